This design comes from an exercise in tuning for small area on the open sky130 flow, not from production work.
Only simulation tests tie the RTL to the original design; equivalence was not proved.
The runs stand in the order in which they began. Some may have run side by side, so a run need not build on the results above it, and the first need not be the original design.
Not every run is shown, and edits may drop behaviour that the tests do not exercise.
No activity file was given, so power comes from the tool's default toggle rates.

[flow/design.v]
`timescale 1ns / 1ps
module morze2 (input clock,
input reset, input [10:0] data,  output reg buzz);
reg [24:0] clk; 
reg[3:0] clk_div1;
reg flag;
reg [4:0] clk_div2;
reg[9:0] cnt;
reg[3:0] state; 
reg res;
parameter   duo=14,    
		    lai=12;
always@(posedge clock or negedge reset)
begin
	if(!reset) begin
		clk_div1<=0;
	 end
	else begin
		if(clk_div1!=11)
			clk_div1<=clk_div1+1;
		else
			clk_div1<=0;
	 end
end
always@ (posedge clock or negedge reset)
begin
	if (!reset) begin
		clk_div2<=0;
		state<=0;
		cnt<=0;
		buzz<=1;
	 end
	else if(clk_div1==11) 
	begin
	case (data)
	11'b10000111000: begin  
			case(state)
			3'b000: begin                
				cnt<=cnt+1;
				if(cnt==10'h03f) 
					state<=3'b001;
				if(clk_div2!=14)   
					clk_div2<=clk_div2+1;
				else begin
					clk_div2<=0;
					buzz<=~buzz;
				end
			 end
			3'b001: begin				 
				cnt<=cnt+1;
				if(cnt==10'h3ff) 
					state<=3'b010;
				if(clk_div2!=lai)
					clk_div2<=clk_div2+1;  
				else begin
					clk_div2<=0;
					buzz<=1;
				end
				end
			3'b010: begin                
				cnt<=cnt+1;
				if(cnt==10'h3ff) 
					state<=3'b011;
				if(clk_div2!=14)   
					clk_div2<=clk_div2+1;
				else begin
					clk_div2<=0;
					buzz<=~buzz;
				end
				end
				3'b011: begin                
					buzz<=1;
					cnt<=0;
					clk_div2<=0;
					end
					endcase
		end
  11'b10001100100:begin  
		case(state)
			3'b000: begin                
				cnt<=cnt+1;
				if(cnt==10'h3ff) 
					state<=3'b001;
				if(clk_div2!=14)   
					clk_div2<=clk_div2+1;
				else begin
					clk_div2<=0;
					buzz<=~buzz;
				end
				end
				3'b001: begin                
				cnt<=cnt+1;
				if(cnt==10'h3ff) 
					state<=3'b010;
				if(clk_div2!=12)   
					clk_div2<=clk_div2+1;
				else begin
					clk_div2<=0;
					buzz<=1;
				end
				end
			3'b010: begin                
				cnt<=cnt+1;
				if(cnt==10'h03f) 
					state<=3'b011;
				if(clk_div2!=14)   
					clk_div2<=clk_div2+1;
				else begin
					clk_div2<=0;
					buzz<=~buzz;
				end
			 end
			3'b011: begin				 
				cnt<=cnt+1;
				if(cnt==10'h3ff) 
					state<=3'b100;
				if(clk_div2!=12)
					clk_div2<=clk_div2+1;  
				else begin
					clk_div2<=0;
					buzz<=1;
				end
				end
			3'b100: begin                
				cnt<=cnt+1;
				if(cnt==10'h03f) 
					state<=3'b101;
				if(clk_div2!=14)   
					clk_div2<=clk_div2+1;
				else begin
					clk_div2<=0;
					buzz<=~buzz;
				end
			   end
			3'b101: begin				 
				cnt<=cnt+1;
				if(cnt==10'h3ff) 
					state<=3'b110;
				if(clk_div2!=12)
					clk_div2<=clk_div2+1;  
				else begin
					clk_div2<=0;
					buzz<=1;
				end
				end
			3'b110:begin                
				cnt<=cnt+1;
				if(cnt==10'h03f) 
					state<=3'b111;
				if(clk_div2!=14)   
					clk_div2<=clk_div2+1;
				else begin
					clk_div2<=0;
					buzz<=~buzz;
				end
			   end	
			3'b111:begin
				buzz<=1;
				cnt<=0;
				clk_div2<=0;
				end
				endcase
			   end
  11'b11001000010: begin 
  case(state)
			   3'b000: begin                
				cnt<=cnt+1;
				if(cnt==10'h3ff) 
					state<=3'b001;
				if(clk_div2!=14)   
					clk_div2<=clk_div2+1;
				else begin
					clk_div2<=0;
					buzz<=~buzz;
				end
				end
				3'b001: begin                
				cnt<=cnt+1;
				if(cnt==10'h3ff) 
					state<=3'b010;
				if(clk_div2!=12)   
					clk_div2<=clk_div2+1;
				else begin
					clk_div2<=0;
					buzz<=1;
				end
				end
			  3'b010: begin                
				cnt<=cnt+1;
				if(cnt==10'h03f) 
					state<=3'b011;
				if(clk_div2!=14)   
					clk_div2<=clk_div2+1;
				else begin
					clk_div2<=0;
					buzz<=~buzz;
				end
			  end
			  3'b011: begin				 
				cnt<=cnt+1;
				if(cnt==10'h3ff) 
					state<=3'b100;
				if(clk_div2!=12)
					clk_div2<=clk_div2+1;  
				else begin
					clk_div2<=0;
					buzz<=1;
				end
				end
				 3'b100: begin                
				cnt<=cnt+1;
				if(cnt==10'h3ff) 
					state<=3'b101;
				if(clk_div2!=14)   
					clk_div2<=clk_div2+1;
				else begin
					clk_div2<=0;
					buzz<=~buzz;
				end
				end
				3'b101: begin                
				cnt<=cnt+1;
				if(cnt==10'h3ff) 
					state<=3'b110;
				if(clk_div2!=12)   
					clk_div2<=clk_div2+1;
				else begin
					clk_div2<=0;
					buzz<=1;
				end
				end
			   3'b110: begin                
				cnt<=cnt+1;
				if(cnt==10'h03f) 
					state<=3'b111;
				if(clk_div2!=14)   
					clk_div2<=clk_div2+1;
				else begin
					clk_div2<=0;
					buzz<=~buzz;
				end
			  end
			  3'b111: begin				 
				cnt<=cnt+1;
				if(cnt==10'h3ff) 
				if(clk_div2!=12)
					clk_div2<=clk_div2+1;  
				else begin
					clk_div2<=0;
					buzz<=1;
				end
				end
				endcase
				end
  11'b10001000110:begin  
	case(state)
			3'b000: begin                
				cnt<=cnt+1;
				if(cnt==10'h3ff) 
					state<=3'b001;
				if(clk_div2!=14)   
					clk_div2<=clk_div2+1;
				else begin
					clk_div2<=0;
					buzz<=~buzz;
				end
				end
				3'b001: begin                
				cnt<=cnt+1;
				if(cnt==10'h3ff) 
					state<=3'b010;
				if(clk_div2!=12)   
					clk_div2<=clk_div2+1;
				else begin
					clk_div2<=0;
					buzz<=1;
				end
				end
			3'b010: begin                
				cnt<=cnt+1;
				if(cnt==10'h03f)       
            	state<=3'b011;
				if(clk_div2!=14)   
					clk_div2<=clk_div2+1;
				else begin
					clk_div2<=0;
					buzz<=~buzz;
				end
			  end
			  3'b011: begin				 
				cnt<=cnt+1;
				if(cnt==10'h3ff) 
					state<=3'b100;
				if(clk_div2!=12)
					clk_div2<=clk_div2+1;  
				else begin
					clk_div2<=0;
					buzz<=1;
						end 
						end
				3'b100: begin                
				cnt<=cnt+1;
				if(cnt==10'h03f)       
            	state<=3'b101;
				if(clk_div2!=14)   
					clk_div2<=clk_div2+1;
				else begin
					clk_div2<=0;
					buzz<=~buzz;
				end
			  end
			  3'b101: begin				 
					clk_div2<=0;
					buzz<=1;
						end
				endcase
				end
  11'b11001001000: begin  
    case (state)
				3'b000: begin                
				cnt<=cnt+1;
				if(cnt==10'h03f)       
            	state<=3'b001;
				if(clk_div2!=14)   
					clk_div2<=clk_div2+1;
				else begin
					clk_div2<=0;
					buzz<=~buzz;
				end
			  end
			  3'b101: begin				 
					clk_div2<=0;
					buzz<=1;
						end
						endcase
						end
  11'b11001010110: begin   
		case (state)
				4'b0000: begin                
				cnt<=cnt+1;
				if(cnt==10'h03f)       
            	state<=3'b001;
				if(clk_div2!=14)   
					clk_div2<=clk_div2+1;
				else begin
					clk_div2<=0;
					buzz<=~buzz;
				end
			  end	
				4'b0001: begin				 
				cnt<=cnt+1;
				if(cnt==10'h3ff) 
					state<=3'b010;
				if(clk_div2!=12)
					clk_div2<=clk_div2+1;  
				else begin
					clk_div2<=0;
					buzz<=1;
						end 
						end	
				4'b0010: begin                
				cnt<=cnt+1;
				if(cnt==10'h03f)       
            	state<=3'b011;
				if(clk_div2!=14)   
					clk_div2<=clk_div2+1;
				else begin
					clk_div2<=0;
					buzz<=~buzz;
				end
			  end	
				4'b0011: begin				 
				cnt<=cnt+1;
				if(cnt==10'h3ff) 
					state<=3'b100;
				if(clk_div2!=12)
					clk_div2<=clk_div2+1;  
				else begin
					clk_div2<=0;
					buzz<=1;
						end 
						end
				4'b0100: begin                
				cnt<=cnt+1;
				if(cnt==10'h3ff) 
					state<=3'b101;
				if(clk_div2!=14)   
					clk_div2<=clk_div2+1;
				else begin
					clk_div2<=0;
					buzz<=~buzz;
				end
				end
				4'b0101: begin                
				cnt<=cnt+1;
				if(cnt==10'h3ff) 
					state<=3'b111;
				if(clk_div2!=12)   
					clk_div2<=clk_div2+1;
				else begin
					clk_div2<=0;
					buzz<=1;
				end
				end
				4'b0111: begin                
				cnt<=cnt+1;
				if(cnt==10'h03f)
				 state<=4'b1000;
				if(clk_div2!=14)   
					clk_div2<=clk_div2+1;
				else begin
					clk_div2<=0;
					buzz<=~buzz;
				end
				end
				4'b1000:begin	
					clk_div2<=0;
					buzz<=1;
					end
				endcase
						end
  11'b10001101000: begin  
       case (state)
				4'b0000: begin                
				cnt<=cnt+1;
				if(cnt==10'h3ff) 
					state<=4'b0001;
				if(clk_div2!=14)   
					clk_div2<=clk_div2+1;
				else begin
					clk_div2<=0;
					buzz<=~buzz;
				end
				end
				4'b0001: begin                
				cnt<=cnt+1;
				if(cnt==10'h3ff) 
					state<=4'b0010;
				if(clk_div2!=12)   
					clk_div2<=clk_div2+1;
				else begin
					clk_div2<=0;
					buzz<=1;
				end
				end
				4'b0010: begin                
				cnt<=cnt+1;
				if(cnt==10'h3ff) 
					state<=4'b0011;
				if(clk_div2!=14)   
					clk_div2<=clk_div2+1;
				else begin
					clk_div2<=0;
					buzz<=~buzz;
				end
				end
				4'b0011: begin                
				cnt<=cnt+1;
				if(cnt==10'h3ff) 
					state<=4'b0100;
				if(clk_div2!=12)   
					clk_div2<=clk_div2+1;
				else begin
					clk_div2<=0;
					buzz<=1;
				end
				end
				4'b0100: begin                
				cnt<=cnt+1;
				if(cnt==10'h03f)
				 state<=4'b0101;
				if(clk_div2!=14)   
					clk_div2<=clk_div2+1;
				else begin
					clk_div2<=0;
					buzz<=~buzz;
				end
				end
				4'b0101:begin	
					clk_div2<=0;
					buzz<=1;
					end
				endcase
						end
	11'b11001100110: begin  
	     case (state)
				4'b0000: begin                
				cnt<=cnt+1;
				if(cnt==10'h03f)       
            	state<=4'b0001;
				if(clk_div2!=14)   
					clk_div2<=clk_div2+1;
				else begin
					clk_div2<=0;
					buzz<=~buzz;
				end
			  end	
				4'b0001: begin				 
				cnt<=cnt+1;
				if(cnt==10'h3ff) 
					state<=4'b0010;
				if(clk_div2!=12)
					clk_div2<=clk_div2+1;  
				else begin
					clk_div2<=0;
					buzz<=1;
						end 
						end
				4'b0010: begin                
				cnt<=cnt+1;
				if(cnt==10'h03f)       
            	state<=4'b0011;
				if(clk_div2!=14)   
					clk_div2<=clk_div2+1;
				else begin
					clk_div2<=0;
					buzz<=~buzz;
				end
			  end	
				4'b0011: begin				 
				cnt<=cnt+1;
				if(cnt==10'h3ff) 
					state<=4'b0100;
				if(clk_div2!=12)
					clk_div2<=clk_div2+1;  
				else begin
					clk_div2<=0;
					buzz<=1;
						end 
						end
				4'b0100: begin                
				cnt<=cnt+1;
				if(cnt==10'h03f)       
            	state<=4'b0101;
				if(clk_div2!=14)   
					clk_div2<=clk_div2+1;
				else begin
					clk_div2<=0;
					buzz<=~buzz;
				end
			  end	
				4'b0101: begin				 
				cnt<=cnt+1;
				if(cnt==10'h3ff) 
					state<=4'b0110;
				if(clk_div2!=12)
					clk_div2<=clk_div2+1;  
				else begin
					clk_div2<=0;
					buzz<=1;
						end 		
						end
				4'b0110: begin                
				cnt<=cnt+1;
				if(cnt==10'h03f)       
            	state<=4'b0111;
				if(clk_div2!=14)   
					clk_div2<=clk_div2+1;
				else begin
					clk_div2<=0;
					buzz<=~buzz;
				end
			  end	
				4'b0111: begin				 
					clk_div2<=0;
					buzz<=1;
						end 		
				endcase
				end
	11'b10010000110: begin  
      case (state)
				3'b000: begin                
				cnt<=cnt+1;
				if(cnt==10'h03f)       
            	state<=3'b001;
				if(clk_div2!=14)   
					clk_div2<=clk_div2+1;
				else begin
					clk_div2<=0;
					buzz<=~buzz;
				end
			  end
			  3'b001: begin				 
				cnt<=cnt+1;
				if(cnt==10'h3ff) 
					state<=3'b010;
				if(clk_div2!=12)
					clk_div2<=clk_div2+1;  
				else begin
					clk_div2<=0;
					buzz<=1;
						end 
						end
				3'b010: begin                
				cnt<=cnt+1;
				if(cnt==10'h03f)       
            	state<=3'b011;
				if(clk_div2!=14)   
					clk_div2<=clk_div2+1;
				else begin
					clk_div2<=0;
					buzz<=~buzz;
				end
			  end
			  3'b011: begin				 
					clk_div2<=0;
					buzz<=1;
						end 
				endcase
				end
	11'b10001110110: begin	 
			case (state)
				4'b000: begin                
				cnt<=cnt+1;
				if(cnt==10'h03f)       
            	state<=4'b0001;
				if(clk_div2!=14)   
					clk_div2<=clk_div2+1;
				else begin
					clk_div2<=0;
					buzz<=~buzz;
				end
			  end
			  4'b001: begin				 
				cnt<=cnt+1;
				if(cnt==10'h3ff) 
					state<=4'b0010;
				if(clk_div2!=12)
					clk_div2<=clk_div2+1;  
				else begin
					clk_div2<=0;
					buzz<=1;
						end 
						end
				4'b0010: begin                
				cnt<=cnt+1;
				if(cnt==10'h3ff) 
					state<=4'b0011;
				if(clk_div2!=14)   
					clk_div2<=clk_div2+1;
				else begin
					clk_div2<=0;
					buzz<=~buzz;
				end
				end
				4'b0011: begin                
				cnt<=cnt+1;
				if(cnt==10'h3ff) 
					state<=4'b0100;
				if(clk_div2!=12)   
					clk_div2<=clk_div2+1;
				else begin
					clk_div2<=0;
					buzz<=1;
				end
				end
				4'b0100: begin                
				cnt<=cnt+1;
				if(cnt==10'h3ff) 
					state<=4'b0101;
				if(clk_div2!=14)   
					clk_div2<=clk_div2+1;
				else begin
					clk_div2<=0;
					buzz<=~buzz;
				end
				end
				4'b0101: begin                
				cnt<=cnt+1;
				if(cnt==10'h3ff) 
					state<=4'b0110;
				if(clk_div2!=12)   
					clk_div2<=clk_div2+1;
				else begin
					clk_div2<=0;
					buzz<=1;
				end
				end
				4'b0110: begin                
				cnt<=cnt+1;
				if(cnt==10'h3ff) 
					state<=4'b0111;
				if(clk_div2!=14)   
					clk_div2<=clk_div2+1;
				else begin
					clk_div2<=0;
					buzz<=~buzz;
				end
				end
				4'b0111: begin                
				cnt<=cnt+1;
				if(cnt==10'h3ff) 
					state<=4'b1000;
				if(clk_div2!=12)   
					clk_div2<=clk_div2+1;
				else begin
					clk_div2<=0;
					buzz<=1;
				end
				end
				4'b1000: buzz<=1;
				endcase
				end
	11'b11010000100: begin  
			case (state)
				4'b0000: begin                
				cnt<=cnt+1;
				if(cnt==10'h3ff) 
					state<=4'b0001;
				if(clk_div2!=14)   
					clk_div2<=clk_div2+1;
				else begin
					clk_div2<=0;
					buzz<=~buzz;
				end
				end
				4'b0001: begin                
				cnt<=cnt+1;
				if(cnt==10'h3ff) 
					state<=4'b0010;
				if(clk_div2!=12)   
					clk_div2<=clk_div2+1;
				else begin
					clk_div2<=0;
					buzz<=1;
				end
				end
				4'b0010: begin                
				cnt<=cnt+1;
				if(cnt==10'h03f)       
            	state<=4'b0011;
				if(clk_div2!=14)   
					clk_div2<=clk_div2+1;
				else begin
					clk_div2<=0;
					buzz<=~buzz;
				end
			  end
			  4'b0011: begin				 
				cnt<=cnt+1;
				if(cnt==10'h3ff) 
					state<=4'b0100;
				if(clk_div2!=12)
					clk_div2<=clk_div2+1;  
				else begin
					clk_div2<=0;
					buzz<=1;
						end 
						end
				4'b0100: begin               
				cnt<=cnt+1;
				if(cnt==10'h3ff)       
            	state<=4'b0101;
				if(clk_div2!=14)   
					clk_div2<=clk_div2+1;
				else begin
					clk_div2<=0;
					buzz<=~buzz;
				end
			  end
			  4'b0101: begin				 
					clk_div2<=0;
					buzz<=1;
						end 
						endcase
				end
	11'b11010010110: begin	 
			case(state)
				4'b0000: begin                
				cnt<=cnt+1;
				if(cnt==10'h03f)       
            	state<=4'b0001;
				if(clk_div2!=14)   
					clk_div2<=clk_div2+1;
				else begin
					clk_div2<=0;
					buzz<=~buzz;
				end
			  end
			  4'b0001: begin				 
				cnt<=cnt+1;
				if(cnt==10'h3ff) 
					state<=4'b0010;
				if(clk_div2!=12)
					clk_div2<=clk_div2+1;  
				else begin
					clk_div2<=0;
					buzz<=1;
						end 
						end
				4'b0010: begin                
				cnt<=cnt+1;
				if(cnt==10'h3ff) 
					state<=4'b0011;
				if(clk_div2!=14)   
					clk_div2<=clk_div2+1;
				else begin
					clk_div2<=0;
					buzz<=~buzz;
				end
				end
				4'b0011: begin                
				cnt<=cnt+1;
				if(cnt==10'h3ff) 
					state<=4'b0100;
				if(clk_div2!=12)   
					clk_div2<=clk_div2+1;
				else begin
					clk_div2<=0;
					buzz<=1;
				end
				end
				4'b0100: begin                
				cnt<=cnt+1;
				if(cnt==10'h03f)       
            	state<=4'b0101;
				if(clk_div2!=14)   
					clk_div2<=clk_div2+1;
				else begin
					clk_div2<=0;
					buzz<=~buzz;
				end
			  end
			  4'b0101: begin				 
				cnt<=cnt+1;
				if(cnt==10'h3ff) 
					state<=4'b0110;
				if(clk_div2!=12)
					clk_div2<=clk_div2+1;  
				else begin
					clk_div2<=0;
					buzz<=1;
						end
						end
				4'b0110: begin                
				cnt<=cnt+1;
				if(cnt==10'h03f)       
            	state<=4'b0111;
				if(clk_div2!=14)   
					clk_div2<=clk_div2+1;
				else begin
					clk_div2<=0;
					buzz<=~buzz;
				end
			  end
			  4'b0111: begin				 
					clk_div2<=0;
					buzz<=1;
						end 		
				endcase
				end
	11'b11001110100: begin  
			case (state)
				4'b0000: begin                
				cnt<=cnt+1;
				if(cnt==10'h3ff) 
					state<=4'b0001;
				if(clk_div2!=14)   
					clk_div2<=clk_div2+1;
				else begin
					clk_div2<=0;
					buzz<=~buzz;
				end
				end
				4'b0001: begin                
				cnt<=cnt+1;
				if(cnt==10'h3ff) 
					state<=4'b0010;
				if(clk_div2!=12)   
					clk_div2<=clk_div2+1;
				else begin
					clk_div2<=0;
					buzz<=1;
				end
				end
				4'b0010: begin                
				cnt<=cnt+1;
				if(cnt==10'h3ff) 
					state<=4'b0011;
				if(clk_div2!=14)   
					clk_div2<=clk_div2+1;
				else begin
					clk_div2<=0;
					buzz<=~buzz;
				end
				end
				4'b0011: begin                
					clk_div2<=0;
					buzz<=1;
					end
					endcase
					end
	11'b10001100010: begin
			case (state)	
				3'b000: begin                
				cnt<=cnt+1;
				if(cnt==10'h3ff) 
					state<=3'b001;
				if(clk_div2!=14)   
					clk_div2<=clk_div2+1;
				else begin
					clk_div2<=0;
					buzz<=~buzz;
				end
				end
				3'b001: begin                
				cnt<=cnt+1;
				if(cnt==10'h3ff) 
					state<=3'b010;
				if(clk_div2!=12)   
					clk_div2<=clk_div2+1;
				else begin
					clk_div2<=0;
					buzz<=1;
				end
				end
			  3'b010: begin                
				cnt<=cnt+1;
				if(cnt==10'h03f) 
					state<=3'b011;
				if(clk_div2!=14)   
					clk_div2<=clk_div2+1;
				else begin
					clk_div2<=0;
					buzz<=~buzz;
				end
			  end
			  3'b011: begin				 
					clk_div2<=0;
					buzz<=1;
	              end
				endcase
				end
	11'b11010001000: begin  
			case (state)
				4'b0000: begin                
				cnt<=cnt+1;
				if(cnt==10'h3ff) 
					state<=4'b0001;
				if(clk_div2!=14)   
					clk_div2<=clk_div2+1;
				else begin
					clk_div2<=0;
					buzz<=~buzz;
				end
				end
				4'b0001: begin                
				cnt<=cnt+1;
				if(cnt==10'h3ff) 
					state<=4'b0010;
				if(clk_div2!=12)   
					clk_div2<=clk_div2+1;
				else begin
					clk_div2<=0;
					buzz<=1;
				end
				end
				4'b0010: begin                
				cnt<=cnt+1;
				if(cnt==10'h3ff) 
					state<=4'b0011;
				if(clk_div2!=14)   
					clk_div2<=clk_div2+1;
				else begin
					clk_div2<=0;
					buzz<=~buzz;
				end
				end
				4'b0011: begin                
				cnt<=cnt+1;
				if(cnt==10'h3ff) 
					state<=4'b0100;
				if(clk_div2!=12)   
					clk_div2<=clk_div2+1;
				else begin
					clk_div2<=0;
					buzz<=1;
				end
				end
				4'b0100: begin                
				cnt<=cnt+1;
				if(cnt==10'h3ff) 
					state<=4'b0101;
				if(clk_div2!=14)   
					clk_div2<=clk_div2+1;
				else begin
					clk_div2<=0;
					buzz<=~buzz;
				end
				end
				4'b0101: begin                
					clk_div2<=0;
					buzz<=1;
					end
					endcase
				end
	11'b11010011010: begin  
			case(state)
				4'b0000: begin                
				cnt<=cnt+1;
				if(cnt==10'h03f)       
            	state<=4'b0001;
				if(clk_div2!=14)   
					clk_div2<=clk_div2+1;
				else begin
					clk_div2<=0;
					buzz<=~buzz;
				end
			  end
			  4'b0001: begin				 
				cnt<=cnt+1;
				if(cnt==10'h3ff) 
					state<=4'b0010;
				if(clk_div2!=12)
					clk_div2<=clk_div2+1;  
				else begin
					clk_div2<=0;
					buzz<=1;
						end 
						end
				4'b0010: begin                
				cnt<=cnt+1;
				if(cnt==10'h3ff) 
					state<=4'b0011;
				if(clk_div2!=14)   
					clk_div2<=clk_div2+1;
				else begin
					clk_div2<=0;
					buzz<=~buzz;
				end
				end
				4'b0011: begin                
				cnt<=cnt+1;
				if(cnt==10'h3ff) 
					state<=4'b0100;
				if(clk_div2!=12)   
					clk_div2<=clk_div2+1;
				else begin
					clk_div2<=0;
					buzz<=1;
				end
				end
				4'b0100: begin                
				cnt<=cnt+1;
				if(cnt==10'h3ff) 
					state<=4'b0101;
				if(clk_div2!=14)   
					clk_div2<=clk_div2+1;
				else begin
					clk_div2<=0;
					buzz<=~buzz;
				end
				end
				4'b0101: begin                
				cnt<=cnt+1;
				if(cnt==10'h3ff) 
					state<=4'b0110;
				if(clk_div2!=12)   
					clk_div2<=clk_div2+1;
				else begin
					clk_div2<=0;
					buzz<=1;
				end
				end
				4'b0110: begin                
				cnt<=cnt+1;
				if(cnt==10'h03f)       
            	state<=4'b0111;
				if(clk_div2!=14)   
					clk_div2<=clk_div2+1;
				else begin
					clk_div2<=0;
					buzz<=~buzz;
				end
			  end
			  4'b0111: begin				 
					clk_div2<=0;
					buzz<=1;
						end 
				endcase
					end
	11'b10000101010: begin  
			case (state)
				4'b0000: begin                
				cnt<=cnt+1;
				if(cnt==10'h3ff) 
					state<=4'b0001;
				if(clk_div2!=14)   
					clk_div2<=clk_div2+1;
				else begin
					clk_div2<=0;
					buzz<=~buzz;
				end
				end
				4'b0001: begin                
				cnt<=cnt+1;
				if(cnt==10'h3ff) 
					state<=4'b0010;
				if(clk_div2!=12)   
					clk_div2<=clk_div2+1;
				else begin
					clk_div2<=0;
					buzz<=1;
				end
				end
				4'b0010: begin                
				cnt<=cnt+1;
				if(cnt==10'h3ff) 
					state<=4'b0011;
				if(clk_div2!=14)   
					clk_div2<=clk_div2+1;
				else begin
					clk_div2<=0;
					buzz<=~buzz;
				end
				end
				4'b0011: begin                
				cnt<=cnt+1;
				if(cnt==10'h3ff) 
					state<=4'b0100;
				if(clk_div2!=12)   
					clk_div2<=clk_div2+1;
				else begin
					clk_div2<=0;
					buzz<=1;
				end
				end
				4'b0100: begin                
				cnt<=cnt+1;
				if(cnt==10'h03f)       
            	state<=4'b0101;
				if(clk_div2!=14)   
					clk_div2<=clk_div2+1;
				else begin
					clk_div2<=0;
					buzz<=~buzz;
				end
			  end
			  4'b0101: begin				 
				cnt<=cnt+1;
				if(cnt==10'h3ff) 
					state<=4'b0110;
				if(clk_div2!=12)
					clk_div2<=clk_div2+1;  
				else begin
					clk_div2<=0;
					buzz<=1;
						end 
						end
				4'b0110: begin                
				cnt<=cnt+1;
				if(cnt==10'h3ff) 
					state<=4'b0111;
				if(clk_div2!=14)   
					clk_div2<=clk_div2+1;
				else begin
					clk_div2<=0;
					buzz<=~buzz;
				end
				end
				4'b0111: begin                
					clk_div2<=0;
					buzz<=1;
				end
			endcase
				end
	11'b11001011010: begin  
			case(state)
				4'b0000: begin                
				cnt<=cnt+1;
				if(cnt==10'h03f)       
            	state<=4'b0001;
				if(clk_div2!=14)   
					clk_div2<=clk_div2+1;
				else begin
					clk_div2<=0;
					buzz<=~buzz;
				end
			  end
			  4'b0001: begin				 
				cnt<=cnt+1;
				if(cnt==10'h3ff) 
					state<=4'b0010;
				if(clk_div2!=12)
					clk_div2<=clk_div2+1;  
				else begin
					clk_div2<=0;
					buzz<=1;
						end 
						end
				4'b0010: begin                
				cnt<=cnt+1;
				if(cnt==10'h3ff) 
					state<=4'b0011;
				if(clk_div2!=14)   
					clk_div2<=clk_div2+1;
				else begin
					clk_div2<=0;
					buzz<=~buzz;
				end
				end
				4'b0011: begin                
				cnt<=cnt+1;
				if(cnt==10'h3ff) 
					state<=4'b0100;
				if(clk_div2!=12)   
					clk_div2<=clk_div2+1;
				else begin
					clk_div2<=0;
					buzz<=1;
				end
				end
				4'b0100: begin                
				cnt<=cnt+1;
				if(cnt==10'h03f)       
            	state<=4'b0101;
				if(clk_div2!=14)   
					clk_div2<=clk_div2+1;
				else begin
					clk_div2<=0;
					buzz<=~buzz;
				end
			  end
			  4'b0101: begin				 
					clk_div2<=0;
					buzz<=1;
						end 
				endcase
				end
	11'b11000110110: begin  
			case (state)
				4'b0000: begin                
				cnt<=cnt+1;
				if(cnt==10'h03f)       
            	state<=4'b0001;
				if(clk_div2!=14)   
					clk_div2<=clk_div2+1;
				else begin
					clk_div2<=0;
					buzz<=~buzz;
				end
			  end
			  4'b0001: begin				 
				cnt<=cnt+1;
				if(cnt==10'h3ff) 
					state<=4'b0010;
				if(clk_div2!=12)
					clk_div2<=clk_div2+1;  
				else begin
					clk_div2<=0;
					buzz<=1;
						end
						end
				4'b0010: begin                
				cnt<=cnt+1;
				if(cnt==10'h03f)       
            	state<=4'b0011;
				if(clk_div2!=14)   
					clk_div2<=clk_div2+1;
				else begin
					clk_div2<=0;
					buzz<=~buzz;
				end
			  end
			  4'b0011: begin				 
				cnt<=cnt+1;
				if(cnt==10'h3ff) 
					state<=4'b0100;
				if(clk_div2!=12)
					clk_div2<=clk_div2+1;  
				else begin
					clk_div2<=0;
					buzz<=1;
						end
						end
				4'b0100: begin                
				cnt<=cnt+1;
				if(cnt==10'h03f)       
            	state<=4'b0101;
				if(clk_div2!=14)   
					clk_div2<=clk_div2+1;
				else begin
					clk_div2<=0;
					buzz<=~buzz;
				end
			  end
			  4'b0101: begin				 
					clk_div2<=0;
					buzz<=1;
						end 		
				endcase
				end
	11'b10001011000:begin  
			case(state)
			   3'b000: begin                
				cnt<=cnt+1;
				if(cnt==10'h3ff) 
					state<=3'b001;
				if(clk_div2!=14)   
					clk_div2<=clk_div2+1;
				else begin
					clk_div2<=0;
					buzz<=~buzz;
				end
				end
				3'b001: begin                
					clk_div2<=0;
					buzz<=1;
					end
				endcase	
					end
	11'b11001111000: begin  
				case (state)
				4'b0000: begin                
				cnt<=cnt+1;
				if(cnt==10'h03f)       
            	state<=4'b0001;
				if(clk_div2!=14)   
					clk_div2<=clk_div2+1;
				else begin
					clk_div2<=0;
					buzz<=~buzz;
				end
			  end
			  4'b0001: begin				 
				cnt<=cnt+1;
				if(cnt==10'h3ff) 
					state<=4'b0010;
				if(clk_div2!=12)
					clk_div2<=clk_div2+1;  
				else begin
					clk_div2<=0;
					buzz<=1;
						end
						end
				4'b0010: begin                
				cnt<=cnt+1;
				if(cnt==10'h03f)       
            	state<=4'b0011;
				if(clk_div2!=14)   
					clk_div2<=clk_div2+1;
				else begin
					clk_div2<=0;
					buzz<=~buzz;
				end
			  end
			  4'b0011: begin				 
				cnt<=cnt+1;
				if(cnt==10'h3ff) 
					state<=4'b0100;
				if(clk_div2!=12)
					clk_div2<=clk_div2+1;  
				else begin
					clk_div2<=0;
					buzz<=1;
					end
					end
			 4'b0100: begin                
				cnt<=cnt+1;
				if(cnt==10'h3ff) 
					state<=4'b0101;
				if(clk_div2!=14)   
					clk_div2<=clk_div2+1;
				else begin
					clk_div2<=0;
					buzz<=~buzz;
				end
				end
				4'b0101: begin                
					clk_div2<=0;
					buzz<=1;
					end
				endcase	
					end	
	11'b10001010100:begin  
			case (state)
				4'b0000: begin                
				cnt<=cnt+1;
				if(cnt==10'h03f)       
            	state<=4'b0001;
				if(clk_div2!=14)   
					clk_div2<=clk_div2+1;
				else begin
					clk_div2<=0;
					buzz<=~buzz;
				end
			   end
			   4'b0001: begin				 
				cnt<=cnt+1;
				if(cnt==10'h3ff) 
					state<=4'b0010;
				if(clk_div2!=12)
					clk_div2<=clk_div2+1;  
				else begin
					clk_div2<=0;
					buzz<=1;
						end
						end
				4'b0010: begin                
				cnt<=cnt+1;
				if(cnt==10'h03f)       
            	state<=4'b0011;
				if(clk_div2!=14)   
					clk_div2<=clk_div2+1;
				else begin
					clk_div2<=0;
					buzz<=~buzz;
				end
			  end
			   4'b0011: begin				 
				cnt<=cnt+1;
				if(cnt==10'h3ff) 
					state<=4'b0100;
				if(clk_div2!=12)
					clk_div2<=clk_div2+1;  
				else begin
					clk_div2<=0;
					buzz<=1;
					end
					end
			   4'b0100: begin                
				cnt<=cnt+1;
				if(cnt==10'h03f)       
            	state<=4'b0101;
				if(clk_div2!=14)   
					clk_div2<=clk_div2+1;
				else begin
					clk_div2<=0;
					buzz<=~buzz;
				end
			  end
			   4'b0101: begin				 
				cnt<=cnt+1;
				if(cnt==10'h3ff) 
					state<=4'b0110;
				if(clk_div2!=12)
					clk_div2<=clk_div2+1;  
				else begin
					clk_div2<=0;
					buzz<=1;
					end
					end
			   4'b0110: begin                
				cnt<=cnt+1;
				if(cnt==10'h3ff) 
					state<=4'b0111;
				if(clk_div2!=14)   
					clk_div2<=clk_div2+1;
				else begin
					clk_div2<=0;
					buzz<=~buzz;
				end
				end
				4'b0111: begin                
					clk_div2<=0;
					buzz<=1;
					end
				endcase	
					end
	11'b11000111010: begin  
			case(state)
				4'b0000: begin                
				cnt<=cnt+1;
				if(cnt==10'h03f)       
            	state<=4'b0001;
				if(clk_div2!=14)   
					clk_div2<=clk_div2+1;
				else begin
					clk_div2<=0;
					buzz<=~buzz;
				end
			  end
			  4'b0001: begin				 
				cnt<=cnt+1;
				if(cnt==10'h3ff) 
					state<=4'b0010;
				if(clk_div2!=12)
					clk_div2<=clk_div2+1;  
				else begin
					clk_div2<=0;
					buzz<=1;
						end 
						end
				4'b0010: begin                
				cnt<=cnt+1;
				if(cnt==10'h3ff) 
					state<=4'b0011;
				if(clk_div2!=14)   
					clk_div2<=clk_div2+1;
				else begin
					clk_div2<=0;
					buzz<=~buzz;
				end
				end
				4'b0011: begin                
				cnt<=cnt+1;
				if(cnt==10'h3ff) 
					state<=4'b0100;
				if(clk_div2!=12)   
					clk_div2<=clk_div2+1;
				else begin
					clk_div2<=0;
					buzz<=1;
				end
				end
				4'b0100: begin                
				cnt<=cnt+1;
				if(cnt==10'h3ff) 
					state<=4'b0101;
				if(clk_div2!=14)   
					clk_div2<=clk_div2+1;
				else begin
					clk_div2<=0;
					buzz<=~buzz;
				end
				end
				4'b0101: begin                
					clk_div2<=0;
					buzz<=1;
				end
				endcase
				end
	11'b11001000100: begin  
			case (state)
				4'b0000: begin                
				cnt<=cnt+1;
				if(cnt==10'h3ff) 
					state<=4'b0001;
				if(clk_div2!=14)   
					clk_div2<=clk_div2+1;
				else begin
					clk_div2<=0;
					buzz<=~buzz;
				end
				end
				4'b0001: begin                
				cnt<=cnt+1;
				if(cnt==10'h3ff) 
					state<=4'b0010;
				if(clk_div2!=12)   
					clk_div2<=clk_div2+1;
				else begin
					clk_div2<=0;
					buzz<=1;
				end
				end
				4'b0010: begin                
				cnt<=cnt+1;
				if(cnt==10'h03f)       
            	state<=4'b0011;
				if(clk_div2!=14)   
					clk_div2<=clk_div2+1;
				else begin
					clk_div2<=0;
					buzz<=~buzz;
				end
			  end
			  4'b0011: begin				 
				cnt<=cnt+1;
				if(cnt==10'h3ff) 
					state<=4'b0100;
				if(clk_div2!=12)
					clk_div2<=clk_div2+1;  
				else begin
					clk_div2<=0;
					buzz<=1;
						end
					end
				4'b0100: begin                
				cnt<=cnt+1;
				if(cnt==10'h03f)       
            	state<=4'b0101;
				if(clk_div2!=14)   
					clk_div2<=clk_div2+1;
				else begin
					clk_div2<=0;
					buzz<=~buzz;
				end
			  end
			  4'b0101: begin				 
				cnt<=cnt+1;
				if(cnt==10'h3ff) 
					state<=4'b0110;
				if(clk_div2!=12)
					clk_div2<=clk_div2+1;  
				else begin
					clk_div2<=0;
					buzz<=1;
						end
					end
				4'b0110: begin                
				cnt<=cnt+1;
				if(cnt==10'h3ff) 
					state<=4'b0111;
				if(clk_div2!=14)   
					clk_div2<=clk_div2+1;
				else begin
					clk_div2<=0;
					buzz<=~buzz;
				end
				end
				4'b0111: begin                
					clk_div2<=0;
					buzz<=1;	
					end
					endcase
					end
	11'b11001101010: begin  
	      case (state)
				4'b0000: begin                
				cnt<=cnt+1;
				if(cnt==10'h3ff) 
					state<=4'b0001;
				if(clk_div2!=14)   
					clk_div2<=clk_div2+1;
				else begin
					clk_div2<=0;
					buzz<=~buzz;
				end
				end
				4'b0001: begin                
				cnt<=cnt+1;
				if(cnt==10'h3ff) 
					state<=4'b0010;
				if(clk_div2!=12)   
					clk_div2<=clk_div2+1;
				else begin
					clk_div2<=0;
					buzz<=1;
				end
				end
				4'b0010: begin                
				cnt<=cnt+1;
				if(cnt==10'h03f)       
            	state<=4'b0011;
				if(clk_div2!=14)   
					clk_div2<=clk_div2+1;
				else begin
					clk_div2<=0;
					buzz<=~buzz;
				end
			   end
			   4'b0011: begin				 
				cnt<=cnt+1;
				if(cnt==10'h3ff) 
					state<=4'b0100;
				if(clk_div2!=12)
					clk_div2<=clk_div2+1;  
				else begin
					clk_div2<=0;
					buzz<=1;
						end
					end
				4'b0100: begin                
				cnt<=cnt+1;
				if(cnt==10'h3ff) 
					state<=4'b0101;
				if(clk_div2!=14)   
					clk_div2<=clk_div2+1;
				else begin
					clk_div2<=0;
					buzz<=~buzz;
				end
				end
				4'b0101: begin                
				cnt<=cnt+1;
				if(cnt==10'h3ff) 
					state<=4'b0110;
				if(clk_div2!=12)   
					clk_div2<=clk_div2+1;
				else begin
					clk_div2<=0;
					buzz<=1;
				end
				end
				4'b0110: begin                
				cnt<=cnt+1;
				if(cnt==10'h3ff) 
					state<=4'b0111;
				if(clk_div2!=14)   
					clk_div2<=clk_div2+1;
				else begin
					clk_div2<=0;
					buzz<=~buzz;
				end
				end
				4'b0111: begin                
					clk_div2<=0;
					buzz<=1;
				end
				endcase
				end
	11'b10000110100: begin  
			case (state)
				4'b0000: begin                
				cnt<=cnt+1;
				if(cnt==10'h3ff) 
					state<=4'b0001;
				if(clk_div2!=14)   
					clk_div2<=clk_div2+1;
				else begin
					clk_div2<=0;
					buzz<=~buzz;
				end
				end
				4'b0001: begin                
				cnt<=cnt+1;
				if(cnt==10'h3ff) 
					state<=4'b0010;
				if(clk_div2!=12)   
					clk_div2<=clk_div2+1;
				else begin
					clk_div2<=0;
					buzz<=1;
				end
				end
				4'b0010: begin                
				cnt<=cnt+1;
				if(cnt==10'h3ff) 
					state<=4'b0011;
				if(clk_div2!=14)   
					clk_div2<=clk_div2+1;
				else begin
					clk_div2<=0;
					buzz<=~buzz;
				end
				end
				4'b0011: begin                
				cnt<=cnt+1;
				if(cnt==10'h3ff) 
					state<=4'b0100;
				if(clk_div2!=12)   
					clk_div2<=clk_div2+1;
				else begin
					clk_div2<=0;
					buzz<=1;
				end
				end
				4'b0100: begin                
				cnt<=cnt+1;
				if(cnt==10'h03f)       
            	state<=4'b0101;
				if(clk_div2!=14)   
					clk_div2<=clk_div2+1;
				else begin
					clk_div2<=0;
					buzz<=~buzz;
					end
			   end
			   4'b0101: begin				 
				cnt<=cnt+1;
				if(cnt==10'h3ff) 
					state<=4'b0110;
				if(clk_div2!=12)
					clk_div2<=clk_div2+1;  
				else begin
					clk_div2<=0;
					buzz<=1;
						end
					end
				4'b0110: begin                
				cnt<=cnt+1;
				if(cnt==10'h03f)       
            	state<=4'b0111;
				if(clk_div2!=14)   
					clk_div2<=clk_div2+1;
				else begin
					clk_div2<=0;
					buzz<=~buzz;
					end
			   end
			   4'b0111: begin				 
					clk_div2<=0;
					buzz<=1;
						end
				endcase
					end
   11'b11111100000: begin  
				clk_div2<=0;
				state<=0;
				cnt<=0;
				buzz<=1;
				end
default: buzz<=1; 
endcase
end
end
 endmodule
[flow/run.sh]
#!/bin/bash
# synth_recipe.tcl (not shown) runs the flow's synth.tcl, then flattens the netlist and writes it again
# the make line also repeats each setting of config.mk as NAME=value (left out here)
make -C /OpenROAD-flow-scripts/flow DESIGN_CONFIG=/design/flow/config.mk WORK_HOME=/design/flow/orfs CLKGATE_MAP_FILE= SYNTH_SCRIPT=/design/flow/synth_recipe.tcl finish
[flow/config.mk]
export PLATFORM = sky130hd
export DESIGN_NAME = morze2
export DESIGN_NICKNAME = morze2
export VERILOG_FILES = /design/flow/design.v
export SDC_FILE = /design/flow/constraint.sdc
export NUM_CORES = 4
export LEC_CHECK = 0
export CAP_MARGIN = 20
export CORE_MARGIN = 2
export CORE_UTILIZATION = 40
export SLEW_MARGIN = 20
[flow/constraint.sdc]
create_clock -name core_clock -period 6.0 [get_ports {clock}]
set_input_delay 1.2000 -clock core_clock [delete_from_list [all_inputs] [get_ports {clock}]]
set_output_delay 1.2000 -clock core_clock [all_outputs]
set_load 0.01 [all_outputs]
==> flow_metrics.py, run 1 <==
metrics = {
    "synth": {
        "netlist_area_sq_mm": 0.00398,
        "synth-main-ff-cell": "dfrtp_1",
        "yosys_warnings": 1,
        "synth.distinct_cells": 86,
        "synth_seq_cells": 24,
        "syn-num-nets": 590,
        "synth_edf_count": 0,
        "synthCells": 572,
        "synthArstFlopShare": 1.00,
        "syn_area_per_cell_sq_um": 6.96,
        "yosysSeqAreaShare": 0.151,
    },
    "global_routing": {
        "grt_overflow_total": 0,
        "gr-usage-all-layers": 0.279,
        "grt_pass1_wl_microns": 24600,
        "grt_pass1_vias": 4548,
        "grt_max_degree": 39,
        "antenna_found_initial": 0,
    },
    "placed_design": {
        "globalplace.congestion": 0.996,
        "dpl_worst_slack_ns": 1.15,
        "dp_hpwl_microns": 11300,
        "io_buffers": 13,
    },
    "critical_path": {
        "crit_path_max_fanout": 13,
        "r2r_cells": 9,
        "crit_path_end_kind": "flip-flop",
        "r2r_setup_slack_ns": 2.68,
        "critPathLaunchType": "input port",
        "r2r-end": "state[2]",
        "critical_path_class": "in2reg",
        "cp.arrival_ns": 4.84,
        "cp.required_ns": 6.18,
        "reg2reg_from": "cnt[0]",
    },
    "sta": {
        "slew_headroom": 0.373,
        "slew_violations": 0,
        "fin_crit_ns": 4.66,
        "setup_slack_ns": 1.34,
        "finalSetupViolCount": 0,
        "hold_viol_final": 0,
        "rsz0062_at_grt": "false",
        "clock.fmax_mhz": 215,
        "fin_worst_skew_ns": 0.00396,
        "worst_slew_pin_slew_ns": 0.938,
        "period_share": 0.776,
        "fin_setup_tns_ns": 0,
    },
    "clock_tree": {
        "cts_tree": "yes",
        "clk_latency_ns": 0.27,
        "cts_made_buffers": 3,
        "cts_resized": 0,
        "clock-root-buffer": "clkbuf_8",
        "holdBufCountCts": 0,
        "cts_max_level": 1,
        "numClockSinks": 24,
        "cts_setup_buffers": 0,
        "clk_pin_slew_ns": 0.09,
        "cts_buffer_depth": 2,
    },
    "drt": {
        "avgRoutedWirePerCell_microns": 22.4,
        "ant_nets": 0,
        "vias": 4893,
        "drc": 0,
        "wirelength_microns": 15500,
        "firstDrtPassIters": 5,
        "drt_iter0_drc": 764,
        "viasPerCell": 7.09,
    },
    "floorplanning": {
        "die-width_microns": 104,
        "core_area_sq_mm": 0.00973,
        "die_h_microns": 104,
        "initial_core_util": 0.409,
        "rows": 36,
        "io_pins": 14,
        "die-area_sq_mm": 0.0108,
    },
    "layout": {
        "fillerInstances": 1058,
        "n_antenna_cell": 0,
        "drive_gt1_frac": 0.0844,
        "nNetsFinal": 576,
        "area_delta_synth_final_pct": 6.72,
    },
    "power": {
        "p_leak_nw": 1.50,
        "total_power_mw": 0.409,
        "power.density_mw_per_mm2": 96.3,
        "vdd_drop_max_v": 0.0000865,
    },
    "min_path": {
        "hold_path_startpoint": "clk_div1[0]",
        "hold_depth": 1,
        "hold_path_end": "clk_div1[0]",
        "hold_path.class": "reg2reg",
    },
    "run_status": {
        "status": "complete, no violations",
    },
    "flow_run": {
        "cap_violations": 0,
    },
}
layer usage:
layer | vias up | wire [microns] | share of wire | GRT usage
met3 | 52 | 1600 | 0.10 | 0.0516
met4 | 0 | 388 | 0.025 | 0.0714
met2 | 315 | 6920 | 0.45 | 0.438
met1 | 2307 | 6580 | 0.42 | 0.395
met5 | - | 0 | 0 | 0
li1 | 2219 | - | - | -
metrics by stage:
stage	hold slack (ns)	cell area (sq um)	instances	utilization
3_3_place_gp	0.444	4190	686	0.430
3_5_place_dp	0.455	4190	686	0.430
2_1_floorplan	0.432	3980	572	-
5_1_grt	0.513	4250	690	0.437
4_1_cts	0.467	4260	690	0.438
6_report	0.461	4250	690	0.437
state kept, by name, indices dropped and copies added, names as in the netlist:
signal,cells
cnt,10
clk_div2,5
clk_div1,4
state,4
buzz,1
placed cells by master, fill, tap and decap left out, types with 7 or more instances in the layout:
| cell type | count |
|---|---|
| nand2_1 | 56 |
| a21oi_1 | 39 |
| o31ai_1 | 11 |
| nor2_1 | 48 |
| a221oi_1 | 8 |
| clkdlybuf4s50_1 | 12 |
| o21ai_0 | 43 |
| nand3_1 | 42 |
| buf_4 | 13 |
| nand4b_1 | 8 |
| inv_1 | 8 |
| and3_1 | 12 |
| nor3_1 | 22 |
| o2111ai_1 | 7 |
| nand4_1 | 9 |
| a211oi_1 | 8 |
| o22ai_1 | 13 |
| a31oi_1 | 14 |
| dfrtp_1 | 23 |
| a22oi_1 | 8 |
worst max-delay path, stage by stage:
cell and delay [ns]:
clkdlybuf4s50_1 0.65, nor4b_2 0.75, nand3_1 0.40, nand4_2 0.33
nor3_1 0.10, nand4b_1 0.19, nand3_1 0.45, or2_1 0.49
o31ai_1 0.26
Yosys cell counts, types with 5 or more instances:
master | n | area share
nand2_1 | 56 | 0.053
nor2_1 | 48 | 0.045
o21ai_0 | 43 | 0.054
nand3_1 | 42 | 0.053
a21oi_1 | 39 | 0.049
dfrtp_1 | 23 | 0.14
clkbuf_1 | 22 | 0.021
nor3_1 | 22 | 0.028
buf_2 | 18 | 0.023
a31oi_1 | 14 | 0.022
o22ai_1 | 13 | 0.020
and3_1 | 12 | 0.019
o31ai_1 | 11 | 0.021
nand4_1 | 9 | 0.014
a211oi_1 | 8 | 0.015
a221oi_1 | 8 | 0.018
a22oi_1 | 8 | 0.015
inv_1 | 8 | 0.0075
nand4b_1 | 8 | 0.018
o2111ai_1 | 7 | 0.015
a32oi_1 | 6 | 0.013
nand2b_1 | 6 | 0.0094
and2_1 | 5 | 0.0079
and4b_1 | 5 | 0.013
ha_1 | 5 | 0.016
nor4bb_1 | 5 | 0.013
or3_1 | 5 | 0.0079
xnor2_1 | 5 | 0.011
cells by family after synthesis:
group,Yosys count,synth area share
adder cells (fa/ha/maj),7,0.0207
multiplexers,7,0.0188
XOR/XNOR,7,0.0154
AND/OR/NAND/NOR,266,0.383
AO/OA/AOI/OAI,206,0.353
buffers and inverters,55,0.0578
flip-flops,24,0.151
worst max-delay path by stage:
stage	endpoint	cells after the start	from	slack (ns)
global placement	cnt[4]	9	data[2]	1.20
floorplan	cnt[3]	11	data[3]	2.66
global route	cnt[6]	9	data[7]	1.07
detailed placement	cnt[6]	9	data[2]	1.15
CTS	cnt[6]	9	data[2]	1.49
finish	cnt[6]	9	data[2]	1.34
power by group:
part | total, mW | internal (mW) | switching [mW]
Clock | 0.145 | 0.0892 | 0.0555
Sequential | 0.167 | 0.164 | 0.00256
Combinational | 0.0980 | 0.0336 | 0.0644
Total | 0.409 | 0.287 | 0.122
cell type report:
| class | count | area, sq um | area share |
|---|---|---|---|
| repair buffers | 26 | 223 | 0.0524 |
| multi-input cells | 493 | 3150 | 0.741 |
| flip-flops and latches | 24 | 602 | 0.142 |
| inverters | 10 | 37.5 | 0.00883 |
| clock inverters | 1 | 30.0 | 0.00706 |
| well taps | 133 | 166 | 0.0391 |
| clock buffers | 3 | 41.3 | 0.00971 |
==> inputs of run 2 (changes only) <==
==> flow/design.v (replaced) <==
module morze2 (input clock, input reset, input [10:0] data, output reg buzz);
reg pendn;
reg [1:0] pa;    
reg [1:0] pb;    
reg [4:0] div;
reg [9:0] cnt;
reg [3:0] state;
wire pend = ~pendn;
wire tick = pa[1] & pa[0] & pb[0];
reg valid;
always @* begin
  case (data)
  11'b10000111000,
  11'b10001100100,
  11'b11001000010,
  11'b10001000110,
  11'b11001001000,
  11'b11001010110,
  11'b10001101000,
  11'b11001100110,
  11'b10010000110,
  11'b10001110110,
  11'b11010000100,
  11'b11010010110,
  11'b11001110100,
  11'b10001100010,
  11'b11010001000,
  11'b11010011010,
  11'b10000101010,
  11'b11001011010,
  11'b11000110110,
  11'b10001011000,
  11'b11001111000,
  11'b10001010100,
  11'b11000111010,
  11'b11001000100,
  11'b11001101010,
  11'b10000110100: valid = 1'b1;
  default: valid = 1'b0;
  endcase
end
wire brk = data == 11'b11111100000;
wire advS, advL, Q, T, clrD, clrC, bset, n0, n1, n2, n3;
ctl u_ctl(.d1(data[1]), .d2(data[2]), .d3(data[3]), .d4(data[4]), .d5(data[5]), .d6(data[6]), .s(state),
  .advS(advS), .advL(advL), .Q(Q), .T(T), .clrD(clrD), .clrC(clrC), .bset(bset), .n0(n0), .n1(n1), .n2(n2), .n3(n3));
wire c3f = cnt == 10'h03f;
wire c3ff = &cnt;
wire lv = tick & valid;
wire inc = lv & (advS | advL | Q);
wire run = lv & (advS | advL | (Q & c3ff));
wire adv = lv & ((advS & c3f) | (advL & c3ff));
wire wrap = T ? (div == 5'd14) : (div == 5'd12);
wire cclr = pend | (tick & brk) | (lv & clrC);
wire dclr = pend | (tick & brk) | (lv & clrD) | (run & wrap);
wire sclr = pend | (tick & brk);
wire bone = pend | (tick & ~valid) | (lv & bset) | (run & wrap & ~T);
wire btog = run & wrap & T;
always @(posedge clock or negedge reset)
  if (!reset) pendn <= 1'b0;
  else pendn <= 1'b1;
always @(posedge clock or negedge reset)
  if (!reset) buzz <= 1'b1;
  else if (bone) buzz <= 1'b1;
  else if (btog) buzz <= ~buzz;
always @(posedge clock) begin
  pa <= pend ? 2'b00 : {pa[0], ~pa[1]};
  pb <= pend ? 2'b00 : {pb[0], ~pb[0] & ~pb[1]};
  cnt <= cclr ? 10'd0 : (inc ? cnt + 10'd1 : cnt);
  div <= dclr ? 5'd0 : (run ? div + 5'd1 : div);
  state <= sclr ? 4'd0 : (adv ? {n3, n2, n1, n0} : state);
end
endmodule
module ctl(input d1,d2,d3,d4,d5,d6, input [3:0] s, output advS,advL,Q,T,clrD,clrC,bset,n0,n1,n2,n3);
assign advS = (d2&~d4&d6&~s[0]&~s[1]&s[2]) | (~d1&~d4&d5&~s[0]&~s[1]&s[2]) | (~d3&~d4&~s[0]&s[1]&~s[2]) | (d1&d4&~s[0]&~s[1]&~s[2]&~s[3]) | (~d3&d4&~d6&~s[0]&~s[1]&s[2]) | (d2&d4&~d5&d6&~s[0]&~s[2]&~s[3]) | (d2&~d4&d5&~s[0]&s[1]) | (d4&~d5&~d6&~s[0]&s[1]&s[2]) | (d3&d4&d5&d6&~s[0]&~s[2]&~s[3]) | (~d2&~d3&~d5&~s[0]&s[1]) | (~d1&~d3&d5&~d6&~s[0]&s[2]) | (d1&d2&~d4&d5&~s[0]&~s[3]) | (~d4&d5&~d6&~s[0]&~s[1]&s[2]) | (d1&~d4&d6&~s[0]&s[1]&~s[2]) | (d1&~d2&d4&d6&~s[0]&~s[1]&s[2]) | (~d1&d2&d4&~d5&~s[0]&~s[1]&~s[3]) | (d3&d4&~d6&~s[0]&~s[1]&~s[2]&~s[3]) | (d1&d2&d5&~d6&~s[0]&s[1]&~s[2]) | (d1&~d3&~d4&~d6&~s[0]&~s[2]&~s[3]) | (d1&~d3&d4&~d5&d6&s[0]&s[1]&s[2]) | (d3&~d4&~d5&d6&~s[0]&~s[1]&~s[2]&~s[3]);
assign advL = (d4&~d5&~d6&s[1]&~s[2]) | (~d3&s[0]&~s[1]&~s[2]) | (d1&d3&s[0]&~s[2]) | (d3&~d4&~d6&~s[2]&~s[3]) | (~d3&~d5&d6&s[0]&~s[2]) | (d3&d5&d6&s[0]&~s[2]) | (~d1&~d3&d4&d5&~s[0]&~s[2]&~s[3]) | (~d3&d4&~d5&s[0]&~s[1]) | (d1&d2&d5&s[0]&~s[2]) | (~d2&~d3&~d5&~s[1]&~s[3]) | (d1&d3&~d4&d6&~s[1]&~s[3]) | (~d1&~d4&~d6&~s[0]&~s[1]&~s[3]) | (d1&d3&d4&s[1]&~s[2]) | (~d1&d2&~d6&s[0]&~s[2]) | (d2&~d4&d5&s[0]&~s[1]) | (~d1&~d4&d5&~s[1]&~s[2]&~s[3]) | (~d2&d4&~d5&~d6&~s[1]&s[2]) | (d1&d3&~d4&~s[0]&s[1]&s[2]) | (~d3&~d4&~d5&d6&~s[1]&~s[2]&~s[3]) | (~d1&d2&~d5&d6&~s[0]&s[1]&s[2]) | (d5&s[0]&~s[1]&~s[2]) | (d3&~d6&~s[0]&s[1]&~s[2]) | (~d1&~d4&d5&s[0]&~s[2]) | (~d2&~d3&~s[1]&~s[2]&~s[3]) | (d1&d3&~d4&s[0]&~s[1]) | (d1&d4&d5&d6&s[1]) | (~d1&~d3&d4&~d6&s[0]&~s[1]) | (~d1&d3&~d4&d5&~s[2]&~s[3]) | (~d1&d2&~d5&d6&s[0]&~s[1]) | (d1&~d3&d4&d6&~s[1]&s[2]) | (~d2&d4&d5&d6&~s[0]&~s[1]&s[2]) | (d1&d3&d4&~d6&~s[0]&~s[1]&s[2]) | (~d1&~d2&d4&~d5&~s[0]&~s[1]&~s[2]&~s[3]);
assign Q = (~d2&~d3&~d5&s[0]&s[1]&s[2]);
assign T = (~s[0]) | (d2&~d5&s[1]&s[2]);
assign clrD = (d4&~d5&~d6&s[0]&s[1]&s[2]) | (d1&d2&~d4&~d5&d6&s[0]&~s[1]&s[2]) | (~d2&~d3&d5&s[0]&s[1]&~s[2]) | (d2&~d4&d5&s[0]&s[1]&s[2]) | (~d1&d3&~d4&s[0]&~s[1]&s[2]) | (d1&d3&~d4&s[0]&s[1]&s[2]) | (~d1&d2&~d5&d6&s[0]&s[1]&s[2]) | (d1&d4&d5&~d6&s[0]&~s[1]&s[2]) | (~d1&~d5&~d6&s[0]&~s[1]&s[2]) | (d1&~d3&d4&~d5&d6&s[3]) | (d1&~d4&~d5&~d6&s[0]&s[1]&~s[2]) | (~d1&~d2&d4&~d6&s[0]&s[1]&~s[2]) | (d1&d3&~d5&d6&s[0]&~s[1]&s[2]) | (~d1&d3&d5&d6&s[0]&~s[1]&s[2]) | (~d1&d2&d5&~d6&s[0]&s[1]&s[2]) | (~d1&~d2&d4&~d5&s[0]&~s[1]&~s[2]) | (~d1&~d3&d4&d5&d6&s[0]&s[1]&~s[2]);
assign clrC = (~d1&~d2&d4&~d6&s[0]&s[1]&~s[2]) | (~d1&d2&~d4&d5&s[0]&s[1]&s[2]);
assign bset = (d4&~d5&~d6&s[0]&s[1]&s[2]) | (d1&d2&~d4&~d5&d6&s[0]&~s[1]&s[2]) | (~d2&~d3&d5&s[0]&s[1]&~s[2]) | (d2&~d4&d5&s[0]&s[1]&s[2]) | (~d1&d3&~d4&s[0]&~s[1]&s[2]) | (d1&~d3&d4&d6&s[3]) | (d1&d3&~d4&s[0]&s[1]&s[2]) | (~d1&d2&~d5&d6&s[0]&s[1]&s[2]) | (d1&d4&d5&~d6&s[0]&~s[1]&s[2]) | (~d1&~d5&~d6&s[0]&~s[1]&s[2]) | (d1&~d4&~d5&~d6&s[0]&s[1]&~s[2]) | (~d1&~d2&d4&~d6&s[0]&s[1]&~s[2]) | (d1&d3&~d5&d6&s[0]&~s[1]&s[2]) | (~d1&d3&d5&d6&s[0]&~s[1]&s[2]) | (~d1&d2&d5&~d6&s[0]&s[1]&s[2]) | (~d1&~d2&d4&~d5&s[0]&~s[1]&~s[2]) | (~d1&~d3&d4&d5&d6&s[0]&s[1]&~s[2]);
assign n0 = (~s[0]) | (d1&d4&~d5&d6&~s[1]&s[2]);
assign n1 = (s[0]&~s[1]) | (~s[0]&s[1]);
assign n2 = (~s[0]&s[2]) | (s[0]&s[1]&~s[2]) | (~s[1]&s[2]);
assign n3 = (s[0]&s[1]&s[2]);
endmodule
==> run 2 against run 1 <==
  * Combinational power fell by about 10%
  * Register-to-register slack got worse by 0.02 ns
  * Synthesized cell count fell by 41%
  * Clock skew rose by 0.0064 ns
  * Total power fell by 12%
  * Final cell count fell by 41%
  * Setup slack improved by 0.20 ns
  * Final area fell by 36%
  * Clock-buffer cell count did not move
  * Via count fell by 48%
  * Flip-flop and latch count rose by 1
  * Sequential share of layout area rose by 4.8 points
==> flow_metrics.py, run 2 <==
metrics = {
    "drt": {
        "met1_length_microns": 3190,
        "viasPerCell": 6.27,
        "wirelength_microns": 6610,
        "drc": 0,
        "ant_nets": 0,
        "vias": 2553,
        "wl_met3_microns": 292,
        "drt_iter0_drc": 219,
        "wl_met2_microns": 3060,
        "firstDrtPassIters": 5,
        "top_layer_used": "met4",
        "avgRoutedWirePerCell_microns": 16.2,
    },
    "synth": {
        "synth-main-ff-cell": "dfxtp_1",
        "synth_compound_area_frac": 0.293,
        "synth_edf_count": 0,
        "yosys.area_share.simple": 0.360,
        "synth_common_cells": "nand2_1 (26), dfxtp_1 (23), nor2_1 (21)",
        "syn-num-nets": 352,
        "synth_seq_cells": 25,
        "synth_top_area_frac": 0.180,
        "netlist_area_sq_mm": 0.00255,
        "yosys_warnings": 1,
        "synth_adder_area_share": 0.0147,
        "syn_area_per_cell_sq_um": 7.60,
        "synth.distinct_cells": 84,
        "yosysMostFrequentCell": "nand2_1",
        "yosysSeqAreaShare": 0.200,
        "synth-xor-area-share": 0.0309,
        "ys_top_cells_by_area": "dfxtp_1 (18%), nand2_1 (3.8%), nand3_1 (3.3%), o21ai_0 (3.3%), nor2_1 (3.1%)",
        "synth_top_family_by_area": "simple AND/OR/NAND/NOR gates",
        "synth_mux_area_frac": 0.0157,
        "synth_top_cell_by_area": "dfxtp_1",
        "synthCells": 336,
        "synthArstFlopShare": 0.0800,
    },
    "flow_run": {
        "cap_violations": 0,
    },
    "floorplanning": {
        "initial_core_util": 0.407,
        "die-width_microns": 83.9,
        "io_pins": 14,
        "rows": 29,
        "core_area_sq_mm": 0.00628,
        "die-area_sq_mm": 0.00704,
        "die_h_microns": 83.9,
    },
    "power": {
        "power.density_mw_per_mm2": 133,
        "power.share.switching": 0.307,
        "p_seq_frac": 0.472,
        "pwr-share-clk": 0.284,
        "p_leak_nw": 0.923,
        "comb_power_share": 0.244,
        "total_power_mw": 0.360,
        "intPower_mw": 0.250,
        "power.switching_mw": 0.111,
        "vdd_drop_max_v": 0.000116,
    },
    "sta": {
        "hold_viol_final": 0,
        "rsz0062_at_grt": "false",
        "worst_slew_pin_slew_ns": 0.989,
        "slew_violations": 0,
        "fin_setup_tns_ns": 0,
        "clock.fmax_mhz": 224,
        "period_share": 0.743,
        "fin_worst_skew_ns": 0.0104,
        "finalSetupViolCount": 0,
        "fin_crit_ns": 4.46,
        "slew_headroom": 0.339,
    },
    "layout": {
        "top_register": "cnt",
        "nNetsFinal": 347,
        "drive_gt1_frac": 0.0758,
        "layout_common_cells": "nand2_1 (26), dfxtp_1 (23), nor2_1 (21)",
        "largest_reg_flops": 10,
        "area_delta_synth_final_pct": 5.78,
        "final_common_cell": "nand2_1",
        "reg_top3": "cnt (10), div (5), state (4)",
        "n_antenna_cell": 0,
    },
    "clock_tree": {
        "cts_tree": "yes",
        "numClockSinks": 25,
        "cts_resized": 0,
        "holdBufCountCts": 0,
        "cts_max_level": 1,
        "clock-root-buffer": "clkbuf_8",
        "clk_pin_slew_ns": 0.10,
        "clk_latency_ns": 0.27,
        "cts_setup_buffers": 0,
        "cts_made_buffers": 3,
        "cts_buffer_depth": 2,
    },
    "placed_design": {
        "dp_hpwl_microns": 4640,
        "io_buffers": 13,
        "globalplace.congestion": 0.903,
    },
    "critical_path": {
        "crit_path_end_kind": "flip-flop",
        "cp.required_ns": 6.14,
        "cp.arrival_ns": 4.60,
        "critPathLaunchType": "input port",
        "critical_path_class": "in2reg",
        "crit_path_max_fanout": 20,
    },
    "min_path": {
        "hold_path.class": "reg2reg",
    },
    "global_routing": {
        "antenna_found_initial": 0,
        "grt_overflow_total": 0,
        "gr-usage-all-layers": 0.188,
        "grt_pass1_vias": 2286,
        "grt_pass1_wl_microns": 11300,
        "grt_max_degree": 31,
    },
    "run_status": {
        "status": "complete, no violations",
    },
}
-- run 2: final timing paths --
check | from | endpoint | slack, ns | cells past startpoint
min in group asynchronous | reset | pendn | 1.10 | 1
min | pb[1] | pb[0] | 0.40 | 1
max in group asynchronous | reset | buzz | 4.68 | 1
max reg2reg | state[2] | cnt[1] | 2.66 | 8
min reg2reg | pb[1] | pb[0] | 0.40 | 1
max | data[6] | cnt[1] | 1.54 | 9
-- run 2: power groups by stage --
stage	Clock (mW)	Sequential, mW	Combinational, mW
finish	0.102	0.170	0.0880
global route	0.113	0.170	0.0963
CTS	0.104	0.170	0.0871
detailed placement	0	0.174	0.0868
global placement	0	0.174	0.0865
floorplan	0	0.173	0.0655
-- run 2: per-layer routing --
layer | up-vias | GRT usage
li1 | 1263 | -
met1 | 1205 | 0.271
met2 | 79 | 0.311
met3 | 6 | 0.0208
met4 | 0 | 0.0264
met5 | - | 0
-- run 2: cell type report --
| cell class | instances | area [sq um] |
|---|---|---|
| clock buffer | 3 | 41.3 |
| clock inverter | 1 | 7.51 |
| fill | 667 | 3570 |
| inverter | 11 | 41.3 |
| multi-input combinational | 271 | 1830 |
| sequential | 25 | 512 |
| tap | 77 | 96.3 |
| timing repair buffer | 19 | 175 |
-- run 2: stage by stage --
step	util	hold slack [ns]	instance area, sq um	worst slack, ns	std cells
after floorplan	-	0.372	2550	2.59	336
after global routing	0.431	0.415	2700	1.32	407
after detailed placement	0.423	0.392	2650	1.27	403
after CTS	0.431	0.405	2700	1.56	407
final	0.431	0.405	2700	1.54	407
after global placement	0.423	0.379	2650	1.38	403
-- run 2: worst max-delay path, stage by stage --
cell and delay [ns]:
clkdlybuf4s50_1 0.82, and2_1 0.39, o2111a_1 0.26, or4_4 0.50, a2111oi_4 0.39, o311ai_4 0.24
o21ai_2 0.50, mux2i_1 0.24, nor2_1 0.05
-- run 2: logic make-up (layout without fill, tap and decap cells) --
group	count (synthesis)	count (layout)
multiplexers	4	4
buffers and inverters	40	34
adder cells (fa/ha/maj)	3	3
flip-flops	25	25
other	1	1
XOR/XNOR	9	9
AO/OA/AOI/OAI	97	97
AND/OR/NAND/NOR	157	157
==> inputs of run 3 (changes only) <==
==> flow/design.v (replaced) <==
module morze2 (input clock, input reset, input [10:0] data, output reg buzz);
reg pendn;
reg [1:0] pa;    
reg [1:0] pb;    
reg [4:0] div;   
reg [9:0] cnt;   
reg [3:0] state;
wire [1:0] pa_d, pb_d;
wire [4:0] div_d;
wire [9:0] cnt_d;
wire [3:0] state_d;
wire buzz_d;
nxt u_nxt(.data(data), .pendn(pendn), .pa(pa), .pb(pb), .div(div), .cnt(cnt), .state(state), .buzz(buzz),
  .pa_d(pa_d), .pb_d(pb_d), .div_d(div_d), .cnt_d(cnt_d), .state_d(state_d), .buzz_d(buzz_d));
always @(posedge clock or negedge reset)
  if (!reset) pendn <= 1'b0;
  else pendn <= 1'b1;
always @(posedge clock or negedge reset)
  if (!reset) buzz <= 1'b1;
  else buzz <= buzz_d;
always @(posedge clock) begin
  pa <= pa_d;
  pb <= pb_d;
  div <= div_d;
  cnt <= cnt_d;
  state <= state_d;
end
endmodule
module nxt(input [10:0] data, input pendn, input [1:0] pa, input [1:0] pb, input [4:0] div, input [9:0] cnt,
  input [3:0] state, input buzz, output [1:0] pa_d, output [1:0] pb_d, output [4:0] div_d, output [9:0] cnt_d,
  output [3:0] state_d, output buzz_d);
  wire new_n61, new_n64, new_n65, new_n68, new_n69, new_n70, new_n71,
    new_n72, new_n73, new_n74, new_n75, new_n76, new_n77, new_n78, new_n79,
    new_n80, new_n81, new_n82, new_n83, new_n84, new_n85, new_n86, new_n87,
    new_n88, new_n89, new_n90, new_n91, new_n92, new_n93, new_n94, new_n95,
    new_n96, new_n97, new_n98, new_n99, new_n100, new_n101, new_n102,
    new_n103, new_n104, new_n105, new_n106, new_n107, new_n108, new_n109,
    new_n110, new_n111, new_n112, new_n113, new_n114, new_n115, new_n116,
    new_n117, new_n118, new_n119, new_n120, new_n121, new_n122, new_n123,
    new_n124, new_n125, new_n126, new_n127, new_n128, new_n129, new_n130,
    new_n131, new_n132, new_n133, new_n134, new_n135, new_n136, new_n137,
    new_n138, new_n139, new_n140, new_n141, new_n142, new_n143, new_n144,
    new_n145, new_n146, new_n147, new_n148, new_n149, new_n150, new_n151,
    new_n152, new_n153, new_n154, new_n155, new_n156, new_n157, new_n158,
    new_n159, new_n160, new_n161, new_n162, new_n163, new_n164, new_n165,
    new_n166, new_n167, new_n168, new_n169, new_n170, new_n171, new_n172,
    new_n173, new_n174, new_n175, new_n176, new_n177, new_n178, new_n179,
    new_n180, new_n181, new_n182, new_n183, new_n184, new_n185, new_n186,
    new_n187, new_n188, new_n189, new_n190, new_n191, new_n192, new_n193,
    new_n194, new_n195, new_n196, new_n197, new_n198, new_n199, new_n200,
    new_n201, new_n202, new_n203, new_n204, new_n205, new_n206, new_n207,
    new_n208, new_n209, new_n210, new_n211, new_n212, new_n213, new_n214,
    new_n215, new_n216, new_n217, new_n218, new_n219, new_n220, new_n221,
    new_n222, new_n223, new_n224, new_n225, new_n226, new_n227, new_n228,
    new_n229, new_n230, new_n231, new_n232, new_n233, new_n235, new_n236,
    new_n237, new_n238, new_n239, new_n241, new_n242, new_n243, new_n244,
    new_n246, new_n247, new_n249, new_n251, new_n252, new_n253, new_n254,
    new_n255, new_n257, new_n259, new_n260, new_n262, new_n264, new_n265,
    new_n267, new_n268, new_n270, new_n272, new_n274, new_n276, new_n277,
    new_n279, new_n280, new_n281, new_n282, new_n283, new_n284, new_n285,
    new_n286, new_n287, new_n290, new_n291, new_n293, new_n294, new_n296,
    new_n297, new_n298, new_n299;
  g_clkinv_1 g000(.A(pendn), .Y(new_n61));
  g_nor2_1 g001(.A(pa[1]), .B(new_n61), .Y(pa_d[0]));
  g_and2_1 g002(.A(pendn), .B(pa[0]), .X(pa_d[1]));
  g_clkinv_1 g003(.A(pb[0]), .Y(new_n64));
  g_nand2_1 g004(.A(new_n64), .B(pendn), .Y(new_n65));
  g_nor2_1 g005(.A(pb[1]), .B(new_n65), .Y(pb_d[0]));
  g_nor2_1 g006(.A(new_n61), .B(new_n64), .Y(pb_d[1]));
  g_clkinv_1 g007(.A(div[1]), .Y(new_n68));
  g_nand3_1 g008(.A(pa[0]), .B(pa[1]), .C(pb[0]), .Y(new_n69));
  g_clkinv_1 g009(.A(new_n69), .Y(new_n70));
  g_nor2_1 g010(.A(data[4]), .B(data[6]), .Y(new_n71));
  g_o22ai_1 g011(.A1(data[5]), .A2(data[6]), .B1(data[7]), .B2(new_n71), .Y(new_n72));
  g_clkinv_1 g012(.A(data[3]), .Y(new_n73));
  g_nand2_1 g013(.A(new_n73), .B(data[2]), .Y(new_n74));
  g_clkinv_1 g014(.A(data[2]), .Y(new_n75));
  g_nand2_1 g015(.A(new_n75), .B(data[3]), .Y(new_n76));
  g_nand2_1 g016(.A(new_n74), .B(new_n76), .Y(new_n77));
  g_clkinv_1 g017(.A(data[7]), .Y(new_n78));
  g_clkinv_1 g018(.A(data[9]), .Y(new_n79));
  g_clkinv_1 g019(.A(data[1]), .Y(new_n80));
  g_o22ai_1 g020(.A1(data[5]), .A2(data[6]), .B1(data[9]), .B2(new_n80), .Y(new_n81));
  g_o21ai_0 g021(.A1(new_n78), .A2(new_n79), .B1(new_n81), .Y(new_n82));
  g_nor2_1 g022(.A(data[1]), .B(new_n79), .Y(new_n83));
  g_clkinv_1 g023(.A(data[4]), .Y(new_n84));
  g_clkinv_1 g024(.A(data[5]), .Y(new_n85));
  g_nand2_1 g025(.A(new_n84), .B(new_n85), .Y(new_n86));
  g_nand2_1 g026(.A(data[4]), .B(data[6]), .Y(new_n87));
  g_nand2_1 g027(.A(new_n86), .B(new_n87), .Y(new_n88));
  g_o21ai_0 g028(.A1(new_n84), .A2(data[5]), .B1(new_n88), .Y(new_n89));
  g_xor2_1 g029(.A(new_n83), .B(new_n89), .X(new_n90));
  g_nand4_1 g030(.A(new_n90), .B(new_n72), .C(new_n77), .D(new_n82), .Y(new_n91));
  g_clkinv_1 g031(.A(data[6]), .Y(new_n92));
  g_nor2_1 g032(.A(data[3]), .B(new_n92), .Y(new_n93));
  g_nand2_1 g033(.A(new_n75), .B(data[4]), .Y(new_n94));
  g_o21ai_0 g034(.A1(data[7]), .A2(new_n93), .B1(new_n94), .Y(new_n95));
  g_o21ai_0 g035(.A1(data[7]), .A2(new_n95), .B1(data[6]), .Y(new_n96));
  g_nor2_1 g036(.A(data[4]), .B(new_n75), .Y(new_n97));
  g_o21ai_0 g037(.A1(data[5]), .A2(data[9]), .B1(new_n78), .Y(new_n98));
  g_o22ai_1 g038(.A1(new_n74), .A2(new_n86), .B1(new_n97), .B2(new_n98), .Y(new_n99));
  g_o21ai_0 g039(.A1(new_n73), .A2(data[4]), .B1(new_n95), .Y(new_n100));
  g_nand3_1 g040(.A(new_n75), .B(new_n73), .C(new_n85), .Y(new_n101));
  g_a21oi_1 g041(.A1(new_n101), .A2(data[9]), .B1(new_n80), .Y(new_n102));
  g_nand4_1 g042(.A(new_n96), .B(new_n102), .C(new_n99), .D(new_n100), .Y(new_n103));
  g_clkinv_1 g043(.A(data[0]), .Y(new_n104));
  g_nand2_1 g044(.A(new_n104), .B(data[10]), .Y(new_n105));
  g_a211oi_1 g045(.A1(new_n91), .A2(new_n103), .B1(data[8]), .C1(new_n105), .Y(new_n106));
  g_and2_1 g046(.A(new_n106), .B(new_n70), .X(new_n107));
  g_clkinv_1 g047(.A(state[0]), .Y(new_n108));
  g_o21ai_0 g048(.A1(state[2]), .A2(new_n94), .B1(data[6]), .Y(new_n109));
  g_nor2_1 g049(.A(data[1]), .B(data[5]), .Y(new_n110));
  g_nor2_1 g050(.A(new_n85), .B(new_n92), .Y(new_n111));
  g_nand3_1 g051(.A(new_n111), .B(data[1]), .C(data[3]), .Y(new_n112));
  g_nand2_1 g052(.A(new_n112), .B(new_n101), .Y(new_n113));
  g_a31oi_1 g053(.A1(new_n109), .A2(new_n108), .A3(new_n110), .B1(new_n113), .Y(new_n114));
  g_nand3_1 g054(.A(new_n73), .B(new_n84), .C(state[1]), .Y(new_n115));
  g_nor2_1 g055(.A(data[1]), .B(new_n85), .Y(new_n116));
  g_clkinv_1 g056(.A(new_n116), .Y(new_n117));
  g_nor2_1 g057(.A(state[0]), .B(new_n117), .Y(new_n118));
  g_nor2_1 g058(.A(data[4]), .B(new_n73), .Y(new_n119));
  g_nor2_1 g059(.A(new_n80), .B(new_n84), .Y(new_n120));
  g_a31oi_1 g060(.A1(new_n119), .A2(new_n85), .A3(data[6]), .B1(new_n120), .Y(new_n121));
  g_clkinv_1 g061(.A(new_n93), .Y(new_n122));
  g_nor2_1 g062(.A(data[5]), .B(new_n122), .Y(new_n123));
  g_clkinv_1 g063(.A(new_n123), .Y(new_n124));
  g_o22a_1 g064(.A1(state[1]), .A2(new_n121), .B1(new_n84), .B2(new_n124), .X(new_n125));
  g_o21ai_0 g065(.A1(data[5]), .A2(new_n92), .B1(data[2]), .Y(new_n126));
  g_nand2_1 g066(.A(data[6]), .B(state[1]), .Y(new_n127));
  g_a32oi_1 g067(.A1(new_n125), .A2(new_n126), .A3(new_n127), .B1(new_n115), .B2(new_n118), .Y(new_n128));
  g_nor2_1 g068(.A(new_n73), .B(new_n84), .Y(new_n129));
  g_o32a_1 g069(.A1(state[2]), .A2(new_n129), .A3(new_n128), .B1(state[1]), .B2(new_n114), .X(new_n130));
  g_clkinv_1 g070(.A(state[1]), .Y(new_n131));
  g_nand2_1 g071(.A(new_n120), .B(state[2]), .Y(new_n132));
  g_nand2_1 g072(.A(new_n132), .B(new_n131), .Y(new_n133));
  g_a32oi_1 g073(.A1(new_n111), .A2(data[4]), .A3(state[2]), .B1(new_n133), .B2(new_n92), .Y(new_n134));
  g_clkinv_1 g074(.A(state[2]), .Y(new_n135));
  g_nor2_1 g075(.A(new_n131), .B(new_n135), .Y(new_n136));
  g_nor2_1 g076(.A(state[0]), .B(new_n136), .Y(new_n137));
  g_o21ai_0 g077(.A1(new_n73), .A2(new_n134), .B1(new_n137), .Y(new_n138));
  g_nor2_1 g078(.A(new_n80), .B(new_n119), .Y(new_n139));
  g_nor2_1 g079(.A(data[1]), .B(new_n123), .Y(new_n140));
  g_nor2_1 g080(.A(new_n139), .B(new_n140), .Y(new_n141));
  g_nand2_1 g081(.A(new_n141), .B(new_n108), .Y(new_n142));
  g_nand2_1 g082(.A(new_n142), .B(new_n136), .Y(new_n143));
  g_nor2_1 g083(.A(data[3]), .B(new_n85), .Y(new_n144));
  g_nor2_1 g084(.A(new_n92), .B(new_n144), .Y(new_n145));
  g_o22ai_1 g085(.A1(new_n73), .A2(data[5]), .B1(new_n131), .B2(new_n145), .Y(new_n146));
  g_nand2_1 g086(.A(new_n97), .B(new_n80), .Y(new_n147));
  g_nand3b_1 g087(.A_N(new_n120), .B(new_n146), .C(new_n147), .Y(new_n148));
  g_nand2_1 g088(.A(new_n148), .B(new_n135), .Y(new_n149));
  g_nor2_1 g089(.A(new_n75), .B(new_n120), .Y(new_n150));
  g_nor2_1 g090(.A(new_n85), .B(new_n150), .Y(new_n151));
  g_nor2_1 g091(.A(new_n88), .B(new_n151), .Y(new_n152));
  g_nor2_1 g092(.A(new_n152), .B(new_n141), .Y(new_n153));
  g_nand3_1 g093(.A(new_n153), .B(state[0]), .C(new_n149), .Y(new_n154));
  g_nor2_1 g094(.A(state[1]), .B(new_n135), .Y(new_n155));
  g_nor2_1 g095(.A(new_n131), .B(new_n123), .Y(new_n156));
  g_nor2_1 g096(.A(data[5]), .B(state[2]), .Y(new_n157));
  g_o221a_1 g097(.A1(new_n93), .A2(new_n157), .B1(new_n155), .B2(new_n156), .C1(new_n120), .X(new_n158));
  g_a31oi_1 g098(.A1(new_n154), .A2(new_n138), .A3(new_n143), .B1(new_n158), .Y(new_n159));
  g_o21ai_0 g099(.A1(state[3]), .A2(new_n130), .B1(new_n159), .Y(new_n160));
  g_o21ai_0 g100(.A1(new_n132), .A2(new_n124), .B1(state[0]), .Y(new_n161));
  g_or2b_1 g101(.A(new_n146), .B_N(new_n129), .X(new_n162));
  g_a31oi_1 g102(.A1(new_n110), .A2(data[4]), .A3(new_n131), .B1(new_n135), .Y(new_n163));
  g_a211oi_1 g103(.A1(new_n125), .A2(new_n162), .B1(state[3]), .C1(new_n163), .Y(new_n164));
  g_o21ai_0 g104(.A1(state[3]), .A2(new_n126), .B1(new_n131), .Y(new_n165));
  g_o21ai_0 g105(.A1(data[2]), .A2(data[6]), .B1(new_n135), .Y(new_n166));
  g_o21ai_0 g106(.A1(data[2]), .A2(data[5]), .B1(new_n166), .Y(new_n167));
  g_nand2_1 g107(.A(new_n115), .B(new_n80), .Y(new_n168));
  g_o21ai_0 g108(.A1(data[6]), .A2(new_n85), .B1(data[4]), .Y(new_n169));
  g_nand4_1 g109(.A(new_n165), .B(new_n167), .C(new_n168), .D(new_n169), .Y(new_n170));
  g_o21ai_0 g110(.A1(state[0]), .A2(new_n152), .B1(new_n136), .Y(new_n171));
  g_or2b_1 g111(.A(new_n71), .B_N(new_n87), .X(new_n172));
  g_nor2_1 g112(.A(data[4]), .B(new_n117), .Y(new_n173));
  g_a211o_1 g113(.A1(data[1]), .A2(new_n172), .B1(data[2]), .C1(new_n173), .X(new_n174));
  g_nand2_1 g114(.A(new_n172), .B(data[2]), .Y(new_n175));
  g_nand3_1 g115(.A(new_n174), .B(new_n155), .C(new_n175), .Y(new_n176));
  g_nand3_1 g116(.A(new_n176), .B(new_n171), .C(new_n170), .Y(new_n177));
  g_o21ai_0 g117(.A1(new_n177), .A2(new_n164), .B1(new_n161), .Y(new_n178));
  g_or2b_1 g118(.A(new_n160), .B_N(new_n178), .X(new_n179));
  g_and2_1 g119(.A(new_n179), .B(new_n107), .X(new_n180));
  g_clkinv_1 g120(.A(cnt[9]), .Y(new_n181));
  g_clkinv_1 g121(.A(cnt[8]), .Y(new_n182));
  g_clkinv_1 g122(.A(cnt[7]), .Y(new_n183));
  g_clkinv_1 g123(.A(cnt[6]), .Y(new_n184));
  g_clkinv_1 g124(.A(cnt[4]), .Y(new_n185));
  g_clkinv_1 g125(.A(cnt[3]), .Y(new_n186));
  g_clkinv_1 g126(.A(cnt[1]), .Y(new_n187));
  g_nand2_1 g127(.A(new_n107), .B(state[1]), .Y(new_n188));
  g_o21bai_1 g128(.A1(new_n101), .A2(new_n188), .B1_N(new_n180), .Y(new_n189));
  g_nand2_1 g129(.A(new_n189), .B(cnt[0]), .Y(new_n190));
  g_nor2_1 g130(.A(new_n187), .B(new_n190), .Y(new_n191));
  g_nand2_1 g131(.A(new_n191), .B(cnt[2]), .Y(new_n192));
  g_nor2_1 g132(.A(new_n186), .B(new_n192), .Y(new_n193));
  g_clkinv_1 g133(.A(new_n193), .Y(new_n194));
  g_nor2_1 g134(.A(new_n185), .B(new_n194), .Y(new_n195));
  g_nand2_1 g135(.A(new_n195), .B(cnt[5]), .Y(new_n196));
  g_nor2_1 g136(.A(new_n184), .B(new_n196), .Y(new_n197));
  g_clkinv_1 g137(.A(new_n197), .Y(new_n198));
  g_nor2_1 g138(.A(new_n183), .B(new_n198), .Y(new_n199));
  g_clkinv_1 g139(.A(new_n199), .Y(new_n200));
  g_nor2_1 g140(.A(new_n182), .B(new_n200), .Y(new_n201));
  g_clkinv_1 g141(.A(new_n201), .Y(new_n202));
  g_nor2_1 g142(.A(new_n181), .B(new_n202), .Y(new_n203));
  g_or2_1 g143(.A(new_n180), .B(new_n203), .X(new_n204));
  g_a31oi_1 g144(.A1(new_n136), .A2(data[2]), .A3(new_n85), .B1(new_n108), .Y(new_n205));
  g_nand2_1 g145(.A(new_n205), .B(div[1]), .Y(new_n206));
  g_clkinv_1 g146(.A(div[2]), .Y(new_n207));
  g_nor2_1 g147(.A(div[0]), .B(new_n207), .Y(new_n208));
  g_clkinv_1 g148(.A(div[3]), .Y(new_n209));
  g_nor2_1 g149(.A(div[4]), .B(new_n209), .Y(new_n210));
  g_nand4_1 g150(.A(new_n204), .B(new_n206), .C(new_n208), .D(new_n210), .Y(new_n211));
  g_nor2_1 g151(.A(new_n68), .B(new_n211), .Y(new_n212));
  g_clkinv_1 g152(.A(new_n212), .Y(new_n213));
  g_or2b_1 g153(.A(new_n211), .B_N(new_n205), .X(new_n214));
  g_nand4_1 g154(.A(new_n104), .B(new_n75), .C(data[8]), .D(data[10]), .Y(new_n215));
  g_nand3_1 g155(.A(new_n93), .B(data[7]), .C(data[9]), .Y(new_n216));
  g_nor2_1 g156(.A(new_n215), .B(new_n216), .Y(new_n217));
  g_a31oi_1 g157(.A1(new_n217), .A2(new_n70), .A3(new_n173), .B1(new_n61), .Y(new_n218));
  g_nand2_1 g158(.A(new_n131), .B(data[4]), .Y(new_n219));
  g_a311o_1 g159(.A1(data[3]), .A2(new_n85), .A3(new_n219), .B1(state[2]), .C1(new_n148), .X(new_n220));
  g_nand2_1 g160(.A(new_n220), .B(new_n176), .Y(new_n221));
  g_nand2_1 g161(.A(new_n153), .B(state[1]), .Y(new_n222));
  g_nand2_1 g162(.A(data[2]), .B(data[6]), .Y(new_n223));
  g_o21ai_0 g163(.A1(new_n84), .A2(new_n85), .B1(data[1]), .Y(new_n224));
  g_o311ai_0 g164(.A1(data[1]), .A2(new_n84), .A3(new_n111), .B1(new_n223), .C1(new_n224), .Y(new_n225));
  g_nand2_1 g165(.A(new_n225), .B(new_n131), .Y(new_n226));
  g_a32o_1 g166(.A1(state[2]), .A2(new_n222), .A3(new_n226), .B1(new_n221), .B2(new_n153), .X(new_n227));
  g_nand2_1 g167(.A(new_n227), .B(state[0]), .Y(new_n228));
  g_nand3_1 g168(.A(new_n120), .B(new_n93), .C(state[3]), .Y(new_n229));
  g_o21ai_0 g169(.A1(data[5]), .A2(new_n229), .B1(new_n228), .Y(new_n230));
  g_nand2_1 g170(.A(new_n230), .B(new_n107), .Y(new_n231));
  g_nand4_1 g171(.A(new_n213), .B(new_n214), .C(new_n218), .D(new_n231), .Y(new_n232));
  g_xnor2_1 g172(.A(div[0]), .B(new_n204), .Y(new_n233));
  g_nor2_1 g173(.A(new_n233), .B(new_n232), .Y(div_d[0]));
  g_nand2_1 g174(.A(new_n204), .B(div[0]), .Y(new_n235));
  g_nor2_1 g175(.A(new_n68), .B(new_n235), .Y(new_n236));
  g_clkinv_1 g176(.A(new_n236), .Y(new_n237));
  g_nand2_1 g177(.A(new_n235), .B(new_n68), .Y(new_n238));
  g_nand2_1 g178(.A(new_n237), .B(new_n238), .Y(new_n239));
  g_nor2_1 g179(.A(new_n239), .B(new_n232), .Y(div_d[1]));
  g_nor2_1 g180(.A(new_n207), .B(new_n237), .Y(new_n241));
  g_clkinv_1 g181(.A(new_n241), .Y(new_n242));
  g_nand2_1 g182(.A(new_n237), .B(new_n207), .Y(new_n243));
  g_nand2_1 g183(.A(new_n242), .B(new_n243), .Y(new_n244));
  g_nor2_1 g184(.A(new_n232), .B(new_n244), .Y(div_d[2]));
  g_nor2_1 g185(.A(new_n209), .B(new_n242), .Y(new_n246));
  g_nor2_1 g186(.A(div[3]), .B(new_n241), .Y(new_n247));
  g_nor3_1 g187(.A(new_n232), .B(new_n247), .C(new_n246), .Y(div_d[3]));
  g_o21bai_1 g188(.A1(div[4]), .A2(new_n246), .B1_N(new_n232), .Y(new_n249));
  g_a31oi_1 g189(.A1(div[3]), .A2(div[4]), .A3(new_n241), .B1(new_n249), .Y(div_d[4]));
  g_nor2_1 g190(.A(cnt[0]), .B(new_n189), .Y(new_n251));
  g_nor2_1 g191(.A(new_n135), .B(new_n97), .Y(new_n252));
  g_nand3_1 g192(.A(new_n116), .B(new_n166), .C(state[0]), .Y(new_n253));
  g_o31a_1 g193(.A1(new_n252), .A2(new_n253), .A3(new_n188), .B1(new_n218), .X(new_n254));
  g_nand2_1 g194(.A(new_n190), .B(new_n254), .Y(new_n255));
  g_nor2_1 g195(.A(new_n251), .B(new_n255), .Y(cnt_d[0]));
  g_nand2_1 g196(.A(new_n190), .B(new_n187), .Y(new_n257));
  g_and3b_1 g197(.A_N(new_n191), .B(new_n254), .C(new_n257), .X(cnt_d[1]));
  g_nor2_1 g198(.A(cnt[2]), .B(new_n191), .Y(new_n259));
  g_nand2_1 g199(.A(new_n192), .B(new_n254), .Y(new_n260));
  g_nor2_1 g200(.A(new_n259), .B(new_n260), .Y(cnt_d[2]));
  g_nand2_1 g201(.A(new_n192), .B(new_n186), .Y(new_n262));
  g_and3_1 g202(.A(new_n194), .B(new_n254), .C(new_n262), .X(cnt_d[3]));
  g_nor2_1 g203(.A(cnt[4]), .B(new_n193), .Y(new_n264));
  g_o21ai_0 g204(.A1(new_n185), .A2(new_n194), .B1(new_n254), .Y(new_n265));
  g_nor2_1 g205(.A(new_n264), .B(new_n265), .Y(cnt_d[4]));
  g_nor2_1 g206(.A(cnt[5]), .B(new_n195), .Y(new_n267));
  g_nand2_1 g207(.A(new_n196), .B(new_n254), .Y(new_n268));
  g_nor2_1 g208(.A(new_n267), .B(new_n268), .Y(cnt_d[5]));
  g_nand2_1 g209(.A(new_n196), .B(new_n184), .Y(new_n270));
  g_and3_1 g210(.A(new_n198), .B(new_n254), .C(new_n270), .X(cnt_d[6]));
  g_nand2_1 g211(.A(new_n198), .B(new_n183), .Y(new_n272));
  g_and3_1 g212(.A(new_n200), .B(new_n254), .C(new_n272), .X(cnt_d[7]));
  g_nand2_1 g213(.A(new_n200), .B(new_n182), .Y(new_n274));
  g_and3_1 g214(.A(new_n202), .B(new_n254), .C(new_n274), .X(cnt_d[8]));
  g_nor2_1 g215(.A(cnt[9]), .B(new_n201), .Y(new_n276));
  g_o21ai_0 g216(.A1(new_n181), .A2(new_n202), .B1(new_n254), .Y(new_n277));
  g_nor2_1 g217(.A(new_n276), .B(new_n277), .Y(cnt_d[9]));
  g_nand2_1 g218(.A(new_n203), .B(new_n160), .Y(new_n279));
  g_nand4_1 g219(.A(new_n184), .B(new_n183), .C(new_n182), .D(new_n181), .Y(new_n280));
  g_or3_1 g220(.A(new_n178), .B(new_n280), .C(new_n196), .X(new_n281));
  g_nand2_1 g221(.A(new_n279), .B(new_n281), .Y(new_n282));
  g_nand2_1 g222(.A(new_n282), .B(state[0]), .Y(new_n283));
  g_nor2_1 g223(.A(new_n131), .B(new_n283), .Y(new_n284));
  g_clkinv_1 g224(.A(new_n284), .Y(new_n285));
  g_nand2_1 g225(.A(new_n285), .B(new_n218), .Y(new_n286));
  g_mux2i_1 g226(.A0(state[0]), .A1(new_n161), .S(new_n282), .Y(new_n287));
  g_nor2_1 g227(.A(new_n287), .B(new_n286), .Y(state_d[0]));
  g_a21oi_1 g228(.A1(new_n131), .A2(new_n283), .B1(new_n286), .Y(state_d[1]));
  g_nor2_1 g229(.A(new_n135), .B(new_n285), .Y(new_n290));
  g_o21ai_0 g230(.A1(state[2]), .A2(new_n284), .B1(new_n218), .Y(new_n291));
  g_nor2_1 g231(.A(new_n291), .B(new_n290), .Y(state_d[2]));
  g_clkinv_1 g232(.A(new_n218), .Y(new_n293));
  g_a31oi_1 g233(.A1(state[3]), .A2(new_n279), .A3(new_n281), .B1(new_n290), .Y(new_n294));
  g_nor2_1 g234(.A(new_n293), .B(new_n294), .Y(state_d[3]));
  g_nand2_1 g235(.A(new_n213), .B(buzz), .Y(new_n296));
  g_or3_1 g236(.A(new_n68), .B(buzz), .C(new_n211), .X(new_n297));
  g_a31oi_1 g237(.A1(new_n228), .A2(new_n106), .A3(new_n229), .B1(new_n69), .Y(new_n298));
  g_nor2_1 g238(.A(new_n61), .B(new_n298), .Y(new_n299));
  g_nand4_1 g239(.A(new_n296), .B(new_n214), .C(new_n297), .D(new_n299), .Y(buzz_d));
endmodule
module g_a211o_1(input A1, A2, B1, C1, output X);
  assign X = (A1&A2) | (B1) | (C1);
endmodule
module g_a211oi_1(input A1, A2, B1, C1, output Y);
  assign Y = (~A1&~B1&~C1) | (~A2&~B1&~C1);
endmodule
module g_a21oi_1(input A1, A2, B1, output Y);
  assign Y = (~A1&~B1) | (~A2&~B1);
endmodule
module g_a311o_1(input A1, A2, A3, B1, C1, output X);
  assign X = (A1&A2&A3) | (B1) | (C1);
endmodule
module g_a31oi_1(input A1, A2, A3, B1, output Y);
  assign Y = (~A1&~B1) | (~A2&~B1) | (~A3&~B1);
endmodule
module g_a32o_1(input A1, A2, A3, B1, B2, output X);
  assign X = (A1&A2&A3) | (B1&B2);
endmodule
module g_a32oi_1(input A1, A2, A3, B1, B2, output Y);
  assign Y = (~A1&~B1) | (~A1&~B2) | (~A2&~B1) | (~A3&~B1) | (~A2&~B2) | (~A3&~B2);
endmodule
module g_and2_1(input A, B, output X);
  assign X = (A&B);
endmodule
module g_and3_1(input A, B, C, output X);
  assign X = (A&B&C);
endmodule
module g_and3b_1(input A_N, B, C, output X);
  assign X = (~A_N&B&C);
endmodule
module g_clkinv_1(input A, output Y);
  assign Y = (~A);
endmodule
module g_mux2i_1(input A0, A1, S, output Y);
  assign Y = (~A0&~S) | (~A1&S);
endmodule
module g_nand2_1(input A, B, output Y);
  assign Y = (~A) | (~B);
endmodule
module g_nand3_1(input A, B, C, output Y);
  assign Y = (~A) | (~B) | (~C);
endmodule
module g_nand3b_1(input A_N, B, C, output Y);
  assign Y = (A_N) | (~B) | (~C);
endmodule
module g_nand4_1(input A, B, C, D, output Y);
  assign Y = (~A) | (~B) | (~C) | (~D);
endmodule
module g_nor2_1(input A, B, output Y);
  assign Y = (~A&~B);
endmodule
module g_nor3_1(input A, B, C, output Y);
  assign Y = (~A&~B&~C);
endmodule
module g_o21ai_0(input A1, A2, B1, output Y);
  assign Y = (~A1&~A2) | (~B1);
endmodule
module g_o21bai_1(input A1, A2, B1_N, output Y);
  assign Y = (~A1&~A2) | (B1_N);
endmodule
module g_o221a_1(input A1, A2, B1, B2, C1, output X);
  assign X = (A1&B1&C1) | (A2&B1&C1) | (A1&B2&C1) | (A2&B2&C1);
endmodule
module g_o22a_1(input A1, A2, B1, B2, output X);
  assign X = (A1&B1) | (A2&B1) | (A1&B2) | (A2&B2);
endmodule
module g_o22ai_1(input A1, A2, B1, B2, output Y);
  assign Y = (~B1&~B2) | (~A1&~A2);
endmodule
module g_o311ai_0(input A1, A2, A3, B1, C1, output Y);
  assign Y = (~A1&~A2&~A3) | (~B1) | (~C1);
endmodule
module g_o31a_1(input A1, A2, A3, B1, output X);
  assign X = (A1&B1) | (A2&B1) | (A3&B1);
endmodule
module g_o32a_1(input A1, A2, A3, B1, B2, output X);
  assign X = (A1&B1) | (A1&B2) | (A2&B1) | (A3&B1) | (A2&B2) | (A3&B2);
endmodule
module g_or2_1(input A, B, output X);
  assign X = (A) | (B);
endmodule
module g_or2b_1(input A, B_N, output X);
  assign X = (A) | (~B_N);
endmodule
module g_or3_1(input A, B, C, output X);
  assign X = (A) | (B) | (C);
endmodule
module g_xnor2_1(input A, B, output Y);
  assign Y = (~A&~B) | (A&B);
endmodule
module g_xor2_1(input A, B, output X);
  assign X = (A&~B) | (~A&B);
endmodule
--- a/flow/config.mk
+++ b/flow/config.mk
@@ -9,3 +9,5 @@
 export CORE_MARGIN = 2
 export CORE_UTILIZATION = 40
 export SLEW_MARGIN = 20
+export SYNTH_HIERARCHICAL = 1
+export SYNTH_MINIMUM_KEEP_SIZE = 0
==> run 3 against run 2 <==
  * Still clean
  * Final cell count fell by 15%
  * Total power fell by 9.2%
  * Global-route usage rose by 0.36 points
  * Clock skew fell by 0.0088 ns
  * Fmax fell by 18%
  * First-iteration DRC count fell by 1.8%
  * Critical path type unchanged
==> flow_metrics.py, run 3 <==
metrics = {
    "drt": {
        "ant_nets": 0,
        "drc": 0,
        "wirelength_microns": 4130,
        "firstDrtPassIters": 4,
        "avgRoutedWirePerCell_microns": 11.9,
        "viasPerCell": 5.19,
        "drt_iter0_drc": 215,
        "vias": 1802,
    },
    "global_routing": {
        "grt_overflow_total": 0,
        "grt_max_degree": 14,
        "gr-usage-all-layers": 0.192,
        "grt_pass1_vias": 1619,
        "antenna_found_initial": 0,
        "grt_pass1_wl_microns": 6960,
    },
    "critical_path": {
        "worstSetupEndpoint": "div[4]",
        "crit_path_end_kind": "flip-flop",
        "r2r-end": "div[4]",
        "critical_path_class": "in2reg",
        "cp_slowest_cell": "clkdlybuf4s50_1",
        "crit_path_max_fanout": 11,
        "cp.required_ns": 6.20,
        "r2r_cells": 32,
        "reg2reg_from": "state[2]",
        "r2r_setup_slack_ns": 1.65,
        "cp.arrival_ns": 5.66,
        "cp_common_cell": "nor2_1",
        "startpoint": "data[6]",
        "critPathLaunchType": "input port",
        "max_stage_delay_ns": 0.51,
    },
    "flow_run": {
        "cap_violations": 0,
    },
    "clock_tree": {
        "holdBufCountCts": 0,
        "cts_made_buffers": 3,
        "clk_latency_ns": 0.26,
        "cts_max_level": 1,
        "numClockSinks": 25,
        "cts_buffer_depth": 2,
        "clock-root-buffer": "clkbuf_8",
        "cts_tree": "yes",
        "clk_pin_slew_ns": 0.08,
    },
    "layout": {
        "fillerInstances": 413,
        "drive_gt1_frac": 0.108,
        "stdcell_count": 347,
        "final_common_cell": "nor2_1",
        "stdcell_area_sq_mm": 0.00203,
        "nNetsFinal": 311,
        "largest_reg_flops": 10,
        "top_register": "cnt",
        "n_antenna_cell": 0,
        "layout_common_cells": "nor2_1 (61), nand2_1 (49), inv_1 (33)",
        "reg_top3": "cnt (10), div (5), state (4)",
        "area_delta_synth_final_pct": 21.8,
    },
    "synth": {
        "yosysMostFrequentCell": "nor2_1",
        "netlist_area_sq_mm": 0.00167,
        "yosysSeqAreaShare": 0.307,
        "synthArstFlopShare": 0.0800,
        "syn_area_per_cell_sq_um": 6.27,
        "synth_top_cell_by_area": "dfxtp_1",
        "synth_compound_area_frac": 0.206,
        "synthCells": 266,
        "synth_seq_cells": 25,
        "synth_top_area_frac": 0.276,
        "yosys.area_share.simple": 0.385,
        "ys_top_cells_by_area": "dfxtp_1 (28%), nor2_1 (15%), nand2_1 (11%), inv_1 (8.3%), o21ai_1 (6.6%)",
        "yosys_warnings": 7,
        "synth.distinct_cells": 35,
        "synth_mux_area_frac": 0.00601,
        "syn-num-nets": 279,
        "synth_common_cells": "nor2_1 (65), nand2_1 (49), inv_1 (37)",
        "synth-main-ff-cell": "dfxtp_1",
        "synth_top_family_by_area": "simple AND/OR/NAND/NOR gates",
        "synth_edf_count": 0,
        "synth_adder_area_share": 0,
        "synth-xor-area-share": 0.0105,
    },
    "sta": {
        "fin_crit_ns": 5.46,
        "slew_violations": 0,
        "fin_worst_skew_ns": 0.00161,
        "finalSetupViolCount": 0,
        "hold_viol_final": 0,
        "period_share": 0.910,
        "holdWs_ns": 0.377,
        "fin_setup_tns_ns": 0,
        "rsz0062_at_grt": "false",
        "worst_slew_pin_slew_ns": 0.500,
        "clock.fmax_mhz": 183,
        "slew_headroom": 0.665,
    },
    "power": {
        "total_power_mw": 0.327,
        "p_seq_frac": 0.518,
        "vdd_drop_max_v": 0.000111,
        "power.switching_mw": 0.0843,
        "power.share.switching": 0.258,
        "intPower_mw": 0.243,
        "comb_power_share": 0.189,
        "p_leak_nw": 0.888,
        "pwr-share-clk": 0.294,
        "power.density_mw_per_mm2": 161,
    },
    "floorplanning": {
        "die-area_sq_mm": 0.00470,
        "die_h_microns": 68.6,
        "core_area_sq_mm": 0.00400,
        "die-width_microns": 68.6,
        "io_pins": 14,
        "rows": 23,
        "initial_core_util": 0.417,
    },
    "run_status": {
        "status": "complete, no violations",
    },
    "placed_design": {
        "place_area_sq_mm": 0.00196,
        "globalplace.congestion": 0.907,
        "io_buffers": 13,
        "dp_hpwl_microns": 3160,
        "place_inst": 343,
    },
    "min_path": {
        "hold_path.class": "reg2reg",
    },
}
run 3: cell types whose count changed after synthesis, sizes merged, moves of 6 or more:
cell	change
a21oi	-13
clkbuf	-6
buf	-23
nor2	+43
inv	+26
nand2	+23
nor3b	-9
nand3	-7
o211ai	-6
nor3	-9
o31ai	-7
nor2b	-8
run 3: power by group through the flow:
stage               combinational (mW)  sequential (mW)  clock [mW]
global route                    0.0683            0.170       0.106
global placement                0.0606            0.173           0
detailed placement              0.0598            0.173           0
CTS                             0.0603            0.169       0.101
finish                          0.0617            0.169      0.0960
floorplan                       0.0320            0.173           0
run 3: cell families after synthesis:
logic type / count (synthesis)
simple gates: 149
compound gates: 51
buf+inv: 37
flops: 25
xor+xnor: 2
mux: 1
other cells: 1
run 3: how the worst min path moves through the flow:
stage / from / to / slack (ns) / cells past startpoint
floorplan: pb[1] / pb[0] / 0.36 / 1
global placement: pb[1] / pb[0] / 0.37 / 1
detailed placement: pb[1] / pb[0] / 0.37 / 1
CTS: pb[1] / pb[0] / 0.38 / 1
global route: pb[1] / pb[0] / 0.40 / 1
finish: pb[1] / pb[0] / 0.38 / 1
run 3: layout make-up:
type,instances,area [sq um],share of cell area
tap,50,62.6,0.0308
multi-input combinational,204,1030,0.506
timing repair buffer,27,244,0.120
clock buffer,4,45.0,0.0222
inverter,37,139,0.0684
sequential,25,512,0.252
run 3: timing repair:
action,4_1_cts,5_1_grt
endpoints found under the setup margin,0,3
resized for setup,0,12
setup buffers,0,0
run 3: metrics by stage:
stage                util  worst slack, ns
CTS                 0.502            0.392
floorplan               -             1.02
finish              0.508            0.540
global placement    0.491            0.125
detailed placement  0.491            0.143
global route        0.508          0.00220
run 3: per-module statistics from Yosys (local to each module, per instance), excerpt:
module,cells inside,flops+latches
g_o311ai_0,1,0
g_o22a_1,1,0
g_and2_1,1,0
g_a32o_1,1,0
g_xnor2_1,1,0
g_a32oi_1,1,0
g_nand4_1,1,0
g_o21bai_1,1,0
g_or3_1,1,0
g_or2_1,1,0
g_a21oi_1,1,0
g_nor2_1,1,0
morze2,26,25
g_nand3b_1,1,0
g_clkinv_1,1,0
g_a31oi_1,1,0
run 3: metal layers:
metal	vias up	track usage	wire length [microns]	part of all wire
met4	0	0.0725	51	0.012
met1	782	0.257	1950	0.47
met3	6	0.0179	271	0.066
met5	-	0	0	0
li1	948	-	-	-
met2	66	0.319	1860	0.45
run 3: worst max-delay path: cells and delay by family:
family	cells	cell delay, ns
and+or+nand+nor	20	2.40
buffers and inverters	8	1.09
AOI/OAI and AO/OA	5	0.79
xor gates and xnor gates	1	0.15
==> inputs of run 4 (changes only) <==
==> flow/design.v (replaced) <==
module morze2 (input clock, input reset, input [10:0] data, output reg buzz);
reg pendn;
reg [1:0] pa;    
reg [1:0] pb;    
reg [4:0] div;   
reg [9:0] cnt;   
reg [3:0] state;
wire [1:0] pa_d, pb_d;
wire [4:0] div_d;
wire [9:0] cnt_d;
wire [3:0] state_d;
wire buzz_d;
nxt u_nxt(.data(data), .pendn(pendn), .pa(pa), .pb(pb), .div(div), .cnt(cnt), .state(state), .buzz(buzz),
  .pa_d(pa_d), .pb_d(pb_d), .div_d(div_d), .cnt_d(cnt_d), .state_d(state_d), .buzz_d(buzz_d));
always @(posedge clock or negedge reset)
  if (!reset) pendn <= 1'b0;
  else pendn <= 1'b1;
always @(posedge clock or negedge reset)
  if (!reset) buzz <= 1'b1;
  else buzz <= buzz_d;
always @(posedge clock) begin
  pa <= pa_d;
  pb <= pb_d;
  div <= div_d;
  cnt <= cnt_d;
  state <= state_d;
end
endmodule
module nxt(input [10:0] data, input pendn, input [1:0] pa, input [1:0] pb, input [4:0] div, input [9:0] cnt,
  input [3:0] state, input buzz, output [1:0] pa_d, output [1:0] pb_d, output [4:0] div_d, output [9:0] cnt_d,
  output [3:0] state_d, output buzz_d);
  wire new_n61, new_n64, new_n65, new_n68, new_n69, new_n70, new_n71,
    new_n72, new_n73, new_n74, new_n75, new_n76, new_n77, new_n78, new_n79,
    new_n80, new_n81, new_n82, new_n83, new_n84, new_n85, new_n86, new_n87,
    new_n88, new_n89, new_n90, new_n91, new_n92, new_n93, new_n94, new_n95,
    new_n96, new_n97, new_n98, new_n99, new_n100, new_n101, new_n102,
    new_n103, new_n104, new_n105, new_n106, new_n107, new_n108, new_n109,
    new_n110, new_n111, new_n112, new_n113, new_n114, new_n115, new_n116,
    new_n117, new_n118, new_n119, new_n120, new_n121, new_n122, new_n123,
    new_n124, new_n125, new_n126, new_n127, new_n128, new_n129, new_n130,
    new_n131, new_n132, new_n133, new_n134, new_n135, new_n136, new_n137,
    new_n138, new_n139, new_n140, new_n141, new_n142, new_n143, new_n144,
    new_n145, new_n146, new_n147, new_n148, new_n149, new_n150, new_n151,
    new_n152, new_n153, new_n154, new_n155, new_n156, new_n157, new_n158,
    new_n159, new_n160, new_n161, new_n162, new_n163, new_n164, new_n165,
    new_n166, new_n167, new_n168, new_n169, new_n170, new_n171, new_n172,
    new_n173, new_n174, new_n175, new_n176, new_n177, new_n178, new_n179,
    new_n180, new_n181, new_n182, new_n183, new_n184, new_n185, new_n186,
    new_n187, new_n188, new_n189, new_n190, new_n191, new_n192, new_n193,
    new_n194, new_n195, new_n196, new_n197, new_n198, new_n199, new_n200,
    new_n201, new_n202, new_n203, new_n204, new_n205, new_n206, new_n207,
    new_n208, new_n209, new_n211, new_n212, new_n213, new_n215, new_n216,
    new_n217, new_n219, new_n220, new_n222, new_n224, new_n225, new_n226,
    new_n227, new_n229, new_n230, new_n232, new_n233, new_n235, new_n236,
    new_n238, new_n239, new_n241, new_n242, new_n244, new_n245, new_n247,
    new_n248, new_n249, new_n251, new_n253, new_n254, new_n256, new_n257,
    new_n258, new_n259, new_n260, new_n261, new_n263, new_n264, new_n266,
    new_n267, new_n269, new_n270, new_n272, new_n273, new_n274, new_n275;
  g_clkinv_1 g000(.A(pendn), .Y(new_n61));
  g_nor2_1 g001(.A(pa[1]), .B(new_n61), .Y(pa_d[0]));
  g_and2_1 g002(.A(pendn), .B(pa[0]), .X(pa_d[1]));
  g_clkinv_1 g003(.A(pb[0]), .Y(new_n64));
  g_nand2_1 g004(.A(new_n64), .B(pendn), .Y(new_n65));
  g_nor2_1 g005(.A(pb[1]), .B(new_n65), .Y(pb_d[0]));
  g_nor2_1 g006(.A(new_n61), .B(new_n64), .Y(pb_d[1]));
  g_clkinv_1 g007(.A(data[3]), .Y(new_n68));
  g_xnor2_1 g008(.A(data[3]), .B(data[6]), .Y(new_n69));
  g_clkinv_1 g009(.A(data[6]), .Y(new_n70));
  g_o21ai_0 g010(.A1(data[5]), .A2(new_n70), .B1(data[4]), .Y(new_n71));
  g_a32o_1 g011(.A1(new_n69), .A2(data[5]), .A3(data[9]), .B1(new_n68), .B2(new_n71), .X(new_n72));
  g_nand3_1 g012(.A(new_n72), .B(data[1]), .C(data[4]), .Y(new_n73));
  g_clkinv_1 g013(.A(state[1]), .Y(new_n74));
  g_clkinv_1 g014(.A(state[2]), .Y(new_n75));
  g_nor2_1 g015(.A(new_n74), .B(new_n75), .Y(new_n76));
  g_clkinv_1 g016(.A(new_n76), .Y(new_n77));
  g_o21ai_0 g017(.A1(new_n77), .A2(new_n73), .B1(state[0]), .Y(new_n78));
  g_and2_1 g018(.A(new_n78), .B(div[1]), .X(new_n79));
  g_nor2_1 g019(.A(div[1]), .B(new_n78), .Y(new_n80));
  g_clkinv_1 g020(.A(div[0]), .Y(new_n81));
  g_nand3_1 g021(.A(pa[0]), .B(pa[1]), .C(pb[0]), .Y(new_n82));
  g_clkinv_1 g022(.A(new_n82), .Y(new_n83));
  g_o21ai_0 g023(.A1(data[1]), .A2(data[7]), .B1(new_n68), .Y(new_n84));
  g_clkinv_1 g024(.A(data[5]), .Y(new_n85));
  g_o21ai_0 g025(.A1(data[4]), .A2(new_n85), .B1(data[3]), .Y(new_n86));
  g_nand3_1 g026(.A(new_n86), .B(data[9]), .C(new_n84), .Y(new_n87));
  g_clkinv_1 g027(.A(data[1]), .Y(new_n88));
  g_nor2_1 g028(.A(data[5]), .B(data[7]), .Y(new_n89));
  g_nand2_1 g029(.A(new_n89), .B(new_n88), .Y(new_n90));
  g_clkinv_1 g030(.A(data[9]), .Y(new_n91));
  g_nor2_1 g031(.A(new_n88), .B(new_n89), .Y(new_n92));
  g_clkinv_1 g032(.A(new_n92), .Y(new_n93));
  g_nand2_1 g033(.A(new_n93), .B(new_n86), .Y(new_n94));
  g_nand2_1 g034(.A(new_n94), .B(new_n91), .Y(new_n95));
  g_nand3_1 g035(.A(new_n95), .B(new_n87), .C(new_n90), .Y(new_n96));
  g_nor2_1 g036(.A(new_n72), .B(new_n96), .Y(new_n97));
  g_clkinv_1 g037(.A(data[4]), .Y(new_n98));
  g_nand2_1 g038(.A(new_n88), .B(new_n70), .Y(new_n99));
  g_o21ai_0 g039(.A1(data[2]), .A2(new_n91), .B1(new_n99), .Y(new_n100));
  g_nand2_1 g040(.A(new_n100), .B(new_n98), .Y(new_n101));
  g_clkinv_1 g041(.A(data[2]), .Y(new_n102));
  g_nand3_1 g042(.A(new_n102), .B(data[1]), .C(data[6]), .Y(new_n103));
  g_o21ai_0 g043(.A1(new_n88), .A2(new_n70), .B1(data[2]), .Y(new_n104));
  g_nand4_1 g044(.A(new_n104), .B(data[4]), .C(new_n99), .D(new_n103), .Y(new_n105));
  g_nand2_1 g045(.A(new_n105), .B(new_n101), .Y(new_n106));
  g_nand2_1 g046(.A(new_n96), .B(new_n72), .Y(new_n107));
  g_nand3b_1 g047(.A_N(new_n97), .B(new_n106), .C(new_n107), .Y(new_n108));
  g_nand2_1 g048(.A(data[5]), .B(data[6]), .Y(new_n109));
  g_mux2i_1 g049(.A0(data[5]), .A1(new_n109), .S(data[4]), .Y(new_n110));
  g_or2b_1 g050(.A(new_n110), .B_N(new_n108), .X(new_n111));
  g_or3_1 g051(.A(data[5]), .B(new_n70), .C(new_n108), .X(new_n112));
  g_nor2_1 g052(.A(data[1]), .B(new_n91), .Y(new_n113));
  g_nand2_1 g053(.A(new_n91), .B(data[1]), .Y(new_n114));
  g_nor2_1 g054(.A(data[3]), .B(new_n114), .Y(new_n115));
  g_xor2_1 g055(.A(data[2]), .B(data[3]), .X(new_n116));
  g_o21ai_0 g056(.A1(new_n113), .A2(new_n115), .B1(new_n116), .Y(new_n117));
  g_clkinv_1 g057(.A(new_n113), .Y(new_n118));
  g_a31oi_1 g058(.A1(new_n116), .A2(new_n114), .A3(new_n118), .B1(new_n110), .Y(new_n119));
  g_nor2_1 g059(.A(data[6]), .B(data[7]), .Y(new_n120));
  g_o21a_1 g060(.A1(new_n98), .A2(new_n85), .B1(new_n120), .X(new_n121));
  g_nand2_1 g061(.A(new_n102), .B(data[1]), .Y(new_n122));
  g_o32a_1 g062(.A1(new_n85), .A2(new_n69), .A3(new_n122), .B1(new_n121), .B2(new_n119), .X(new_n123));
  g_o21ai_0 g063(.A1(data[5]), .A2(data[6]), .B1(data[7]), .Y(new_n124));
  g_clkinv_1 g064(.A(data[0]), .Y(new_n125));
  g_nand2_1 g065(.A(new_n125), .B(data[10]), .Y(new_n126));
  g_nor2_1 g066(.A(data[8]), .B(new_n126), .Y(new_n127));
  g_o311ai_0 g067(.A1(new_n98), .A2(data[5]), .A3(new_n99), .B1(new_n124), .C1(new_n127), .Y(new_n128));
  g_a311oi_1 g068(.A1(new_n112), .A2(new_n111), .A3(new_n117), .B1(new_n123), .C1(new_n128), .Y(new_n129));
  g_and2_1 g069(.A(new_n129), .B(new_n83), .X(new_n130));
  g_nand2_1 g070(.A(data[1]), .B(data[4]), .Y(new_n131));
  g_o21ai_0 g071(.A1(new_n98), .A2(data[5]), .B1(new_n93), .Y(new_n132));
  g_a21oi_1 g072(.A1(new_n90), .A2(new_n98), .B1(data[2]), .Y(new_n133));
  g_nand2_1 g073(.A(new_n132), .B(new_n102), .Y(new_n134));
  g_o21ai_0 g074(.A1(new_n132), .A2(new_n133), .B1(new_n134), .Y(new_n135));
  g_a21o_1 g075(.A1(new_n135), .A2(new_n131), .B1(state[3]), .X(new_n136));
  g_nand2_1 g076(.A(new_n136), .B(new_n74), .Y(new_n137));
  g_o21ai_0 g077(.A1(new_n74), .A2(new_n72), .B1(new_n137), .Y(new_n138));
  g_clkinv_1 g078(.A(new_n96), .Y(new_n139));
  g_nor2_1 g079(.A(new_n85), .B(new_n91), .Y(new_n140));
  g_nor2_1 g080(.A(data[1]), .B(data[4]), .Y(new_n141));
  g_nor2_1 g081(.A(data[7]), .B(new_n98), .Y(new_n142));
  g_o22ai_1 g082(.A1(new_n141), .A2(new_n142), .B1(data[3]), .B2(new_n140), .Y(new_n143));
  g_nor2_1 g083(.A(data[7]), .B(new_n115), .Y(new_n144));
  g_o21a_1 g084(.A1(data[4]), .A2(new_n144), .B1(new_n143), .X(new_n145));
  g_nand2_1 g085(.A(new_n139), .B(new_n145), .Y(new_n146));
  g_o21ai_0 g086(.A1(new_n74), .A2(new_n146), .B1(state[2]), .Y(new_n147));
  g_clkinv_1 g087(.A(state[0]), .Y(new_n148));
  g_nor2_1 g088(.A(new_n75), .B(new_n73), .Y(new_n149));
  g_nand2_1 g089(.A(new_n149), .B(new_n148), .Y(new_n150));
  g_o21ai_0 g090(.A1(new_n75), .A2(new_n73), .B1(state[0]), .Y(new_n151));
  g_nand3_1 g091(.A(new_n147), .B(new_n150), .C(new_n151), .Y(new_n152));
  g_clkinv_1 g092(.A(new_n106), .Y(new_n153));
  g_o21ai_0 g093(.A1(new_n75), .A2(new_n145), .B1(new_n108), .Y(new_n154));
  g_o21ai_0 g094(.A1(new_n141), .A2(new_n139), .B1(new_n75), .Y(new_n155));
  g_o31a_1 g095(.A1(new_n75), .A2(new_n141), .A3(new_n139), .B1(new_n74), .X(new_n156));
  g_nand2_1 g096(.A(new_n156), .B(new_n155), .Y(new_n157));
  g_nand2_1 g097(.A(new_n157), .B(new_n154), .Y(new_n158));
  g_nand4_1 g098(.A(new_n158), .B(new_n148), .C(new_n74), .D(new_n153), .Y(new_n159));
  g_a22o_1 g099(.A1(new_n75), .A2(new_n138), .B1(new_n159), .B2(new_n152), .X(new_n160));
  g_o21ai_0 g100(.A1(data[3]), .A2(new_n153), .B1(state[0]), .Y(new_n161));
  g_nand2_1 g101(.A(new_n161), .B(new_n96), .Y(new_n162));
  g_nand3_1 g102(.A(new_n159), .B(new_n145), .C(new_n152), .Y(new_n163));
  g_nor2_1 g103(.A(new_n74), .B(new_n72), .Y(new_n164));
  g_nor2_1 g104(.A(state[0]), .B(new_n85), .Y(new_n165));
  g_nor2_1 g105(.A(new_n74), .B(new_n165), .Y(new_n166));
  g_o21ai_0 g106(.A1(new_n89), .A2(new_n166), .B1(new_n96), .Y(new_n167));
  g_o21ai_0 g107(.A1(state[0]), .A2(new_n153), .B1(state[2]), .Y(new_n168));
  g_o311ai_0 g108(.A1(state[0]), .A2(state[2]), .A3(new_n164), .B1(new_n167), .C1(new_n168), .Y(new_n169));
  g_a22o_1 g109(.A1(new_n76), .A2(new_n162), .B1(new_n163), .B2(new_n169), .X(new_n170));
  g_o41a_1 g110(.A1(state[0]), .A2(state[2]), .A3(state[3]), .A4(new_n137), .B1(new_n170), .X(new_n171));
  g_nand2_1 g111(.A(new_n171), .B(new_n160), .Y(new_n172));
  g_nand2_1 g112(.A(new_n172), .B(new_n130), .Y(new_n173));
  g_clkinv_1 g113(.A(cnt[6]), .Y(new_n174));
  g_nand3_1 g114(.A(new_n135), .B(data[6]), .C(state[2]), .Y(new_n175));
  g_o22ai_1 g115(.A1(new_n99), .A2(new_n135), .B1(new_n175), .B2(new_n146), .Y(new_n176));
  g_nand2_1 g116(.A(new_n130), .B(new_n176), .Y(new_n177));
  g_o21ai_0 g117(.A1(new_n96), .A2(new_n177), .B1(new_n173), .Y(new_n178));
  g_nand2_1 g118(.A(new_n178), .B(cnt[0]), .Y(new_n179));
  g_clkinv_1 g119(.A(new_n179), .Y(new_n180));
  g_nand2_1 g120(.A(new_n180), .B(cnt[1]), .Y(new_n181));
  g_clkinv_1 g121(.A(new_n181), .Y(new_n182));
  g_nand2_1 g122(.A(new_n182), .B(cnt[2]), .Y(new_n183));
  g_clkinv_1 g123(.A(new_n183), .Y(new_n184));
  g_nand2_1 g124(.A(new_n184), .B(cnt[3]), .Y(new_n185));
  g_clkinv_1 g125(.A(new_n185), .Y(new_n186));
  g_nand2_1 g126(.A(new_n186), .B(cnt[4]), .Y(new_n187));
  g_clkinv_1 g127(.A(new_n187), .Y(new_n188));
  g_nand2_1 g128(.A(new_n188), .B(cnt[5]), .Y(new_n189));
  g_nor2_1 g129(.A(new_n174), .B(new_n189), .Y(new_n190));
  g_and3_1 g130(.A(new_n190), .B(cnt[7]), .C(cnt[8]), .X(new_n191));
  g_nand2_1 g131(.A(new_n191), .B(cnt[9]), .Y(new_n192));
  g_nand2_1 g132(.A(new_n192), .B(new_n173), .Y(new_n193));
  g_clkinv_1 g133(.A(div[3]), .Y(new_n194));
  g_nor2_1 g134(.A(div[4]), .B(new_n194), .Y(new_n195));
  g_nand4_1 g135(.A(new_n193), .B(new_n81), .C(div[2]), .D(new_n195), .Y(new_n196));
  g_o21bai_1 g136(.A1(new_n79), .A2(new_n80), .B1_N(new_n196), .Y(new_n197));
  g_nand3_1 g137(.A(data[5]), .B(data[6]), .C(data[8]), .Y(new_n198));
  g_nand3_1 g138(.A(new_n141), .B(new_n125), .C(data[10]), .Y(new_n199));
  g_or4_1 g139(.A(new_n82), .B(new_n198), .C(new_n199), .D(new_n108), .X(new_n200));
  g_and2_1 g140(.A(new_n200), .B(pendn), .X(new_n201));
  g_nand3_1 g141(.A(new_n170), .B(state[0]), .C(new_n158), .Y(new_n202));
  g_nand3b_1 g142(.A_N(new_n73), .B(state[3]), .C(new_n145), .Y(new_n203));
  g_nand2_1 g143(.A(new_n202), .B(new_n203), .Y(new_n204));
  g_nand2_1 g144(.A(new_n204), .B(new_n130), .Y(new_n205));
  g_nand3_1 g145(.A(new_n197), .B(new_n201), .C(new_n205), .Y(new_n206));
  g_clkinv_1 g146(.A(new_n206), .Y(new_n207));
  g_nand2_1 g147(.A(new_n193), .B(div[0]), .Y(new_n208));
  g_nand3_1 g148(.A(new_n192), .B(new_n81), .C(new_n173), .Y(new_n209));
  g_and3_1 g149(.A(new_n207), .B(new_n208), .C(new_n209), .X(div_d[0]));
  g_clkinv_1 g150(.A(div[1]), .Y(new_n211));
  g_nand2_1 g151(.A(new_n208), .B(new_n211), .Y(new_n212));
  g_nor2_1 g152(.A(new_n211), .B(new_n208), .Y(new_n213));
  g_and3b_1 g153(.A_N(new_n213), .B(new_n207), .C(new_n212), .X(div_d[1]));
  g_nor2_1 g154(.A(div[2]), .B(new_n213), .Y(new_n215));
  g_nand2_1 g155(.A(new_n213), .B(div[2]), .Y(new_n216));
  g_nand2_1 g156(.A(new_n207), .B(new_n216), .Y(new_n217));
  g_nor2_1 g157(.A(new_n215), .B(new_n217), .Y(div_d[2]));
  g_nand2_1 g158(.A(new_n216), .B(new_n194), .Y(new_n219));
  g_nor2_1 g159(.A(new_n194), .B(new_n216), .Y(new_n220));
  g_and3b_1 g160(.A_N(new_n220), .B(new_n207), .C(new_n219), .X(div_d[3]));
  g_o21ai_0 g161(.A1(div[4]), .A2(new_n220), .B1(new_n207), .Y(new_n222));
  g_a21oi_1 g162(.A1(div[4]), .A2(new_n220), .B1(new_n222), .Y(div_d[4]));
  g_nor2_1 g163(.A(cnt[0]), .B(new_n178), .Y(new_n224));
  g_o21ai_0 g164(.A1(new_n177), .A2(new_n202), .B1(new_n201), .Y(new_n225));
  g_clkinv_1 g165(.A(new_n225), .Y(new_n226));
  g_nand2_1 g166(.A(new_n179), .B(new_n226), .Y(new_n227));
  g_nor2_1 g167(.A(new_n224), .B(new_n227), .Y(cnt_d[0]));
  g_nor2_1 g168(.A(cnt[1]), .B(new_n180), .Y(new_n229));
  g_nand2_1 g169(.A(new_n181), .B(new_n226), .Y(new_n230));
  g_nor2_1 g170(.A(new_n229), .B(new_n230), .Y(cnt_d[1]));
  g_nor2_1 g171(.A(cnt[2]), .B(new_n182), .Y(new_n232));
  g_nand2_1 g172(.A(new_n183), .B(new_n226), .Y(new_n233));
  g_nor2_1 g173(.A(new_n232), .B(new_n233), .Y(cnt_d[2]));
  g_nor2_1 g174(.A(cnt[3]), .B(new_n184), .Y(new_n235));
  g_nand2_1 g175(.A(new_n185), .B(new_n226), .Y(new_n236));
  g_nor2_1 g176(.A(new_n235), .B(new_n236), .Y(cnt_d[3]));
  g_nor2_1 g177(.A(cnt[4]), .B(new_n186), .Y(new_n238));
  g_nand2_1 g178(.A(new_n187), .B(new_n226), .Y(new_n239));
  g_nor2_1 g179(.A(new_n238), .B(new_n239), .Y(cnt_d[4]));
  g_nor2_1 g180(.A(cnt[5]), .B(new_n188), .Y(new_n241));
  g_nand2_1 g181(.A(new_n189), .B(new_n226), .Y(new_n242));
  g_nor2_1 g182(.A(new_n241), .B(new_n242), .Y(cnt_d[5]));
  g_clkinv_1 g183(.A(new_n190), .Y(new_n244));
  g_nand2_1 g184(.A(new_n189), .B(new_n174), .Y(new_n245));
  g_and3_1 g185(.A(new_n244), .B(new_n226), .C(new_n245), .X(cnt_d[6]));
  g_clkinv_1 g186(.A(cnt[7]), .Y(new_n247));
  g_nor2_1 g187(.A(new_n247), .B(new_n244), .Y(new_n248));
  g_nor2_1 g188(.A(new_n225), .B(new_n248), .Y(new_n249));
  g_o21a_1 g189(.A1(cnt[7]), .A2(new_n190), .B1(new_n249), .X(cnt_d[7]));
  g_nor2_1 g190(.A(new_n225), .B(new_n191), .Y(new_n251));
  g_o21a_1 g191(.A1(cnt[8]), .A2(new_n248), .B1(new_n251), .X(cnt_d[8]));
  g_nor2_1 g192(.A(cnt[9]), .B(new_n191), .Y(new_n253));
  g_nand2_1 g193(.A(new_n192), .B(new_n226), .Y(new_n254));
  g_nor2_1 g194(.A(new_n253), .B(new_n254), .Y(cnt_d[9]));
  g_or4_1 g195(.A(cnt[6]), .B(cnt[7]), .C(cnt[8]), .D(cnt[9]), .X(new_n256));
  g_or3_1 g196(.A(new_n160), .B(new_n256), .C(new_n189), .X(new_n257));
  g_o21ai_0 g197(.A1(new_n171), .A2(new_n192), .B1(new_n257), .Y(new_n258));
  g_nand2_1 g198(.A(new_n258), .B(state[0]), .Y(new_n259));
  g_o21ai_0 g199(.A1(new_n74), .A2(new_n259), .B1(new_n201), .Y(new_n260));
  g_mux2i_1 g200(.A0(state[0]), .A1(new_n151), .S(new_n258), .Y(new_n261));
  g_nor2_1 g201(.A(new_n260), .B(new_n261), .Y(state_d[0]));
  g_clkinv_1 g202(.A(new_n259), .Y(new_n263));
  g_nor2_1 g203(.A(state[1]), .B(new_n263), .Y(new_n264));
  g_nor2_1 g204(.A(new_n260), .B(new_n264), .Y(state_d[1]));
  g_o21ai_0 g205(.A1(new_n74), .A2(new_n259), .B1(new_n75), .Y(new_n266));
  g_nand2_1 g206(.A(new_n263), .B(new_n76), .Y(new_n267));
  g_and3_1 g207(.A(new_n267), .B(new_n266), .C(new_n201), .X(state_d[2]));
  g_or2b_1 g208(.A(new_n258), .B_N(state[3]), .X(new_n269));
  g_nand2_1 g209(.A(new_n267), .B(new_n269), .Y(new_n270));
  g_and2_1 g210(.A(new_n270), .B(new_n201), .X(state_d[3]));
  g_or2b_1 g211(.A(buzz), .B_N(new_n197), .X(new_n272));
  g_nand3b_1 g212(.A_N(new_n196), .B(buzz), .C(new_n79), .Y(new_n273));
  g_nand4_1 g213(.A(new_n91), .B(data[1]), .C(data[4]), .D(state[3]), .Y(new_n274));
  g_nand4_1 g214(.A(new_n202), .B(new_n129), .C(new_n203), .D(new_n274), .Y(new_n275));
  g_a221o_1 g215(.A1(new_n83), .A2(new_n275), .B1(new_n272), .B2(new_n273), .C1(new_n61), .X(buzz_d));
endmodule
module g_a21o_1(input A1, A2, B1, output X);
  assign X = (A1&A2) | (B1);
endmodule
module g_a21oi_1(input A1, A2, B1, output Y);
  assign Y = (~A1&~B1) | (~A2&~B1);
endmodule
module g_a221o_1(input A1, A2, B1, B2, C1, output X);
  assign X = (B1&B2) | (A1&A2) | (C1);
endmodule
module g_a22o_1(input A1, A2, B1, B2, output X);
  assign X = (B1&B2) | (A1&A2);
endmodule
module g_a311oi_1(input A1, A2, A3, B1, C1, output Y);
  assign Y = (~A1&~B1&~C1) | (~A2&~B1&~C1) | (~A3&~B1&~C1);
endmodule
module g_a31oi_1(input A1, A2, A3, B1, output Y);
  assign Y = (~A1&~B1) | (~A2&~B1) | (~A3&~B1);
endmodule
module g_a32o_1(input A1, A2, A3, B1, B2, output X);
  assign X = (A1&A2&A3) | (B1&B2);
endmodule
module g_and2_1(input A, B, output X);
  assign X = (A&B);
endmodule
module g_and3_1(input A, B, C, output X);
  assign X = (A&B&C);
endmodule
module g_and3b_1(input A_N, B, C, output X);
  assign X = (~A_N&B&C);
endmodule
module g_clkinv_1(input A, output Y);
  assign Y = (~A);
endmodule
module g_mux2i_1(input A0, A1, S, output Y);
  assign Y = (~A0&~S) | (~A1&S);
endmodule
module g_nand2_1(input A, B, output Y);
  assign Y = (~A) | (~B);
endmodule
module g_nand3_1(input A, B, C, output Y);
  assign Y = (~A) | (~B) | (~C);
endmodule
module g_nand3b_1(input A_N, B, C, output Y);
  assign Y = (A_N) | (~B) | (~C);
endmodule
module g_nand4_1(input A, B, C, D, output Y);
  assign Y = (~A) | (~B) | (~C) | (~D);
endmodule
module g_nor2_1(input A, B, output Y);
  assign Y = (~A&~B);
endmodule
module g_o21a_1(input A1, A2, B1, output X);
  assign X = (A1&B1) | (A2&B1);
endmodule
module g_o21ai_0(input A1, A2, B1, output Y);
  assign Y = (~A1&~A2) | (~B1);
endmodule
module g_o21bai_1(input A1, A2, B1_N, output Y);
  assign Y = (~A1&~A2) | (B1_N);
endmodule
module g_o22ai_1(input A1, A2, B1, B2, output Y);
  assign Y = (~B1&~B2) | (~A1&~A2);
endmodule
module g_o311ai_0(input A1, A2, A3, B1, C1, output Y);
  assign Y = (~A1&~A2&~A3) | (~B1) | (~C1);
endmodule
module g_o31a_1(input A1, A2, A3, B1, output X);
  assign X = (A1&B1) | (A2&B1) | (A3&B1);
endmodule
module g_o32a_1(input A1, A2, A3, B1, B2, output X);
  assign X = (A1&B1) | (A1&B2) | (A2&B1) | (A3&B1) | (A2&B2) | (A3&B2);
endmodule
module g_o41a_1(input A1, A2, A3, A4, B1, output X);
  assign X = (A1&B1) | (A2&B1) | (A3&B1) | (A4&B1);
endmodule
module g_or2b_1(input A, B_N, output X);
  assign X = (A) | (~B_N);
endmodule
module g_or3_1(input A, B, C, output X);
  assign X = (A) | (B) | (C);
endmodule
module g_or4_1(input A, B, C, D, output X);
  assign X = (A) | (B) | (C) | (D);
endmodule
module g_xnor2_1(input A, B, output Y);
  assign Y = (~A&~B) | (A&B);
endmodule
module g_xor2_1(input A, B, output X);
  assign X = (A&~B) | (~A&B);
endmodule
--- a/flow/config.mk
+++ b/flow/config.mk
@@ -8,6 +8,7 @@
 export CAP_MARGIN = 20
 export CORE_MARGIN = 2
 export CORE_UTILIZATION = 40
+export GPL_TIMING_DRIVEN = 0
 export SLEW_MARGIN = 20
 export SYNTH_HIERARCHICAL = 1
 export SYNTH_MINIMUM_KEEP_SIZE = 0
==> run 4 against run 3 <==
  * Still clean
  * Combinational power shrank 12%
  * Area after synthesis shrank 5.9%
  * Die area shrank 5.6%
  * Wire length shrank 20%
  * Flip-flop and latch count is the same
==> flow_metrics.py, run 4 <==
metrics = {
    "layout": {
        "area_delta_synth_final_pct": 16.8,
        "fillerInstances": 383,
        "reg_top3": "cnt (10), div (5), state (4)",
        "regArea_sq_um": 512,
        "final_common_cell": "nand2_1",
        "stdcell_count": 307,
        "multiInputGateArea_sq_um": 957,
        "layout_common_cells": "nand2_1 (49), nor2_1 (44), inv_1 (32)",
        "largest_reg_flops": 10,
        "n_antenna_cell": 0,
        "top_register": "cnt",
        "nNetsFinal": 273,
        "drive_gt1_frac": 0.0618,
    },
    "drt": {
        "drc": 0,
        "firstDrtPassIters": 4,
        "ant_nets": 0,
        "viasPerCell": 5.00,
        "wirelength_microns": 3310,
        "vias": 1535,
        "avgRoutedWirePerCell_microns": 10.8,
        "drt_iter0_drc": 80,
    },
    "synth": {
        "synth-main-ff-cell": "dfxtp_1",
        "synth_top_cell_by_area": "dfxtp_1",
        "syn-num-nets": 255,
        "synth_mux_area_frac": 0.0128,
        "syn_area_per_cell_sq_um": 6.48,
        "ys_top_cells_by_area": "dfxtp_1 (29%), nand2_1 (12%), nor2_1 (11%), inv_1 (7.9%), o21ai_1 (7.7%)",
        "synth_top_family_by_area": "simple AND/OR/NAND/NOR gates",
        "synth_top_area_frac": 0.294,
        "yosys_warnings": 7,
        "yosysMostFrequentCell": "nand2_1",
        "yosys.area_share.simple": 0.380,
        "yosysSeqAreaShare": 0.326,
        "synth_compound_area_frac": 0.188,
        "synth_edf_count": 0,
        "synth.distinct_cells": 34,
        "synthCells": 242,
        "synthArstFlopShare": 0.0800,
        "synth_common_cells": "nand2_1 (49), nor2_1 (46), inv_1 (33)",
        "synth_adder_area_share": 0,
        "netlist_area_sq_mm": 0.00157,
        "synth_seq_cells": 25,
        "synth-xor-area-share": 0.0112,
    },
    "sta": {
        "setup_slack_ns": 0.550,
        "clock.fmax_mhz": 183,
        "fin_crit_ns": 5.45,
        "rsz0062_at_grt": "false",
        "holdWs_ns": 0.385,
        "fin_setup_tns_ns": 0,
        "finalSetupViolCount": 0,
        "hold_viol_final": 0,
        "period_share": 0.908,
        "slew_violations": 0,
        "fin_worst_skew_ns": 0.00806,
    },
    "critical_path": {
        "cp_slowest_cell": "clkdlybuf4s50_1",
        "max_stage_delay_ns": 0.45,
        "cp_common_cell": "nand2_1",
        "critical_path_class": "in2reg",
        "cp.depth": 31,
        "reg2reg_from": "state[2]",
        "cp.required_ns": 6.16,
        "path_buf_inv": 7,
        "crit_path_end_kind": "flip-flop",
        "startpoint": "data[9]",
        "r2r-end": "div[3]",
        "cpLargestDelayFamily": "simple AND/OR/NAND/NOR gates",
        "r2r_cells": 31,
        "worstSetupEndpoint": "div[3]",
        "crit_path_max_fanout": 6,
        "r2r_setup_slack_ns": 1.85,
        "critPathLaunchType": "input port",
        "cp.arrival_ns": 5.61,
    },
    "floorplanning": {
        "rows": 22,
        "initial_core_util": 0.422,
        "die-area_sq_mm": 0.00444,
        "core_area_sq_mm": 0.00372,
        "io_pins": 14,
        "die_h_microns": 66.6,
        "die-width_microns": 66.6,
    },
    "clock_tree": {
        "holdBufCountCts": 0,
        "cts_max_level": 1,
        "cts_setup_buffers": 0,
        "cts_made_buffers": 3,
        "cts_buffer_depth": 2,
        "clk_pin_slew_ns": 0.08,
        "clk_latency_ns": 0.27,
        "cts_tree": "yes",
        "numClockSinks": 25,
        "clock-root-buffer": "clkbuf_8",
    },
    "placed_design": {
        "place_inst": 303,
        "globalplace.congestion": 0.812,
        "io_buffers": 13,
        "dp_hpwl_microns": 2540,
        "dpl_worst_slack_ns": -0.331,
    },
    "power": {
        "comb_power_share": 0.170,
        "power.share.switching": 0.264,
        "power.switching_mw": 0.0849,
        "pwr-share-clk": 0.303,
        "intPower_mw": 0.236,
        "p_leak_nw": 0.900,
        "total_power_mw": 0.321,
        "p_seq_frac": 0.527,
        "vdd_drop_max_v": 0.0000964,
        "power.density_mw_per_mm2": 175,
    },
    "flow_run": {
        "cap_violations": 0,
    },
    "run_status": {
        "status": "complete, no violations",
    },
    "global_routing": {
        "grt_max_degree": 15,
        "grt_pass1_vias": 1396,
        "gr-usage-all-layers": 0.166,
        "grt_pass1_wl_microns": 5910,
        "antenna_found_initial": 0,
        "grt_overflow_total": 0,
    },
    "min_path": {
        "hold_path.class": "reg2reg",
    },
}
==> run 4: changes by cell type after synthesis, sizes merged, moves of 3 or more <==
cell   before  now
o21a        0    4
a31oi       9    1
inv        37   33
nand3      10   13
nor2       65   46
nand4       8    5
==> run 4: cells by family after synthesis <==
family	count (synthesis)
buffers and inverters	33
XOR/XNOR	2
other	1
multiplexers	2
flip-flops	25
AND/OR/NAND/NOR	134
AO/OA/AOI/OAI	45
==> run 4: per-module statistics from Yosys (local to each module, per instance), excerpt <==
module      cells inside  times used
g_a311oi_1             1           1
morze2                26           1
g_nand2_1              1          49
g_o22ai_1              1           2
g_nand4_1              1           5
g_or3_1                1           2
g_xor2_1               1           1
g_xnor2_1              1           1
g_or2b_1               1           3
g_a21oi_1              1           2
g_nand3b_1             1           3
g_o21ai_0              1          24
g_clkinv_1             1          33
g_o21bai_1             1           1
==> run 4: routing by layer <==
| layer | part of all wire | vias up | routed length (microns) | GRT usage |
|---|---|---|---|---|
| li1 | - | 844 | - | - |
| met1 | 0.54 | 667 | 1800 | 0.224 |
| met2 | 0.41 | 22 | 1370 | 0.270 |
| met3 | 0.040 | 2 | 134 | 0.0389 |
| met4 | 0.0033 | 0 | 11 | 0.0332 |
| met5 | 0 | - | 0 | 0 |
==> run 4: power by group through the flow <==
stage               clock, mW  sequential [mW]  combinational [mW]
global placement            0            0.173              0.0534
finish                 0.0972            0.169              0.0546
detailed placement          0            0.173              0.0531
global route            0.111            0.170              0.0622
CTS                     0.102            0.169              0.0529
floorplan                   0            0.173              0.0327
==> run 4: final cells by class <==
| type | instances | area share |
|---|---|---|
| clock buffer | 3 | 0.0225 |
| clock inverter | 1 | 0.00273 |
| inverter | 33 | 0.0676 |
| multi-input combinational | 184 | 0.523 |
| sequential | 25 | 0.279 |
| tap | 48 | 0.0328 |
| timing repair buffer | 13 | 0.0724 |
==> run 4: worst min-delay path by stage <==
stage                     startpoint     to  cells past startpoint
after floorplan                pb[1]  pb[0]                      1
after global placement         pb[1]  pb[0]                      1
after detailed placement       pb[1]  pb[0]                      1
after CTS                      pb[1]  pb[0]                      1
after global routing           pb[1]  pb[0]                      1
final                          pb[1]  pb[0]                      1
==> run 4: per-stage QoR <==
stage,utilization,instance area (sq um)
floorplan,-,1570
global placement,0.473,1760
finish,0.493,1830
detailed placement,0.473,1760
global route,0.493,1830
CTS,0.485,1800
==> run 4: what timing repair did <==
action,CTS,global route
endpoints found under the setup margin,2,10
gates resized for setup,2,16
pin swaps,0,0
==> run 4: worst reg2reg max path, delay by kind of cell (launching register included) <==
family / cells / cell delay (ns)
AND/OR/NAND/NOR: 21 / 2.31
buffers and inverters: 6 / 0.51
flip-flops: 1 / 0.42
AO/OA/AOI/OAI: 4 / 0.80
==> inputs of run 5 (changes only) <==
==> flow/flow/run.sh (new file) <==
#!/bin/bash
# The standard layout, except that the port buffers are the smallest buffer (buf_1)
# instead of the resizer's default choice. Full make output goes to standard.log;
# ORFS keeps each step's own log under orfs/logs/.
set -euo pipefail
bash standard.sh BUFFER_PORTS_ARGS="-buffer_cell sky130_fd_sc_hd__buf_1" finish > standard.log 2>&1
==> flow/standard.sh (new file) <==
#!/bin/bash
# synth_recipe.tcl (not shown) runs the flow's synth.tcl, then flattens the netlist and writes it again
# the make line also repeats each setting of config.mk as NAME=value (left out here)
make -C /OpenROAD-flow-scripts/flow DESIGN_CONFIG=/design/flow/config.mk WORK_HOME=/design/flow/orfs CLKGATE_MAP_FILE= SYNTH_SCRIPT=/design/flow/synth_recipe.tcl "${@:-finish}"
removed: flow/run.sh
==> run 5 against run 4 <==
  * First-iteration DRC count grew 16%
  * Wire length up 3.0%
  * Worst hold slack got worse by 0.0053 ns
  * Critical path type unchanged
  * Final area shrank 4.4%
  * Non-clock buffer count did not move
  * Combinational power decreased by 7.3%
  * Clock-buffer cell count up 1
  * Critical path depth unchanged
  * Still clean on timing, DRC and antenna
  * Highest routed layer unchanged
==> flow_metrics.py, run 5 <==
metrics = {
    "clock_tree": {
        "numClockSinks": 25,
        "clk_latency_ns": 0.26,
        "clk_pin_slew_ns": 0.08,
        "holdBufCountCts": 0,
        "cts_made_buffers": 3,
        "cts_max_level": 1,
        "cts_setup_buffers": 0,
        "cts_tree": "yes",
        "clock-root-buffer": "clkbuf_8",
        "cts_buffer_depth": 2,
    },
    "synth": {
        "yosysSeqAreaShare": 0.326,
        "synth.distinct_cells": 34,
        "yosysMostFrequentCell": "nand2_1",
        "synth-main-ff-cell": "dfxtp_1",
        "synth_top_cell_by_area": "dfxtp_1",
        "synth_common_cells": "nand2_1 (49), nor2_1 (46), inv_1 (33)",
        "synthArstFlopShare": 0.0800,
        "netlist_area_sq_mm": 0.00157,
        "synth_edf_count": 0,
        "ys_top_cells_by_area": "dfxtp_1 (29%), nand2_1 (12%), nor2_1 (11%), inv_1 (7.9%), o21ai_1 (7.7%)",
        "yosys_warnings": 7,
        "synth_seq_cells": 25,
        "synthCells": 242,
        "syn_area_per_cell_sq_um": 6.48,
        "syn-num-nets": 255,
        "synth_top_area_frac": 0.294,
    },
    "sta": {
        "clock.fmax_mhz": 182,
        "fin_crit_ns": 5.50,
        "holdWs_ns": 0.380,
        "slew_violations": 0,
        "period_share": 0.917,
        "hold_viol_final": 0,
        "fin_worst_skew_ns": 0.00466,
        "finalSetupViolCount": 0,
    },
    "global_routing": {
        "grt_pass1_vias": 1382,
        "grt_overflow_total": 0,
        "grt_pass1_wl_microns": 5920,
        "grt_max_degree": 14,
        "gr-usage-all-layers": 0.169,
        "antenna_found_initial": 0,
    },
    "layout": {
        "top_register": "cnt",
        "reg_top3": "cnt (10), div (5), state (4)",
        "stdcell_count": 307,
        "drive_gt1_frac": 0.0656,
        "fin_util": 0.471,
        "n_antenna_cell": 0,
        "layout_common_cells": "nand2_1 (49), nor2_1 (42), inv_1 (32)",
        "area_delta_synth_final_pct": 11.7,
        "largest_reg_flops": 10,
        "final_common_cell": "nand2_1",
        "nNetsFinal": 273,
    },
    "critical_path": {
        "critPathLaunchType": "input port",
        "cpLargestDelayFamily": "simple AND/OR/NAND/NOR gates",
        "r2r-end": "div[3]",
        "cp.depth": 31,
        "cp.required_ns": 6.16,
        "critical_path_class": "in2reg",
        "cp.arrival_ns": 5.66,
        "r2r_cells": 31,
        "max_stage_delay_ns": 0.37,
        "worstSetupEndpoint": "div[3]",
        "path_buf_inv": 7,
        "crit_path_end_kind": "flip-flop",
        "r2r_setup_slack_ns": 1.87,
        "cp_common_cell": "nand2_1",
        "crit_path_max_fanout": 8,
        "reg2reg_from": "state[2]",
        "startpoint": "data[6]",
        "cp_slowest_cell": "or3_1",
    },
    "placed_design": {
        "place_inst": 303,
        "io_buffers": 13,
        "globalplace.congestion": 0.829,
        "dp_hpwl_microns": 2580,
    },
    "power": {
        "power.density_mw_per_mm2": 181,
        "p_leak_nw": 0.815,
        "vdd_drop_max_v": 0.000134,
    },
    "floorplanning": {
        "die-width_microns": 66.6,
        "rows": 22,
        "io_pins": 14,
        "initial_core_util": 0.422,
        "core_area_sq_mm": 0.00372,
        "die-area_sq_mm": 0.00444,
        "die_h_microns": 66.6,
    },
    "flow_run": {
        "cap_violations": 0,
    },
    "drt": {
        "firstDrtPassIters": 4,
        "drc": 0,
        "vias": 1554,
        "drt_iter0_drc": 93,
        "avgRoutedWirePerCell_microns": 11.1,
        "viasPerCell": 5.06,
        "wirelength_microns": 3410,
        "ant_nets": 0,
    },
    "run_status": {
        "status": "complete, no violations",
    },
    "min_path": {
        "hold_path.class": "reg2reg",
    },
}
-- run 5: how the worst min path moves through the flow --
| stage | from | endpoint | slack [ns] | cells after the start |
|---|---|---|---|---|
| floorplan | pb[1] | pb[0] | 0.36 | 1 |
| global placement | pb[1] | pb[0] | 0.37 | 1 |
| detailed placement | pb[1] | pb[0] | 0.37 | 1 |
| CTS | pb[1] | pb[0] | 0.38 | 1 |
| global route | pb[1] | pb[0] | 0.41 | 1 |
| finish | pb[1] | pb[0] | 0.38 | 1 |
-- run 5: cell type report --
class | instances | area [sq um]
timing repair buffer | 13 | 52.6
sequential | 25 | 512
clock buffer | 4 | 45.0
fill | 393 | 1970
tap | 48 | 60.1
multi-input combinational | 184 | 957
inverter | 33 | 124
-- run 5: metrics by stage --
stage,instance area [sq um],power (mW),setup TNS (ns),setup WS (ns)
after floorplan,1570,0.206,0,1.06
after CTS,1720,0.322,0,0.165
after global placement,1680,0.221,-0.110,-0.0728
final,1750,0.317,0,0.500
after global routing,1750,0.336,-0.0190,-0.0190
after detailed placement,1680,0.221,-0.174,-0.103
-- run 5: what timing repair did --
item,in CTS,in global routing
setup endpoints to repair,0,10
gates resized for setup,0,11
endpoints found under the hold margin,0,0
-- run 5: cells by family after synthesis --
logic type             count (synthesis)  synth area share
AND/OR/NAND/NOR                      134             0.380
buffers and inverters                 33            0.0790
flip-flops                            25             0.326
XOR/XNOR                               2            0.0112
AO/OA/AOI/OAI                         45             0.188
multiplexers                           2            0.0128
other                                  1           0.00239
-- run 5: routing by layer --
metal | up-vias | routed length [microns] | GRT usage
met4 | 0 | 17 | 0.0383
met5 | - | 0 | 0
met3 | 2 | 100 | 0.0355
met1 | 699 | 1850 | 0.234
li1 | 835 | - | -
met2 | 18 | 1450 | 0.269
-- run 5: Yosys stat by module, one instance, submodules excluded, excerpt --
| module | flops+latches | times used |
|---|---|---|
| g_a21o_1 | 0 | 1 |
| g_a22o_1 | 0 | 2 |
| g_nand3_1 | 0 | 13 |
| g_o21ai_0 | 0 | 24 |
| g_xnor2_1 | 0 | 1 |
| g_xor2_1 | 0 | 1 |
| morze2 | 25 | 1 |
-- run 5: worst reg2reg max path: cells and delay by family (launching register included) --
kind,cells,cell delay (ns)
compound gates,4,0.84
buf+inv,6,0.51
flops,1,0.42
simple gates,21,2.29
-- run 5: power by group --
| group | internal [mW] | leakage (nW) | switching [mW] |
|---|---|---|---|
| Clock | 0.0474 | 0.0228 | 0.0497 |
| Sequential | 0.168 | 0.208 | 0.00118 |
| Combinational | 0.0174 | 0.584 | 0.0332 |
==> inputs of run 6 (changes only) <==
==> flow/design.v (replaced) <==
module morze2 (input clock, input reset, input [10:0] data, output reg buzz);
reg pendn;
reg [1:0] pa;    
reg [1:0] pb;    
reg [4:0] div;   
reg [9:0] cnt;   
reg [3:0] state;
wire [1:0] pa_d, pb_d;
wire [4:0] div_d;
wire [9:0] cnt_d;
wire [3:0] state_d;
wire buzz_d;
nxt u_nxt(.data(data), .pendn(pendn), .pa(pa), .pb(pb), .div(div), .cnt(cnt), .state(state), .buzz(buzz),
  .pa_d(pa_d), .pb_d(pb_d), .div_d(div_d), .cnt_d(cnt_d), .state_d(state_d), .buzz_d(buzz_d));
always @(posedge clock or negedge reset)
  if (!reset) pendn <= 1'b0;
  else pendn <= 1'b1;
always @(posedge clock or negedge reset)
  if (!reset) buzz <= 1'b1;
  else buzz <= buzz_d;
always @(posedge clock) begin
  pa <= pa_d;
  pb <= pb_d;
  div <= div_d;
  cnt <= cnt_d;
  state <= state_d;
end
endmodule
module nxt(input [10:0] data, input pendn, input [1:0] pa, input [1:0] pb, input [4:0] div, input [9:0] cnt,
  input [3:0] state, input buzz, output [1:0] pa_d, output [1:0] pb_d, output [4:0] div_d, output [9:0] cnt_d,
  output [3:0] state_d, output buzz_d);
  wire new_n61, new_n64, new_n65, new_n68, new_n69, new_n70, new_n71,
    new_n72, new_n73, new_n74, new_n75, new_n76, new_n77, new_n78, new_n79,
    new_n80, new_n81, new_n82, new_n83, new_n84, new_n85, new_n86, new_n87,
    new_n88, new_n89, new_n90, new_n91, new_n92, new_n93, new_n94, new_n95,
    new_n96, new_n97, new_n98, new_n99, new_n100, new_n101, new_n102,
    new_n103, new_n104, new_n105, new_n106, new_n107, new_n108, new_n109,
    new_n110, new_n111, new_n112, new_n113, new_n114, new_n115, new_n116,
    new_n117, new_n118, new_n119, new_n120, new_n121, new_n122, new_n123,
    new_n124, new_n125, new_n126, new_n127, new_n128, new_n129, new_n130,
    new_n131, new_n132, new_n133, new_n134, new_n135, new_n136, new_n137,
    new_n138, new_n139, new_n140, new_n141, new_n142, new_n143, new_n144,
    new_n145, new_n146, new_n147, new_n148, new_n149, new_n150, new_n151,
    new_n152, new_n153, new_n154, new_n155, new_n156, new_n157, new_n158,
    new_n159, new_n160, new_n161, new_n162, new_n163, new_n164, new_n165,
    new_n166, new_n167, new_n168, new_n169, new_n170, new_n171, new_n172,
    new_n173, new_n174, new_n175, new_n176, new_n177, new_n178, new_n179,
    new_n180, new_n181, new_n182, new_n183, new_n184, new_n185, new_n186,
    new_n187, new_n188, new_n189, new_n190, new_n191, new_n192, new_n193,
    new_n194, new_n195, new_n196, new_n197, new_n198, new_n199, new_n200,
    new_n202, new_n203, new_n204, new_n205, new_n206, new_n208, new_n209,
    new_n210, new_n212, new_n213, new_n214, new_n215, new_n217, new_n218,
    new_n220, new_n221, new_n222, new_n223, new_n224, new_n225, new_n227,
    new_n228, new_n230, new_n232, new_n233, new_n235, new_n236, new_n238,
    new_n239, new_n241, new_n242, new_n244, new_n245, new_n247, new_n248,
    new_n250, new_n251, new_n253, new_n254, new_n255, new_n256, new_n257,
    new_n258, new_n259, new_n260, new_n261, new_n262, new_n263, new_n265,
    new_n267, new_n268, new_n270, new_n272, new_n273, new_n274;
  g_clkinv_1 g000(.A(pendn), .Y(new_n61));
  g_nor2_1 g001(.A(pa[1]), .B(new_n61), .Y(pa_d[0]));
  g_and2_1 g002(.A(pendn), .B(pa[0]), .X(pa_d[1]));
  g_clkinv_1 g003(.A(pb[0]), .Y(new_n64));
  g_nand2_1 g004(.A(new_n64), .B(pendn), .Y(new_n65));
  g_nor2_1 g005(.A(pb[1]), .B(new_n65), .Y(pb_d[0]));
  g_nor2_1 g006(.A(new_n61), .B(new_n64), .Y(pb_d[1]));
  g_clkinv_1 g007(.A(state[0]), .Y(new_n68));
  g_clkinv_1 g008(.A(state[2]), .Y(new_n69));
  g_nor2_1 g009(.A(state[0]), .B(state[1]), .Y(new_n70));
  g_nor2_1 g010(.A(data[3]), .B(data[9]), .Y(new_n71));
  g_clkinv_1 g011(.A(data[4]), .Y(new_n72));
  g_o21ai_0 g012(.A1(data[7]), .A2(new_n72), .B1(data[1]), .Y(new_n73));
  g_clkinv_1 g013(.A(data[9]), .Y(new_n74));
  g_nor2_1 g014(.A(data[5]), .B(data[7]), .Y(new_n75));
  g_nor2_1 g015(.A(new_n74), .B(new_n75), .Y(new_n76));
  g_clkinv_1 g016(.A(data[3]), .Y(new_n77));
  g_nand2_1 g017(.A(new_n73), .B(new_n77), .Y(new_n78));
  g_o22ai_1 g018(.A1(new_n71), .A2(new_n73), .B1(new_n76), .B2(new_n78), .Y(new_n79));
  g_nor2_1 g019(.A(new_n70), .B(new_n79), .Y(new_n80));
  g_clkinv_1 g020(.A(new_n80), .Y(new_n81));
  g_clkinv_1 g021(.A(data[1]), .Y(new_n82));
  g_clkinv_1 g022(.A(new_n75), .Y(new_n83));
  g_nand2_1 g023(.A(new_n74), .B(data[1]), .Y(new_n84));
  g_nand2_1 g024(.A(new_n83), .B(new_n84), .Y(new_n85));
  g_o21ai_0 g025(.A1(new_n82), .A2(new_n83), .B1(new_n85), .Y(new_n86));
  g_nor2_1 g026(.A(new_n72), .B(new_n74), .Y(new_n87));
  g_nor2_1 g027(.A(data[1]), .B(data[4]), .Y(new_n88));
  g_clkinv_1 g028(.A(new_n88), .Y(new_n89));
  g_nand2_1 g029(.A(new_n89), .B(data[3]), .Y(new_n90));
  g_nand2_1 g030(.A(new_n82), .B(data[9]), .Y(new_n91));
  g_o221a_1 g031(.A1(data[3]), .A2(new_n91), .B1(new_n87), .B2(new_n90), .C1(new_n86), .X(new_n92));
  g_o21ai_0 g032(.A1(new_n92), .A2(new_n81), .B1(new_n69), .Y(new_n93));
  g_nand2_1 g033(.A(new_n83), .B(new_n69), .Y(new_n94));
  g_o21ai_0 g034(.A1(data[2]), .A2(new_n74), .B1(new_n70), .Y(new_n95));
  g_nand3_1 g035(.A(data[1]), .B(data[4]), .C(data[6]), .Y(new_n96));
  g_clkinv_1 g036(.A(state[1]), .Y(new_n97));
  g_nor2_1 g037(.A(new_n68), .B(new_n97), .Y(new_n98));
  g_clkinv_1 g038(.A(new_n98), .Y(new_n99));
  g_clkinv_1 g039(.A(data[2]), .Y(new_n100));
  g_o22ai_1 g040(.A1(new_n100), .A2(new_n96), .B1(data[6]), .B2(new_n89), .Y(new_n101));
  g_a31oi_1 g041(.A1(new_n95), .A2(new_n96), .A3(new_n99), .B1(new_n101), .Y(new_n102));
  g_a221o_1 g042(.A1(new_n80), .A2(new_n94), .B1(new_n92), .B2(state[1]), .C1(new_n102), .X(new_n103));
  g_nand2_1 g043(.A(new_n103), .B(new_n93), .Y(new_n104));
  g_a31oi_1 g044(.A1(new_n82), .A2(new_n72), .A3(state[2]), .B1(new_n92), .Y(new_n105));
  g_o21bai_1 g045(.A1(state[1]), .A2(new_n105), .B1_N(new_n79), .Y(new_n106));
  g_nor2_1 g046(.A(data[3]), .B(new_n96), .Y(new_n107));
  g_xor2_1 g047(.A(new_n68), .B(new_n107), .X(new_n108));
  g_nand2_1 g048(.A(new_n106), .B(new_n108), .Y(new_n109));
  g_nor2_1 g049(.A(new_n100), .B(new_n75), .Y(new_n110));
  g_nor2_1 g050(.A(data[2]), .B(new_n83), .Y(new_n111));
  g_nor2_1 g051(.A(new_n110), .B(new_n111), .Y(new_n112));
  g_o22ai_1 g052(.A1(data[4]), .A2(new_n110), .B1(data[1]), .B2(new_n112), .Y(new_n113));
  g_nand2_1 g053(.A(new_n111), .B(new_n88), .Y(new_n114));
  g_nor2_1 g054(.A(state[1]), .B(state[3]), .Y(new_n115));
  g_nand3_1 g055(.A(new_n113), .B(new_n114), .C(new_n115), .Y(new_n116));
  g_clkinv_1 g056(.A(data[6]), .Y(new_n117));
  g_nand2_1 g057(.A(new_n117), .B(data[3]), .Y(new_n118));
  g_nand2_1 g058(.A(new_n77), .B(data[6]), .Y(new_n119));
  g_and4_1 g059(.A(new_n118), .B(new_n119), .C(data[5]), .D(data[9]), .X(new_n120));
  g_nor2_1 g060(.A(data[5]), .B(new_n119), .Y(new_n121));
  g_o21ai_0 g061(.A1(data[3]), .A2(data[4]), .B1(state[1]), .Y(new_n122));
  g_nor2_1 g062(.A(state[0]), .B(state[2]), .Y(new_n123));
  g_o311ai_0 g063(.A1(new_n120), .A2(new_n121), .A3(new_n122), .B1(new_n123), .C1(new_n116), .Y(new_n124));
  g_and2_1 g064(.A(new_n97), .B(state[3]), .X(new_n125));
  g_o22ai_1 g065(.A1(new_n124), .A2(new_n125), .B1(new_n104), .B2(new_n109), .Y(new_n126));
  g_nor2_1 g066(.A(new_n68), .B(new_n126), .Y(new_n127));
  g_nand2_1 g067(.A(new_n107), .B(state[3]), .Y(new_n128));
  g_nor2_1 g068(.A(new_n74), .B(new_n128), .Y(new_n129));
  g_nor2_1 g069(.A(new_n129), .B(new_n127), .Y(new_n130));
  g_a31oi_1 g070(.A1(new_n104), .A2(new_n114), .A3(new_n124), .B1(new_n126), .Y(new_n131));
  g_nand2_1 g071(.A(new_n84), .B(new_n91), .Y(new_n132));
  g_nor2_1 g072(.A(data[2]), .B(data[3]), .Y(new_n133));
  g_nor2_1 g073(.A(data[4]), .B(new_n133), .Y(new_n134));
  g_xnor2_1 g074(.A(new_n134), .B(new_n132), .Y(new_n135));
  g_clkinv_1 g075(.A(data[5]), .Y(new_n136));
  g_nor2_1 g076(.A(new_n136), .B(new_n117), .Y(new_n137));
  g_clkinv_1 g077(.A(new_n137), .Y(new_n138));
  g_clkinv_1 g078(.A(data[7]), .Y(new_n139));
  g_nand2_1 g079(.A(new_n87), .B(new_n136), .Y(new_n140));
  g_a31oi_1 g080(.A1(new_n140), .A2(new_n84), .A3(new_n89), .B1(new_n139), .Y(new_n141));
  g_a31oi_1 g081(.A1(new_n90), .A2(new_n72), .A3(data[5]), .B1(new_n137), .Y(new_n142));
  g_o311ai_0 g082(.A1(data[5]), .A2(data[6]), .A3(new_n141), .B1(new_n135), .C1(new_n142), .Y(new_n143));
  g_o21ai_0 g083(.A1(new_n135), .A2(new_n138), .B1(new_n143), .Y(new_n144));
  g_nand2_1 g084(.A(new_n72), .B(data[5]), .Y(new_n145));
  g_a31oi_1 g085(.A1(new_n145), .A2(data[1]), .A3(new_n74), .B1(data[2]), .Y(new_n146));
  g_o21ai_0 g086(.A1(data[4]), .A2(new_n82), .B1(new_n133), .Y(new_n147));
  g_o21ai_0 g087(.A1(data[5]), .A2(data[6]), .B1(data[7]), .Y(new_n148));
  g_clkinv_1 g088(.A(data[10]), .Y(new_n149));
  g_nor2_1 g089(.A(data[0]), .B(new_n149), .Y(new_n150));
  g_and3b_1 g090(.A_N(data[8]), .B(new_n150), .C(new_n148), .X(new_n151));
  g_o2111a_1 g091(.A1(new_n77), .A2(new_n146), .B1(new_n147), .C1(new_n151), .D1(new_n144), .X(new_n152));
  g_nand3_1 g092(.A(pa[0]), .B(pa[1]), .C(pb[0]), .Y(new_n153));
  g_clkinv_1 g093(.A(new_n153), .Y(new_n154));
  g_nand2_1 g094(.A(new_n152), .B(new_n154), .Y(new_n155));
  g_clkinv_1 g095(.A(cnt[2]), .Y(new_n156));
  g_clkinv_1 g096(.A(cnt[0]), .Y(new_n157));
  g_nand2_1 g097(.A(new_n133), .B(data[9]), .Y(new_n158));
  g_o21ai_0 g098(.A1(new_n69), .A2(new_n158), .B1(new_n131), .Y(new_n159));
  g_clkinv_1 g099(.A(new_n155), .Y(new_n160));
  g_nand2_1 g100(.A(new_n159), .B(new_n160), .Y(new_n161));
  g_nor2_1 g101(.A(new_n157), .B(new_n161), .Y(new_n162));
  g_nand2_1 g102(.A(new_n162), .B(cnt[1]), .Y(new_n163));
  g_nor2_1 g103(.A(new_n156), .B(new_n163), .Y(new_n164));
  g_nand2_1 g104(.A(new_n164), .B(cnt[3]), .Y(new_n165));
  g_clkinv_1 g105(.A(new_n165), .Y(new_n166));
  g_nand2_1 g106(.A(new_n166), .B(cnt[4]), .Y(new_n167));
  g_clkinv_1 g107(.A(new_n167), .Y(new_n168));
  g_nand2_1 g108(.A(new_n168), .B(cnt[5]), .Y(new_n169));
  g_clkinv_1 g109(.A(new_n169), .Y(new_n170));
  g_nand2_1 g110(.A(new_n170), .B(cnt[6]), .Y(new_n171));
  g_clkinv_1 g111(.A(new_n171), .Y(new_n172));
  g_nand2_1 g112(.A(new_n172), .B(cnt[7]), .Y(new_n173));
  g_clkinv_1 g113(.A(new_n173), .Y(new_n174));
  g_nand2_1 g114(.A(new_n174), .B(cnt[8]), .Y(new_n175));
  g_clkinv_1 g115(.A(new_n175), .Y(new_n176));
  g_nand2_1 g116(.A(new_n176), .B(cnt[9]), .Y(new_n177));
  g_o21ai_0 g117(.A1(new_n131), .A2(new_n155), .B1(new_n177), .Y(new_n178));
  g_clkinv_1 g118(.A(div[4]), .Y(new_n179));
  g_nand2_1 g119(.A(new_n127), .B(div[1]), .Y(new_n180));
  g_clkinv_1 g120(.A(div[2]), .Y(new_n181));
  g_nor2_1 g121(.A(div[0]), .B(new_n181), .Y(new_n182));
  g_and4_1 g122(.A(new_n180), .B(div[3]), .C(new_n179), .D(new_n182), .X(new_n183));
  g_nand2_1 g123(.A(new_n178), .B(new_n183), .Y(new_n184));
  g_clkinv_1 g124(.A(new_n129), .Y(new_n185));
  g_a31oi_1 g125(.A1(data[4]), .A2(data[6]), .A3(state[1]), .B1(data[9]), .Y(new_n186));
  g_nor2_1 g126(.A(new_n186), .B(new_n87), .Y(new_n187));
  g_nor2_1 g127(.A(state[2]), .B(new_n187), .Y(new_n188));
  g_o21ai_0 g128(.A1(new_n106), .A2(new_n188), .B1(new_n160), .Y(new_n189));
  g_a21o_1 g129(.A1(new_n159), .A2(new_n185), .B1(new_n189), .X(new_n190));
  g_a21o_1 g130(.A1(new_n184), .A2(new_n190), .B1(new_n130), .X(new_n191));
  g_and3_1 g131(.A(new_n137), .B(new_n150), .C(data[8]), .X(new_n192));
  g_nor2_1 g132(.A(new_n153), .B(new_n158), .Y(new_n193));
  g_a31oi_1 g133(.A1(new_n141), .A2(new_n192), .A3(new_n193), .B1(new_n61), .Y(new_n194));
  g_clkinv_1 g134(.A(new_n194), .Y(new_n195));
  g_clkinv_1 g135(.A(div[1]), .Y(new_n196));
  g_nor2_1 g136(.A(new_n196), .B(new_n184), .Y(new_n197));
  g_nor2_1 g137(.A(new_n195), .B(new_n197), .Y(new_n198));
  g_nand2_1 g138(.A(new_n198), .B(new_n191), .Y(new_n199));
  g_xnor2_1 g139(.A(div[0]), .B(new_n178), .Y(new_n200));
  g_nor2_1 g140(.A(new_n200), .B(new_n199), .Y(div_d[0]));
  g_clkinv_1 g141(.A(new_n199), .Y(new_n202));
  g_nand2_1 g142(.A(new_n178), .B(div[0]), .Y(new_n203));
  g_nand2_1 g143(.A(new_n203), .B(new_n196), .Y(new_n204));
  g_nor2_1 g144(.A(new_n196), .B(new_n203), .Y(new_n205));
  g_clkinv_1 g145(.A(new_n205), .Y(new_n206));
  g_and3_1 g146(.A(new_n202), .B(new_n204), .C(new_n206), .X(div_d[1]));
  g_nand2_1 g147(.A(new_n206), .B(new_n181), .Y(new_n208));
  g_nor2_1 g148(.A(new_n181), .B(new_n206), .Y(new_n209));
  g_clkinv_1 g149(.A(new_n209), .Y(new_n210));
  g_and3_1 g150(.A(new_n202), .B(new_n210), .C(new_n208), .X(div_d[2]));
  g_clkinv_1 g151(.A(div[3]), .Y(new_n212));
  g_nand2_1 g152(.A(new_n210), .B(new_n212), .Y(new_n213));
  g_nor2_1 g153(.A(new_n212), .B(new_n210), .Y(new_n214));
  g_clkinv_1 g154(.A(new_n214), .Y(new_n215));
  g_and3_1 g155(.A(new_n215), .B(new_n202), .C(new_n213), .X(div_d[3]));
  g_nand2_1 g156(.A(new_n215), .B(new_n179), .Y(new_n217));
  g_nand2_1 g157(.A(new_n214), .B(div[4]), .Y(new_n218));
  g_and3_1 g158(.A(new_n217), .B(new_n202), .C(new_n218), .X(div_d[4]));
  g_nand2_1 g159(.A(new_n161), .B(new_n157), .Y(new_n220));
  g_nand2_1 g160(.A(data[6]), .B(state[2]), .Y(new_n221));
  g_nand2_1 g161(.A(new_n118), .B(new_n221), .Y(new_n222));
  g_nand4_1 g162(.A(new_n222), .B(new_n82), .C(data[5]), .D(new_n98), .Y(new_n223));
  g_nor2_1 g163(.A(new_n223), .B(new_n189), .Y(new_n224));
  g_nor2_1 g164(.A(new_n195), .B(new_n224), .Y(new_n225));
  g_and3b_1 g165(.A_N(new_n162), .B(new_n220), .C(new_n225), .X(cnt_d[0]));
  g_nor2_1 g166(.A(cnt[1]), .B(new_n162), .Y(new_n227));
  g_nand2_1 g167(.A(new_n163), .B(new_n225), .Y(new_n228));
  g_nor2_1 g168(.A(new_n227), .B(new_n228), .Y(cnt_d[1]));
  g_nand2_1 g169(.A(new_n163), .B(new_n156), .Y(new_n230));
  g_and3b_1 g170(.A_N(new_n164), .B(new_n225), .C(new_n230), .X(cnt_d[2]));
  g_nor2_1 g171(.A(cnt[3]), .B(new_n164), .Y(new_n232));
  g_nand2_1 g172(.A(new_n165), .B(new_n225), .Y(new_n233));
  g_nor2_1 g173(.A(new_n232), .B(new_n233), .Y(cnt_d[3]));
  g_nor2_1 g174(.A(cnt[4]), .B(new_n166), .Y(new_n235));
  g_nand2_1 g175(.A(new_n167), .B(new_n225), .Y(new_n236));
  g_nor2_1 g176(.A(new_n235), .B(new_n236), .Y(cnt_d[4]));
  g_nor2_1 g177(.A(cnt[5]), .B(new_n168), .Y(new_n238));
  g_nand2_1 g178(.A(new_n169), .B(new_n225), .Y(new_n239));
  g_nor2_1 g179(.A(new_n238), .B(new_n239), .Y(cnt_d[5]));
  g_nor2_1 g180(.A(cnt[6]), .B(new_n170), .Y(new_n241));
  g_nand2_1 g181(.A(new_n171), .B(new_n225), .Y(new_n242));
  g_nor2_1 g182(.A(new_n241), .B(new_n242), .Y(cnt_d[6]));
  g_nor2_1 g183(.A(cnt[7]), .B(new_n172), .Y(new_n244));
  g_nand2_1 g184(.A(new_n173), .B(new_n225), .Y(new_n245));
  g_nor2_1 g185(.A(new_n244), .B(new_n245), .Y(cnt_d[7]));
  g_nor2_1 g186(.A(cnt[8]), .B(new_n174), .Y(new_n247));
  g_nand2_1 g187(.A(new_n175), .B(new_n225), .Y(new_n248));
  g_nor2_1 g188(.A(new_n247), .B(new_n248), .Y(cnt_d[8]));
  g_nor2_1 g189(.A(cnt[9]), .B(new_n176), .Y(new_n250));
  g_nand2_1 g190(.A(new_n177), .B(new_n225), .Y(new_n251));
  g_nor2_1 g191(.A(new_n250), .B(new_n251), .Y(cnt_d[9]));
  g_nand3_1 g192(.A(new_n104), .B(new_n114), .C(new_n124), .Y(new_n253));
  g_nor2_1 g193(.A(cnt[6]), .B(cnt[7]), .Y(new_n254));
  g_nor2_1 g194(.A(cnt[8]), .B(cnt[9]), .Y(new_n255));
  g_nand3_1 g195(.A(new_n126), .B(new_n254), .C(new_n255), .Y(new_n256));
  g_o22ai_1 g196(.A1(new_n169), .A2(new_n256), .B1(new_n253), .B2(new_n177), .Y(new_n257));
  g_nand2_1 g197(.A(new_n257), .B(state[0]), .Y(new_n258));
  g_a31oi_1 g198(.A1(new_n139), .A2(state[2]), .A3(new_n87), .B1(new_n258), .Y(new_n259));
  g_nand2_1 g199(.A(new_n257), .B(new_n98), .Y(new_n260));
  g_clkinv_1 g200(.A(new_n260), .Y(new_n261));
  g_nor2_1 g201(.A(new_n195), .B(new_n261), .Y(new_n262));
  g_o21ai_0 g202(.A1(state[0]), .A2(new_n257), .B1(new_n262), .Y(new_n263));
  g_nor2_1 g203(.A(new_n259), .B(new_n263), .Y(state_d[0]));
  g_nand2_1 g204(.A(new_n258), .B(new_n97), .Y(new_n265));
  g_and3_1 g205(.A(new_n265), .B(new_n194), .C(new_n260), .X(state_d[1]));
  g_nand2_1 g206(.A(new_n260), .B(new_n69), .Y(new_n267));
  g_nand2_1 g207(.A(new_n261), .B(state[2]), .Y(new_n268));
  g_and3_1 g208(.A(new_n268), .B(new_n194), .C(new_n267), .X(state_d[2]));
  g_or2b_1 g209(.A(new_n257), .B_N(state[3]), .X(new_n270));
  g_a21oi_1 g210(.A1(new_n268), .A2(new_n270), .B1(new_n195), .Y(state_d[3]));
  g_nand2_1 g211(.A(new_n152), .B(new_n128), .Y(new_n272));
  g_nand2_1 g212(.A(new_n272), .B(new_n154), .Y(new_n273));
  g_xnor2_1 g213(.A(buzz), .B(new_n197), .Y(new_n274));
  g_nand4_1 g214(.A(new_n274), .B(pendn), .C(new_n191), .D(new_n273), .Y(buzz_d));
endmodule
module g_a21o_1(input A1, A2, B1, output X);
  assign X = (A1&A2) | (B1);
endmodule
module g_a21oi_1(input A1, A2, B1, output Y);
  assign Y = (~A1&~B1) | (~A2&~B1);
endmodule
module g_a221o_1(input A1, A2, B1, B2, C1, output X);
  assign X = (B1&B2) | (A1&A2) | (C1);
endmodule
module g_a31oi_1(input A1, A2, A3, B1, output Y);
  assign Y = (~A1&~B1) | (~A2&~B1) | (~A3&~B1);
endmodule
module g_and2_1(input A, B, output X);
  assign X = (A&B);
endmodule
module g_and3_1(input A, B, C, output X);
  assign X = (A&B&C);
endmodule
module g_and3b_1(input A_N, B, C, output X);
  assign X = (~A_N&B&C);
endmodule
module g_and4_1(input A, B, C, D, output X);
  assign X = (A&B&C&D);
endmodule
module g_clkinv_1(input A, output Y);
  assign Y = (~A);
endmodule
module g_nand2_1(input A, B, output Y);
  assign Y = (~A) | (~B);
endmodule
module g_nand3_1(input A, B, C, output Y);
  assign Y = (~A) | (~B) | (~C);
endmodule
module g_nand4_1(input A, B, C, D, output Y);
  assign Y = (~A) | (~B) | (~C) | (~D);
endmodule
module g_nor2_1(input A, B, output Y);
  assign Y = (~A&~B);
endmodule
module g_o2111a_1(input A1, A2, B1, C1, D1, output X);
  assign X = (A1&B1&C1&D1) | (A2&B1&C1&D1);
endmodule
module g_o21ai_0(input A1, A2, B1, output Y);
  assign Y = (~A1&~A2) | (~B1);
endmodule
module g_o21bai_1(input A1, A2, B1_N, output Y);
  assign Y = (~A1&~A2) | (B1_N);
endmodule
module g_o221a_1(input A1, A2, B1, B2, C1, output X);
  assign X = (A1&B1&C1) | (A2&B1&C1) | (A1&B2&C1) | (A2&B2&C1);
endmodule
module g_o22ai_1(input A1, A2, B1, B2, output Y);
  assign Y = (~B1&~B2) | (~A1&~A2);
endmodule
module g_o311ai_0(input A1, A2, A3, B1, C1, output Y);
  assign Y = (~A1&~A2&~A3) | (~B1) | (~C1);
endmodule
module g_or2b_1(input A, B_N, output X);
  assign X = (A) | (~B_N);
endmodule
module g_xnor2_1(input A, B, output Y);
  assign Y = (~A&~B) | (A&B);
endmodule
module g_xor2_1(input A, B, output X);
  assign X = (A&~B) | (~A&B);
endmodule
==> run 6 against run 5 <==
  * Combinational power is 18% lower
  * Core utilization is 1.1 points lower
  * Clock power hardly changed
  * Fmax is 3.9% higher
  * Area after synthesis is 4.2% lower
  * Flip-flop and latch count stayed put
  * Clock skew is 0.0053 ns higher
  * Die area is 4.0% lower
  * Still clean
  * Setup slack better by 0.21 ns
==> flow_metrics.py, run 6 <==
metrics = {
    "run_status": {
        "status": "complete, no violations",
    },
    "floorplanning": {
        "die-width_microns": 65.3,
        "die-area_sq_mm": 0.00426,
        "die_h_microns": 65.3,
        "core_area_sq_mm": 0.00363,
        "initial_core_util": 0.413,
        "io_pins": 14,
        "rows": 22,
    },
    "layout": {
        "drive_gt1_frac": 0.0388,
        "largest_reg_flops": 10,
        "layout_common_cells": "nor2_1 (58), nand2_1 (55), inv_1 (40)",
        "top_register": "cnt",
        "stdcell_area_sq_mm": 0.00167,
        "n_antenna_cell": 0,
        "reg_top3": "cnt (10), div (5), state (4)",
        "nNetsFinal": 272,
        "final_common_cell": "nor2_1",
        "area_delta_synth_final_pct": 11.2,
    },
    "critical_path": {
        "critical_path_class": "in2reg",
        "crit_path_max_fanout": 6,
        "max_stage_delay_ns": 0.25,
        "critPathLaunchType": "input port",
        "cp.arrival_ns": 5.46,
        "cp_slowest_cell": "o221a_1",
        "cp_common_cell": "nand2_1",
        "crit_path_end_kind": "flip-flop",
        "cp.required_ns": 6.16,
    },
    "synth": {
        "ys_top_cells_by_area": "dfxtp_1 (31%), nor2_1 (15%), nand2_1 (14%), inv_1 (10%), o21ai_1 (4.0%)",
        "yosysMostFrequentCell": "nor2_1",
        "synth-main-ff-cell": "dfxtp_1",
        "synth_edf_count": 0,
        "synth_top_cell_by_area": "dfxtp_1",
        "synth-xor-area-share": 0.0233,
        "netlist_area_sq_mm": 0.00150,
        "synthCells": 241,
        "syn-num-nets": 254,
        "synthArstFlopShare": 0.0800,
        "synth_top_family_by_area": "simple AND/OR/NAND/NOR gates",
        "synth_adder_area_share": 0,
        "synth_mux_area_frac": 0,
        "yosys_warnings": 7,
        "yosysSeqAreaShare": 0.341,
        "synth_compound_area_frac": 0.153,
        "syn_area_per_cell_sq_um": 6.23,
        "synth_common_cells": "nor2_1 (59), nand2_1 (55), inv_1 (40)",
        "synth.distinct_cells": 26,
        "synth_top_area_frac": 0.307,
        "yosys.area_share.simple": 0.381,
        "synth_seq_cells": 25,
    },
    "drt": {
        "drc": 0,
        "ant_nets": 0,
        "drt_iter0_drc": 55,
        "avgRoutedWirePerCell_microns": 10.5,
        "firstDrtPassIters": 4,
        "vias": 1494,
        "viasPerCell": 4.88,
        "wirelength_microns": 3220,
    },
    "clock_tree": {
        "cts_setup_buffers": 0,
        "cts_max_level": 1,
        "clk_pin_slew_ns": 0.08,
        "cts_tree": "yes",
        "numClockSinks": 25,
        "clock-root-buffer": "clkbuf_8",
        "cts_made_buffers": 3,
        "cts_buffer_depth": 2,
        "clk_latency_ns": 0.27,
    },
    "min_path": {
        "hold_path.class": "reg2reg",
    },
    "sta": {
        "slew_violations": 0,
        "finalSetupViolCount": 0,
        "rsz0062_at_grt": "false",
        "worst_slew_pin_slew_ns": 0.662,
        "slew_headroom": 0.557,
        "period_share": 0.882,
        "clock.fmax_mhz": 189,
        "holdWs_ns": 0.377,
        "fin_setup_tns_ns": 0,
        "hold_viol_final": 0,
        "fin_crit_ns": 5.29,
        "fin_worst_skew_ns": 0.00996,
    },
    "power": {
        "vdd_drop_max_v": 0.000119,
        "p_leak_nw": 0.817,
        "power.density_mw_per_mm2": 186,
    },
    "flow_run": {
        "cap_violations": 0,
    },
    "placed_design": {
        "globalplace.congestion": 0.903,
        "io_buffers": 13,
        "dp_hpwl_microns": 2550,
        "place_area_sq_mm": 0.00161,
    },
    "global_routing": {
        "grt_max_degree": 16,
        "antenna_found_initial": 0,
        "grt_overflow_total": 0,
        "grt_pass1_vias": 1417,
        "gr-usage-all-layers": 0.177,
        "grt_pass1_wl_microns": 5980,
    },
}
-- run 6: per-stage QoR --
step                      setup slack, ns  instances  utilization  power, mW
after CTS                           0.597        306        0.457      0.315
after global routing               0.0556        306        0.460      0.329
final                               0.706        306        0.460      0.311
after global placement              0.306        302        0.443      0.213
after detailed placement            0.319        302        0.443      0.213
after floorplan                      1.28        241            -      0.200
-- run 6: area by class of cell --
| class | instances | area (sq um) |
|---|---|---|
| clock buffer | 3 | 41.3 |
| clock inverter | 1 | 7.51 |
| fill | 419 | 1960 |
| inverter | 40 | 150 |
| multi-input combinational | 176 | 848 |
| sequential | 25 | 512 |
| tap | 48 | 60.1 |
| timing repair buffer | 13 | 51.3 |
-- run 6: cells by family after synthesis --
logic type	count (synthesis)
other	1
AO/OA/AOI/OAI	35
buffers and inverters	40
flip-flops	25
XOR/XNOR	4
AND/OR/NAND/NOR	136
-- run 6: worst paths after layout --
check	from	to	slack [ns]	depth (start not counted)
setup / recovery	data[9]	div[3]	0.71	38
hold / removal	pb[1]	pb[0]	0.38	1
setup reg to reg	state[1]	div[3]	1.69	35
hold reg to reg	pb[1]	pb[0]	0.38	1
max in group asynchronous	reset	buzz	5.09	1
min in group asynchronous	reset	pendn	0.70	1
-- run 6: layer usage --
| layer | global-route usage | up-vias | wire [microns] | part of all wire |
|---|---|---|---|---|
| li1 | - | 803 | - | - |
| met1 | 0.234 | 668 | 1640 | 0.51 |
| met2 | 0.287 | 21 | 1420 | 0.44 |
| met3 | 0.0308 | 2 | 133 | 0.041 |
| met4 | 0.0677 | 0 | 25 | 0.0078 |
| met5 | 0 | - | 0 | 0 |
-- run 6: repair_timing --
item	in CTS	in global routing
gates resized for setup	0	4
hold buffers	0	0
endpoints found under the setup margin	0	2
hold endpoints to repair	0	0
-- run 6: where the power goes --
group	internal [mW]	leakage (nW)	switching [mW]	total, mW
sequential	0.168	0.208	0.00105	0.169
clock	0.0470	0.0217	0.0531	0.100
combinational	0.0145	0.587	0.0271	0.0416
-- run 6: Yosys stat by module, one instance, submodules excluded, a selection --
module | cells inside | flip-flops and latches | area, sq um
g_and2_1 | 1 | 0 | 6.26
g_o311ai_0 | 1 | 0 | 8.76
g_nor2_1 | 1 | 0 | 3.75
g_nand3_1 | 1 | 0 | 5.00
g_xnor2_1 | 1 | 0 | 8.76
g_o21ai_0 | 1 | 0 | 5.00
g_xor2_1 | 1 | 0 | 8.76
-- run 6: critical path: cells and delay by family --
kind | cells | cell delay, ns
buffers and inverters | 11 | 1.00
AOI/OAI and AO/OA | 8 | 1.27
and+or+nand+nor | 19 | 1.98
==> inputs of run 7 (changes only) <==
==> flow/design.v (replaced) <==
module morze2 (input clock, input reset, input [10:0] data, output reg buzz);
reg pendn;
reg [1:0] pa;    
reg [1:0] pb;    
reg [4:0] div;   
reg [9:0] cnt;   
reg [3:0] state;
wire [1:0] pa_d, pb_d;
wire [4:0] div_d;
wire [9:0] cnt_d;
wire [3:0] state_d;
wire buzz_d;
nxt u_nxt(.data(data), .pendn(pendn), .pa(pa), .pb(pb), .div(div), .cnt(cnt), .state(state), .buzz(buzz),
  .pa_d(pa_d), .pb_d(pb_d), .div_d(div_d), .cnt_d(cnt_d), .state_d(state_d), .buzz_d(buzz_d));
always @(posedge clock or negedge reset)
  if (!reset) pendn <= 1'b0;
  else pendn <= 1'b1;
always @(posedge clock or negedge reset)
  if (!reset) buzz <= 1'b1;
  else buzz <= buzz_d;
always @(posedge clock) begin
  pa <= pa_d;
  pb <= pb_d;
  div <= div_d;
  cnt <= cnt_d;
  state <= state_d;
end
endmodule
module nxt(input [10:0] data, input pendn, input [1:0] pa, input [1:0] pb, input [4:0] div, input [9:0] cnt,
  input [3:0] state, input buzz, output [1:0] pa_d, output [1:0] pb_d, output [4:0] div_d, output [9:0] cnt_d,
  output [3:0] state_d, output buzz_d);
  wire new_n61, new_n62, new_n63, new_n64, new_n65, new_n66, new_n67,
    new_n68, new_n69, new_n70, new_n71, new_n72, new_n73, new_n74, new_n75,
    new_n76, new_n77, new_n78, new_n79, new_n80, new_n81, new_n86, new_n87,
    new_n88, new_n89, new_n90, new_n91, new_n92, new_n93, new_n94, new_n95,
    new_n96, new_n97, new_n98, new_n99, new_n100, new_n101, new_n102,
    new_n103, new_n104, new_n105, new_n106, new_n107, new_n108, new_n109,
    new_n110, new_n111, new_n112, new_n113, new_n114, new_n115, new_n116,
    new_n117, new_n118, new_n119, new_n120, new_n121, new_n122, new_n123,
    new_n124, new_n125, new_n126, new_n127, new_n128, new_n129, new_n130,
    new_n131, new_n132, new_n133, new_n134, new_n135, new_n136, new_n137,
    new_n138, new_n139, new_n140, new_n141, new_n142, new_n143, new_n144,
    new_n145, new_n146, new_n147, new_n148, new_n149, new_n150, new_n151,
    new_n152, new_n153, new_n154, new_n155, new_n156, new_n157, new_n158,
    new_n159, new_n160, new_n161, new_n162, new_n163, new_n164, new_n165,
    new_n166, new_n167, new_n168, new_n169, new_n170, new_n171, new_n172,
    new_n173, new_n174, new_n175, new_n176, new_n177, new_n178, new_n179,
    new_n180, new_n181, new_n182, new_n183, new_n184, new_n185, new_n186,
    new_n187, new_n188, new_n189, new_n190, new_n191, new_n192, new_n193,
    new_n194, new_n196, new_n197, new_n199, new_n200, new_n202, new_n203,
    new_n206, new_n207, new_n208, new_n215, new_n220, new_n221, new_n222,
    new_n223, new_n224, new_n225, new_n226, new_n227, new_n229, new_n230,
    new_n232, new_n234, new_n236, new_n237, new_n238, new_n239;
  g_clkinv_1 g000(.A(data[1]), .Y(new_n61));
  g_clkinv_1 g001(.A(data[2]), .Y(new_n62));
  g_clkinv_1 g002(.A(data[3]), .Y(new_n63));
  g_clkinv_1 g003(.A(data[4]), .Y(new_n64));
  g_clkinv_1 g004(.A(data[5]), .Y(new_n65));
  g_clkinv_1 g005(.A(data[6]), .Y(new_n66));
  g_clkinv_1 g006(.A(data[7]), .Y(new_n67));
  g_clkinv_1 g007(.A(data[9]), .Y(new_n68));
  g_clkinv_1 g008(.A(data[10]), .Y(new_n69));
  g_clkinv_1 g009(.A(pendn), .Y(new_n70));
  g_clkinv_1 g010(.A(pb[0]), .Y(new_n71));
  g_clkinv_1 g011(.A(div[0]), .Y(new_n72));
  g_clkinv_1 g012(.A(div[4]), .Y(new_n73));
  g_clkinv_1 g013(.A(cnt[6]), .Y(new_n74));
  g_clkinv_1 g014(.A(cnt[7]), .Y(new_n75));
  g_clkinv_1 g015(.A(cnt[8]), .Y(new_n76));
  g_clkinv_1 g016(.A(state[0]), .Y(new_n77));
  g_clkinv_1 g017(.A(state[1]), .Y(new_n78));
  g_clkinv_1 g018(.A(state[2]), .Y(new_n79));
  g_clkinv_1 g019(.A(state[3]), .Y(new_n80));
  g_clkinv_1 g020(.A(buzz), .Y(new_n81));
  g_nor2_1 g021(.A(new_n70), .B(pa[1]), .Y(pa_d[0]));
  g_and2_0 g022(.A(pendn), .B(pa[0]), .X(pa_d[1]));
  g_and3b_1 g023(.A_N(pb[1]), .B(new_n71), .C(pendn), .X(pb_d[0]));
  g_nor2_1 g024(.A(new_n70), .B(new_n71), .Y(pb_d[1]));
  g_nand3_1 g025(.A(pa[0]), .B(pa[1]), .C(pb[0]), .Y(new_n86));
  g_nor2_1 g026(.A(new_n61), .B(data[9]), .Y(new_n87));
  g_clkinv_1 g027(.A(new_n87), .Y(new_n88));
  g_o22a_1 g028(.A1(new_n62), .A2(data[3]), .B1(data[2]), .B2(new_n63), .X(new_n89));
  g_nor2_1 g029(.A(data[4]), .B(data[5]), .Y(new_n90));
  g_nor2_1 g030(.A(new_n64), .B(data[7]), .Y(new_n91));
  g_nand2_1 g031(.A(data[5]), .B(new_n91), .Y(new_n92));
  g_clkinv_1 g032(.A(new_n92), .Y(new_n93));
  g_nor2_1 g033(.A(new_n66), .B(data[7]), .Y(new_n94));
  g_nor2_1 g034(.A(data[6]), .B(new_n67), .Y(new_n95));
  g_o22ai_1 g035(.A1(new_n90), .A2(new_n93), .B1(new_n94), .B2(new_n95), .Y(new_n96));
  g_nor2_1 g036(.A(data[1]), .B(new_n68), .Y(new_n97));
  g_clkinv_1 g037(.A(new_n97), .Y(new_n98));
  g_o21ai_0 g038(.A1(new_n66), .A2(data[7]), .B1(new_n92), .Y(new_n99));
  g_nand4_1 g039(.A(data[1]), .B(new_n65), .C(data[4]), .D(new_n95), .Y(new_n100));
  g_o21ai_0 g040(.A1(new_n96), .A2(new_n98), .B1(new_n100), .Y(new_n101));
  g_a31oi_1 g041(.A1(new_n98), .A2(new_n99), .A3(new_n96), .B1(new_n101), .Y(new_n102));
  g_nor2_1 g042(.A(new_n89), .B(new_n102), .Y(new_n103));
  g_nor2_1 g043(.A(new_n87), .B(new_n103), .Y(new_n104));
  g_nor2_1 g044(.A(new_n65), .B(new_n68), .Y(new_n105));
  g_or3_1 g045(.A(data[3]), .B(data[7]), .C(new_n105), .X(new_n106));
  g_or2_0 g046(.A(new_n61), .B(new_n106), .X(new_n107));
  g_nor2_1 g047(.A(data[2]), .B(data[4]), .Y(new_n108));
  g_nor2_1 g048(.A(data[3]), .B(new_n66), .Y(new_n109));
  g_nand2_1 g049(.A(new_n108), .B(new_n109), .Y(new_n110));
  g_o21ai_0 g050(.A1(new_n107), .A2(new_n110), .B1(new_n104), .Y(new_n111));
  g_nor2_1 g051(.A(new_n63), .B(data[6]), .Y(new_n112));
  g_nor2_1 g052(.A(new_n109), .B(new_n112), .Y(new_n113));
  g_nor2_1 g053(.A(new_n65), .B(new_n113), .Y(new_n114));
  g_nand3_1 g054(.A(new_n67), .B(new_n108), .C(new_n114), .Y(new_n115));
  g_o311ai_0 g055(.A1(new_n62), .A2(data[3]), .A3(new_n96), .B1(new_n87), .C1(new_n115), .Y(new_n116));
  g_nor2_1 g056(.A(data[0]), .B(new_n69), .Y(new_n117));
  g_nand4b_1 g057(.A_N(data[8]), .B(new_n117), .C(new_n116), .D(new_n111), .Y(new_n118));
  g_nor2_1 g058(.A(new_n86), .B(new_n118), .Y(new_n119));
  g_clkinv_1 g059(.A(new_n119), .Y(new_n120));
  g_nor2_1 g060(.A(new_n105), .B(new_n109), .Y(new_n121));
  g_o22a_1 g061(.A1(data[3]), .A2(data[4]), .B1(new_n114), .B2(new_n121), .X(new_n122));
  g_o21ai_0 g062(.A1(data[1]), .A2(new_n64), .B1(data[6]), .Y(new_n123));
  g_a22o_1 g063(.A1(data[2]), .A2(data[4]), .B1(data[1]), .B2(new_n108), .X(new_n124));
  g_nand2_1 g064(.A(new_n123), .B(new_n124), .Y(new_n125));
  g_o211a_1 g065(.A1(new_n123), .A2(new_n124), .B1(state[2]), .C1(new_n125), .X(new_n126));
  g_o22a_1 g066(.A1(state[2]), .A2(new_n122), .B1(state[1]), .B2(new_n126), .X(new_n127));
  g_nor2_1 g067(.A(state[0]), .B(new_n127), .Y(new_n128));
  g_o21ai_0 g068(.A1(new_n79), .A2(new_n98), .B1(new_n128), .Y(new_n129));
  g_o21ai_0 g069(.A1(new_n61), .A2(new_n91), .B1(new_n106), .Y(new_n130));
  g_o31a_1 g070(.A1(data[3]), .A2(data[4]), .A3(new_n88), .B1(new_n130), .X(new_n131));
  g_clkinv_1 g071(.A(new_n131), .Y(new_n132));
  g_nor2_1 g072(.A(new_n64), .B(new_n68), .Y(new_n133));
  g_nand2_1 g073(.A(data[6]), .B(new_n133), .Y(new_n134));
  g_clkinv_1 g074(.A(new_n134), .Y(new_n135));
  g_o22ai_1 g075(.A1(new_n77), .A2(new_n135), .B1(state[0]), .B2(new_n134), .Y(new_n136));
  g_o21a_1 g076(.A1(new_n132), .A2(new_n136), .B1(new_n129), .X(new_n137));
  g_a31oi_1 g077(.A1(new_n78), .A2(new_n79), .A3(state[3]), .B1(new_n137), .Y(new_n138));
  g_nor2_1 g078(.A(data[5]), .B(data[7]), .Y(new_n139));
  g_clkinv_1 g079(.A(new_n139), .Y(new_n140));
  g_nor2_1 g080(.A(new_n62), .B(new_n139), .Y(new_n141));
  g_a31oi_1 g081(.A1(new_n65), .A2(new_n67), .A3(new_n62), .B1(new_n141), .Y(new_n142));
  g_o22ai_1 g082(.A1(data[1]), .A2(new_n142), .B1(data[4]), .B2(new_n141), .Y(new_n143));
  g_nand4_1 g083(.A(new_n78), .B(new_n79), .C(new_n80), .D(new_n143), .Y(new_n144));
  g_o21ai_0 g084(.A1(new_n65), .A2(new_n66), .B1(new_n68), .Y(new_n145));
  g_xor2_1 g085(.A(new_n109), .B(new_n145), .X(new_n146));
  g_a221o_1 g086(.A1(state[1]), .A2(new_n139), .B1(new_n78), .B2(new_n140), .C1(state[2]), .X(new_n147));
  g_a31oi_1 g087(.A1(new_n78), .A2(state[2]), .A3(new_n146), .B1(new_n131), .Y(new_n148));
  g_o21ai_0 g088(.A1(new_n146), .A2(new_n147), .B1(new_n148), .Y(new_n149));
  g_a31o_1 g089(.A1(state[1]), .A2(state[2]), .A3(new_n107), .B1(new_n132), .X(new_n150));
  g_and3_1 g090(.A(state[0]), .B(new_n150), .C(new_n149), .X(new_n151));
  g_o21ai_0 g091(.A1(data[1]), .A2(new_n140), .B1(new_n79), .Y(new_n152));
  g_o22ai_1 g092(.A1(new_n61), .A2(data[5]), .B1(data[3]), .B2(new_n65), .Y(new_n153));
  g_nand3_1 g093(.A(state[1]), .B(new_n88), .C(new_n153), .Y(new_n154));
  g_nand2_1 g094(.A(new_n149), .B(new_n154), .Y(new_n155));
  g_a221o_1 g095(.A1(new_n152), .A2(new_n155), .B1(new_n128), .B2(new_n144), .C1(new_n151), .X(new_n156));
  g_clkinv_1 g096(.A(new_n156), .Y(new_n157));
  g_nor2_1 g097(.A(new_n138), .B(new_n157), .Y(new_n158));
  g_nand2_1 g098(.A(state[2]), .B(new_n104), .Y(new_n159));
  g_o22ai_1 g099(.A1(new_n120), .A2(new_n158), .B1(new_n120), .B2(new_n159), .Y(new_n160));
  g_nand2_1 g100(.A(cnt[0]), .B(new_n160), .Y(new_n161));
  g_clkinv_1 g101(.A(new_n161), .Y(new_n162));
  g_nand2_1 g102(.A(cnt[1]), .B(new_n162), .Y(new_n163));
  g_clkinv_1 g103(.A(new_n163), .Y(new_n164));
  g_nand2_1 g104(.A(cnt[2]), .B(new_n164), .Y(new_n165));
  g_clkinv_1 g105(.A(new_n165), .Y(new_n166));
  g_nand2_1 g106(.A(cnt[3]), .B(new_n166), .Y(new_n167));
  g_clkinv_1 g107(.A(new_n167), .Y(new_n168));
  g_nand2_1 g108(.A(cnt[4]), .B(new_n168), .Y(new_n169));
  g_clkinv_1 g109(.A(new_n169), .Y(new_n170));
  g_nand2_1 g110(.A(cnt[5]), .B(new_n170), .Y(new_n171));
  g_nor2_1 g111(.A(new_n74), .B(new_n171), .Y(new_n172));
  g_clkinv_1 g112(.A(new_n172), .Y(new_n173));
  g_nor2_1 g113(.A(new_n75), .B(new_n173), .Y(new_n174));
  g_clkinv_1 g114(.A(new_n174), .Y(new_n175));
  g_nor2_1 g115(.A(new_n76), .B(new_n175), .Y(new_n176));
  g_nand2_1 g116(.A(cnt[9]), .B(new_n176), .Y(new_n177));
  g_o21ai_0 g117(.A1(new_n120), .A2(new_n158), .B1(new_n177), .Y(new_n178));
  g_clkinv_1 g118(.A(new_n178), .Y(new_n179));
  g_a31oi_1 g119(.A1(state[1]), .A2(state[2]), .A3(new_n133), .B1(new_n77), .Y(new_n180));
  g_nor2_1 g120(.A(div[1]), .B(new_n180), .Y(new_n181));
  g_nand4_1 g121(.A(new_n72), .B(div[2]), .C(div[3]), .D(new_n73), .Y(new_n182));
  g_a211o_1 g122(.A1(div[1]), .A2(new_n180), .B1(new_n181), .C1(new_n182), .X(new_n183));
  g_nor2_1 g123(.A(new_n179), .B(new_n183), .Y(new_n184));
  g_nand3_1 g124(.A(data[5]), .B(data[7]), .C(data[8]), .Y(new_n185));
  g_nand2_1 g125(.A(new_n97), .B(new_n117), .Y(new_n186));
  g_or4_1 g126(.A(new_n185), .B(new_n186), .C(new_n86), .D(new_n110), .X(new_n187));
  g_nand2_1 g127(.A(pendn), .B(new_n187), .Y(new_n188));
  g_clkinv_1 g128(.A(new_n188), .Y(new_n189));
  g_a31o_1 g129(.A1(state[3]), .A2(new_n135), .A3(new_n130), .B1(new_n151), .X(new_n190));
  g_a211o_1 g130(.A1(new_n119), .A2(new_n190), .B1(new_n188), .C1(new_n184), .X(new_n191));
  g_clkinv_1 g131(.A(new_n191), .Y(new_n192));
  g_nor2_1 g132(.A(new_n72), .B(new_n179), .Y(new_n193));
  g_o22ai_1 g133(.A1(new_n72), .A2(new_n179), .B1(div[0]), .B2(new_n178), .Y(new_n194));
  g_nor2_1 g134(.A(new_n191), .B(new_n194), .Y(div_d[0]));
  g_and3_1 g135(.A(div[0]), .B(new_n178), .C(div[1]), .X(new_n196));
  g_o21ai_0 g136(.A1(div[1]), .A2(new_n193), .B1(new_n192), .Y(new_n197));
  g_nor2_1 g137(.A(new_n196), .B(new_n197), .Y(div_d[1]));
  g_and3_1 g138(.A(div[1]), .B(new_n193), .C(div[2]), .X(new_n199));
  g_o21ai_0 g139(.A1(div[2]), .A2(new_n196), .B1(new_n192), .Y(new_n200));
  g_nor2_1 g140(.A(new_n199), .B(new_n200), .Y(div_d[2]));
  g_nand2_1 g141(.A(div[3]), .B(new_n199), .Y(new_n202));
  g_clkinv_1 g142(.A(new_n202), .Y(new_n203));
  g_o211a_1 g143(.A1(div[3]), .A2(new_n199), .B1(new_n192), .C1(new_n202), .X(div_d[3]));
  g_o221a_1 g144(.A1(div[4]), .A2(new_n203), .B1(new_n73), .B2(new_n202), .C1(new_n192), .X(div_d[4]));
  g_nand4_1 g145(.A(new_n61), .B(new_n68), .C(new_n114), .D(new_n151), .Y(new_n206));
  g_nor2_1 g146(.A(new_n120), .B(new_n206), .Y(new_n207));
  g_nor2_1 g147(.A(new_n188), .B(new_n207), .Y(new_n208));
  g_o211a_1 g148(.A1(cnt[0]), .A2(new_n160), .B1(new_n161), .C1(new_n208), .X(cnt_d[0]));
  g_o211a_1 g149(.A1(cnt[1]), .A2(new_n162), .B1(new_n163), .C1(new_n208), .X(cnt_d[1]));
  g_o211a_1 g150(.A1(cnt[2]), .A2(new_n164), .B1(new_n165), .C1(new_n208), .X(cnt_d[2]));
  g_o211a_1 g151(.A1(cnt[3]), .A2(new_n166), .B1(new_n167), .C1(new_n208), .X(cnt_d[3]));
  g_o211a_1 g152(.A1(cnt[4]), .A2(new_n168), .B1(new_n169), .C1(new_n208), .X(cnt_d[4]));
  g_o211a_1 g153(.A1(cnt[5]), .A2(new_n170), .B1(new_n171), .C1(new_n208), .X(cnt_d[5]));
  g_nand2_1 g154(.A(new_n74), .B(new_n171), .Y(new_n215));
  g_and3_1 g155(.A(new_n173), .B(new_n208), .C(new_n215), .X(cnt_d[6]));
  g_o211a_1 g156(.A1(cnt[7]), .A2(new_n172), .B1(new_n175), .C1(new_n208), .X(cnt_d[7]));
  g_o221a_1 g157(.A1(new_n76), .A2(new_n175), .B1(cnt[8]), .B2(new_n174), .C1(new_n208), .X(cnt_d[8]));
  g_o211a_1 g158(.A1(cnt[9]), .A2(new_n176), .B1(new_n177), .C1(new_n208), .X(cnt_d[9]));
  g_nand3_1 g159(.A(new_n74), .B(new_n75), .C(new_n76), .Y(new_n220));
  g_or3_1 g160(.A(new_n157), .B(new_n220), .C(new_n171), .X(new_n221));
  g_a221o_1 g161(.A1(cnt[9]), .A2(new_n156), .B1(new_n177), .B2(new_n221), .C1(new_n179), .X(new_n222));
  g_clkinv_1 g162(.A(new_n222), .Y(new_n223));
  g_nor2_1 g163(.A(new_n77), .B(new_n222), .Y(new_n224));
  g_clkinv_1 g164(.A(new_n224), .Y(new_n225));
  g_a31oi_1 g165(.A1(new_n78), .A2(state[2]), .A3(new_n135), .B1(new_n225), .Y(new_n226));
  g_o21ai_0 g166(.A1(state[0]), .A2(new_n223), .B1(new_n189), .Y(new_n227));
  g_nor2_1 g167(.A(new_n226), .B(new_n227), .Y(state_d[0]));
  g_nor2_1 g168(.A(new_n78), .B(new_n225), .Y(new_n229));
  g_o21ai_0 g169(.A1(state[1]), .A2(new_n224), .B1(new_n189), .Y(new_n230));
  g_nor2_1 g170(.A(new_n229), .B(new_n230), .Y(state_d[1]));
  g_nand2_1 g171(.A(state[2]), .B(new_n229), .Y(new_n232));
  g_o211a_1 g172(.A1(state[2]), .A2(new_n229), .B1(new_n189), .C1(new_n232), .X(state_d[2]));
  g_o21a_1 g173(.A1(new_n80), .A2(new_n223), .B1(new_n232), .X(new_n234));
  g_nor2_1 g174(.A(new_n188), .B(new_n234), .Y(state_d[3]));
  g_o21ai_0 g175(.A1(new_n179), .A2(new_n183), .B1(buzz), .Y(new_n236));
  g_o21ai_0 g176(.A1(new_n81), .A2(new_n180), .B1(new_n184), .Y(new_n237));
  g_a31o_1 g177(.A1(data[4]), .A2(state[3]), .A3(new_n87), .B1(new_n190), .X(new_n238));
  g_o21bai_1 g178(.A1(new_n118), .A2(new_n238), .B1_N(new_n86), .Y(new_n239));
  g_nand4_1 g179(.A(pendn), .B(new_n239), .C(new_n237), .D(new_n236), .Y(buzz_d));
endmodule
module g_a211o_1(input A1, A2, B1, C1, output X);
  assign X = (A1&A2) | (B1) | (C1);
endmodule
module g_a221o_1(input A1, A2, B1, B2, C1, output X);
  assign X = (B1&B2) | (A1&A2) | (C1);
endmodule
module g_a22o_1(input A1, A2, B1, B2, output X);
  assign X = (B1&B2) | (A1&A2);
endmodule
module g_a31o_1(input A1, A2, A3, B1, output X);
  assign X = (A1&A2&A3) | (B1);
endmodule
module g_a31oi_1(input A1, A2, A3, B1, output Y);
  assign Y = (~A1&~B1) | (~A2&~B1) | (~A3&~B1);
endmodule
module g_and2_0(input A, B, output X);
  assign X = (A&B);
endmodule
module g_and3_1(input A, B, C, output X);
  assign X = (A&B&C);
endmodule
module g_and3b_1(input A_N, B, C, output X);
  assign X = (~A_N&B&C);
endmodule
module g_clkinv_1(input A, output Y);
  assign Y = (~A);
endmodule
module g_nand2_1(input A, B, output Y);
  assign Y = (~A) | (~B);
endmodule
module g_nand3_1(input A, B, C, output Y);
  assign Y = (~A) | (~B) | (~C);
endmodule
module g_nand4_1(input A, B, C, D, output Y);
  assign Y = (~A) | (~B) | (~C) | (~D);
endmodule
module g_nand4b_1(input A_N, B, C, D, output Y);
  assign Y = (A_N) | (~B) | (~C) | (~D);
endmodule
module g_nor2_1(input A, B, output Y);
  assign Y = (~A&~B);
endmodule
module g_o211a_1(input A1, A2, B1, C1, output X);
  assign X = (A1&B1&C1) | (A2&B1&C1);
endmodule
module g_o21a_1(input A1, A2, B1, output X);
  assign X = (A1&B1) | (A2&B1);
endmodule
module g_o21ai_0(input A1, A2, B1, output Y);
  assign Y = (~A1&~A2) | (~B1);
endmodule
module g_o21bai_1(input A1, A2, B1_N, output Y);
  assign Y = (~A1&~A2) | (B1_N);
endmodule
module g_o221a_1(input A1, A2, B1, B2, C1, output X);
  assign X = (A1&B1&C1) | (A2&B1&C1) | (A1&B2&C1) | (A2&B2&C1);
endmodule
module g_o22a_1(input A1, A2, B1, B2, output X);
  assign X = (A1&B1) | (A2&B1) | (A1&B2) | (A2&B2);
endmodule
module g_o22ai_1(input A1, A2, B1, B2, output Y);
  assign Y = (~B1&~B2) | (~A1&~A2);
endmodule
module g_o311ai_0(input A1, A2, A3, B1, C1, output Y);
  assign Y = (~A1&~A2&~A3) | (~B1) | (~C1);
endmodule
module g_o31a_1(input A1, A2, A3, B1, output X);
  assign X = (A1&B1) | (A2&B1) | (A3&B1);
endmodule
module g_or2_0(input A, B, output X);
  assign X = (A) | (B);
endmodule
module g_or3_1(input A, B, C, output X);
  assign X = (A) | (B) | (C);
endmodule
module g_or4_1(input A, B, C, D, output X);
  assign X = (A) | (B) | (C) | (D);
endmodule
module g_xor2_1(input A, B, output X);
  assign X = (A&~B) | (~A&B);
endmodule
==> run 7 against run 6 <==
  * Still clean
  * Global-route usage decreased by 2.2 points
  * Wire length is 2.8% lower
  * Sequential power barely moved
  * Flip-flop and latch count is the same
  * Register-to-register slack worse by 0.25 ns
  * Final cell count fell by 11%
  * Clock power barely moved
  * Highest routed layer is now met3
==> flow_metrics.py, run 7 <==
metrics = {
    "run_status": {
        "status": "complete, no violations",
    },
    "synth": {
        "synth_edf_count": 0,
        "synth-main-ff-cell": "dfxtp_1",
        "syn_area_per_cell_sq_um": 7.12,
        "netlist_area_sq_mm": 0.00147,
        "synth_top_area_frac": 0.314,
        "synth.distinct_cells": 31,
        "yosysMostFrequentCell": "inv_1",
        "synthCells": 206,
        "synth_seq_cells": 25,
        "synth_top_cell_by_area": "dfxtp_1",
        "yosys_warnings": 7,
        "ys_top_cells_by_area": "dfxtp_1 (31%), inv_1 (11%), nor2_1 (10%), o211a_1 (7.5%), o21ai_1 (5.5%)",
        "synth_common_cells": "inv_1 (42), nor2_1 (40), dfxtp_1 (23)",
        "synthArstFlopShare": 0.0800,
        "yosysSeqAreaShare": 0.349,
        "syn-num-nets": 219,
    },
    "power": {
        "total_power_mw": 0.304,
        "vdd_drop_max_v": 0.000105,
        "p_leak_nw": 0.809,
        "power.density_mw_per_mm2": 185,
    },
    "floorplanning": {
        "die-area_sq_mm": 0.00417,
        "io_pins": 14,
        "initial_core_util": 0.407,
        "rows": 22,
        "die_h_microns": 64.6,
        "core_area_sq_mm": 0.00361,
        "die-width_microns": 64.6,
    },
    "global_routing": {
        "grt_pass1_wl_microns": 5190,
        "antenna_found_initial": 0,
        "grt_max_degree": 14,
        "gr-usage-all-layers": 0.155,
        "grt_overflow_total": 0,
        "grt_pass1_vias": 1176,
    },
    "critical_path": {
        "max_stage_delay_ns": 0.32,
        "cpLargestDelayFamily": "simple AND/OR/NAND/NOR gates",
        "path_buf_inv": 13,
        "critical_path_class": "in2reg",
        "crit_path_max_fanout": 6,
        "cp_common_cell": "inv_1",
        "crit_path_end_kind": "flip-flop",
        "cp.arrival_ns": 5.80,
        "cp_slowest_cell": "or3_1",
        "r2r_setup_slack_ns": 1.44,
        "critPathLaunchType": "input port",
        "cp.required_ns": 6.20,
    },
    "clock_tree": {
        "cts_tree": "yes",
        "clk_pin_slew_ns": 0.09,
        "clock-root-buffer": "clkbuf_8",
        "cts_max_level": 1,
        "cts_made_buffers": 3,
        "numClockSinks": 25,
        "cts_buffer_depth": 2,
        "cts_setup_buffers": 0,
        "clk_latency_ns": 0.26,
    },
    "layout": {
        "n_antenna_cell": 0,
        "reg_top3": "cnt (10), div (5), state (4)",
        "drive_gt1_frac": 0.0673,
        "area_delta_synth_final_pct": 12.2,
        "layout_common_cells": "inv_1 (40), nor2_1 (35), dfxtp_1 (23)",
        "final_common_cell": "inv_1",
        "fillerInstances": 387,
        "stdcell_area_sq_mm": 0.00165,
        "top_register": "cnt",
        "largest_reg_flops": 10,
        "nNetsFinal": 237,
    },
    "sta": {
        "slew_headroom": 0.580,
        "fin_worst_skew_ns": 0.00328,
        "finalSetupViolCount": 0,
        "fin_crit_ns": 5.60,
        "worst_slew_pin_slew_ns": 0.627,
        "slew_violations": 0,
        "hold_viol_final": 0,
        "period_share": 0.933,
        "holdWs_ns": 0.416,
        "fin_setup_tns_ns": 0,
        "setup_slack_ns": 0.402,
        "clock.fmax_mhz": 179,
    },
    "drt": {
        "drt_iter0_drc": 45,
        "vias": 1387,
        "wirelength_microns": 3130,
        "drc": 0,
        "viasPerCell": 5.12,
        "firstDrtPassIters": 4,
        "ant_nets": 0,
        "avgRoutedWirePerCell_microns": 11.6,
    },
    "placed_design": {
        "dpl_worst_slack_ns": -0.159,
        "dp_hpwl_microns": 2410,
        "io_buffers": 13,
        "globalplace.congestion": 0.824,
        "place_area_sq_mm": 0.00158,
    },
    "min_path": {
        "hold_path.class": "reg2reg",
    },
    "flow_run": {
        "cap_violations": 0,
    },
}
run 7: cell count changes after synthesis, sizes merged, moves of 3 or more:
cell / delta
nand2: -37
nor2: -19
o211a: +11
o21ai: +4
a31o: +3
a31oi: -3
and3: -3
nand4: +3
o22a: +3
xnor2: -3
run 7: where the power goes:
| part | total, mW | switching, mW | internal [mW] |
|---|---|---|---|
| Combinational | 0.0373 | 0.0239 | 0.0133 |
| Clock | 0.0978 | 0.0504 | 0.0474 |
| Sequential | 0.169 | 0.00115 | 0.168 |
| Total | 0.304 | 0.0755 | 0.229 |
run 7: what timing repair did:
item,4_1_cts,5_1_grt
endpoints found under the setup margin,0,6
hold buffers,0,0
hold endpoints to repair,0,0
gates resized for setup,0,11
run 7: final cells by class:
class	count	area, sq um	area share
Inverter	42	158	0.0957
Sequential cell	25	512	0.311
Clock buffer	4	45.0	0.0274
Tap cell	48	60.1	0.0365
Timing Repair Buffer	13	51.3	0.0312
Multi-Input combinational cell	139	821	0.498
run 7: final timing paths:
check	cells past startpoint	to	start
min reg2reg	1	pa[0]	pa[1]
max	39	state[3]	data[5]
max reg2reg	34	state[3]	state[1]
min	1	pa[0]	pa[1]
max in group asynchronous	1	buzz	reset
min in group asynchronous	1	pendn	reset
run 7: modules after synthesis (local to each module, per instance), excerpt:
module | copies in the design | flops+latches | cell area (sq um) | cells
g_nand4_1 | 5 | 0 | 6.26 | 1
g_nand2_1 | 18 | 0 | 3.75 | 1
g_and2_0 | 1 | 0 | 6.26 | 1
g_a22o_1 | 1 | 0 | 8.76 | 1
g_o21a_1 | 2 | 0 | 7.51 | 1
g_nand3_1 | 5 | 0 | 5.00 | 1
g_o311ai_0 | 1 | 0 | 8.76 | 1
g_a211o_1 | 2 | 0 | 8.76 | 1
g_or3_1 | 2 | 0 | 6.26 | 1
morze2 | 1 | 25 | 515 | 26
g_nor2_1 | 40 | 0 | 3.75 | 1
g_o21bai_1 | 1 | 0 | 7.51 | 1
g_or2_0 | 1 | 0 | 6.26 | 1
run 7: kinds of logic after synthesis:
logic type,after synthesis,share of synthesized area
and+or+nand+nor,79,0.238
AOI/OAI and AO/OA,58,0.298
buffers and inverters,42,0.107
DFF,25,0.349
xor gates and xnor gates,1,0.00597
other,1,0.00256
run 7: through the flow:
stage          std cells  utilization
6_report             271        0.457
2_1_floorplan        206            -
4_1_cts              271        0.450
3_3_place_gp         267        0.437
5_1_grt              271        0.457
3_5_place_dp         267        0.437
run 7: per-layer routing:
metal | up-vias | part of all wire | GRT usage
li1 | 751 | - | -
met1 | 614 | 0.52 | 0.222
met2 | 22 | 0.44 | 0.246
met3 | 0 | 0.040 | 0.0313
met4 | 0 | 0 | 0.0239
met5 | - | 0 | 0
==> inputs of run 8 (changes only) <==
==> flow/design.v (replaced) <==
module morze2 (input clock, input reset, input [10:0] data, output reg buzz);
reg pendn;
reg [1:0] pa;    
reg [1:0] pb;    
reg [4:0] div;   
reg [9:0] cnt;   
reg [3:0] state;
wire [1:0] pa_d, pb_d;
wire [4:0] div_d;
wire [9:0] cnt_d;
wire [3:0] state_d;
wire buzz_d;
nxt u_nxt(.data(data), .pendn(pendn), .pa(pa), .pb(pb), .div(div), .cnt(cnt), .state(state), .buzz(buzz),
  .pa_d(pa_d), .pb_d(pb_d), .div_d(div_d), .cnt_d(cnt_d), .state_d(state_d), .buzz_d(buzz_d));
always @(posedge clock or negedge reset)
  if (!reset) pendn <= 1'b0;
  else pendn <= 1'b1;
always @(posedge clock or negedge reset)
  if (!reset) buzz <= 1'b1;
  else buzz <= buzz_d;
always @(posedge clock) begin
  pa <= pa_d;
  pb <= pb_d;
  div <= div_d;
  cnt <= cnt_d;
  state <= state_d;
end
endmodule
module nxt(input [10:0] data, input pendn, input [1:0] pa, input [1:0] pb, input [4:0] div, input [9:0] cnt,
  input [3:0] state, input buzz, output [1:0] pa_d, output [1:0] pb_d, output [4:0] div_d, output [9:0] cnt_d,
  output [3:0] state_d, output buzz_d);
  wire new_n61, new_n62, new_n63, new_n64, new_n65, new_n66, new_n67,
    new_n68, new_n69, new_n70, new_n71, new_n72, new_n73, new_n74, new_n75,
    new_n80, new_n81, new_n82, new_n83, new_n84, new_n85, new_n86, new_n87,
    new_n88, new_n89, new_n90, new_n91, new_n92, new_n93, new_n94, new_n95,
    new_n96, new_n97, new_n98, new_n99, new_n100, new_n101, new_n102,
    new_n103, new_n104, new_n105, new_n106, new_n107, new_n108, new_n109,
    new_n110, new_n111, new_n112, new_n113, new_n114, new_n115, new_n116,
    new_n117, new_n118, new_n119, new_n120, new_n121, new_n122, new_n123,
    new_n124, new_n125, new_n126, new_n127, new_n128, new_n129, new_n130,
    new_n131, new_n132, new_n133, new_n134, new_n135, new_n136, new_n137,
    new_n138, new_n139, new_n140, new_n141, new_n142, new_n143, new_n144,
    new_n145, new_n146, new_n147, new_n148, new_n149, new_n150, new_n151,
    new_n152, new_n153, new_n154, new_n155, new_n156, new_n157, new_n158,
    new_n159, new_n160, new_n161, new_n162, new_n163, new_n164, new_n165,
    new_n166, new_n167, new_n168, new_n169, new_n170, new_n171, new_n172,
    new_n173, new_n174, new_n176, new_n177, new_n178, new_n180, new_n181,
    new_n182, new_n184, new_n185, new_n187, new_n189, new_n190, new_n191,
    new_n192, new_n194, new_n196, new_n198, new_n200, new_n202, new_n204,
    new_n206, new_n208, new_n211, new_n212, new_n213, new_n214, new_n215,
    new_n216, new_n217, new_n218, new_n220, new_n221, new_n223, new_n225,
    new_n227, new_n228, new_n229;
  g_clkinv_1 g000(.A(data[1]), .Y(new_n61));
  g_clkinv_1 g001(.A(data[2]), .Y(new_n62));
  g_clkinv_1 g002(.A(data[3]), .Y(new_n63));
  g_clkinv_1 g003(.A(data[4]), .Y(new_n64));
  g_clkinv_1 g004(.A(data[5]), .Y(new_n65));
  g_clkinv_1 g005(.A(data[6]), .Y(new_n66));
  g_clkinv_1 g006(.A(data[9]), .Y(new_n67));
  g_clkinv_1 g007(.A(data[10]), .Y(new_n68));
  g_clkinv_1 g008(.A(pendn), .Y(new_n69));
  g_clkinv_1 g009(.A(pb[0]), .Y(new_n70));
  g_clkinv_1 g010(.A(div[0]), .Y(new_n71));
  g_clkinv_1 g011(.A(state[1]), .Y(new_n72));
  g_clkinv_1 g012(.A(state[2]), .Y(new_n73));
  g_clkinv_1 g013(.A(state[3]), .Y(new_n74));
  g_clkinv_1 g014(.A(buzz), .Y(new_n75));
  g_nor2_1 g015(.A(new_n69), .B(pa[1]), .Y(pa_d[0]));
  g_and2_0 g016(.A(pendn), .B(pa[0]), .X(pa_d[1]));
  g_and3b_1 g017(.A_N(pb[1]), .B(pendn), .C(new_n70), .X(pb_d[0]));
  g_nor2_1 g018(.A(new_n69), .B(new_n70), .Y(pb_d[1]));
  g_nand2_1 g019(.A(data[4]), .B(data[9]), .Y(new_n80));
  g_nor2_1 g020(.A(new_n72), .B(new_n73), .Y(new_n81));
  g_clkinv_1 g021(.A(new_n81), .Y(new_n82));
  g_o21ai_0 g022(.A1(new_n80), .A2(new_n82), .B1(state[0]), .Y(new_n83));
  g_nor2_1 g023(.A(div[1]), .B(new_n83), .Y(new_n84));
  g_and2_0 g024(.A(div[1]), .B(new_n83), .X(new_n85));
  g_nand3_1 g025(.A(pa[0]), .B(pb[0]), .C(pa[1]), .Y(new_n86));
  g_o22a_1 g026(.A1(data[4]), .A2(data[6]), .B1(data[5]), .B2(data[6]), .X(new_n87));
  g_o22ai_1 g027(.A1(data[2]), .A2(data[3]), .B1(data[7]), .B2(new_n87), .Y(new_n88));
  g_nor2_1 g028(.A(new_n61), .B(new_n88), .Y(new_n89));
  g_o22ai_1 g029(.A1(new_n65), .A2(new_n67), .B1(data[5]), .B2(data[9]), .Y(new_n90));
  g_clkinv_1 g030(.A(new_n90), .Y(new_n91));
  g_nor2_1 g031(.A(new_n64), .B(new_n66), .Y(new_n92));
  g_clkinv_1 g032(.A(new_n92), .Y(new_n93));
  g_a32o_1 g033(.A1(new_n80), .A2(new_n93), .A3(new_n91), .B1(new_n90), .B2(new_n92), .X(new_n94));
  g_nor2_1 g034(.A(data[3]), .B(data[4]), .Y(new_n95));
  g_o21ai_0 g035(.A1(data[3]), .A2(new_n66), .B1(new_n67), .Y(new_n96));
  g_nor2_1 g036(.A(new_n95), .B(new_n96), .Y(new_n97));
  g_o21a_1 g037(.A1(new_n94), .A2(new_n97), .B1(new_n89), .X(new_n98));
  g_nand3_1 g038(.A(data[1]), .B(new_n67), .C(data[3]), .Y(new_n99));
  g_nand3_1 g039(.A(data[1]), .B(new_n91), .C(data[6]), .Y(new_n100));
  g_o21ai_0 g040(.A1(data[5]), .A2(data[6]), .B1(data[7]), .Y(new_n101));
  g_nand2_1 g041(.A(data[2]), .B(data[3]), .Y(new_n102));
  g_nor2_1 g042(.A(data[0]), .B(new_n68), .Y(new_n103));
  g_nand4b_1 g043(.A_N(data[8]), .B(new_n103), .C(new_n102), .D(new_n101), .Y(new_n104));
  g_a311oi_1 g044(.A1(new_n88), .A2(new_n100), .A3(new_n99), .B1(new_n104), .C1(new_n98), .Y(new_n105));
  g_o21ai_0 g045(.A1(new_n89), .A2(new_n94), .B1(new_n105), .Y(new_n106));
  g_nor2_1 g046(.A(new_n86), .B(new_n106), .Y(new_n107));
  g_o22ai_1 g047(.A1(data[4]), .A2(data[6]), .B1(new_n61), .B2(new_n93), .Y(new_n108));
  g_o21ai_0 g048(.A1(data[1]), .A2(data[4]), .B1(new_n62), .Y(new_n109));
  g_xor2_1 g049(.A(new_n108), .B(new_n109), .X(new_n110));
  g_o22a_1 g050(.A1(new_n65), .A2(new_n67), .B1(data[3]), .B2(new_n66), .X(new_n111));
  g_nor2_1 g051(.A(new_n65), .B(new_n66), .Y(new_n112));
  g_nand2_1 g052(.A(new_n63), .B(new_n112), .Y(new_n113));
  g_nand3_1 g053(.A(data[3]), .B(data[5]), .C(new_n66), .Y(new_n114));
  g_nand2_1 g054(.A(new_n113), .B(new_n114), .Y(new_n115));
  g_nor2_1 g055(.A(new_n111), .B(new_n115), .Y(new_n116));
  g_nor2_1 g056(.A(state[0]), .B(new_n81), .Y(new_n117));
  g_o31a_1 g057(.A1(new_n72), .A2(new_n95), .A3(new_n116), .B1(new_n117), .X(new_n118));
  g_o21ai_0 g058(.A1(new_n73), .A2(new_n110), .B1(new_n118), .Y(new_n119));
  g_o22ai_1 g059(.A1(new_n61), .A2(data[9]), .B1(new_n63), .B2(new_n65), .Y(new_n120));
  g_o21ai_0 g060(.A1(data[1]), .A2(data[5]), .B1(new_n81), .Y(new_n121));
  g_o21ai_0 g061(.A1(new_n120), .A2(new_n121), .B1(new_n119), .Y(new_n122));
  g_nor2_1 g062(.A(data[5]), .B(data[7]), .Y(new_n123));
  g_clkinv_1 g063(.A(new_n123), .Y(new_n124));
  g_nor2_1 g064(.A(data[1]), .B(new_n124), .Y(new_n125));
  g_o22ai_1 g065(.A1(data[2]), .A2(new_n125), .B1(new_n62), .B2(new_n124), .Y(new_n126));
  g_nand3_1 g066(.A(new_n72), .B(new_n73), .C(new_n74), .Y(new_n127));
  g_nor2_1 g067(.A(new_n61), .B(new_n123), .Y(new_n128));
  g_a221o_1 g068(.A1(data[2]), .A2(new_n128), .B1(data[4]), .B2(new_n126), .C1(new_n127), .X(new_n129));
  g_o21ai_0 g069(.A1(data[1]), .A2(new_n124), .B1(new_n73), .Y(new_n130));
  g_o21ai_0 g070(.A1(new_n96), .A2(new_n112), .B1(new_n113), .Y(new_n131));
  g_o22ai_1 g071(.A1(new_n72), .A2(new_n123), .B1(state[1]), .B2(new_n124), .Y(new_n132));
  g_nand3_1 g072(.A(new_n73), .B(new_n132), .C(new_n131), .Y(new_n133));
  g_nand2_1 g073(.A(new_n64), .B(data[7]), .Y(new_n134));
  g_o21ai_0 g074(.A1(new_n65), .A2(new_n80), .B1(new_n134), .Y(new_n135));
  g_a31oi_1 g075(.A1(data[1]), .A2(new_n67), .A3(new_n95), .B1(new_n135), .Y(new_n136));
  g_o21ai_0 g076(.A1(new_n63), .A2(new_n128), .B1(new_n136), .Y(new_n137));
  g_o311a_1 g077(.A1(state[1]), .A2(new_n73), .A3(new_n131), .B1(new_n137), .C1(new_n133), .X(new_n138));
  g_a21o_1 g078(.A1(new_n81), .A2(new_n100), .B1(new_n137), .X(new_n139));
  g_nand2_1 g079(.A(state[0]), .B(new_n139), .Y(new_n140));
  g_nor2_1 g080(.A(new_n138), .B(new_n140), .Y(new_n141));
  g_a221o_1 g081(.A1(new_n130), .A2(new_n138), .B1(new_n122), .B2(new_n129), .C1(new_n141), .X(new_n142));
  g_clkinv_1 g082(.A(new_n142), .Y(new_n143));
  g_and3_1 g083(.A(new_n61), .B(data[9]), .C(state[2]), .X(new_n144));
  g_nor2_1 g084(.A(new_n67), .B(new_n93), .Y(new_n145));
  g_xor2_1 g085(.A(state[0]), .B(new_n145), .X(new_n146));
  g_o22a_1 g086(.A1(new_n119), .A2(new_n144), .B1(new_n137), .B2(new_n146), .X(new_n147));
  g_a31oi_1 g087(.A1(new_n72), .A2(new_n73), .A3(state[3]), .B1(new_n147), .Y(new_n148));
  g_o21ai_0 g088(.A1(new_n143), .A2(new_n148), .B1(new_n107), .Y(new_n149));
  g_nand4_1 g089(.A(new_n62), .B(new_n63), .C(new_n65), .D(new_n107), .Y(new_n150));
  g_o21ai_0 g090(.A1(new_n73), .A2(new_n150), .B1(new_n149), .Y(new_n151));
  g_and2_0 g091(.A(cnt[0]), .B(new_n151), .X(new_n152));
  g_and3_1 g092(.A(cnt[0]), .B(new_n151), .C(cnt[1]), .X(new_n153));
  g_and2_0 g093(.A(cnt[2]), .B(new_n153), .X(new_n154));
  g_and3_1 g094(.A(cnt[2]), .B(new_n153), .C(cnt[3]), .X(new_n155));
  g_and2_0 g095(.A(cnt[4]), .B(new_n155), .X(new_n156));
  g_and3_1 g096(.A(cnt[4]), .B(new_n155), .C(cnt[5]), .X(new_n157));
  g_and2_0 g097(.A(cnt[6]), .B(new_n157), .X(new_n158));
  g_and3_1 g098(.A(cnt[6]), .B(new_n157), .C(cnt[7]), .X(new_n159));
  g_and3_1 g099(.A(cnt[7]), .B(new_n158), .C(cnt[8]), .X(new_n160));
  g_nand2_1 g100(.A(cnt[9]), .B(new_n160), .Y(new_n161));
  g_nand2_1 g101(.A(new_n149), .B(new_n161), .Y(new_n162));
  g_clkinv_1 g102(.A(new_n162), .Y(new_n163));
  g_nor2_1 g103(.A(div[0]), .B(div[4]), .Y(new_n164));
  g_and4_1 g104(.A(div[3]), .B(new_n164), .C(div[2]), .D(new_n162), .X(new_n165));
  g_o21ai_0 g105(.A1(new_n84), .A2(new_n85), .B1(new_n165), .Y(new_n166));
  g_nor2_1 g106(.A(new_n64), .B(new_n74), .Y(new_n167));
  g_a31oi_1 g107(.A1(new_n91), .A2(new_n167), .A3(new_n116), .B1(new_n141), .Y(new_n168));
  g_clkinv_1 g108(.A(new_n168), .Y(new_n169));
  g_nand3_1 g109(.A(new_n62), .B(data[8]), .C(new_n103), .Y(new_n170));
  g_or4_1 g110(.A(data[1]), .B(new_n67), .C(new_n134), .D(new_n170), .X(new_n171));
  g_o31a_1 g111(.A1(new_n86), .A2(new_n113), .A3(new_n171), .B1(pendn), .X(new_n172));
  g_o311ai_0 g112(.A1(new_n86), .A2(new_n106), .A3(new_n168), .B1(new_n172), .C1(new_n166), .Y(new_n173));
  g_nor2_1 g113(.A(new_n71), .B(new_n163), .Y(new_n174));
  g_a311oi_1 g114(.A1(new_n149), .A2(new_n161), .A3(new_n71), .B1(new_n173), .C1(new_n174), .Y(div_d[0]));
  g_nand2_1 g115(.A(div[1]), .B(new_n174), .Y(new_n176));
  g_clkinv_1 g116(.A(new_n176), .Y(new_n177));
  g_o21ai_0 g117(.A1(div[1]), .A2(new_n174), .B1(new_n176), .Y(new_n178));
  g_nor2_1 g118(.A(new_n173), .B(new_n178), .Y(div_d[1]));
  g_nand2_1 g119(.A(div[2]), .B(new_n177), .Y(new_n180));
  g_clkinv_1 g120(.A(new_n180), .Y(new_n181));
  g_o21ai_0 g121(.A1(div[2]), .A2(new_n177), .B1(new_n180), .Y(new_n182));
  g_nor2_1 g122(.A(new_n173), .B(new_n182), .Y(div_d[2]));
  g_and2_0 g123(.A(div[3]), .B(new_n181), .X(new_n184));
  g_nor2_1 g124(.A(new_n173), .B(new_n184), .Y(new_n185));
  g_o21a_1 g125(.A1(div[3]), .A2(new_n181), .B1(new_n185), .X(div_d[3]));
  g_nor2_1 g126(.A(div[4]), .B(new_n184), .Y(new_n187));
  g_a311oi_1 g127(.A1(div[3]), .A2(new_n181), .A3(div[4]), .B1(new_n187), .C1(new_n173), .Y(div_d[4]));
  g_nor2_1 g128(.A(data[1]), .B(data[9]), .Y(new_n189));
  g_nand4_1 g129(.A(new_n115), .B(new_n189), .C(new_n141), .D(new_n107), .Y(new_n190));
  g_and2_0 g130(.A(new_n172), .B(new_n190), .X(new_n191));
  g_o21ai_0 g131(.A1(cnt[0]), .A2(new_n151), .B1(new_n191), .Y(new_n192));
  g_nor2_1 g132(.A(new_n152), .B(new_n192), .Y(cnt_d[0]));
  g_o21ai_0 g133(.A1(cnt[1]), .A2(new_n152), .B1(new_n191), .Y(new_n194));
  g_nor2_1 g134(.A(new_n153), .B(new_n194), .Y(cnt_d[1]));
  g_o21ai_0 g135(.A1(cnt[2]), .A2(new_n153), .B1(new_n191), .Y(new_n196));
  g_nor2_1 g136(.A(new_n154), .B(new_n196), .Y(cnt_d[2]));
  g_o21ai_0 g137(.A1(cnt[3]), .A2(new_n154), .B1(new_n191), .Y(new_n198));
  g_nor2_1 g138(.A(new_n155), .B(new_n198), .Y(cnt_d[3]));
  g_o21ai_0 g139(.A1(cnt[4]), .A2(new_n155), .B1(new_n191), .Y(new_n200));
  g_nor2_1 g140(.A(new_n156), .B(new_n200), .Y(cnt_d[4]));
  g_o21ai_0 g141(.A1(cnt[5]), .A2(new_n156), .B1(new_n191), .Y(new_n202));
  g_nor2_1 g142(.A(new_n157), .B(new_n202), .Y(cnt_d[5]));
  g_o21ai_0 g143(.A1(cnt[6]), .A2(new_n157), .B1(new_n191), .Y(new_n204));
  g_nor2_1 g144(.A(new_n158), .B(new_n204), .Y(cnt_d[6]));
  g_o21ai_0 g145(.A1(cnt[7]), .A2(new_n158), .B1(new_n191), .Y(new_n206));
  g_nor2_1 g146(.A(new_n159), .B(new_n206), .Y(cnt_d[7]));
  g_o21ai_0 g147(.A1(cnt[8]), .A2(new_n159), .B1(new_n191), .Y(new_n208));
  g_nor2_1 g148(.A(new_n160), .B(new_n208), .Y(cnt_d[8]));
  g_o211a_1 g149(.A1(cnt[9]), .A2(new_n160), .B1(new_n191), .C1(new_n161), .X(cnt_d[9]));
  g_nand3_1 g150(.A(new_n72), .B(state[2]), .C(new_n145), .Y(new_n211));
  g_nor2_1 g151(.A(cnt[6]), .B(cnt[7]), .Y(new_n212));
  g_nor2_1 g152(.A(cnt[8]), .B(cnt[9]), .Y(new_n213));
  g_nand4_1 g153(.A(new_n212), .B(new_n213), .C(new_n142), .D(new_n157), .Y(new_n214));
  g_o22ai_1 g154(.A1(new_n142), .A2(new_n161), .B1(new_n163), .B2(new_n214), .Y(new_n215));
  g_nand2_1 g155(.A(state[0]), .B(new_n215), .Y(new_n216));
  g_clkinv_1 g156(.A(new_n216), .Y(new_n217));
  g_o21ai_0 g157(.A1(state[0]), .A2(new_n215), .B1(new_n172), .Y(new_n218));
  g_a31oi_1 g158(.A1(state[0]), .A2(new_n215), .A3(new_n211), .B1(new_n218), .Y(state_d[0]));
  g_nor2_1 g159(.A(new_n72), .B(new_n216), .Y(new_n220));
  g_o21ai_0 g160(.A1(state[1]), .A2(new_n217), .B1(new_n172), .Y(new_n221));
  g_nor2_1 g161(.A(new_n220), .B(new_n221), .Y(state_d[1]));
  g_nor2_1 g162(.A(new_n82), .B(new_n216), .Y(new_n223));
  g_o221a_1 g163(.A1(new_n82), .A2(new_n216), .B1(state[2]), .B2(new_n220), .C1(new_n172), .X(state_d[2]));
  g_nor2_1 g164(.A(new_n74), .B(new_n215), .Y(new_n225));
  g_o21a_1 g165(.A1(new_n223), .A2(new_n225), .B1(new_n172), .X(state_d[3]));
  g_a32oi_1 g166(.A1(new_n85), .A2(new_n165), .A3(buzz), .B1(new_n75), .B2(new_n166), .Y(new_n227));
  g_a311oi_1 g167(.A1(data[1]), .A2(new_n67), .A3(new_n167), .B1(new_n106), .C1(new_n169), .Y(new_n228));
  g_nor2_1 g168(.A(new_n69), .B(new_n227), .Y(new_n229));
  g_o21ai_0 g169(.A1(new_n86), .A2(new_n228), .B1(new_n229), .Y(buzz_d));
endmodule
module g_a21o_1(input A1, A2, B1, output X);
  assign X = (A1&A2) | (B1);
endmodule
module g_a221o_1(input A1, A2, B1, B2, C1, output X);
  assign X = (B1&B2) | (A1&A2) | (C1);
endmodule
module g_a311oi_1(input A1, A2, A3, B1, C1, output Y);
  assign Y = (~A1&~B1&~C1) | (~A2&~B1&~C1) | (~A3&~B1&~C1);
endmodule
module g_a31oi_1(input A1, A2, A3, B1, output Y);
  assign Y = (~A1&~B1) | (~A2&~B1) | (~A3&~B1);
endmodule
module g_a32o_1(input A1, A2, A3, B1, B2, output X);
  assign X = (A1&A2&A3) | (B1&B2);
endmodule
module g_a32oi_1(input A1, A2, A3, B1, B2, output Y);
  assign Y = (~A1&~B1) | (~A1&~B2) | (~A2&~B1) | (~A3&~B1) | (~A2&~B2) | (~A3&~B2);
endmodule
module g_and2_0(input A, B, output X);
  assign X = (A&B);
endmodule
module g_and3_1(input A, B, C, output X);
  assign X = (A&B&C);
endmodule
module g_and3b_1(input A_N, B, C, output X);
  assign X = (~A_N&B&C);
endmodule
module g_and4_1(input A, B, C, D, output X);
  assign X = (A&B&C&D);
endmodule
module g_clkinv_1(input A, output Y);
  assign Y = (~A);
endmodule
module g_nand2_1(input A, B, output Y);
  assign Y = (~A) | (~B);
endmodule
module g_nand3_1(input A, B, C, output Y);
  assign Y = (~A) | (~B) | (~C);
endmodule
module g_nand4_1(input A, B, C, D, output Y);
  assign Y = (~A) | (~B) | (~C) | (~D);
endmodule
module g_nand4b_1(input A_N, B, C, D, output Y);
  assign Y = (A_N) | (~B) | (~C) | (~D);
endmodule
module g_nor2_1(input A, B, output Y);
  assign Y = (~A&~B);
endmodule
module g_o211a_1(input A1, A2, B1, C1, output X);
  assign X = (A1&B1&C1) | (A2&B1&C1);
endmodule
module g_o21a_1(input A1, A2, B1, output X);
  assign X = (A1&B1) | (A2&B1);
endmodule
module g_o21ai_0(input A1, A2, B1, output Y);
  assign Y = (~A1&~A2) | (~B1);
endmodule
module g_o221a_1(input A1, A2, B1, B2, C1, output X);
  assign X = (A1&B1&C1) | (A2&B1&C1) | (A1&B2&C1) | (A2&B2&C1);
endmodule
module g_o22a_1(input A1, A2, B1, B2, output X);
  assign X = (A1&B1) | (A2&B1) | (A1&B2) | (A2&B2);
endmodule
module g_o22ai_1(input A1, A2, B1, B2, output Y);
  assign Y = (~B1&~B2) | (~A1&~A2);
endmodule
module g_o311a_1(input A1, A2, A3, B1, C1, output X);
  assign X = (A1&B1&C1) | (A2&B1&C1) | (A3&B1&C1);
endmodule
module g_o311ai_0(input A1, A2, A3, B1, C1, output Y);
  assign Y = (~A1&~A2&~A3) | (~B1) | (~C1);
endmodule
module g_o31a_1(input A1, A2, A3, B1, output X);
  assign X = (A1&B1) | (A2&B1) | (A3&B1);
endmodule
module g_or4_1(input A, B, C, D, output X);
  assign X = (A) | (B) | (C) | (D);
endmodule
module g_xor2_1(input A, B, output X);
  assign X = (A&~B) | (~A&B);
endmodule
--- a/flow/config.mk
+++ b/flow/config.mk
@@ -8,6 +8,7 @@
 export CAP_MARGIN = 20
 export CORE_MARGIN = 2
 export CORE_UTILIZATION = 40
+export CTS_BUF_LIST = sky130_fd_sc_hd__clkbuf_8
 export GPL_TIMING_DRIVEN = 0
 export SLEW_MARGIN = 20
 export SYNTH_HIERARCHICAL = 1
==> run 8 against run 7 <==
  * Largest power group unchanged
  * Critical endpoint is now div[4]
  * Clock-buffer cell count down 1
  * Core utilization up 0.77 points
  * Area after synthesis down 4.1%
  * Still clean
  * Register-to-register slack better by 0.24 ns
  * Via count up 5.7%
  * Worst hold slack better by 0.016 ns
  * Critical path type unchanged
  * Clock power down 0.4%
  * Synthesized cell count down 4.9%
  * Largest cell class unchanged
  * Non-clock buffer count unchanged
==> flow_metrics.py, run 8 <==
metrics = {
    "synth": {
        "syn_area_per_cell_sq_um": 7.18,
        "synth_common_cells": "nor2_1 (42), o21ai_1 (29), inv_1 (25)",
        "synth_top_cell_by_area": "dfxtp_1",
        "syn-num-nets": 209,
        "netlist_area_sq_mm": 0.00141,
        "synth_edf_count": 0,
        "ys_top_cells_by_area": "dfxtp_1 (33%), nor2_1 (11%), o21ai_1 (10%), inv_1 (6.7%), and2_1 (3.6%)",
        "synth_seq_cells": 25,
        "synth_top_area_frac": 0.327,
        "yosys_warnings": 7,
        "synthCells": 196,
        "synth.distinct_cells": 31,
        "yosysSeqAreaShare": 0.364,
        "yosysMostFrequentCell": "nor2_1",
        "synth-main-ff-cell": "dfxtp_1",
        "synthArstFlopShare": 0.0800,
    },
    "clock_tree": {
        "cts_buffer_depth": 2,
        "numClockSinks": 25,
        "cts_tree": "yes",
        "clk_pin_slew_ns": 0.08,
        "holdBufCountCts": 0,
        "cts_max_level": 1,
        "cts_made_buffers": 3,
        "clock-root-buffer": "clkbuf_8",
        "clk_latency_ns": 0.26,
    },
    "power": {
        "power.share.switching": 0.251,
        "intPower_mw": 0.228,
        "comb_power_share": 0.122,
        "pwr-share-clk": 0.320,
        "power.switching_mw": 0.0763,
        "p_seq_frac": 0.557,
        "p_leak_nw": 0.666,
        "power.density_mw_per_mm2": 195,
        "vdd_drop_max_v": 0.0000765,
    },
    "layout": {
        "stdcell_area_sq_mm": 0.00156,
        "layout_common_cells": "nor2_1 (42), o21ai_1 (29), inv_1 (25)",
        "fin_util": 0.464,
        "nNetsFinal": 227,
        "top_register": "cnt",
        "drive_gt1_frac": 0.0282,
        "final_common_cell": "nor2_1",
        "reg_top3": "cnt (10), div (5), state (4)",
        "largest_reg_flops": 10,
        "n_antenna_cell": 0,
        "area_delta_synth_final_pct": 10.9,
    },
    "sta": {
        "period_share": 0.915,
        "finalSetupViolCount": 0,
        "fin_worst_skew_ns": 0.000999,
        "fin_crit_ns": 5.49,
        "slew_violations": 0,
        "worst_slew_pin_slew_ns": 0.665,
        "fin_setup_tns_ns": 0,
        "rsz0062_at_grt": "false",
        "slew_headroom": 0.550,
        "clock.fmax_mhz": 182,
        "hold_viol_final": 0,
    },
    "critical_path": {
        "worstSetupEndpoint": "div[4]",
        "cp_common_cell": "inv_1",
        "cp.required_ns": 6.18,
        "cp.arrival_ns": 5.67,
        "r2r_setup_slack_ns": 1.68,
        "crit_path_max_fanout": 8,
        "cp_slowest_cell": "a32o_1",
        "r2r_cells": 26,
        "r2r-end": "div[4]",
        "cp.depth": 27,
        "startpoint": "data[9]",
        "reg2reg_from": "state[2]",
        "critical_path_class": "in2reg",
        "cpLargestDelayFamily": "simple AND/OR/NAND/NOR gates",
        "critPathLaunchType": "input port",
        "max_stage_delay_ns": 0.28,
        "crit_path_end_kind": "flip-flop",
        "path_buf_inv": 6,
    },
    "global_routing": {
        "grt_overflow_total": 0,
        "grt_max_degree": 15,
        "antenna_found_initial": 0,
        "gr-usage-all-layers": 0.176,
        "grt_pass1_vias": 1329,
        "grt_pass1_wl_microns": 5790,
    },
    "min_path": {
        "hold_path.class": "reg2reg",
        "hold_depth": 1,
    },
    "run_status": {
        "status": "complete, no violations",
    },
    "placed_design": {
        "dp_hpwl_microns": 2610,
        "place_area_sq_mm": 0.00151,
        "io_buffers": 13,
        "globalplace.congestion": 0.914,
    },
    "drt": {
        "vias": 1466,
        "drt_iter0_drc": 87,
        "ant_nets": 0,
        "wirelength_microns": 3330,
        "avgRoutedWirePerCell_microns": 12.9,
        "firstDrtPassIters": 4,
        "drc": 0,
        "viasPerCell": 5.66,
    },
    "floorplanning": {
        "io_pins": 14,
        "die-width_microns": 63.3,
        "die_h_microns": 63.3,
        "die-area_sq_mm": 0.00401,
        "core_area_sq_mm": 0.00336,
        "rows": 21,
        "initial_core_util": 0.419,
    },
    "flow_run": {
        "cap_violations": 0,
    },
}
run 8: cell count changes after synthesis, moves of 3 or more:
cell	before	now
inv_1	42	25
nand2_1	18	11
and2_1	1	8
a311oi_1	0	4
o21ai_1	16	29
o211a_1	11	1
nand3_1	5	8
a31o_1	3	0
run 8: Yosys stat by module, one instance, submodules excluded, excerpt:
module,area (sq um),flip-flops and latches,times used,cells
g_o311a_1,10.0,0,1,1
g_nand4_1,6.26,0,3,1
g_o311ai_0,8.76,0,1,1
g_and4_1,8.76,0,1,1
g_o21a_1,7.51,0,3,1
g_nand3_1,5.00,0,8,1
g_o221a_1,11.3,0,1,1
g_a32oi_1,8.76,0,1,1
run 8: area by class of cell:
class	instances	area, sq um
Fill cell	366	1800
Multi-Input combinational cell	146	802
Sequential cell	25	512
Inverter	25	93.8
Tap cell	46	57.6
Timing Repair Buffer	13	50.0
Clock buffer	3	41.3
Clock inverter	1	5.00
run 8: what timing repair did:
action | CTS | global route
setup buffers | 0 | 0
setup endpoints to repair | 0 | 1
gates resized for setup | 0 | 1
run 8: cell families (layout without fill, tap and decap cells):
logic type      count (synthesis)  after routing  synth area share
flops                          25             25             0.364
simple gates                   82             82             0.269
other cells                     1              1           0.00266
xor+xnor                        2              2            0.0124
buf+inv                        25             42            0.0667
compound gates                 61             61             0.285
run 8: worst register-to-register path, cell delays in order (launching register included):
cell      delay, ns
dfxtp_1        0.38
inv_1          0.15
nor2_1         0.25
nor2_1         0.08
o31a_1         0.11
o21ai_1        0.11
o21ai_1        0.10
a221o_1        0.41
inv_1          0.07
o21ai_1        0.08
o21ai_1        0.18
and3_1         0.25
and3_1         0.22
and3_1         0.24
and2_1         0.19
and3_1         0.21
nand2_1        0.12
nand2_1        0.10
inv_1          0.06
nor2_1         0.19
nand2_1        0.10
inv_1          0.08
nand2_1        0.06
inv_1          0.09
and2_1         0.14
nor2_1         0.05
a311oi_1       0.21
run 8: layer usage:
layer	global-route usage	part of all wire	wire length (microns)	vias to the layer above
met5	0	0	0	-
met4	0.0870	0.014	48	0
met3	0.0196	0.045	149	6
met2	0.284	0.46	1550	59
met1	0.233	0.48	1590	670
li1	-	-	-	731
run 8: worst min path at each step:
stage | slack, ns | endpoint | from
detailed placement | 0.42 | pa[0] | pa[1]
global placement | 0.40 | pa[0] | pa[1]
global route | 0.47 | pa[0] | pa[1]
floorplan | 0.39 | pa[0] | pa[1]
finish | 0.43 | pa[0] | pa[1]
CTS | 0.43 | pa[0] | pa[1]
run 8: power groups by stage:
stage | sequential, mW | combinational (mW) | clock (mW)
after global routing | 0.170 | 0.0411 | 0.108
after detailed placement | 0.173 | 0.0361 | 0
final | 0.169 | 0.0372 | 0.0974
after floorplan | 0.173 | 0.0237 | 0
after CTS | 0.170 | 0.0363 | 0.100
after global placement | 0.173 | 0.0355 | 0
run 8: through the flow:
step	power, mW	cells	hold WS [ns]	worst slack [ns]
finish	0.304	259	0.432	0.509
global route	0.319	259	0.467	0.0244
CTS	0.306	259	0.434	0.521
detailed placement	0.209	255	0.422	0.254
global placement	0.209	255	0.405	0.457
floorplan	0.197	196	0.393	1.28

## afterwards: timing with drivers on the ports
No port has a modelled driver above. Below, the same layouts with a new extraction and two added sets of constraints.
Step 1, drivers: a clkbuf_16 drives clock and a buf_2 each remaining input, both assumed.
Step 2 times the ports against the registers' clock, not the clock port: input delays grow and output delays shrink by t, the midpoint of the rising clock arrivals with the driver on.
Three values: no drivers, after step 1, after step 2; two values: the first two.
run | t, ns | slack for setup (ns) | hold WS [ns] | slew at the worst register clock pin (ns) | pins driven straight from the clock port
run 1 | 0.297 | 1.343 / 1.351 / 1.054 | 0.461 / 0.461 / 0.461 | 0.09 / 0.09 | 1
run 2 | 0.293 | 1.540 / 1.542 / 1.249 | 0.405 / 0.405 / 0.405 | 0.10 / 0.10 | 1
run 3 | 0.282 | 0.540 / 0.536 / 0.253 | 0.377 / 0.377 / 0.377 | 0.08 / 0.08 | 1
run 4 | 0.285 | 0.550 / 0.549 / 0.264 | 0.385 / 0.385 / 0.385 | 0.09 / 0.09 | 1
run 5 | 0.285 | 0.500 / 0.500 / 0.215 | 0.380 / 0.380 / 0.380 | 0.08 / 0.08 | 1
run 6 | 0.292 | 0.706 / 0.711 / 0.419 | 0.377 / 0.377 / 0.377 | 0.09 / 0.09 | 1
run 7 | 0.283 | 0.402 / 0.405 / 0.122 | 0.416 / 0.416 / 0.416 | 0.09 / 0.09 | 1
run 8 | 0.286 | 0.509 / 0.510 / 0.223 | 0.432 / 0.432 / 0.432 | 0.08 / 0.08 | 1
After both steps every run listed still meets setup and hold. For run 2, which loses most, drivers alone change the setup slack by +0.002 ns; drivers and shift together by -0.291 ns.
